What follows belongs to an exercise in optimizing a design on an open flow for small area and a short achievable clock period; a production flow would make more cautious choices. Function was checked by simulation only, so behaviour that the tests miss may differ from the original. Runs are listed by start time; runs that overlapped did not see each other's results, and the first one shown may already differ from the original design. The series may have gaps, and a smaller design here may also do less where the tests do not look. Power is estimated from default activity; no workload was simulated.

$ cat flow/design.v
`timescale 1ns / 1ps
module riscv_core(clk,restart,imem_addr,imem_rdata,dmem_addr,dmem_wdata,dmem_we,dmem_rdata);
input clk,restart;
output [31:0]imem_addr;
input  [31:0]imem_rdata;
output [31:0]dmem_addr;
output [31:0]dmem_wdata;
output dmem_we;
input  [31:0]dmem_rdata;
wire CLK=clk, RESTART=restart;
wire [31:0]INSTR,DATA_OUT,RD1,RD2,IMM_i,IMM_u,IMM_s,IMM_b,IMM_j,SHMT_i,WR_DATA;
wire [31:0]RESULT,JLR,A,B,PC_plus_4,PC_plus_IMM_u,REG_INPUT;
wire [3:0]ALUop;
wire [2:0]CTRL;
wire [1:0]CTR,SEL,X,ALU_src,MEM_ALU;
wire FLAG,MEM_EN,WR_RD,REG_WR,REG_RD,PC_R,ALU_DT;
wire  BT,PC_SRC,JT;
wire  [31:0]PC_OUT,PC_ADD;
assign      PC_ADD=RESTART?32'b0:PC_OUT;
PC_GEN      M1(PC_OUT,CLK,RESTART,IMM_j,IMM_b,PC_SRC,JLR,JT,BT);
memory      M2(PC_ADD,RD2,RESULT,PC_R,CLK,RESTART,MEM_EN,WR_RD,INSTR,DATA_OUT,
               imem_rdata,dmem_addr,dmem_wdata,dmem_we,dmem_rdata);
assign      imem_addr=PC_ADD;
assign      WR_DATA=ALU_DT?DATA_OUT:REG_INPUT;
reg_file    M4(INSTR,WR_DATA,REG_WR,REG_RD,CLK,RESTART,RD1,RD2);
assign      A=RD1;
assign      B=ALU_src[1]?(ALU_src[0]?SHMT_i:IMM_s):(ALU_src[0]?IMM_i:RD2);
ALU         M7(A,B,CLK,RESTART,CTRL,FLAG,SEL,X,CTR,BT,JLR,RESULT);
addition    M8(PC_OUT,32'd1,PC_plus_4);
addition    M9(PC_OUT,IMM_u,PC_plus_IMM_u);
assign      REG_INPUT=MEM_ALU[1]?(MEM_ALU[0]?RESULT:IMM_u):(MEM_ALU[0]?PC_plus_IMM_u:PC_plus_4);
CONTROLLER  M3(INSTR,CLK,RESTART,ALUop,PC_SRC,JT,REG_RD,REG_WR,WR_RD,MEM_EN,PC_R,ALU_DT,MEM_ALU,ALU_src);
ALU_ctrl    M5(ALUop,CLK,RESTART,CTRL,FLAG,CTR,SEL,X);
imm_gen     M6(INSTR,CLK,RESTART,IMM_i,IMM_u,IMM_s,IMM_b,IMM_j,SHMT_i);
endmodule
module CONTROLLER(instr,clock,rst,ALUop,PC_src,JT,reg_rd,reg_wr,wr_rd,mem_en,pc_r,alu_dt,mem_alu,alu_src);
input [31:0]instr;
input clock,rst;
output reg [3:0]ALUop;
output reg [1:0]mem_alu;
output reg [1:0]alu_src;
output reg mem_en,wr_rd,pc_r,reg_wr,reg_rd,alu_dt,PC_src,JT;
always@(posedge clock)
begin
if(rst) begin ALUop<=4'd0;PC_src<=1'b0;JT<=1'b0;reg_rd<=1'b0;reg_wr<=1'b0;wr_rd<=1'b0;pc_r<=1'b0;mem_alu<=2'd0;alu_src<=2'd0;alu_dt<=1'b0;mem_en<=1'b1; end
else begin
mem_en<=1'b1;
case(instr[6:0])
7'b0110011:begin  
           case({instr[30],instr[14:12]})
           4'b0000: begin ALUop<=4'd1;PC_src<=1'b0;JT<=1'b0;reg_rd<=1'b1;reg_wr<=1'b1;wr_rd<=1'b0;pc_r<=1'b0;mem_alu<=2'd3;alu_src<=2'd0;alu_dt<=1'b0; end   
           4'b1000: begin ALUop<=4'd2;PC_src<=1'b0;JT<=1'b0;reg_rd<=1'b1;reg_wr<=1'b1;wr_rd<=1'b0;pc_r<=1'b0;mem_alu<=2'd3;alu_src<=2'd0;alu_dt<=1'b0; end   
           4'b0001: begin ALUop<=4'd6;PC_src<=1'b0;JT<=1'b0;reg_rd<=1'b1;reg_wr<=1'b1;wr_rd<=1'b0;pc_r<=1'b0;mem_alu<=2'd3;alu_src<=2'd0;alu_dt<=1'b0; end   
           4'b0010: begin ALUop<=4'd9;PC_src<=1'b0;JT<=1'b0;reg_rd<=1'b1;reg_wr<=1'b1;wr_rd<=1'b0;pc_r<=1'b0;mem_alu<=2'd3;alu_src<=2'd0;alu_dt<=1'b0; end   
           4'b0100: begin ALUop<=4'd5;PC_src<=1'b0;JT<=1'b0;reg_rd<=1'b1;reg_wr<=1'b1;wr_rd<=1'b0;pc_r<=1'b0;mem_alu<=2'd3;alu_src<=2'd0;alu_dt<=1'b0; end   
           4'b0101: begin ALUop<=4'd7;PC_src<=1'b0;JT<=1'b0;reg_rd<=1'b1;reg_wr<=1'b1;wr_rd<=1'b0;pc_r<=1'b0;mem_alu<=2'd3;alu_src<=2'd0;alu_dt<=1'b0; end   
           4'b1101: begin ALUop<=4'd8;PC_src<=1'b0;JT<=1'b0;reg_rd<=1'b1;reg_wr<=1'b1;wr_rd<=1'b0;pc_r<=1'b0;mem_alu<=2'd3;alu_src<=2'd0;alu_dt<=1'b0; end   
           4'b0110: begin ALUop<=4'd3;PC_src<=1'b0;JT<=1'b0;reg_rd<=1'b1;reg_wr<=1'b1;wr_rd<=1'b0;pc_r<=1'b0;mem_alu<=2'd3;alu_src<=2'd0;alu_dt<=1'b0; end   
           4'b0111: begin ALUop<=4'd4;PC_src<=1'b0;JT<=1'b0;reg_rd<=1'b1;reg_wr<=1'b1;wr_rd<=1'b0;pc_r<=1'b0;mem_alu<=2'd3;alu_src<=2'd0;alu_dt<=1'b0; end   
           default  : begin ALUop<=4'd0;PC_src<=1'b0;JT<=1'b0;reg_rd<=1'b0;reg_wr<=1'b0;wr_rd<=1'b0;pc_r<=1'b0;mem_alu<=2'd0;alu_src<=2'd0;alu_dt<=1'b0; end
           endcase
           end
7'b0010011:begin  
           case({instr[30],instr[14:12]})
           4'b000: begin ALUop<=4'd1;PC_src<=1'b0;JT<=1'b0;reg_rd<=1'b1;reg_wr<=1'b1;wr_rd<=1'b0;pc_r<=1'b0;mem_alu<=2'd3;alu_src<=2'd1;alu_dt<=1'b0; end   
           4'b010: begin ALUop<=4'd9;PC_src<=1'b0;JT<=1'b0;reg_rd<=1'b1;reg_wr<=1'b1;wr_rd<=1'b0;pc_r<=1'b0;mem_alu<=2'd3;alu_src<=2'd1;alu_dt<=1'b0; end   
           4'b100: begin ALUop<=4'd5;PC_src<=1'b0;JT<=1'b0;reg_rd<=1'b1;reg_wr<=1'b1;wr_rd<=1'b0;pc_r<=1'b0;mem_alu<=2'd3;alu_src<=2'd1;alu_dt<=1'b0; end   
           4'b110: begin ALUop<=4'd3;PC_src<=1'b0;JT<=1'b0;reg_rd<=1'b1;reg_wr<=1'b1;wr_rd<=1'b0;pc_r<=1'b0;mem_alu<=2'd3;alu_src<=2'd1;alu_dt<=1'b0; end   
           4'b111: begin ALUop<=4'd4;PC_src<=1'b0;JT<=1'b0;reg_rd<=1'b1;reg_wr<=1'b1;wr_rd<=1'b0;pc_r<=1'b0;mem_alu<=2'd3;alu_src<=2'd1;alu_dt<=1'b0; end   
           4'b0001: begin ALUop<=4'd6;PC_src<=1'b0;JT<=1'b0;reg_rd<=1'b1;reg_wr<=1'b1;wr_rd<=1'b0;pc_r<=1'b0;mem_alu<=2'd3;alu_src<=2'd1;alu_dt<=1'b0; end    
           4'b0101: begin ALUop<=4'd7;PC_src<=1'b0;JT<=1'b0;reg_rd<=1'b1;reg_wr<=1'b1;wr_rd<=1'b0;pc_r<=1'b0;mem_alu<=2'd3;alu_src<=2'd1;alu_dt<=1'b0; end    
           4'b1101: begin ALUop<=4'd8;PC_src<=1'b0;JT<=1'b0;reg_rd<=1'b1;reg_wr<=1'b1;wr_rd<=1'b0;pc_r<=1'b0;mem_alu<=2'd3;alu_src<=2'd1;alu_dt<=1'b0; end    
           default  : begin ALUop<=4'd0;PC_src<=1'b0;JT<=1'b0;reg_rd<=1'b0;reg_wr<=1'b0;wr_rd<=1'b0;pc_r<=1'b0;mem_alu<=2'd0;alu_src<=2'd0;alu_dt<=1'b0; end
           endcase
           end
7'b0000011:begin  
           if(instr[14:12]==3'b010)
           begin ALUop<=4'd1;PC_src<=1'b0;JT<=1'b0;reg_rd<=1'b1;reg_wr<=1'b1;wr_rd<=1'b0;pc_r<=1'b1;mem_alu<=2'd0;alu_src<=2'd1;alu_dt<=1'b1; end  
           end
7'b1100111:begin  
           if(instr[14:12]==3'b000)
           begin ALUop<=4'd14;PC_src<=1'b0;JT<=1'b1;reg_rd<=1'b1;reg_wr<=1'b1;wr_rd<=1'b0;pc_r<=1'b0;mem_alu<=2'd0;alu_src<=2'd1;alu_dt<=1'b0; end  
           end
7'b0100011:begin  
           if(instr[14:12]==3'b010)
           begin ALUop<=4'd1;PC_src<=1'b0;JT<=1'b0;reg_rd<=1'b1;reg_wr<=1'b0;wr_rd<=1'b1;pc_r<=1'b1;mem_alu<=2'd0;alu_src<=2'd2;alu_dt<=1'b0; end  
           end
7'b1100011:begin  
           case(instr[14:12])
           3'b000: begin ALUop<=4'd10;PC_src<=1'b0;JT<=1'b0;reg_rd<=1'b1;reg_wr<=1'b0;wr_rd<=1'b0;pc_r<=1'b0;mem_alu<=2'd0;alu_src<=2'd0;alu_dt<=1'b0; end  
           3'b001: begin ALUop<=4'd11;PC_src<=1'b0;JT<=1'b0;reg_rd<=1'b1;reg_wr<=1'b0;wr_rd<=1'b0;pc_r<=1'b0;mem_alu<=2'd0;alu_src<=2'd0;alu_dt<=1'b0; end  
           3'b100: begin ALUop<=4'd12;PC_src<=1'b0;JT<=1'b0;reg_rd<=1'b1;reg_wr<=1'b0;wr_rd<=1'b0;pc_r<=1'b0;mem_alu<=2'd0;alu_src<=2'd0;alu_dt<=1'b0; end  
           3'b101: begin ALUop<=4'd13;PC_src<=1'b0;JT<=1'b0;reg_rd<=1'b1;reg_wr<=1'b0;wr_rd<=1'b0;pc_r<=1'b0;mem_alu<=2'd0;alu_src<=2'd0;alu_dt<=1'b0; end  
           default : begin ALUop<=4'd0;PC_src<=1'b0;JT<=1'b0;reg_rd<=1'b0;reg_wr<=1'b0;wr_rd<=1'b0;pc_r<=1'b0;mem_alu<=2'd0;alu_src<=2'd0;alu_dt<=1'b0; end
           endcase
           end
7'b1101111:begin  
           ALUop<=4'd0;PC_src<=1'b1;JT<=1'b0;reg_rd<=1'b0;reg_wr<=1'b1;wr_rd<=1'b0;pc_r<=1'b0;mem_alu<=2'd0;alu_src<=2'd0;alu_dt<=1'b0;    
           end
7'b0110111:begin  
           ALUop<=4'd0;PC_src<=1'b0;JT<=1'b0;reg_rd<=1'b0;reg_wr<=1'b1;wr_rd<=1'b0;pc_r<=1'b0;mem_alu<=2'd2;alu_src<=2'd0;alu_dt<=1'b0;    
           end
7'b0010111:begin  
           ALUop<=4'd1;PC_src<=1'b0;JT<=1'b0;reg_rd<=1'b0;reg_wr<=1'b1;wr_rd<=1'b0;pc_r<=1'b0;mem_alu<=2'd1;alu_src<=2'd0;alu_dt<=1'b0;  
           end
default   :begin ALUop<=4'd0;PC_src<=1'b0;JT<=1'b0;reg_rd<=1'b0;reg_wr<=1'b0;wr_rd<=1'b0;pc_r<=1'b0;mem_alu<=2'd0;alu_src<=2'd0;alu_dt<=1'b0; end
endcase
end
end
endmodule
module ALU_ctrl(ALUop,clk,rst,ctrl,flag,ctr,sel,x);
input [3:0]ALUop;
input clk,rst;
output reg[2:0]ctrl;
output reg[1:0]ctr,sel,x;
output reg flag;
always @(posedge clk)
begin
     if(rst)          begin ctrl<=3'b000; flag<=1'b0; sel<=2'd0;x<=2'd0;ctr<=2'd0;end
else if(ALUop==4'd1)  begin ctrl<=3'b000; flag<=1'b0; sel<=2'd0;x<=2'd0;ctr<=2'd0;end       
else if(ALUop==4'd2)  begin ctrl<=3'b000; flag<=1'b1; sel<=2'd0;x<=2'd0;ctr<=2'd0;end       
else if(ALUop==4'd3)  begin ctrl<=3'b001; sel<=2'd1; flag<=1'b0;x<=2'd0;ctr<=2'd0;end       
else if(ALUop==4'd4)  begin ctrl<=3'b001; sel<=2'd0; flag<=1'b0;x<=2'd0;ctr<=2'd0;end       
else if(ALUop==4'd5)  begin ctrl<=3'b001; sel<=2'd2; flag<=1'b0;x<=2'd0;ctr<=2'd0;end       
else if(ALUop==4'd6)  begin ctrl<=3'b010; x<=2'd0; flag<=1'b0;sel<=2'd0;ctr<=2'd0;end       
else if(ALUop==4'd7)  begin ctrl<=3'b010; x<=2'd1; flag<=1'b0;sel<=2'd0;ctr<=2'd0;end       
else if(ALUop==4'd8)  begin ctrl<=3'b010; x<=2'd2; flag<=1'b0;sel<=2'd0;ctr<=2'd0;end       
else if(ALUop==4'd9)  begin ctrl<=3'b011; flag<=1'b0;sel<=2'd0;x<=2'd0;ctr<=2'd0; end       
else if(ALUop==4'd10) begin ctrl<=3'b100; ctr<=2'd0; flag<=1'b0;sel<=2'd0;x<=2'd0;end       
else if(ALUop==4'd11) begin ctrl<=3'b100; ctr<=2'd1; flag<=1'b0;sel<=2'd0;x<=2'd0;end       
else if(ALUop==4'd12) begin ctrl<=3'b100; ctr<=2'd2; flag<=1'b0;sel<=2'd0;x<=2'd0;end       
else if(ALUop==4'd13) begin ctrl<=3'b100; ctr<=2'd3; flag<=1'b0;sel<=2'd0;x<=2'd0;end       
else if(ALUop==4'd14) begin ctrl<=3'b101; flag<=1'b0; sel<=2'd0;x<=2'd0;ctr<=2'd0;end       
else                  begin ctrl<=3'd0;flag<=1'b0;sel<=2'd0;x<=2'd0;ctr<=2'd0;    end
end
endmodule
module memory(add,data_in,ALU_res,i_r,clk,rst,rd_i,wr_rd,instr,data_out,
              imem_rdata,dmem_addr,dmem_wdata,dmem_we,dmem_rdata);
input [31:0]add,data_in,ALU_res;
input clk,rst,rd_i,wr_rd,i_r;
output reg[31:0]instr;
output [31:0]data_out;
input  [31:0]imem_rdata;
output [31:0]dmem_addr;
output [31:0]dmem_wdata;
output dmem_we;
input  [31:0]dmem_rdata;
wire [31:0]add1;
assign add1=i_r?ALU_res:add;
always@(posedge clk)
begin
if(rst)
instr<=32'd0;
else if(rd_i)
instr<=imem_rdata;
end
assign dmem_addr=add1;
assign dmem_wdata=data_in;
assign dmem_we=wr_rd;
assign data_out=wr_rd?32'b0:dmem_rdata;
endmodule
module reg_file(instr,wr_data,reg_wr,reg_rd,clk,rst,rd1,rd2);
input [31:0]instr,wr_data;
input reg_wr,reg_rd,clk,rst;
output reg[31:0]rd1,rd2;
reg [31:0]R[0:31];
wire [4:0]rs1,rs2,rd;
integer k;
assign rd =instr[11:7];
assign rs1=instr[19:15];
assign rs2=instr[24:20];
always@(negedge clk)
begin
if(rst)
begin
for(k=0;k<32;k=k+1) R[k]<=32'd0;
R[1]<=32'h00000007;
R[2]<=32'h0000000a;
end
else if(reg_wr)
R[rd]<=wr_data;
end
always@(posedge clk)
begin
if(rst)
begin
rd1<=32'd0; rd2<=32'd0;
end
else if(reg_rd)
begin
rd1<=R[rs1];
rd2<=R[rs2];
end
end
endmodule
module PC_GEN(pc_out,clock,i_pc,imm_j,imm_b,pc_src,jlr,jt,bt);
input [31:0]jlr,imm_j,imm_b;
input jt,bt,clock,pc_src,i_pc;
output reg[31:0]pc_out;
wire [31:0]i1,i2,i3,pc,out;
assign i1=bt?imm_b:32'd1;
assign i2=pc_src?imm_j:i1;
assign pc=i_pc?32'b0:pc_out;
addition m1(pc,i2,i3);
assign out=jt?jlr:i3;
always @(posedge clock)
begin
if(i_pc)
pc_out<=32'd0;
else
pc_out<=out;
end
endmodule
module addition(a,b,res);
input [31:0]a,b;
output [31:0]res;
wire c1,c2,c3;
wire [31:16]out1,out2;
wire [32:0]out;
adder A1(1'b0,a[15:0],b[15:0],out[15:0],c1);
adder A2(1'b0,a[31:16],b[31:16],out1[31:16],c2);
adder A3(1'b1,a[31:16],b[31:16],out2[31:16],c3);
assign out[32:16]=c1?{c3,out2[31:16]}:{c2,out1[31:16]};
assign res = out[31:0];
endmodule
module imm_gen(instr,clock,rst,imm_i,imm_u,imm_s,imm_b,imm_j,shmt_i);
input [31:0]instr;
input clock,rst;
output reg[31:0]imm_i,imm_u,imm_s,imm_b,imm_j,shmt_i;
always @(posedge clock)
begin
if(rst) begin imm_i<=32'b0;imm_u<=32'b0;imm_s<=32'b0;imm_b<=32'b0;imm_j<=32'b0;shmt_i<=32'b0;end
else if(instr[6:0]==7'b0000011) imm_i<= {{20{instr[31]}},instr[31:20]};        
else if(instr[6:0]==7'b0010011) begin
            if((instr[14:12]==3'd1)||(instr[14:12]==3'd5))
            shmt_i<= {27'b0,instr[24:20]};        
            else
            imm_i<= {{20{instr[31]}},instr[31:20]};        
            end
else if(instr[6:0]==7'b1100111) imm_i<= {{20{instr[31]}},instr[31:20]};        
else if(instr[6:0]==7'b0100011) imm_s<= {{20{instr[31]}},instr[31:25],instr[11:7]};        
else if(instr[6:0]==7'b1100011) imm_b<= {{18{instr[31]}},instr[31],instr[7],instr[30:25],instr[11:8],1'b0};        
else if(instr[6:0]==7'b1101111) imm_j<= {{11{instr[31]}},instr[31],instr[19:12],instr[21],instr[30:22],1'b0};        
else if(instr[6:0]==7'b0110111) imm_u<= {instr[31:12],12'b0} ;        
else if(instr[6:0]==7'b0010111) imm_u<= {instr[31:12],12'b0} ;        
else begin imm_i<=32'b0;imm_u<=32'b0;imm_s<=32'b0;imm_b<=32'b0;imm_j<=32'b0;shmt_i<=32'b0;end
end
endmodule
module ALU(A,B,clock,rst,ctrl,flag,sel,x,ctr,BT,JLR,result);
input [31:0]A,B;
input [2:0]ctrl;
input [1:0]sel,x,ctr;
input clock,rst,flag;
output reg[31:0]result,JLR;
output reg BT;
wire [32:0]i0;
wire [31:0]i1,i2;
wire i8,i3;
sub_add m1(A,B,flag,i0);           
logical m3(A,B,clock,rst,sel,i1);     
shift   m6(A,B,clock,rst,x,i2);      
comp    m9(A,B,2'd2,clock,rst,i8);     
comp    m10(A,B,ctr,clock,rst,i3);    
always@(posedge clock)
begin
if(rst) begin result <= 32'd0; BT<=1'b0; JLR<=32'b0; end
else
case (ctrl)
3'd0: begin result <= i0[31:0]; BT<=1'b0; JLR<=32'b0; end                            
3'd1: begin result <= i1; BT<=1'b0; JLR<=32'b0; end                                  
3'd2: begin result <= i2; BT<=1'b0; JLR<=32'b0; end                                  
3'd3: begin result <=(i8)?(32'd1):(32'd0); BT<=1'b0; JLR<=32'b0; end                 
3'd4:begin  BT<=i3; JLR<=32'b0; result <= 32'd0; end                                 
3'd5:begin JLR<=i0[31:0]; result <= 32'd0; BT<=1'b0; end                             
default:begin result <= 32'd0; BT<=1'b0; JLR<=32'b0; end
endcase
end
endmodule
module shift(rs,s_value,clk,rst,x,out);
input [31:0]rs,s_value;
input [1:0]x;
input clk,rst;
output reg[31:0]out;
always@(posedge clk)
begin
if(rst) out<=32'd0;
else
case(x)
2'd0:out<=rs<<s_value;
2'd1:out<=rs>>s_value;
2'd2:out<=rs>>>s_value;
default:out<=32'd0;
endcase
end
endmodule
module logical(x,y,clk,rst,sel,out);
input [31:0]x,y;
input [1:0]sel;
input clk,rst;
output reg[31:0]out;
always@(posedge clk)
begin
if(rst) out<=32'd0;
else
case (sel)
2'd0: out<=(x&y);
2'd1: out<=(x|y);
2'd2: out<=(x^y);
default: out<=32'b0;
endcase
end
endmodule
module comp(x,y,ctrl,clk,rst,bt);
input [31:0]x,y;
input clk,rst;
input [1:0]ctrl;
output reg bt;
wire [32:0]tempo;
sub_add m1(x,y,1'b1,tempo);
always@ (posedge clk)
begin
if(rst) bt<=1'b0;
else
case(ctrl)
2'd0: bt<=(x==y)?1'b1:1'b0;
2'd1: bt<=(x!=y)?1'b1:1'b0;
2'd2: bt<=(tempo[32]==1'b1)?1'b1:1'b0;
2'd3: bt<=(tempo[32]==1'b0)?1'b1:1'b0;
endcase
end
endmodule
module sub_add(a,B,flag,res);
input [31:0]a,B;
input flag;
output [32:0]res;
wire [31:0]b;
wire c1,c2,c3,cin;
wire [31:16]out1,out2;
wire [32:0]out;
assign cin = flag?1'b1:1'b0;
assign b = cin?(~B):B;
adder A1(cin,a[15:0],b[15:0],out[15:0],c1);
adder A2(1'b0,a[31:16],b[31:16],out1[31:16],c2);
adder A3(1'b1,a[31:16],b[31:16],out2[31:16],c3);
assign out[32:16]=c1?{c3,out2[31:16]}:{c2,out1[31:16]};
assign res = {out[31],out[31:0]};
endmodule
module adder(carryin,x,y,s,carryout);
output [15:0]s;
output carryout;
input [15:0]x,y;
input carryin;
 wire [15:1]w;
full_adder fa0(s[0],w[1],x[0],y[0],carryin);
full_adder fa1(s[1],w[2],x[1],y[1],w[1]);
full_adder fa2(s[2],w[3],x[2],y[2],w[2]);
full_adder fa3(s[3],w[4],x[3],y[3],w[3]);
full_adder fa4(s[4],w[5],x[4],y[4],w[4]);
full_adder fa5(s[5],w[6],x[5],y[5],w[5]);
full_adder fa6(s[6],w[7],x[6],y[6],w[6]);
full_adder fa7(s[7],w[8],x[7],y[7],w[7]);
full_adder fa8(s[8],w[9],x[8],y[8],w[8]);
full_adder fa9(s[9],w[10],x[9],y[9],w[9]);
full_adder fa10(s[10],w[11],x[10],y[10],w[10]);
full_adder fa11(s[11],w[12],x[11],y[11],w[11]);
full_adder fa12(s[12],w[13],x[12],y[12],w[12]);
full_adder fa13(s[13],w[14],x[13],y[13],w[13]);
full_adder fa14(s[14],w[15],x[14],y[14],w[14]);
full_adder fa15(s[15],carryout,x[15],y[15],w[15]);
endmodule
module full_adder(sum,cout,a,b,cin);
output sum,cout;
input a,b,cin;
assign sum = a^b^cin;
assign cout = (a&b)|(b&cin)|(a&cin);
endmodule
$ cat flow/run.sh
#!/bin/bash
# synth_recipe.tcl (not shown) runs the flow's synth.tcl, then flattens the netlist and writes it again
# the make line also repeats each setting of config.mk as NAME=value (left out here)
make -C /OpenROAD-flow-scripts/flow DESIGN_CONFIG=/design/flow/config.mk WORK_HOME=/design/flow/orfs CLKGATE_MAP_FILE= SYNTH_SCRIPT=/design/flow/synth_recipe.tcl finish
$ cat flow/config.mk
export PLATFORM = sky130hd
export DESIGN_NAME = riscv_core
export DESIGN_NICKNAME = riscv_core
export VERILOG_FILES = /design/flow/design.v
export SDC_FILE = /design/flow/constraint.sdc
export NUM_CORES = 4
export LEC_CHECK = 0
export CAP_MARGIN = 20
export CORE_MARGIN = 2
export CORE_UTILIZATION = 35
export GPL_ROUTABILITY_DRIVEN = 1
export PLACE_DENSITY = 0.45
export SLEW_MARGIN = 20
$ cat flow/constraint.sdc
create_clock -name core_clock -period 13.0 [get_ports {clk}]
set_input_delay 2.6000 -clock core_clock [delete_from_list [all_inputs] [get_ports {clk}]]
set_output_delay 2.6000 -clock core_clock [all_outputs]
set_load 0.01 [all_outputs]
==> results of run 1 <==
==> layer usage <==
metal  wire length (microns)  share of wire  track usage
met1                  130000           0.39        0.364
met2                  161000           0.49        0.486
met3                   25300          0.076       0.0684
met4                   15000          0.045        0.142
met5                      29       0.000087            0
==> power breakdown <==
group	total (W)	internal (W)	switching, W
Combinational	0.000972	0.000394	0.000577
Clock	0.00587	0.00302	0.00285
Sequential	0.00502	0.00491	0.000113
Total	0.0119	0.00833	0.00354
==> layout make-up <==
type	count	area, sq um	area share
Sequential cell	1394	38200	0.422
Antenna cell	6	15.0	0.000166
Multi-Input combinational cell	4101	35400	0.391
Timing Repair Buffer	384	3630	0.0401
Tap cell	2854	3570	0.0395
Clock inverter	1146	4810	0.0531
Clock buffer	185	4360	0.0482
Inverter	125	470	0.00520
==> worst paths after layout <==
path                  end  slack (ns)    startpoint  cells past startpoint
max          M4.R[29][20]        0.87  M1.pc_out[0]                     23
min           M6.imm_i[4]        0.45   M6.imm_i[4]                      2
max reg2reg  M4.R[29][20]        0.87  M1.pc_out[0]                     23
min reg2reg   M6.imm_i[4]        0.45   M6.imm_i[4]                      2
==> worst min-delay path, cell delays in order (launching register included) <==
cell,delay (ns)
sky130_fd_sc_hd__dfxtp_1,0.31
sky130_fd_sc_hd__nand2_1,0.05
sky130_fd_sc_hd__a21oi_1,0.05
==> cells by family (layout without fill, tap and decap cells) <==
family,count (synthesis),after routing,share of synthesized area
AO/OA/AOI/OAI,734,734,0.0651
XOR/XNOR,82,82,0.00943
buffers and inverters,732,1840,0.0390
multiplexers,949,949,0.232
AND/OR/NAND/NOR,2125,2125,0.116
adder cells (fa/ha/maj),211,211,0.0379
flip-flops,1394,1394,0.501
other,0,6,0
==> layout by cell type (no fill, tap or decap), types with 12 or more instances in the layout <==
master                            count
sky130_fd_sc_hd__nor2b_1             55
sky130_fd_sc_hd__or3_1               13
sky130_fd_sc_hd__inv_1             1173
sky130_fd_sc_hd__dfxtp_1            351
sky130_fd_sc_hd__a22oi_1             84
sky130_fd_sc_hd__nand2b_1            30
sky130_fd_sc_hd__nand2_1            249
sky130_fd_sc_hd__nand2_2             60
sky130_fd_sc_hd__buf_4              196
sky130_fd_sc_hd__ha_1               178
sky130_fd_sc_hd__a21oi_1            155
sky130_fd_sc_hd__mux2i_1            263
sky130_fd_sc_hd__o22a_1              38
sky130_fd_sc_hd__buf_12              25
sky130_fd_sc_hd__and3_1              21
sky130_fd_sc_hd__fa_1                33
sky130_fd_sc_hd__nor2_1            1412
sky130_fd_sc_hd__o211ai_1            20
sky130_fd_sc_hd__nor3_1             146
sky130_fd_sc_hd__and2_1              17
sky130_fd_sc_hd__a32oi_1             12
sky130_fd_sc_hd__nor4_1              23
sky130_fd_sc_hd__inv_2               13
sky130_fd_sc_hd__mux4_2             644
sky130_fd_sc_hd__xor2_1              20
sky130_fd_sc_hd__edfxtp_1          1024
sky130_fd_sc_hd__a211oi_1            91
sky130_fd_sc_hd__a31oi_1             13
sky130_fd_sc_hd__xnor2_1             62
sky130_fd_sc_hd__clkbuf_16          170
sky130_fd_sc_hd__o21ai_1             12
sky130_fd_sc_hd__clkinvlp_2          38
sky130_fd_sc_hd__nand3_1             35
sky130_fd_sc_hd__o21ai_0            160
sky130_fd_sc_hd__mux2_2              33
sky130_fd_sc_hd__a221oi_1            17
sky130_fd_sc_hd__clkdlybuf4s50_1    161
==> through the flow <==
stage,setup WS [ns],utilization,hold WS (ns)
floorplan,1.22,-,0.413
global placement,0.854,0.375,0.438
detailed placement,0.916,0.375,0.447
CTS,0.861,0.417,0.455
global route,0.597,0.417,0.473
finish,0.867,0.417,0.453
==> state kept, by name (all words and copies together) (netlist names), 32 cells and up, named ones only <==
signal	cells
M7.m6.out	32
M4.rd1	32
M1.pc_out	32
M7.JLR	32
M7.m3.out	32
M7.result	32
M4.rd2	32
M2.instr	32
M4.R	1024
==> impl_summary.txt, run 1 <==
----------------------------------------------------
[Run status]
  Run status ... complete, no violations

[Worst setup path]
  Sort of element at the end of the critical path ... flop
  Buf/Inv on CP ... 2
  Top cell by count, worst path ... sky130_fd_sc_hd__ha_1
  Crit path launch type ... flop
  Standard cell with the maximum stage delay on the critical path ... sky130_fd_sc_hd__buf_4
  Top fanout value on the critical path ... 32
  Arrival @ worst endpoint ... 6.14 ns
  Worst path required time ... about 7.0 ns
  Critical Path, Cell by Cell ... ha_1 -> ha_1 -> ha_1 -> ha_1 -> ha_1 -> ha_1 -> ha_1 -> ha_1 -> ha_1 -> ha_1 -> ha_1 -> and2_1 -> ha_1 -> ha_1 -> ha_1 -> buf_4 -> a211oi_1 -> a21oi_1 -> o21ai_0 -> o21ai_0 -> nand2_1 -> buf_4 -> nor2_1
  Slowest cell delay on critical path ... just under 0.4 ns
  Cell type group with the largest total delay on the critical path ... adder cells
  Kind of critical path ... reg -> reg

[Clocking]
  Hold_buf cts ... 0
  Clock Tree Root ... sky130_fd_sc_hd__clkbuf_16
  Maximum clock insertion buffer count ... 3
  Number of clock sinks seen by CTS ... between 1k and 1.5k
  Clock transition time at the flip-flop clock pins of the worst setup and hold paths ... 0.06 ns
  Clock buffer count from CTS ... 168
  H-tree depth ... 4
  CTS tree ... done
  Post-cts repair resize count ... 0
  Source-to-sink clock delay at the later pin of the worst-skew pair ... 0.86 ns
  Setup Fix Bufs, Post-CTS ... 0

[Placed design]
  Global placer's final weighted congestion ... 0.905
  Count of placed standard cells including taps ... 8858
  Post-detail-place hpwl ... ~210000 microns
  Area after DPL ... 0.0813 sq mm
  Port buffer count ... 162

[Final layout]
  Final design instance area without fill ... 0.0905 sq mm
  Final-stage net count ... 7475
  Fill cells ... 20.7k
  Relative area change from synthesis to final layout ... 18.8%
  Post-route insts no fill ... 10.2k
  Share of layout cells above drive strength 1 ... 0.181

[Global routing]
  Overall fraction of global-route tracks in use ... 0.295
  Remaining Overflow, GRT ... 0
  Antenna violations before repair ... 14
  Pin count of the biggest net entering global routing ... 126
  First-pass GRT wire length ... 458000 microns
  Vias in the first global route ... 60.4k

[Synth]
  Synth Cell Area ... 0.0762 sq mm
  Most used standard cells in the synthesized netlist ... 1413 x sky130_fd_sc_hd__nor2_1, 1024 x sky130_fd_sc_hd__edfxtp_1, 644 x sky130_fd_sc_hd__mux4_2, 453 x sky130_fd_sc_hd__clkbuf_1, 370 x sky130_fd_sc_hd__dfxtp_1
  Avg Synthesized Cell Area ... 12.2 sq um
  Post-Synthesis Cells ... 6227
  Share of the synthesized area in the top cell type ... 0.404
  Share of synthesized registers carrying an async set or reset ... 0
  Proportion of synthesized chip area in sequential cells ... 0.501
  Post-synthesis register bit count ... 1394
  Warning count from the yosys run ... 10
  Leading post-synthesis cells by cell area ... sky130_fd_sc_hd__edfxtp_1 40%, sky130_fd_sc_hd__mux4_2 19%, sky130_fd_sc_hd__dfxtp_1 9.7%
  Most common flop cell mapped by yosys ... sky130_fd_sc_hd__edfxtp_1
  Number of distinct library cells after synthesis ... around 100
  Largest area contributor in the synthesized netlist ... sky130_fd_sc_hd__edfxtp_1
  Most frequent cell after synthesis ... sky130_fd_sc_hd__nor2_1
  Count of flip-flops with a built-in enable after synthesis ... 1024
  Net Count, Synth ... 6504

[Die]
  Die Area ... 0.221 sq mm
  Std cell rows ... 171
  Ports placed on the boundary ... around 160
  Starting density of the core ... 0.351
  Height of the chip ... 470 microns
  X dimension of the die ... 470 microns
  Std-Cell Core Area ... 0.217 sq mm

[STA]
  RSZ-0062 raised after global routing ... no
  Hold violation total from the final report ... 0
  Normalized max-slew margin ... 0.0944
  Worst clock skew on the final layout ... 0.0668 ns
  Transition at the pin with the smallest max-transition slack ... 1.36 ns
  Count of pins over their slew limit ... 0
  Setup violations, final ... 0
  Total Neg Setup Slack ... 0 ns

[Drt]
  Routed wire length per instance ... 32.5 microns
  Total number of vias ... 59.3k
  Residual DRC count ... 0
  Number of antenna-violating nets in the routed design ... 0
  Number of DRC markers in iteration 0 ... around 6.5k
  Vias/cell ... 5.82
  Router iterations before antenna repair ... 7
  Total length of routed wires ... about 330000 microns

[Pwr]
  Leak pwr ... 35.0 nW
  IR Drop Worst-Case VDD ... between 0.08 and 0.09 mV
  Power per cell area ... 131 mW/mm^2
  Power, Total ... 0.0119 W

[Hold path]
  Class of the most critical hold timing path ... reg -> reg

[Flow run]
  Number of violations of the max-capacitance limit ... 0

----------------------------------------------------
==> run 2: changes to the inputs <==
==> flow/design.v (replaced) <==
`timescale 1ns / 1ps
module riscv_core(clk,restart,imem_addr,imem_rdata,dmem_addr,dmem_wdata,dmem_we,dmem_rdata);
input clk,restart;
output [31:0]imem_addr;
input  [31:0]imem_rdata;
output [31:0]dmem_addr;
output [31:0]dmem_wdata;
output dmem_we;
input  [31:0]dmem_rdata;
localparam [3:0] K_ADD  = 4'b0000,
                 K_SUB  = 4'b0001,
                 K_SLL  = 4'b0010,
                 K_SRL  = 4'b0011,
                 K_AND  = 4'b0100,
                 K_OR   = 4'b0101,
                 K_XOR  = 4'b0110,
                 K_SLT  = 4'b0111,
                 K_BEQ  = 4'b1000,
                 K_BNE  = 4'b1001,
                 K_BLT  = 4'b1010,
                 K_BGE  = 4'b1011,
                 K_JALR = 4'b1100;
reg [31:0] pc;
reg [31:0] ir;           
reg        rst_q;        
reg [3:0]  aluop;
reg        pc_src, jt, reg_rd, reg_wr, wr_rd, pc_r, alu_dt;
reg [1:0]  mem_alu, alu_src;
reg [3:0]  op2;
reg [11:0] imm_i_r;      
reg [11:0] imm_s_r;      
reg [11:0] imm_b_r;      
reg [19:0] imm_uj_r;     
reg [31:0] rd1, rd2;
reg [31:0] alu_y;        
reg        r_en, j_en;   
reg [31:0] alu_p;        
reg        bt;
reg [31:0] rf [0:31];
reg [31:0] rf_v;
wire [6:0] opc = rst_q ? 7'd0 : ir[6:0];
wire [2:0] f3  = ir[14:12];
wire       f30 = ir[30];
wire op_r    = opc == 7'b0110011;
wire op_i    = opc == 7'b0010011;
wire op_lw   = opc == 7'b0000011;
wire op_jalr = opc == 7'b1100111;
wire op_sw   = opc == 7'b0100011;
wire op_br   = opc == 7'b1100011;
wire op_jal  = opc == 7'b1101111;
wire op_lui  = opc == 7'b0110111;
wire op_aui  = opc == 7'b0010111;
wire op_unk  = !(op_r | op_i | op_lw | op_jalr | op_sw | op_br | op_jal | op_lui | op_aui);
reg        c_hold;
reg [3:0]  n_aluop;
reg        n_pc_src, n_jt, n_reg_rd, n_reg_wr, n_wr_rd, n_pc_r, n_alu_dt;
reg [1:0]  n_mem_alu, n_alu_src;
always @* begin
  c_hold = 1'b0;
  n_aluop = K_ADD; n_pc_src = 1'b0; n_jt = 1'b0; n_reg_rd = 1'b0; n_reg_wr = 1'b0;
  n_wr_rd = 1'b0; n_pc_r = 1'b0; n_alu_dt = 1'b0; n_mem_alu = 2'd0; n_alu_src = 2'd0;
  if (op_r) begin
    n_reg_rd = 1'b1; n_reg_wr = 1'b1; n_mem_alu = 2'd3;
    case ({f30,f3})
      4'b0000: n_aluop = K_ADD;
      4'b1000: n_aluop = K_SUB;
      4'b0001: n_aluop = K_SLL;
      4'b0010: n_aluop = K_SLT;
      4'b0100: n_aluop = K_XOR;
      4'b0101: n_aluop = K_SRL;
      4'b1101: n_aluop = K_SRL;
      4'b0110: n_aluop = K_OR;
      4'b0111: n_aluop = K_AND;
      default: begin n_reg_rd = 1'b0; n_reg_wr = 1'b0; n_mem_alu = 2'd0; end
    endcase
  end
  else if (op_i) begin
    n_reg_rd = 1'b1; n_reg_wr = 1'b1; n_mem_alu = 2'd3; n_alu_src = 2'd1;
    case ({f30,f3})
      4'b0000: n_aluop = K_ADD;
      4'b0010: n_aluop = K_SLT;
      4'b0100: n_aluop = K_XOR;
      4'b0110: n_aluop = K_OR;
      4'b0111: n_aluop = K_AND;
      4'b0001: n_aluop = K_SLL;
      4'b0101: n_aluop = K_SRL;
      4'b1101: n_aluop = K_SRL;
      default: begin n_reg_rd = 1'b0; n_reg_wr = 1'b0; n_mem_alu = 2'd0; n_alu_src = 2'd0; end
    endcase
  end
  else if (op_lw) begin
    c_hold = f3 != 3'b010;
    n_reg_rd = 1'b1; n_reg_wr = 1'b1; n_pc_r = 1'b1; n_alu_src = 2'd1; n_alu_dt = 1'b1;
  end
  else if (op_jalr) begin
    c_hold = f3 != 3'b000;
    n_aluop = K_JALR; n_jt = 1'b1; n_reg_rd = 1'b1; n_reg_wr = 1'b1; n_alu_src = 2'd1;
  end
  else if (op_sw) begin
    c_hold = f3 != 3'b010;
    n_reg_rd = 1'b1; n_wr_rd = 1'b1; n_pc_r = 1'b1; n_alu_src = 2'd2;
  end
  else if (op_br) begin
    n_reg_rd = 1'b1;
    case (f3)
      3'b000: n_aluop = K_BEQ;
      3'b001: n_aluop = K_BNE;
      3'b100: n_aluop = K_BLT;
      3'b101: n_aluop = K_BGE;
      default: n_reg_rd = 1'b0;
    endcase
  end
  else if (op_jal) begin
    n_pc_src = 1'b1; n_reg_wr = 1'b1;
  end
  else if (op_lui) begin
    n_reg_wr = 1'b1; n_mem_alu = 2'd2;
  end
  else if (op_aui) begin
    n_reg_wr = 1'b1; n_mem_alu = 2'd1;
  end
end
always @(posedge clk) begin
  if (restart) begin
    aluop <= K_ADD; pc_src <= 1'b0; jt <= 1'b0; reg_rd <= 1'b0; reg_wr <= 1'b0;
    wr_rd <= 1'b0; pc_r <= 1'b0; alu_dt <= 1'b0; mem_alu <= 2'd0; alu_src <= 2'd0;
  end
  else if (!c_hold) begin
    aluop <= n_aluop; pc_src <= n_pc_src; jt <= n_jt; reg_rd <= n_reg_rd; reg_wr <= n_reg_wr;
    wr_rd <= n_wr_rd; pc_r <= n_pc_r; alu_dt <= n_alu_dt; mem_alu <= n_mem_alu; alu_src <= n_alu_src;
  end
end
wire imm_clr = op_unk | op_r;
always @(posedge clk) begin
  if (imm_clr) imm_i_r <= 12'd0;
  else if (op_lw || op_jalr || (op_i && f3 != 3'd1 && f3 != 3'd5)) imm_i_r <= ir[31:20];
  if (op_sw) imm_s_r <= {ir[31:25], ir[11:7]};
  if (imm_clr) imm_b_r <= 12'd0;
  else if (op_br) imm_b_r <= {ir[31], ir[7], ir[30:25], ir[11:8]};
  if (op_jal || op_lui || op_aui) imm_uj_r <= ir[31:12];
end
wire [31:0] imm_i = {{20{imm_i_r[11]}}, imm_i_r};
wire [31:0] imm_s = {{20{imm_s_r[11]}}, imm_s_r};
wire [31:0] imm_b = {1'b0, {19{imm_b_r[11]}}, imm_b_r[10:0], 1'b0};
wire [31:0] imm_j = {1'b0, {11{imm_uj_r[19]}}, imm_uj_r[19], imm_uj_r[7:0], imm_uj_r[9], imm_uj_r[18:10], 1'b0};
wire [31:0] imm_u = {imm_uj_r, 12'd0};
wire [31:0] A = rd1;
wire [31:0] B = alu_src[1] ? imm_s : (alu_src[0] ? imm_i : rd2);
wire        flag = op2 == K_SUB;
wire [31:0] addsub = A + (flag ? ~B : B) + {31'd0, flag};
wire [31:0] diff = A - B;
wire [31:0] logic_o = (op2 == K_OR) ? (A | B) : (op2 == K_XOR) ? (A ^ B) : (A & B);
wire        sh_right = op2 == K_SRL;
wire [31:0] sh_in;
wire [31:0] sh_out;
wire [31:0] sh_r = (|B[31:5]) ? 32'd0 : (sh_in >> B[4:0]);
genvar gi;
generate
  for (gi = 0; gi < 32; gi = gi + 1) begin : g_rev
    assign sh_in[gi]  = sh_right ? A[gi] : A[31-gi];
    assign sh_out[gi] = sh_right ? sh_r[gi] : sh_r[31-gi];
  end
endgenerate
wire cmp_o = (op2 == K_BNE) ? (A != B) :
             (op2 == K_BLT) ? diff[31] :
             (op2 == K_BGE) ? !diff[31] : (A == B);
wire nx_shift = aluop[3:1] == 3'b001;
wire nx_slt   = aluop == K_SLT;
wire nx_br    = aluop[3:2] == 2'b10;
wire cu_p     = (op2[3:2] == 2'b01) || (op2[3:1] == 3'b001);    
wire cu_br    = op2[3:2] == 2'b10;
wire cu_jalr  = op2 == K_JALR;
always @(posedge clk) begin
  alu_p <= nx_shift ? sh_out :
           nx_slt   ? {31'd0, diff[31]} :
           nx_br    ? {31'd0, cmp_o} : logic_o;
  alu_y <= cu_p ? alu_p : addsub;
  if (restart) begin
    op2 <= K_ADD; r_en <= 1'b0; j_en <= 1'b0; bt <= 1'b0;
  end
  else begin
    op2 <= aluop; r_en <= !cu_br && !cu_jalr; j_en <= cu_jalr; bt <= cu_br && alu_p[0];
  end
end
wire [31:0] result = r_en ? alu_y : 32'd0;
wire [31:0] jlr    = j_en ? alu_y : 32'd0;
wire [31:0] pc_inc = pc_src ? imm_j : (bt ? imm_b : 32'd1);
wire [31:0] pc_sum = pc + pc_inc;
always @(posedge clk) begin
  if (restart) pc <= 32'd0;
  else         pc <= jt ? jlr : pc_sum;
  ir    <= imem_rdata;
  rst_q <= restart;
end
assign imem_addr = restart ? 32'd0 : pc;
assign dmem_addr  = pc_r ? result : imem_addr;
assign dmem_wdata = rd2;
assign dmem_we    = wr_rd;
wire [31:0] pc_usum = pc + (mem_alu[0] ? imm_u : 32'd1);
wire [31:0] reg_in  = mem_alu[1] ? (mem_alu[0] ? result : imm_u) : pc_usum;
wire [31:0] wd      = alu_dt ? dmem_rdata : reg_in;
wire [4:0]  a_rd  = ir[11:7];
wire [4:0]  a_rs1 = ir[19:15];
wire [4:0]  a_rs2 = ir[24:20];
wire [31:0] dec_rd  = 32'd1 << a_rd;
wire [31:0] dec_rs1 = 32'd1 << a_rs1;
wire [31:0] dec_rs2 = 32'd1 << a_rs2;
generate
  for (gi = 0; gi < 32; gi = gi + 1) begin : g_rf
    always @(posedge clk)
      if (reg_wr && dec_rd[gi]) rf[gi] <= wd;
  end
endgenerate
always @(posedge clk)
  if (restart)     rf_v <= 32'd0;
  else if (reg_wr) rf_v <= rf_v | dec_rd;
wire [31:0] s1 = dec_rs1 & rf_v;
wire [31:0] s2 = dec_rs2 & rf_v;
wire        i1_7  = dec_rs1[1] & !rf_v[1], i1_10 = dec_rs1[2] & !rf_v[2];
wire        i2_7  = dec_rs2[1] & !rf_v[1], i2_10 = dec_rs2[2] & !rf_v[2];
reg [31:0] q1, q2;
integer k;
always @* begin
  q1 = {28'd0, i1_10, i1_7, i1_7 | i1_10, i1_7};
  q2 = {28'd0, i2_10, i2_7, i2_7 | i2_10, i2_7};
  for (k = 0; k < 32; k = k + 1) begin
    q1 = q1 | ({32{s1[k]}} & rf[k]);
    q2 = q2 | ({32{s2[k]}} & rf[k]);
  end
end
wire byp1 = reg_wr && (a_rd == a_rs1);
wire byp2 = reg_wr && (a_rd == a_rs2);
always @(posedge clk) begin
  if (restart) begin
    rd1 <= 32'd0; rd2 <= 32'd0;
  end
  else if (reg_rd) begin
    rd1 <= byp1 ? wd : q1;
    rd2 <= byp2 ? wd : q2;
  end
end
endmodule
==> run 2 against run 1 <==
Compared with the run above:
- routed wire length grew 7.0%
- final cell count shrank 19%
- cell area shrank 18%
- hold slack lost 0.037 ns
- die area shrank 15%
- critical path type is now in -> out
- largest cell class unchanged
==> impl_summary.txt, run 2 <==
----------------------------------------------------
[Global routing]
  Global-route layer with the greatest usage ... met2 (unchanged)
  Pin count of the biggest net entering global routing ... 73 (was 126)
  Met1 demand-to-capacity share in global routing ... 0.455 (was 0.364)
  Remaining Overflow, GRT ... 0 (unchanged)
  Met2 track utilization from global routing ... 0.558 (was 0.486)
  Antenna violations before repair ... 15 (was 14)
  First-pass GRT wire length ... 469000 microns (was 458000 microns)
  Overall fraction of global-route tracks in use ... 0.368 (was 0.295)
  Vias in the first global route ... 52.7k (was 60.4k)
  Met3 demand-to-capacity share in global routing ... 0.118 (was 0.0684)

[Synth]
  Number of distinct library cells after synthesis ... 86 (was 103)
  Most frequent cell after synthesis ... sky130_fd_sc_hd__edfxtp_1 (was sky130_fd_sc_hd__nor2_1)
  Largest area contributor in the synthesized netlist ... sky130_fd_sc_hd__edfxtp_1 (unchanged)
  Most used standard cells in the synthesized netlist ... 1056 x sky130_fd_sc_hd__edfxtp_1, 560 x sky130_fd_sc_hd__a22oi_1, 378 x sky130_fd_sc_hd__nor2_1, 370 x sky130_fd_sc_hd__clkbuf_1, 351 x sky130_fd_sc_hd__nand2_1 (was 1413 x sky130_fd_sc_hd__nor2_1, 1024 x sky130_fd_sc_hd__edfxtp_1, 644 x sky130_fd_sc_hd__mux4_2, 453 x sky130_fd_sc_hd__clkbuf_1, 370 x sky130_fd_sc_hd__dfxtp_1)
  Proportion of synthesized chip area in sequential cells ... 0.578 (was 0.501)
  Share of synthesized registers carrying an async set or reset ... 0 (unchanged)
  Avg Synthesized Cell Area ... 11.6 sq um (was 12.2 sq um)
  Warning count from the yosys run ... 2 (was 10)
  Net Count, Synth ... 5823 (was 6504)
  Leading post-synthesis cells by cell area ... sky130_fd_sc_hd__edfxtp_1 49%, sky130_fd_sc_hd__dfxtp_1 8.6%, sky130_fd_sc_hd__a22oi_1 6.5% (was sky130_fd_sc_hd__edfxtp_1 40%, sky130_fd_sc_hd__mux4_2 19%, sky130_fd_sc_hd__dfxtp_1 9.7%)
  Synth Cell Area ... 0.0644 sq mm (was 0.0762 sq mm)
  Count of flip-flops with a built-in enable after synthesis ... 1056 (was 1024)
  Most common flop cell mapped by yosys ... sky130_fd_sc_hd__edfxtp_1 (unchanged)
  Post-synthesis register bit count ... 1332 (was 1394)
  Post-Synthesis Cells ... 5544 (was 6227)
  Share of the synthesized area in the top cell type ... 0.492 (was 0.404)

[STA]
  Transition at the pin with the smallest max-transition slack ... 1.29 ns (was 1.36 ns)
  Final critical path time including I/O delays and setup ... roughly 7.2 ns
  Part of the cycle the worst path needs ... 0.555
  Hold violation total from the final report ... 0 (unchanged)
  Worst clock skew on the final layout ... 0.0318 ns (was 0.0668 ns)
  Count of pins over their slew limit ... 0 (unchanged)
  Setup violations, final ... 0 (unchanged)
  Total Neg Setup Slack ... 0 ns (unchanged)
  Final hold slack ... 0.416 ns (was 0.453 ns)
  Max Fclk ... roughly 140 MHz
  RSZ-0062 raised after global routing ... no (unchanged)
  Normalized max-slew margin ... 0.134 (was 0.0944)

[Run status]
  Run status ... complete, no violations (unchanged)

[Final layout]
  Final-stage net count ... 5899 (was 7475)
  Number of flip-flops in the largest register ... 1024 (unchanged)
  Commonest non-fill, non-tap cell in the layout ... sky130_fd_sc_hd__edfxtp_1 (was sky130_fd_sc_hd__nor2_1)
  Biggest register ... rf (was M4.R)
  Relative area change from synthesis to final layout ... 15.6% (was 18.8%)
  Final design instance area without fill ... 0.0744 sq mm (was 0.0905 sq mm)
  Most frequent cells in the layout ... 1056 x sky130_fd_sc_hd__edfxtp_1, 560 x sky130_fd_sc_hd__a22oi_1, 351 x sky130_fd_sc_hd__nand2_1, 341 x sky130_fd_sc_hd__nor2_1, 274 x sky130_fd_sc_hd__a21oi_1 (was 1412 x sky130_fd_sc_hd__nor2_1, 1173 x sky130_fd_sc_hd__inv_1, 1024 x sky130_fd_sc_hd__edfxtp_1, 644 x sky130_fd_sc_hd__mux4_2, 351 x sky130_fd_sc_hd__dfxtp_1)
  Fill cells ... 17.3k (was 20.7k)
  Sequential standard cell area ... 0.0372 sq mm (was 0.0382 sq mm)
  Share of layout cells above drive strength 1 ... 0.0991 (was 0.181)
  Area used by multi-input combinational logic ... 0.0256 sq mm (was 0.0354 sq mm)

[Worst setup path]
  Endpoint of the worst-slack reg-to-reg timing path ... rf[23][28] (was M4.R[29][20])
  Arrival @ worst endpoint ... 4.61 ns (was 6.14 ns)
  Kind of critical path ... in -> out (was reg -> reg)
  Crit path launch type ... input pin (was flop)
  Cell type group with the largest total delay on the critical path ... buffers and inverters (was adder cells)
  Slowest cell delay on critical path ... 0.58 ns (was 0.39 ns)
  Worst path required time ... 10.40 ns (was 7.01 ns)
  Standard cell with the maximum stage delay on the critical path ... sky130_fd_sc_hd__buf_4 (unchanged)
  Critical Path, Cell by Cell ... buf_6 -> buf_4 -> nor2b_1 -> a22o_1 -> clkdlybuf4s50_1 (was ha_1 -> ha_1 -> ha_1 -> ha_1 -> ha_1 -> ha_1 -> ha_1 -> ha_1 -> ha_1 -> ha_1 -> ha_1 -> and2_1 -> ha_1 -> ha_1 -> ha_1 -> buf_4 -> a211oi_1 -> a21oi_1 -> o21ai_0 -> o21ai_0 -> nand2_1 -> buf_4 -> nor2_1)
  R2R Path Start ... mem_alu[0] (was M1.pc_out[0])
  Reg2reg path depth ... 14 (was 23)
  Register-to-register path setup slack ... 7.69 ns (was 0.87 ns)
  Sort of element at the end of the critical path ... primary output (was flop)
  Top fanout value on the critical path ... 72 (was 32)
  Buf/Inv on CP ... 3 (was 2)

[Placed design]
  Area after DPL ... 0.0695 sq mm (was 0.0813 sq mm)
  Post-detail-place hpwl ... 211000 microns (was 209000 microns)
  Global placer's final weighted congestion ... 0.929 (was 0.905)
  Port buffer count ... 162 (unchanged)

[Clocking]
  Clock buffer count from CTS ... 151 (was 168)
  Setup Fix Bufs, Post-CTS ... 0 (unchanged)
  Clock transition time at the flip-flop clock pins of the worst setup and hold paths ... 0.06 ns (about the same)
  Number of clock sinks seen by CTS ... 1332 (was 1394)
  Post-cts repair resize count ... 0 (unchanged)
  CTS tree ... done (unchanged)
  Hold_buf cts ... 0 (unchanged)
  H-tree depth ... 4 (unchanged)
  Source-to-sink clock delay at the later pin of the worst-skew pair ... 0.84 ns (was 0.86 ns)
  Maximum clock insertion buffer count ... 3 (unchanged)
  Clock Tree Root ... sky130_fd_sc_hd__clkbuf_16 (unchanged)

[Drt]
  Number of antenna-violating nets in the routed design ... 0 (unchanged)
  Routed wire length per instance ... 43.2 microns (was 32.5 microns)
  Number of DRC markers in iteration 0 ... 10.8k (was 6518)
  Total length of routed wires ... 355000 microns (was 332000 microns)
  Total number of vias ... 56.4k (was 59.3k)
  Vias/cell ... 6.87 (was 5.82)
  Residual DRC count ... 0 (unchanged)
  Router iterations before antenna repair ... 9 (was 7)

[Die]
  Die Area ... 0.187 sq mm (was 0.221 sq mm)
  Std-Cell Core Area ... 0.183 sq mm (was 0.217 sq mm)
  Height of the chip ... 433 microns (was 470 microns)
  Ports placed on the boundary ... 163 (unchanged)
  Std cell rows ... 157 (was 171)
  Starting density of the core ... 0.352 (was 0.351)
  X dimension of the die ... 433 microns (was 470 microns)

[Flow run]
  Number of violations of the max-capacitance limit ... 0 (unchanged)

[Hold path]
  Worst hold endpoint ... alu_y[14] (was M6.imm_i[4])
  Class of the most critical hold timing path ... reg -> reg (unchanged)
  Startpoint of the worst hold path ... alu_p[14] (was M6.imm_i[4])
  Worst hold path depth ... 2 (unchanged)

----------------------------------------------------
-- run 2: cell type report --
class / instances / area share
Sequential cell: 1332 / 0.500
Multi-Input combinational cell: 3650 / 0.344
Clock buffer: 195 / 0.0547
Timing Repair Buffer: 353 / 0.0416
Tap cell: 2464 / 0.0414
Clock inverter: 82 / 0.0110
Inverter: 132 / 0.00666
Antenna cell: 9 / 0.000303
-- run 2: worst register-to-register path: stages (launching register included) --
cell,delay [ns]
sky130_fd_sc_hd__dfxtp_1,0.30
sky130_fd_sc_hd__inv_1,0.41
sky130_fd_sc_hd__ha_1,0.32
sky130_fd_sc_hd__ha_1,0.22
sky130_fd_sc_hd__nand4_1,0.20
sky130_fd_sc_hd__o41ai_2,0.58
sky130_fd_sc_hd__o31ai_1,0.22
sky130_fd_sc_hd__o2111ai_1,0.29
sky130_fd_sc_hd__and2_1,0.23
sky130_fd_sc_hd__a21o_1,0.13
sky130_fd_sc_hd__a21oi_1,0.07
sky130_fd_sc_hd__xnor2_1,0.13
sky130_fd_sc_hd__a211oi_1,0.35
sky130_fd_sc_hd__o21bai_1,0.58
sky130_fd_sc_hd__inv_1,0.80
-- run 2: kinds of logic (layout without fill, tap and decap cells) --
kind of cell / after synthesis / after routing / synth area share
buf+inv: 562 / 762 / 0.0333
mux: 159 / 159 / 0.0251
compound gates: 1747 / 1747 / 0.199
flops: 1332 / 1332 / 0.578
simple gates: 1414 / 1414 / 0.107
other cells: 0 / 9 / 0
xor+xnor: 117 / 117 / 0.0159
fa+ha+maj: 213 / 213 / 0.0416
-- run 2: per-stage QoR --
stage,cells,utilization,setup WS (ns)
final,8217,0.407,5.79
after global routing,8209,0.407,5.64
after CTS,8208,0.407,5.77
after detailed placement,7931,0.380,5.78
after global placement,7928,0.380,5.80
after floorplan,5544,-,6.90
-- run 2: worst max-delay path by stage --
stage	slack, ns	cells past startpoint	from	end
finish	5.79	5	restart	dmem_addr[11]
global route	5.64	6	restart	dmem_addr[14]
floorplan	6.90	4	restart	dmem_addr[10]
CTS	5.77	5	restart	dmem_addr[11]
global placement	5.80	5	restart	dmem_addr[11]
detailed placement	5.78	5	restart	dmem_addr[11]
-- run 2: per-layer routing --
metal  wire, microns  vias to the layer above
li1                -                    22035
met1          130000                    28253
met2          154000                     4836
met3           44100                     1278
met4           26400                       14
met5             100                        -
Power of run 2 is not shown: the default activity estimate is doubtful for this run.
==> run 3: changes to the inputs <==
--- a/flow/design.v
+++ b/flow/design.v
@@ -33,4 +33,7 @@
 reg [19:0] imm_uj_r;     
 reg [31:0] rd1, rd2;
+reg        rd_z;
+wire [31:0] rd1_e = rd_z ? 32'd0 : rd1;
+wire [31:0] rd2_e = rd_z ? 32'd0 : rd2;
 reg [31:0] alu_y;        
 reg        r_en, j_en;   
@@ -145,6 +148,6 @@
 wire [31:0] imm_j = {1'b0, {11{imm_uj_r[19]}}, imm_uj_r[19], imm_uj_r[7:0], imm_uj_r[9], imm_uj_r[18:10], 1'b0};
 wire [31:0] imm_u = {imm_uj_r, 12'd0};
-wire [31:0] A = rd1;
-wire [31:0] B = alu_src[1] ? imm_s : (alu_src[0] ? imm_i : rd2);
+wire [31:0] A = rd1_e;
+wire [31:0] B = alu_src[1] ? imm_s : (alu_src[0] ? imm_i : rd2_e);
 wire        flag = op2 == K_SUB;
 wire [31:0] addsub = A + (flag ? ~B : B) + {31'd0, flag};
@@ -185,17 +188,17 @@
 wire [31:0] result = r_en ? alu_y : 32'd0;
 wire [31:0] jlr    = j_en ? alu_y : 32'd0;
+wire [31:0] pc_e   = rst_q ? 32'd0 : pc;
 wire [31:0] pc_inc = pc_src ? imm_j : (bt ? imm_b : 32'd1);
-wire [31:0] pc_sum = pc + pc_inc;
-always @(posedge clk) begin
-  if (restart) pc <= 32'd0;
-  else         pc <= jt ? jlr : pc_sum;
+wire [31:0] pc_sum = pc_e + pc_inc;
+always @(posedge clk) begin
+  pc    <= jt ? jlr : pc_sum;
   ir    <= imem_rdata;
   rst_q <= restart;
 end
-assign imem_addr = restart ? 32'd0 : pc;
+assign imem_addr = restart ? 32'd0 : pc_e;
 assign dmem_addr  = pc_r ? result : imem_addr;
-assign dmem_wdata = rd2;
+assign dmem_wdata = rd2_e;
 assign dmem_we    = wr_rd;
-wire [31:0] pc_usum = pc + (mem_alu[0] ? imm_u : 32'd1);
+wire [31:0] pc_usum = pc_e + (mem_alu[0] ? imm_u : 32'd1);
 wire [31:0] reg_in  = mem_alu[1] ? (mem_alu[0] ? result : imm_u) : pc_usum;
 wire [31:0] wd      = alu_dt ? dmem_rdata : reg_in;
@@ -212,11 +215,11 @@
   end
 endgenerate
+wire [31:0] rf_ve = rst_q ? 32'd0 : rf_v;
 always @(posedge clk)
-  if (restart)     rf_v <= 32'd0;
-  else if (reg_wr) rf_v <= rf_v | dec_rd;
-wire [31:0] s1 = dec_rs1 & rf_v;
-wire [31:0] s2 = dec_rs2 & rf_v;
-wire        i1_7  = dec_rs1[1] & !rf_v[1], i1_10 = dec_rs1[2] & !rf_v[2];
-wire        i2_7  = dec_rs2[1] & !rf_v[1], i2_10 = dec_rs2[2] & !rf_v[2];
+  rf_v <= reg_wr ? (rf_ve | dec_rd) : rf_ve;
+wire [31:0] s1 = dec_rs1 & rf_ve;
+wire [31:0] s2 = dec_rs2 & rf_ve;
+wire        i1_7  = dec_rs1[1] & !rf_ve[1], i1_10 = dec_rs1[2] & !rf_ve[2];
+wire        i2_7  = dec_rs2[1] & !rf_ve[1], i2_10 = dec_rs2[2] & !rf_ve[2];
 reg [31:0] q1, q2;
 integer k;
@@ -232,11 +235,10 @@
 wire byp2 = reg_wr && (a_rd == a_rs2);
 always @(posedge clk) begin
-  if (restart) begin
-    rd1 <= 32'd0; rd2 <= 32'd0;
-  end
-  else if (reg_rd) begin
+  if (reg_rd) begin
     rd1 <= byp1 ? wd : q1;
     rd2 <= byp2 ? wd : q2;
   end
+  if (restart)     rd_z <= 1'b1;
+  else if (reg_rd) rd_z <= 1'b0;
 end
 endmodule
==> flow/flow/run.sh (new file) <==
#!/bin/bash
set -uo pipefail
bash standard.sh SETUP_SLACK_MARGIN=7.5 finish > run_standard.log 2>&1
==> flow/standard.sh (new file) <==
#!/bin/bash
# synth_recipe.tcl (not shown) runs the flow's synth.tcl, then flattens the netlist and writes it again
# the make line also repeats each setting of config.mk as NAME=value (left out here)
make -C /OpenROAD-flow-scripts/flow DESIGN_CONFIG=/design/flow/config.mk WORK_HOME=/design/flow/orfs CLKGATE_MAP_FILE= SYNTH_SCRIPT=/design/flow/synth_recipe.tcl "${@:-finish}"
removed: flow/run.sh
==> run 3 against run 2 <==
Compared with the run above:
- via count down 0.27%
- sequential cell count increased by 1
- synthesized cell count is 1.3% lower
- clock skew increased by 0.077 ns
- core utilization is 0.70 points higher
- non-clock buffer count increased by 71
- count of clock-buffer cells in the layout is 7 lower
- first-iteration DRC count fell by 3.5%
- fmax up 20%
- critical endpoint is now dmem_addr[22]
- largest cell class unchanged
==> impl_summary.txt, run 3 <==
----------------------------------------------------
[Synth]
  Share of synthesized registers carrying an async set or reset ... 0 (unchanged)
  Leading post-synthesis cells by cell area ... sky130_fd_sc_hd__edfxtp_1 52%, sky130_fd_sc_hd__dfxtp_1 6.5%, sky130_fd_sc_hd__a22oi_1 5.8% (was sky130_fd_sc_hd__edfxtp_1 49%, sky130_fd_sc_hd__dfxtp_1 8.6%, sky130_fd_sc_hd__a22oi_1 6.5%)
  Number of distinct library cells after synthesis ... 92 (was 86)
  Post-synthesis register bit count ... 1333 (was 1332)
  Most common flop cell mapped by yosys ... sky130_fd_sc_hd__edfxtp_1 (unchanged)
  Synth Cell Area ... 0.0651 sq mm (was 0.0644 sq mm)
  Count of flip-flops with a built-in enable after synthesis ... 1120 (was 1056)
  Most frequent cell after synthesis ... sky130_fd_sc_hd__edfxtp_1 (unchanged)
  Post-Synthesis Cells ... 5472 (was 5544)
  Avg Synthesized Cell Area ... 11.9 sq um (was 11.6 sq um)
  Share of the synthesized area in the top cell type ... 0.516 (was 0.492)
  Net Count, Synth ... 5751 (was 5823)
  Warning count from the yosys run ... 2 (unchanged)
  Largest area contributor in the synthesized netlist ... sky130_fd_sc_hd__edfxtp_1 (unchanged)
  Proportion of synthesized chip area in sequential cells ... 0.582 (was 0.578)
  Most used standard cells in the synthesized netlist ... 1120 x sky130_fd_sc_hd__edfxtp_1, 507 x sky130_fd_sc_hd__a22oi_1, 306 x sky130_fd_sc_hd__nand2_1, 295 x sky130_fd_sc_hd__clkbuf_1, 289 x sky130_fd_sc_hd__nor2_1 (was 1056 x sky130_fd_sc_hd__edfxtp_1, 560 x sky130_fd_sc_hd__a22oi_1, 378 x sky130_fd_sc_hd__nor2_1, 370 x sky130_fd_sc_hd__clkbuf_1, 351 x sky130_fd_sc_hd__nand2_1)

[STA]
  Hold violation total from the final report ... 0 (unchanged)
  RSZ-0062 raised after global routing ... yes (was no)
  Max Fclk ... 167 MHz (was 139 MHz)
  Final critical path time including I/O delays and setup ... 5.99 ns (was 7.21 ns)
  Count of pins over their slew limit ... 0 (unchanged)
  Normalized max-slew margin ... 0.0981 (was 0.134)
  Part of the cycle the worst path needs ... 0.461 (was 0.555)
  Setup violations, final ... 0 (unchanged)
  Transition at the pin with the smallest max-transition slack ... 1.34 ns (was 1.29 ns)
  Worst clock skew on the final layout ... 0.108 ns (was 0.0318 ns)
  Total Neg Setup Slack ... 0 ns (unchanged)
  Final hold slack ... 0.397 ns (was 0.416 ns)

[Die]
  Die Area ... 0.190 sq mm (was 0.187 sq mm)
  Ports placed on the boundary ... 163 (unchanged)
  Std cell rows ... 158 (was 157)
  Height of the chip ... 435 microns (was 433 microns)
  Starting density of the core ... 0.352 (about the same)
  X dimension of the die ... 435 microns (was 433 microns)
  Std-Cell Core Area ... 0.185 sq mm (was 0.183 sq mm)

[Drt]
  Router iterations before antenna repair ... 7 (was 9)
  Number of DRC markers in iteration 0 ... 10.4k (was 10.8k)
  Number of antenna-violating nets in the routed design ... 0 (unchanged)
  Vias/cell ... 6.78 (was 6.87)
  Residual DRC count ... 0 (unchanged)
  Total length of routed wires ... 352000 microns (was 355000 microns)
  Total number of vias ... 56.3k (was 56.4k)
  Routed wire length per instance ... 42.5 microns (was 43.2 microns)

[Worst setup path]
  Worst path required time ... 10.40 ns (about the same)
  Crit path launch type ... input pin (unchanged)
  Arrival @ worst endpoint ... 3.39 ns (was 4.61 ns)
  Top fanout value on the critical path ... 8 (was 72)
  Kind of critical path ... in -> out (unchanged)
  Sort of element at the end of the critical path ... primary output (unchanged)

[Pwr]
  Power per cell area ... 121 mW/mm^2
  Leak pwr ... 27.2 nW
  IR Drop Worst-Case VDD ... 0.0987 mV

[Final layout]
  Relative area change from synthesis to final layout ... 17.7% (was 15.6%)
  Most frequent cells in the layout ... 1120 x sky130_fd_sc_hd__edfxtp_1, 507 x sky130_fd_sc_hd__a22oi_1, 304 x sky130_fd_sc_hd__nand2_1, 249 x sky130_fd_sc_hd__nor2_1, 241 x sky130_fd_sc_hd__a221oi_1 (was 1056 x sky130_fd_sc_hd__edfxtp_1, 560 x sky130_fd_sc_hd__a22oi_1, 351 x sky130_fd_sc_hd__nand2_1, 341 x sky130_fd_sc_hd__nor2_1, 274 x sky130_fd_sc_hd__a21oi_1)
  Final-stage net count ... 5959 (was 5899)
  Biggest register ... rf (unchanged)
  Share of layout cells above drive strength 1 ... 0.136 (was 0.0991)
  Sequential standard cell area ... 0.0379 sq mm (was 0.0372 sq mm)
  Commonest non-fill, non-tap cell in the layout ... sky130_fd_sc_hd__edfxtp_1 (unchanged)
  Area used by multi-input combinational logic ... 0.0262 sq mm (was 0.0256 sq mm)
  Fill cells ... 17.5k (was 17.3k)
  Number of flip-flops in the largest register ... 1024 (unchanged)

[Clocking]
  Hold_buf cts ... 0 (unchanged)
  Clock buffer count from CTS ... 154 (was 151)
  Maximum clock insertion buffer count ... 3 (unchanged)
  CTS tree ... done (unchanged)
  Number of clock sinks seen by CTS ... 1333 (was 1332)
  H-tree depth ... 4 (unchanged)
  Clock transition time at the flip-flop clock pins of the worst setup and hold paths ... 0.05 ns (was 0.06 ns)
  Clock Tree Root ... sky130_fd_sc_hd__clkbuf_16 (unchanged)
  Source-to-sink clock delay at the later pin of the worst-skew pair ... 0.86 ns (was 0.84 ns)

[Hold path]
  Class of the most critical hold timing path ... reg -> reg (unchanged)

[Global routing]
  Vias in the first global route ... 52.9k (was 52.7k)
  Pin count of the biggest net entering global routing ... 69 (was 73)
  First-pass GRT wire length ... 468000 microns (was 469000 microns)
  Remaining Overflow, GRT ... 0 (unchanged)
  Overall fraction of global-route tracks in use ... 0.358 (was 0.368)
  Antenna violations before repair ... 16 (was 15)

[Placed design]
  Post-detail-place hpwl ... 213000 microns (was 211000 microns)
  Port buffer count ... 162 (unchanged)
  Global placer's final weighted congestion ... 0.945 (was 0.929)

[Flow run]
  Number of violations of the max-capacitance limit ... 0 (unchanged)

[Run status]
  Run status ... complete, no violations (unchanged)

----------------------------------------------------
run 3: cell type report:
class                   count  share of cell area
diodes                     12            0.000391
clock buffers             188              0.0532
clock inverters            94              0.0143
inverters                 143             0.00710
multi-input cells        3622               0.342
flip-flops and latches   1333               0.494
well taps                2480              0.0405
repair buffers            424              0.0484
repair inverters            2            0.000196
run 3: cell families after synthesis:
family                   Yosys count  synth area share
adder cells (fa/ha/maj)          213            0.0411
buffers and inverters            517            0.0312
AND/OR/NAND/NOR                 1395             0.109
AO/OA/AOI/OAI                   1756             0.198
flip-flops                      1333             0.582
XOR/XNOR                         112            0.0151
multiplexers                     146            0.0235
run 3: what timing repair did:
action	in CTS	in global routing
cloned	4	1
pin swaps	3	4
setup buffers	13	16
setup endpoints to repair	161	132
gates resized for setup	294	32
run 3: final timing paths:
path,from,endpoint,slack (ns),depth (start not counted)
worst max-delay path,restart,dmem_addr[22],7.01,6
worst min-delay path,alu_p[20],alu_y[20],0.40,2
worst max register to register,rst_q,rf[23][30],7.84,12
worst min register to register,alu_p[20],alu_y[20],0.40,2
run 3: stage by stage:
stage	instance area (sq um)	setup WS, ns	instances	power, W	util
4_1_cts	76400	7.02	8269	0.00933	0.413
6_report	76700	7.01	8298	0.00931	0.414
5_1_grt	76700	6.97	8286	0.00951	0.414
2_1_floorplan	65400	7.31	5472	0.00478	-
3_3_place_gp	71100	5.86	7970	0.00488	0.384
3_5_place_dp	71100	5.83	7970	0.00488	0.384
run 3: power breakdown:
group	switching (W)	internal, W	total, W	leakage, nW
logic	0.000114	0.0000611	0.000176	12.6
registers	0.0000238	0.00460	0.00463	12.1
clock network	0.00195	0.00256	0.00451	2.51
total	0.00208	0.00723	0.00931	27.2
run 3: metal layers:
metal / wire (microns) / part of all wire / track usage
met5: 92 / 0.00026 / 0
met4: 24800 / 0.070 / 0.206
met3: 42000 / 0.12 / 0.102
met2: 155000 / 0.44 / 0.552
met1: 130000 / 0.37 / 0.450
run 3: critical path: stages:
cell,delay [ns]
sky130_fd_sc_hd__buf_16,0.12
sky130_fd_sc_hd__buf_16,0.14
sky130_fd_sc_hd__buf_12,0.15
sky130_fd_sc_hd__nor2b_4,0.12
sky130_fd_sc_hd__a21o_1,0.13
sky130_fd_sc_hd__buf_2,0.13
==> run 4: changes to the inputs <==
--- a/flow/design.v
+++ b/flow/design.v
@@ -33,7 +33,4 @@
 reg [19:0] imm_uj_r;     
 reg [31:0] rd1, rd2;
-reg        rd_z;
-wire [31:0] rd1_e = rd_z ? 32'd0 : rd1;
-wire [31:0] rd2_e = rd_z ? 32'd0 : rd2;
 reg [31:0] alu_y;        
 reg        r_en, j_en;   
@@ -148,9 +145,10 @@
 wire [31:0] imm_j = {1'b0, {11{imm_uj_r[19]}}, imm_uj_r[19], imm_uj_r[7:0], imm_uj_r[9], imm_uj_r[18:10], 1'b0};
 wire [31:0] imm_u = {imm_uj_r, 12'd0};
-wire [31:0] A = rd1_e;
-wire [31:0] B = alu_src[1] ? imm_s : (alu_src[0] ? imm_i : rd2_e);
+wire [31:0] A = rd1;
+wire [31:0] B = alu_src[1] ? imm_s : (alu_src[0] ? imm_i : rd2);
 wire        flag = op2 == K_SUB;
-wire [31:0] addsub = A + (flag ? ~B : B) + {31'd0, flag};
-wire [31:0] diff = A - B;
+wire [31:0] addsub, diff;
+bk_add32 u_addsub(.a(A), .b(flag ? ~B : B), .cin(flag), .s(addsub));
+bk_add32 u_diff  (.a(A), .b(~B),            .cin(1'b1), .s(diff));
 wire [31:0] logic_o = (op2 == K_OR) ? (A | B) : (op2 == K_XOR) ? (A ^ B) : (A & B);
 wire        sh_right = op2 == K_SRL;
@@ -188,17 +186,19 @@
 wire [31:0] result = r_en ? alu_y : 32'd0;
 wire [31:0] jlr    = j_en ? alu_y : 32'd0;
-wire [31:0] pc_e   = rst_q ? 32'd0 : pc;
 wire [31:0] pc_inc = pc_src ? imm_j : (bt ? imm_b : 32'd1);
-wire [31:0] pc_sum = pc_e + pc_inc;
-always @(posedge clk) begin
-  pc    <= jt ? jlr : pc_sum;
+wire [31:0] pc_sum;
+bk_add32 u_pc_sum(.a(pc), .b(pc_inc), .cin(1'b0), .s(pc_sum));
+always @(posedge clk) begin
+  if (restart) pc <= 32'd0;
+  else         pc <= jt ? jlr : pc_sum;
   ir    <= imem_rdata;
   rst_q <= restart;
 end
-assign imem_addr = restart ? 32'd0 : pc_e;
+assign imem_addr = restart ? 32'd0 : pc;
 assign dmem_addr  = pc_r ? result : imem_addr;
-assign dmem_wdata = rd2_e;
+assign dmem_wdata = rd2;
 assign dmem_we    = wr_rd;
-wire [31:0] pc_usum = pc_e + (mem_alu[0] ? imm_u : 32'd1);
+wire [31:0] pc_usum;
+bk_add32 u_pc_usum(.a(pc), .b(mem_alu[0] ? imm_u : 32'd0), .cin(!mem_alu[0]), .s(pc_usum));
 wire [31:0] reg_in  = mem_alu[1] ? (mem_alu[0] ? result : imm_u) : pc_usum;
 wire [31:0] wd      = alu_dt ? dmem_rdata : reg_in;
@@ -215,11 +215,11 @@
   end
 endgenerate
-wire [31:0] rf_ve = rst_q ? 32'd0 : rf_v;
 always @(posedge clk)
-  rf_v <= reg_wr ? (rf_ve | dec_rd) : rf_ve;
-wire [31:0] s1 = dec_rs1 & rf_ve;
-wire [31:0] s2 = dec_rs2 & rf_ve;
-wire        i1_7  = dec_rs1[1] & !rf_ve[1], i1_10 = dec_rs1[2] & !rf_ve[2];
-wire        i2_7  = dec_rs2[1] & !rf_ve[1], i2_10 = dec_rs2[2] & !rf_ve[2];
+  if (restart)     rf_v <= 32'd0;
+  else if (reg_wr) rf_v <= rf_v | dec_rd;
+wire [31:0] s1 = dec_rs1 & rf_v;
+wire [31:0] s2 = dec_rs2 & rf_v;
+wire        i1_7  = dec_rs1[1] & !rf_v[1], i1_10 = dec_rs1[2] & !rf_v[2];
+wire        i2_7  = dec_rs2[1] & !rf_v[1], i2_10 = dec_rs2[2] & !rf_v[2];
 reg [31:0] q1, q2;
 integer k;
@@ -235,10 +235,39 @@
 wire byp2 = reg_wr && (a_rd == a_rs2);
 always @(posedge clk) begin
-  if (reg_rd) begin
+  if (restart) begin
+    rd1 <= 32'd0; rd2 <= 32'd0;
+  end
+  else if (reg_rd) begin
     rd1 <= byp1 ? wd : q1;
     rd2 <= byp2 ? wd : q2;
   end
-  if (restart)     rd_z <= 1'b1;
-  else if (reg_rd) rd_z <= 1'b0;
 end
 endmodule
+module bk_add32(a, b, cin, s);
+input  [31:0] a, b;
+input         cin;
+output [31:0] s;
+reg [31:0] g, p, x;
+reg [31:0] c;
+integer l, i;
+always @* begin
+  x = a ^ b;
+  g = a & b;
+  p = x;
+  g[0] = g[0] | (p[0] & cin);
+  for (l = 0; l < 5; l = l + 1)
+    for (i = 0; i < 32; i = i + 1)
+      if (((i + 1) % (2 << l)) == 0) begin
+        g[i] = g[i] | (p[i] & g[i - (1 << l)]);
+        p[i] = p[i] & p[i - (1 << l)];
+      end
+  for (l = 3; l >= 0; l = l - 1)
+    for (i = 0; i < 32; i = i + 1)
+      if (((i + 1) % (2 << l)) == (1 << l) && (i + 1) > (2 << l)) begin
+        g[i] = g[i] | (p[i] & g[i - (1 << l)]);
+        p[i] = p[i] & p[i - (1 << l)];
+      end
+  c = {g[30:0], cin};
+end
+assign s = x ^ c;
+endmodule
==> flow/flow/run.sh (replaced) <==
#!/bin/bash
set -uo pipefail
bash standard.sh SETUP_SLACK_MARGIN=7.5 IO_CONSTRAINTS="$PWD/flow/io.tcl" finish > run_standard.log 2>&1
==> flow/flow/io.tcl (new file) <==
# Keep restart next to the address outputs it gates combinationally.
set_io_pin_constraint -group -order -region right:* -pin_names {imem_addr[31] dmem_addr[31] imem_addr[30] dmem_addr[30] imem_addr[29] dmem_addr[29] imem_addr[28] dmem_addr[28] imem_addr[27] dmem_addr[27] imem_addr[26] dmem_addr[26] imem_addr[25] dmem_addr[25] imem_addr[24] dmem_addr[24] imem_addr[23] dmem_addr[23] imem_addr[22] dmem_addr[22] imem_addr[21] dmem_addr[21] imem_addr[20] dmem_addr[20] imem_addr[19] dmem_addr[19] imem_addr[18] dmem_addr[18] imem_addr[17] dmem_addr[17] imem_addr[16] dmem_addr[16] restart imem_addr[15] dmem_addr[15] imem_addr[14] dmem_addr[14] imem_addr[13] dmem_addr[13] imem_addr[12] dmem_addr[12] imem_addr[11] dmem_addr[11] imem_addr[10] dmem_addr[10] imem_addr[9] dmem_addr[9] imem_addr[8] dmem_addr[8] imem_addr[7] dmem_addr[7] imem_addr[6] dmem_addr[6] imem_addr[5] dmem_addr[5] imem_addr[4] dmem_addr[4] imem_addr[3] dmem_addr[3] imem_addr[2] dmem_addr[2] imem_addr[1] dmem_addr[1] imem_addr[0] dmem_addr[0]}
--- a/flow/config.mk
+++ b/flow/config.mk
@@ -8,6 +8,8 @@
 export CAP_MARGIN = 20
 export CORE_MARGIN = 2
-export CORE_UTILIZATION = 35
+export CORE_UTILIZATION = 45
+export CTS_CLUSTER_DIAMETER = 60
+export CTS_CLUSTER_SIZE = 16
 export GPL_ROUTABILITY_DRIVEN = 1
-export PLACE_DENSITY = 0.45
+export PLACE_DENSITY = 0.55
 export SLEW_MARGIN = 20
==> run 4 against run 3 <==
Compared with the run above:
- still clean on timing, DRC and antenna
- fmax up 2.7%
- via count shrank 2.6%
- routed wire length decreased by 9.9%
- sequential cell count is 1 lower
- setup slack gained 0.16 ns
- total power down 11%
- sequential power decreased by 0.9%
- non-clock buffer count fell by 80
- die area is 23% lower
- critical path type unchanged
- largest power group unchanged
- highest routed layer unchanged
==> impl_summary.txt, run 4 <==
----------------------------------------------------
[Placed design]
  Port buffer count ... 162 (unchanged)
  Global placer's final weighted congestion ... 0.959 (was 0.945)
  Count of placed standard cells including taps ... 7173 (was 7970)
  Post-detail-place hpwl ... 175000 microns (was 213000 microns)

[Drt]
  Number of DRC markers in iteration 0 ... 11.2k (was 10.4k)
  Total length of routed wires ... 317000 microns (was 352000 microns)
  Number of antenna-violating nets in the routed design ... 0 (unchanged)
  Router iterations before antenna repair ... 10 (was 7)
  Residual DRC count ... 0 (unchanged)
  Routed wire length per instance ... 42.8 microns (was 42.5 microns)
  Vias/cell ... 7.40 (was 6.78)
  Total number of vias ... 54.8k (was 56.3k)

[Synth]
  Synthesized-area fraction occupied by xor and xnor cells ... 0.0121 (was 0.0151)
  Portion of netlist area occupied by mux cells ... 0.0278 (was 0.0235)
  Post-synthesis register bit count ... 1332 (was 1333)
  Fraction of the mapped netlist area in adder cells ... 0.0541 (was 0.0411)
  Number of distinct library cells after synthesis ... 88 (was 92)
  Net Count, Synth ... 5727 (was 5751)
  Synth Cell Area ... 0.0644 sq mm (was 0.0651 sq mm)
  Share of the synthesized area in the top cell type ... 0.492 (was 0.516)
  Proportion of synthesized chip area in sequential cells ... 0.578 (was 0.582)
  Most common flop cell mapped by yosys ... sky130_fd_sc_hd__edfxtp_1 (unchanged)
  Leading post-synthesis cells by cell area ... sky130_fd_sc_hd__edfxtp_1 49%, sky130_fd_sc_hd__dfxtp_1 8.6%, sky130_fd_sc_hd__a22oi_1 7.6% (was sky130_fd_sc_hd__edfxtp_1 52%, sky130_fd_sc_hd__dfxtp_1 6.5%, sky130_fd_sc_hd__a22oi_1 5.8%)
  Largest area contributor in the synthesized netlist ... sky130_fd_sc_hd__edfxtp_1 (unchanged)
  Simple-gate portion of the synthesized area ... 0.108 (was 0.109)
  Most frequent cell after synthesis ... sky130_fd_sc_hd__edfxtp_1 (unchanged)
  Share of synthesized registers carrying an async set or reset ... 0 (unchanged)
  Compound-gate portion of the synthesized area ... 0.185 (was 0.198)
  Most used standard cells in the synthesized netlist ... 1056 x sky130_fd_sc_hd__edfxtp_1, 654 x sky130_fd_sc_hd__a22oi_1, 386 x sky130_fd_sc_hd__clkbuf_1, 372 x sky130_fd_sc_hd__nor2_1, 276 x sky130_fd_sc_hd__dfxtp_1 (was 1120 x sky130_fd_sc_hd__edfxtp_1, 507 x sky130_fd_sc_hd__a22oi_1, 306 x sky130_fd_sc_hd__nand2_1, 295 x sky130_fd_sc_hd__clkbuf_1, 289 x sky130_fd_sc_hd__nor2_1)
  Main combinational cell family by area after synthesis ... compound AO/OA/AOI/OAI gates (unchanged)
  Warning count from the yosys run ... 3 (was 2)
  Count of flip-flops with a built-in enable after synthesis ... 1056 (was 1120)
  Post-Synthesis Cells ... 5408 (was 5472)
  Avg Synthesized Cell Area ... 11.9 sq um (about the same)

[Final layout]
  Commonest non-fill, non-tap cell in the layout ... sky130_fd_sc_hd__edfxtp_1 (unchanged)
  Final-stage net count ... 5751 (was 5959)
  Most frequent cells in the layout ... 1056 x sky130_fd_sc_hd__edfxtp_1, 654 x sky130_fd_sc_hd__a22oi_1, 331 x sky130_fd_sc_hd__nor2_1, 269 x sky130_fd_sc_hd__dfxtp_1, 251 x sky130_fd_sc_hd__nand2_1 (was 1120 x sky130_fd_sc_hd__edfxtp_1, 507 x sky130_fd_sc_hd__a22oi_1, 304 x sky130_fd_sc_hd__nand2_1, 249 x sky130_fd_sc_hd__nor2_1, 241 x sky130_fd_sc_hd__a221oi_1)
  Relative area change from synthesis to final layout ... 13.3% (was 17.7%)
  Number of flip-flops in the largest register ... 1024 (unchanged)
  Post-route insts no fill ... 7409 (was 8298)
  Biggest register ... rf (unchanged)
  Share of layout cells above drive strength 1 ... 0.119 (was 0.136)

[Die]
  Std-Cell Core Area ... 0.142 sq mm (was 0.185 sq mm)
  Ports placed on the boundary ... 163 (unchanged)
  X dimension of the die ... 382 microns (was 435 microns)
  Starting density of the core ... 0.454 (was 0.352)
  Std cell rows ... 138 (was 158)
  Height of the chip ... 382 microns (was 435 microns)
  Die Area ... 0.146 sq mm (was 0.190 sq mm)

[Clocking]
  Number of clock sinks seen by CTS ... 1332 (was 1333)
  Maximum clock insertion buffer count ... 3 (unchanged)
  Clock Tree Root ... sky130_fd_sc_hd__clkbuf_16 (unchanged)
  Source-to-sink clock delay at the later pin of the worst-skew pair ... 0.79 ns (was 0.86 ns)
  Clock transition time at the flip-flop clock pins of the worst setup and hold paths ... 0.07 ns (was 0.05 ns)
  H-tree depth ... 3 (was 4)
  Clock buffer count from CTS ... 116 (was 154)
  CTS tree ... done (unchanged)

[Global routing]
  Vias in the first global route ... 50.9k (was 52.9k)
  First-pass GRT wire length ... 424000 microns (was 468000 microns)
  Pin count of the biggest net entering global routing ... 73 (was 69)
  Remaining Overflow, GRT ... 0 (unchanged)
  Antenna violations before repair ... 16 (unchanged)
  Overall fraction of global-route tracks in use ... 0.421 (was 0.358)

[Pwr]
  Power, Total ... 0.00831 W (was 0.00931 W)
  Power per cell area ... 114 mW/mm^2 (was 121 mW/mm^2)
  IR Drop Worst-Case VDD ... 0.117 mV (was 0.0987 mV)
  Leak pwr ... 25.2 nW (was 27.2 nW)

[Worst setup path]
  Top fanout value on the critical path ... 8 (unchanged)
  Worst path required time ... 10.40 ns (about the same)
  Crit path launch type ... input pin (unchanged)
  Kind of critical path ... in -> out (unchanged)
  Arrival @ worst endpoint ... 3.23 ns (was 3.39 ns)
  Sort of element at the end of the critical path ... primary output (unchanged)

[STA]
  Final critical path time including I/O delays and setup ... 5.83 ns (was 5.99 ns)
  Part of the cycle the worst path needs ... 0.449 (was 0.461)
  Total Neg Setup Slack ... 0 ns (unchanged)
  RSZ-0062 raised after global routing ... yes (unchanged)
  Normalized max-slew margin ... 0.148 (was 0.0981)
  Count of pins over their slew limit ... 0 (unchanged)
  Transition at the pin with the smallest max-transition slack ... 1.26 ns (was 1.34 ns)
  Hold violation total from the final report ... 0 (unchanged)
  Worst clock skew on the final layout ... 0.0487 ns (was 0.108 ns)
  Max Fclk ... 171 MHz (was 167 MHz)
  Setup violations, final ... 0 (unchanged)

[Run status]
  Run status ... complete, no violations (unchanged)

[Flow run]
  Number of violations of the max-capacitance limit ... 0 (unchanged)

[Hold path]
  Class of the most critical hold timing path ... reg -> reg (unchanged)

----------------------------------------------------
-- run 4: cell types whose count changed after synthesis, moves of 69 or more --
| cell | delta |
|---|---|
| sky130_fd_sc_hd__a22oi_1 | +147 |
| sky130_fd_sc_hd__nor3_1 | -69 |
| sky130_fd_sc_hd__nor2b_1 | -75 |
| sky130_fd_sc_hd__clkbuf_1 | +91 |
| sky130_fd_sc_hd__nor2_1 | +83 |
| sky130_fd_sc_hd__a221oi_1 | -107 |
| sky130_fd_sc_hd__nand4_1 | +82 |
| sky130_fd_sc_hd__o21ai_0 | -71 |
| sky130_fd_sc_hd__a22o_1 | -82 |
-- run 4: cell type report --
type | instances | area, sq um
antenna | 4 | 10.0
clock inverter | 64 | 717
sequential | 1332 | 37200
multi-input combinational | 3491 | 25900
inverter | 147 | 556
clock buffer | 137 | 3070
fill | 12316 | 68800
timing repair buffer | 344 | 3120
tap | 1890 | 2360
-- run 4: cell families (layout without fill, tap and decap cells) --
kind of cell	Yosys count	after routing
xor gates and xnor gates	89	89
and+or+nand+nor	1362	1362
adders and majority gates	253	253
buffers and inverters	585	692
other	0	4
DFF	1332	1332
muxes	174	174
AOI/OAI and AO/OA	1613	1613
-- run 4: path summary, 6_finish.rpt --
path | slack (ns) | from | endpoint | cells past startpoint
setup reg to reg | 7.92 | mem_alu[0] | rd2[20] | 17
hold / removal | 0.47 | alu_p[29] | alu_y[29] | 2
setup / recovery | 7.17 | restart | dmem_addr[16] | 4
hold reg to reg | 0.47 | alu_p[29] | alu_y[29] | 2
-- run 4: where the power goes --
part           switching (W)  leakage, nW  internal (W)
clock                0.00174         1.85       0.00184
sequential         0.0000231         11.9       0.00457
combinational      0.0000903         11.4     0.0000515
-- run 4: stage by stage --
| stage | hold slack [ns] | area, sq um | worst slack, ns | util |
|---|---|---|---|---|
| 6_report | 0.469 | 73000 | 7.17 | 0.515 |
| 4_1_cts | 0.455 | 72700 | 7.17 | 0.513 |
| 5_1_grt | 0.489 | 73000 | 7.16 | 0.515 |
| 2_1_floorplan | 0.406 | 64800 | 7.09 | - |
| 3_3_place_gp | 0.454 | 68700 | 5.58 | 0.485 |
| 3_5_place_dp | 0.462 | 68700 | 5.56 | 0.485 |
-- run 4: layer usage --
layer	up-vias	global-route usage	share of wire
met5	-	0	0.00050
met3	1595	0.140	0.15
met4	18	0.305	0.092
met2	5246	0.623	0.42
met1	26593	0.515	0.34
li1	21353	-	-
-- run 4: critical path, cell delays in order --
cell and delay (ns):
sky130_fd_sc_hd__buf_16 0.14, sky130_fd_sc_hd__buf_16 0.14, sky130_fd_sc_hd__o31ai_4 0.16, sky130_fd_sc_hd__buf_2 0.17
-- run 4: repair_timing --
action,in CTS,in global routing
setup buffers,5,18
endpoints found under the setup margin,66,68
resized for setup,289,38
gates cloned,7,0
endpoints found under the hold margin,0,0
pin swaps,4,3
hold buffers,0,0
==> run 5: changes to the inputs <==
--- a/flow/config.mk
+++ b/flow/config.mk
@@ -9,6 +9,6 @@
 export CORE_MARGIN = 2
 export CORE_UTILIZATION = 45
-export CTS_CLUSTER_DIAMETER = 60
-export CTS_CLUSTER_SIZE = 16
+export CTS_CLUSTER_DIAMETER = 70
+export CTS_CLUSTER_SIZE = 20
 export GPL_ROUTABILITY_DRIVEN = 1
 export PLACE_DENSITY = 0.55
==> run 5 against run 4 <==
Compared with the run above:
- still clean
- final cell count decreased by 0.35%
- synthesized cell count unchanged
- via count increased by 0.65%
- non-clock buffer count decreased by 1
- hold slack got worse by 0.018 ns
- clock power decreased by 11%
- sequential cell count unchanged
- global-route usage increased by 0.050 points
- cell area decreased by 0.84%
- largest cell class unchanged
==> impl_summary.txt, run 5 <==
----------------------------------------------------
[Placed design]
  Area after DPL ... 0.0687 sq mm (unchanged)
  Port buffer count ... 162 (unchanged)
  Global placer's final weighted congestion ... 0.959 (unchanged)
  Post-detail-place hpwl ... 175000 microns (unchanged)

[STA]
  Final critical path time including I/O delays and setup ... 5.84 ns (was 5.83 ns)
  Total Neg Setup Slack ... 0 ns (unchanged)
  RSZ-0062 raised after global routing ... yes (unchanged)
  Setup violations, final ... 0 (unchanged)
  Final hold slack ... 0.452 ns (was 0.469 ns)
  Count of pins over their slew limit ... 0 (unchanged)
  Max Fclk ... 171 MHz (about the same)
  Normalized max-slew margin ... 0.151 (was 0.148)
  Transition at the pin with the smallest max-transition slack ... 1.27 ns (was 1.26 ns)
  Part of the cycle the worst path needs ... 0.449 (about the same)
  Worst clock skew on the final layout ... 0.0662 ns (was 0.0487 ns)
  Hold violation total from the final report ... 0 (unchanged)

[Hold path]
  Class of the most critical hold timing path ... reg -> reg (unchanged)

[Clocking]
  CTS tree ... done (unchanged)
  Maximum clock insertion buffer count ... 3 (unchanged)
  Clock buffer count from CTS ... 96 (was 116)
  Clock Tree Root ... sky130_fd_sc_hd__clkbuf_16 (unchanged)
  H-tree depth ... 3 (unchanged)
  Hold_buf cts ... 0 (unchanged)
  Source-to-sink clock delay at the later pin of the worst-skew pair ... 0.78 ns (was 0.79 ns)
  Clock transition time at the flip-flop clock pins of the worst setup and hold paths ... 0.07 ns (about the same)
  Number of clock sinks seen by CTS ... 1332 (unchanged)

[Synth]
  Number of distinct library cells after synthesis ... 88 (unchanged)
  Synth Cell Area ... 0.0644 sq mm (unchanged)
  Most frequent cell after synthesis ... sky130_fd_sc_hd__edfxtp_1 (unchanged)
  Share of synthesized registers carrying an async set or reset ... 0 (unchanged)
  Most used standard cells in the synthesized netlist ... 1056 x sky130_fd_sc_hd__edfxtp_1, 654 x sky130_fd_sc_hd__a22oi_1, 386 x sky130_fd_sc_hd__clkbuf_1, 372 x sky130_fd_sc_hd__nor2_1, 276 x sky130_fd_sc_hd__dfxtp_1 (unchanged)
  Post-Synthesis Cells ... 5408 (unchanged)
  Warning count from the yosys run ... 3 (unchanged)
  Post-synthesis register bit count ... 1332 (unchanged)
  Proportion of synthesized chip area in sequential cells ... 0.578 (unchanged)
  Net Count, Synth ... 5727 (unchanged)
  Count of flip-flops with a built-in enable after synthesis ... 1056 (unchanged)
  Share of the synthesized area in the top cell type ... 0.492 (unchanged)
  Largest area contributor in the synthesized netlist ... sky130_fd_sc_hd__edfxtp_1 (unchanged)
  Avg Synthesized Cell Area ... 11.9 sq um (unchanged)
  Most common flop cell mapped by yosys ... sky130_fd_sc_hd__edfxtp_1 (unchanged)
  Leading post-synthesis cells by cell area ... sky130_fd_sc_hd__edfxtp_1 49%, sky130_fd_sc_hd__dfxtp_1 8.6%, sky130_fd_sc_hd__a22oi_1 7.6% (unchanged)

[Pwr]
  Leak pwr ... 24.9 nW (was 25.2 nW)
  Power, Total ... 0.00793 W (was 0.00831 W)
  Power per cell area ... 110 mW/mm^2 (was 114 mW/mm^2)
  IR Drop Worst-Case VDD ... 0.118 mV (was 0.117 mV)

[Worst setup path]
  Crit path launch type ... input pin (unchanged)
  Kind of critical path ... in -> out (unchanged)
  Buf/Inv on CP ... 3 (unchanged)
  Top cell by count, worst path ... sky130_fd_sc_hd__buf_16 (unchanged)
  Critical Path, Cell by Cell ... buf_16 -> buf_16 -> o31ai_4 -> buf_2 (unchanged)
  Slowest cell delay on critical path ... 0.18 ns (was 0.17 ns)
  Worst path required time ... 10.40 ns (about the same)
  Cell type group with the largest total delay on the critical path ... buffers and inverters (unchanged)
  Arrival @ worst endpoint ... 3.24 ns (was 3.23 ns)
  Sort of element at the end of the critical path ... primary output (unchanged)
  Top fanout value on the critical path ... 8 (unchanged)
  Standard cell with the maximum stage delay on the critical path ... sky130_fd_sc_hd__buf_2 (unchanged)

[Final layout]
  Final-stage net count ... 5730 (was 5751)
  Share of layout cells above drive strength 1 ... 0.115 (was 0.119)
  Fill cells ... 12.4k (was 12.3k)
  Relative area change from synthesis to final layout ... 12.4% (was 13.3%)
  Commonest non-fill, non-tap cell in the layout ... sky130_fd_sc_hd__edfxtp_1 (unchanged)
  Final design instance area without fill ... 0.0724 sq mm (was 0.0730 sq mm)
  Most frequent cells in the layout ... 1056 x sky130_fd_sc_hd__edfxtp_1, 654 x sky130_fd_sc_hd__a22oi_1, 331 x sky130_fd_sc_hd__nor2_1, 269 x sky130_fd_sc_hd__dfxtp_1, 251 x sky130_fd_sc_hd__nand2_1 (unchanged)
  Biggest register ... rf (unchanged)
  Number of flip-flops in the largest register ... 1024 (unchanged)

[Global routing]
  Overall fraction of global-route tracks in use ... 0.422 (was 0.421)
  Antenna violations before repair ... 17 (was 16)
  Pin count of the biggest net entering global routing ... 73 (unchanged)
  Remaining Overflow, GRT ... 0 (unchanged)
  First-pass GRT wire length ... 424000 microns (about the same)
  Vias in the first global route ... 50.7k (was 50.9k)

[Die]
  Die Area ... 0.146 sq mm (unchanged)
  Ports placed on the boundary ... 163 (unchanged)
  Height of the chip ... 382 microns (unchanged)
  X dimension of the die ... 382 microns (unchanged)
  Starting density of the core ... 0.454 (unchanged)
  Std-Cell Core Area ... 0.142 sq mm (unchanged)
  Std cell rows ... 138 (unchanged)

[Drt]
  Routed wire length per instance ... 43.1 microns (was 42.8 microns)
  Total length of routed wires ... 318000 microns (was 317000 microns)
  Residual DRC count ... 0 (unchanged)
  Router iterations before antenna repair ... 10 (unchanged)
  Number of DRC markers in iteration 0 ... 11.1k (was 11.2k)
  Total number of vias ... 55.2k (was 54.8k)
  Number of antenna-violating nets in the routed design ... 0 (unchanged)
  Vias/cell ... 7.47 (was 7.40)

[Flow run]
  Number of violations of the max-capacitance limit ... 0 (unchanged)

[Run status]
  Run status ... complete, no violations (unchanged)

----------------------------------------------------
==> run 5: changes by cell type in the layout (fill, tap and decap cells not counted), sizes merged <==
| cell | before | now |
|---|---|---|
| diode | 4 | 11 |
| inv | 166 | 170 |
| clkinvlp | 2 | 1 |
| bufinv | 6 | 3 |
| dlygate4sd2 | 2 | 3 |
| clkinv | 37 | 27 |
| clkdlybuf4s15 | 3 | 2 |
| clkbuf | 143 | 121 |
| buf | 233 | 232 |
==> run 5: per-stage QoR <==
stage               std cells   util  setup slack (ns)
floorplan                5408      -              7.09
global placement         7173  0.485              5.58
detailed placement       7173  0.485              5.56
CTS                      7354  0.509              7.17
global route             7372  0.510              7.16
finish                   7383  0.510              7.16
==> run 5: worst register-to-register path: stages (launching register included) <==
cell and delay, ns:
sky130_fd_sc_hd__dfxtp_2 0.32, sky130_fd_sc_hd__clkbuf_8 0.32, sky130_fd_sc_hd__mux2_2 0.41, sky130_fd_sc_hd__mux2i_1 0.62, sky130_fd_sc_hd__xnor2_1 0.21, sky130_fd_sc_hd__ha_1 0.26
sky130_fd_sc_hd__or4_1 0.51, sky130_fd_sc_hd__nor2_1 0.10, sky130_fd_sc_hd__o41a_1 0.39, sky130_fd_sc_hd__a2bb2oi_1 0.28, sky130_fd_sc_hd__o2bb2ai_1 0.19, sky130_fd_sc_hd__o21ai_1 0.18
sky130_fd_sc_hd__o41ai_1 0.38, sky130_fd_sc_hd__fa_1 0.26, sky130_fd_sc_hd__xor2_1 0.17, sky130_fd_sc_hd__xnor2_1 0.15, sky130_fd_sc_hd__xnor2_1 0.14, sky130_fd_sc_hd__a21oi_1 0.08
==> run 5: worst paths after layout <==
path,cells after the start,startpoint,end,slack (ns)
setup / recovery,4,restart,dmem_addr[16],7.16
hold / removal,2,alu_p[29],alu_y[29],0.45
setup reg to reg,17,alu_src[0],alu_y[31],7.86
hold reg to reg,2,alu_p[29],alu_y[29],0.45
==> run 5: cell type report <==
cell class / instances / area (sq um) / share of cell area
Sequential cell: 1332 / 37200 / 0.515
Multi-Input combinational cell: 3491 / 25900 / 0.358
Timing Repair Buffer: 343 / 3100 / 0.0428
Clock buffer: 115 / 2590 / 0.0358
Tap cell: 1890 / 2360 / 0.0327
Clock inverter: 54 / 584 / 0.00807
Inverter: 147 / 556 / 0.00768
Antenna cell: 11 / 27.5 / 0.000380
==> run 5: metal layers <==
layer / global-route usage / wire length (microns)
met2: 0.625 / 134000
met3: 0.139 / 46500
met5: 0.00595 / 103
met4: 0.296 / 29000
met1: 0.519 / 108000
==> run 5: power breakdown <==
| part | leakage, nW | internal [W] | switching (W) |
|---|---|---|---|
| sequential | 11.9 | 0.00456 | 0.0000232 |
| clock | 1.56 | 0.00153 | 0.00167 |
| combinational | 11.4 | 0.0000515 | 0.0000907 |
==> run 5: logic make-up (layout without fill, tap and decap cells) <==
logic type / after synthesis / in the layout / share of synthesized area
DFF: 1332 / 1332 / 0.578
xor gates and xnor gates: 89 / 89 / 0.0121
AOI/OAI and AO/OA: 1613 / 1613 / 0.185
and+or+nand+nor: 1362 / 1362 / 0.108
muxes: 174 / 174 / 0.0278
other: 0 / 11 / 0
adders and majority gates: 253 / 253 / 0.0541
buffers and inverters: 585 / 659 / 0.0355
==> run 5: timing repair <==
action | in CTS | in global routing
buffers inserted | 5 | 18
endpoints found under the setup margin | 66 | 67
pin swaps | 4 | 3
cloned | 7 | 0
endpoints found under the hold margin | 0 | 0
resized for setup | 288 | 37
==> run 6: changes to the inputs <==
==> flow/flow/run.sh (replaced) <==
#!/bin/bash
set -uo pipefail
bash standard.sh SETUP_SLACK_MARGIN=7.5 IO_CONSTRAINTS="$PWD/flow/io.tcl" \
  BUFFER_PORTS_ARGS="-buffer_cell sky130_fd_sc_hd__buf_1" finish > run_standard.log 2>&1
==> run 6 against run 5 <==
Compared with the run above:
- hold slack lost 0.028 ns
- final cell count up 0.19%
- via count increased by 0.55%
- area after synthesis is the same
- die area unchanged
- first-iteration DRC count up 0.44%
- setup slack worse by 0.081 ns
- clock power rose by 8.1%
- core utilization shrank 0.36 points
- clock skew rose by 0.0056 ns
- critical path type unchanged
- critical endpoint is now dmem_addr[11]
==> impl_summary.txt, run 6 <==
----------------------------------------------------
[STA]
  Setup violations, final ... 0 (unchanged)
  RSZ-0062 raised after global routing ... yes (unchanged)
  Normalized max-slew margin ... 0.117 (was 0.151)
  Transition at the pin with the smallest max-transition slack ... 1.32 ns (was 1.27 ns)
  Worst clock skew on the final layout ... 0.0718 ns (was 0.0662 ns)
  Total Neg Setup Slack ... 0 ns (unchanged)
  Max Fclk ... 169 MHz (was 171 MHz)
  Count of pins over their slew limit ... 0 (unchanged)
  Hold violation total from the final report ... 0 (unchanged)
  Final critical path time including I/O delays and setup ... 5.92 ns (was 5.84 ns)
  Part of the cycle the worst path needs ... 0.455 (was 0.449)

[Global routing]
  Antenna violations before repair ... 12 (was 17)
  Vias in the first global route ... 51.0k (was 50.7k)
  First-pass GRT wire length ... 424000 microns (about the same)
  Overall fraction of global-route tracks in use ... 0.420 (was 0.422)
  Remaining Overflow, GRT ... 0 (unchanged)
  Pin count of the biggest net entering global routing ... 71 (was 73)

[Synth]
  Number of distinct library cells after synthesis ... 88 (unchanged)
  Post-Synthesis Cells ... 5408 (unchanged)
  Net Count, Synth ... 5727 (unchanged)
  Share of synthesized registers carrying an async set or reset ... 0 (unchanged)
  Leading post-synthesis cells by cell area ... sky130_fd_sc_hd__edfxtp_1 49%, sky130_fd_sc_hd__dfxtp_1 8.6%, sky130_fd_sc_hd__a22oi_1 7.6% (unchanged)
  Count of flip-flops with a built-in enable after synthesis ... 1056 (unchanged)
  Most common flop cell mapped by yosys ... sky130_fd_sc_hd__edfxtp_1 (unchanged)
  Post-synthesis register bit count ... 1332 (unchanged)
  Most used standard cells in the synthesized netlist ... 1056 x sky130_fd_sc_hd__edfxtp_1, 654 x sky130_fd_sc_hd__a22oi_1, 386 x sky130_fd_sc_hd__clkbuf_1, 372 x sky130_fd_sc_hd__nor2_1, 276 x sky130_fd_sc_hd__dfxtp_1 (unchanged)
  Avg Synthesized Cell Area ... 11.9 sq um (unchanged)
  Share of the synthesized area in the top cell type ... 0.492 (unchanged)
  Largest area contributor in the synthesized netlist ... sky130_fd_sc_hd__edfxtp_1 (unchanged)
  Proportion of synthesized chip area in sequential cells ... 0.578 (unchanged)
  Synth Cell Area ... 0.0644 sq mm (unchanged)
  Warning count from the yosys run ... 3 (unchanged)
  Most frequent cell after synthesis ... sky130_fd_sc_hd__edfxtp_1 (unchanged)

[Pwr]
  Power, Total ... 0.00817 W (was 0.00793 W)
  Power per cell area ... 114 mW/mm^2 (was 110 mW/mm^2)
  IR Drop Worst-Case VDD ... 0.102 mV (was 0.118 mV)
  Sequential share of power ... 0.562 (was 0.578)
  Net switching power figure ... 0.00188 W (was 0.00178 W)
  Switching share of total power ... 0.231 (was 0.225)
  Combinational power share ... 0.015 (was 0.018)
  Internal cell power ... 0.00628 W (was 0.00615 W)
  Proportion of power drawn by the clock network ... 0.423 (was 0.404)
  Leak pwr ... 24.7 nW (was 24.9 nW)

[Drt]
  Router iterations before antenna repair ... 11 (was 10)
  Vias/cell ... 7.50 (was 7.47)
  Routed wire length per instance ... 43.0 microns (was 43.1 microns)
  Number of DRC markers in iteration 0 ... 11.2k (was 11.1k)
  Total length of routed wires ... 318000 microns (about the same)
  Number of antenna-violating nets in the routed design ... 0 (unchanged)
  Total number of vias ... 55.5k (was 55.2k)
  Residual DRC count ... 0 (unchanged)

[Die]
  Ports placed on the boundary ... 163 (unchanged)
  Height of the chip ... 382 microns (unchanged)
  Std-Cell Core Area ... 0.142 sq mm (unchanged)
  X dimension of the die ... 382 microns (unchanged)
  Die Area ... 0.146 sq mm (unchanged)
  Std cell rows ... 138 (unchanged)
  Starting density of the core ... 0.454 (unchanged)

[Worst setup path]
  Critical Path, Cell by Cell ... clkbuf_16 -> buf_16 -> nor2b_4 -> a22o_1 -> buf_2 (was buf_16 -> buf_16 -> o31ai_4 -> buf_2)
  Sort of element at the end of the critical path ... primary output (unchanged)
  Slowest cell delay on critical path ... 0.22 ns (was 0.18 ns)
  Standard cell with the maximum stage delay on the critical path ... sky130_fd_sc_hd__a22o_1 (was sky130_fd_sc_hd__buf_2)
  Kind of critical path ... in -> out (unchanged)
  Arrival @ worst endpoint ... 3.32 ns (was 3.24 ns)
  Worst path required time ... 10.40 ns (about the same)
  Register-to-register path setup slack ... 7.74 ns (was 7.86 ns)
  Top fanout value on the critical path ... 9 (was 8)
  Crit path launch type ... input pin (unchanged)

[Clocking]
  CTS tree ... done (unchanged)
  Clock transition time at the flip-flop clock pins of the worst setup and hold paths ... 0.08 ns (was 0.07 ns)
  Hold_buf cts ... 0 (unchanged)
  Clock Tree Root ... sky130_fd_sc_hd__clkbuf_16 (unchanged)
  H-tree depth ... 3 (unchanged)
  Source-to-sink clock delay at the later pin of the worst-skew pair ... 0.78 ns (about the same)
  Clock buffer count from CTS ... 100 (was 96)
  Maximum clock insertion buffer count ... 3 (unchanged)
  Number of clock sinks seen by CTS ... 1332 (unchanged)

[Final layout]
  Number of flip-flops in the largest register ... 1024 (unchanged)
  Most frequent cells in the layout ... 1056 x sky130_fd_sc_hd__edfxtp_1, 654 x sky130_fd_sc_hd__a22oi_1, 331 x sky130_fd_sc_hd__nor2_1, 269 x sky130_fd_sc_hd__dfxtp_1, 250 x sky130_fd_sc_hd__nand2_1 (was 1056 x sky130_fd_sc_hd__edfxtp_1, 654 x sky130_fd_sc_hd__a22oi_1, 331 x sky130_fd_sc_hd__nor2_1, 269 x sky130_fd_sc_hd__dfxtp_1, 251 x sky130_fd_sc_hd__nand2_1)
  Final-stage net count ... 5730 (unchanged)
  Fill cells ... 12.5k (was 12.4k)
  Relative area change from synthesis to final layout ... 11.6% (was 12.4%)
  Share of layout cells above drive strength 1 ... 0.117 (was 0.115)
  Commonest non-fill, non-tap cell in the layout ... sky130_fd_sc_hd__edfxtp_1 (unchanged)
  Biggest register ... rf (unchanged)

[Flow run]
  Number of violations of the max-capacitance limit ... 0 (unchanged)

[Placed design]
  Port buffer count ... 162 (unchanged)
  Post-detail-place hpwl ... 180000 microns (was 175000 microns)
  Global placer's final weighted congestion ... 0.972 (was 0.959)

[Run status]
  Run status ... complete, no violations (unchanged)

[Hold path]
  Class of the most critical hold timing path ... reg -> reg (unchanged)

----------------------------------------------------
## run 6: cell counts after synthesis
No cell type changed its count.
## run 6: power by group through the flow
stage	sequential (W)	clock (W)	combinational, W
finish	0.00459	0.00346	0.000121
detailed placement	0.00469	0	0.000106
global route	0.00459	0.00359	0.000128
global placement	0.00469	0	0.000105
floorplan	0.00467	0	0.0000661
CTS	0.00459	0.00343	0.000117
## run 6: worst max-delay path, delay by kind of cell
kind                   cells  cell delay [ns]
buffers and inverters      3             0.44
AOI/OAI and AO/OA          1             0.22
and+or+nand+nor            1             0.05
## run 6: layout make-up
| class | instances | area (sq um) | area share |
|---|---|---|---|
| diodes | 10 | 25.0 | 0.000348 |
| clock buffers | 121 | 2660 | 0.0371 |
| clock inverters | 67 | 863 | 0.0120 |
| inverters | 147 | 558 | 0.00777 |
| multi-input cells | 3491 | 25800 | 0.360 |
| flip-flops and latches | 1332 | 37300 | 0.518 |
| well taps | 1890 | 2360 | 0.0329 |
| repair buffers | 339 | 2290 | 0.0318 |
## run 6: worst paths after layout
check,depth (start not counted),start,to
worst min-delay path,2,alu_p[26],alu_y[26]
worst min register to register,2,alu_p[26],alu_y[26]
worst max register to register,13,mem_alu[0],rd2[13]
worst max-delay path,5,restart,dmem_addr[11]
## run 6: what timing repair did
action,4_1_cts,5_1_grt
gates cloned,5,0
endpoints found under the hold margin,0,0
pin swaps,3,2
setup buffers,5,4
resized for setup,88,31
setup endpoints to repair,66,69
## run 6: kinds of logic after synthesis
logic type,share of synthesized area
mux,0.0278
xor+xnor,0.0121
compound gates,0.185
flops,0.578
buf+inv,0.0355
fa+ha+maj,0.0541
simple gates,0.108
## run 6: per-stage QoR
stage / cell area [sq um] / setup WS, ns / hold slack, ns / cells / util
CTS: 71600 / 7.11 / 0.426 / 7382 / 0.505
detailed placement: 67700 / 5.54 / 0.456 / 7184 / 0.478
finish: 71900 / 7.08 / 0.424 / 7397 / 0.507
global route: 71800 / 7.06 / 0.467 / 7388 / 0.507
floorplan: 64800 / 7.09 / 0.406 / 5408 / -
global placement: 67700 / 5.58 / 0.453 / 7184 / 0.478
## run 6: routing by layer
metal | track usage | wire (microns) | up-vias
li1 | - | - | 21321
met1 | 0.515 | 110000 | 27172
met2 | 0.613 | 133000 | 5442
met3 | 0.158 | 47900 | 1512
met4 | 0.286 | 27400 | 18
met5 | 0.00992 | 301 | -
==> run 7: changes to the inputs <==
==> flow/flow/run.sh (replaced) <==
#!/bin/bash
set -uo pipefail
bash standard.sh SETUP_SLACK_MARGIN=7.2 IO_CONSTRAINTS="$PWD/flow/io.tcl" \
  BUFFER_PORTS_ARGS="-buffer_cell sky130_fd_sc_hd__buf_1" finish > run_standard.log 2>&1
==> run 7 against run 6 <==
Compared with the run above:
- critical endpoint is now imem_addr[14]
- area after synthesis is the same
- core utilization shrank 0.27 points
- non-clock buffer count grew 5
- first-iteration DRC count grew 2.6%
- critical path type unchanged
- largest power group unchanged
- count of clock-buffer cells in the layout shrank 2
- die area is the same
- routed wire length grew 0.38%
- largest cell class unchanged
- cell area shrank 0.53%
- sequential share of layout area grew 0.28 points
==> impl_summary.txt, run 7 <==
----------------------------------------------------
[Flow run]
  Number of violations of the max-capacitance limit ... 0 (unchanged)

[STA]
  Worst clock skew on the final layout ... 0.0422 ns (was 0.0718 ns)
  Setup violations, final ... 0 (unchanged)
  Count of pins over their slew limit ... 0 (unchanged)
  Max Fclk ... 169 MHz (about the same)
  Hold violation total from the final report ... 0 (unchanged)
  PnR worst setup slack ... 7.09 ns (was 7.08 ns)
  Final critical path time including I/O delays and setup ... 5.91 ns (was 5.92 ns)
  Part of the cycle the worst path needs ... 0.455 (about the same)
  Total Neg Setup Slack ... 0 ns (unchanged)
  Transition at the pin with the smallest max-transition slack ... 1.26 ns (was 1.32 ns)
  Normalized max-slew margin ... 0.160 (was 0.117)
  RSZ-0062 raised after global routing ... yes (unchanged)

[Synth]
  Warning count from the yosys run ... 3 (unchanged)
  Count of flip-flops with a built-in enable after synthesis ... 1056 (unchanged)
  Synth Cell Area ... 0.0644 sq mm (unchanged)
  Most frequent cell after synthesis ... sky130_fd_sc_hd__edfxtp_1 (unchanged)
  Share of synthesized registers carrying an async set or reset ... 0 (unchanged)
  Number of distinct library cells after synthesis ... 88 (unchanged)
  Post-Synthesis Cells ... 5408 (unchanged)
  Most common flop cell mapped by yosys ... sky130_fd_sc_hd__edfxtp_1 (unchanged)
  Post-synthesis register bit count ... 1332 (unchanged)
  Most used standard cells in the synthesized netlist ... 1056 x sky130_fd_sc_hd__edfxtp_1, 654 x sky130_fd_sc_hd__a22oi_1, 386 x sky130_fd_sc_hd__clkbuf_1, 372 x sky130_fd_sc_hd__nor2_1, 276 x sky130_fd_sc_hd__dfxtp_1 (unchanged)
  Leading post-synthesis cells by cell area ... sky130_fd_sc_hd__edfxtp_1 49%, sky130_fd_sc_hd__dfxtp_1 8.6%, sky130_fd_sc_hd__a22oi_1 7.6% (unchanged)
  Proportion of synthesized chip area in sequential cells ... 0.578 (unchanged)
  Avg Synthesized Cell Area ... 11.9 sq um (unchanged)
  Share of the synthesized area in the top cell type ... 0.492 (unchanged)
  Largest area contributor in the synthesized netlist ... sky130_fd_sc_hd__edfxtp_1 (unchanged)
  Net Count, Synth ... 5727 (unchanged)

[Worst setup path]
  Kind of critical path ... in -> out (unchanged)
  Top fanout value on the critical path ... 5 (was 9)
  Worst Setup SP ... restart (unchanged)
  Critical Path, Cell by Cell ... clkbuf_16 -> buf_16 -> buf_12 -> buf_4 -> nor2_4 -> buf_6 (was clkbuf_16 -> buf_16 -> nor2b_4 -> a22o_1 -> buf_2)
  Arrival @ worst endpoint ... 3.31 ns (was 3.32 ns)
  Buf/Inv on CP ... 5 (was 3)
  R2R Path Start ... alu_src[0] (was mem_alu[0])
  Standard cell with the maximum stage delay on the critical path ... sky130_fd_sc_hd__clkbuf_16 (was sky130_fd_sc_hd__a22o_1)
  Slowest cell delay on critical path ... 0.14 ns (was 0.22 ns)
  Cell type group with the largest total delay on the critical path ... buffers and inverters (unchanged)
  Sort of element at the end of the critical path ... primary output (unchanged)
  Crit path launch type ... input pin (unchanged)
  Worst path required time ... 10.40 ns (about the same)

[Clocking]
  Maximum clock insertion buffer count ... 3 (unchanged)
  Clock buffer count from CTS ... 99 (was 100)
  CTS tree ... done (unchanged)
  Hold_buf cts ... 0 (unchanged)
  Clock Tree Root ... sky130_fd_sc_hd__clkbuf_16 (unchanged)
  H-tree depth ... 3 (unchanged)
  Number of clock sinks seen by CTS ... 1332 (unchanged)
  Clock transition time at the flip-flop clock pins of the worst setup and hold paths ... 0.07 ns (was 0.08 ns)
  Source-to-sink clock delay at the later pin of the worst-skew pair ... 0.79 ns (was 0.78 ns)

[Hold path]
  Class of the most critical hold timing path ... reg -> reg (unchanged)
  Startpoint of the worst hold path ... alu_p[11] (was alu_p[26])

[Drt]
  Number of antenna-violating nets in the routed design ... 0 (unchanged)
  Vias/cell ... 7.47 (was 7.50)
  Total length of routed wires ... 319000 microns (was 318000 microns)
  Total number of vias ... 55.3k (was 55.5k)
  Number of DRC markers in iteration 0 ... 11.5k (was 11.2k)
  Routed wire length per instance ... 43.2 microns (was 43.0 microns)
  Residual DRC count ... 0 (unchanged)
  Router iterations before antenna repair ... 13 (was 11)

[Final layout]
  Number of flip-flops in the largest register ... 1024 (unchanged)
  Biggest register ... rf (unchanged)
  Area used by multi-input combinational logic ... 0.0257 sq mm (was 0.0258 sq mm)
  Relative area change from synthesis to final layout ... 11.0% (was 11.6%)
  Most frequent cells in the layout ... 1056 x sky130_fd_sc_hd__edfxtp_1, 654 x sky130_fd_sc_hd__a22oi_1, 331 x sky130_fd_sc_hd__nor2_1, 271 x sky130_fd_sc_hd__dfxtp_1, 251 x sky130_fd_sc_hd__nand2_1 (was 1056 x sky130_fd_sc_hd__edfxtp_1, 654 x sky130_fd_sc_hd__a22oi_1, 331 x sky130_fd_sc_hd__nor2_1, 269 x sky130_fd_sc_hd__dfxtp_1, 250 x sky130_fd_sc_hd__nand2_1)
  Final design instance area without fill ... 0.0715 sq mm (was 0.0719 sq mm)
  Share of layout cells above drive strength 1 ... 0.107 (was 0.117)
  Commonest non-fill, non-tap cell in the layout ... sky130_fd_sc_hd__edfxtp_1 (unchanged)
  Sequential standard cell area ... 0.0372 sq mm (was 0.0373 sq mm)
  Utilization of the core after routing ... 0.504 (was 0.507)
  Final-stage net count ... 5734 (was 5730)
  Fill cells ... 12.4k (was 12.5k)

[Pwr]
  IR Drop Worst-Case VDD ... 0.130 mV (was 0.102 mV)
  Power, Total ... 0.00809 W (was 0.00817 W)
  Power per cell area ... 113 mW/mm^2 (was 114 mW/mm^2)
  Leak pwr ... 24.5 nW (was 24.7 nW)

[Placed design]
  Area after DPL ... 0.0677 sq mm (about the same)
  Global placer's final weighted congestion ... 0.968 (was 0.972)
  Port buffer count ... 162 (unchanged)
  Post-placement setup slack ... 5.73 ns (was 5.54 ns)
  Post-detail-place hpwl ... 184000 microns (was 180000 microns)

[Die]
  Die Area ... 0.146 sq mm (unchanged)
  Height of the chip ... 382 microns (unchanged)
  Ports placed on the boundary ... 163 (unchanged)
  X dimension of the die ... 382 microns (unchanged)
  Starting density of the core ... 0.454 (unchanged)
  Std-Cell Core Area ... 0.142 sq mm (unchanged)
  Std cell rows ... 138 (unchanged)

[Global routing]
  First-pass GRT wire length ... 427000 microns (was 424000 microns)
  Overall fraction of global-route tracks in use ... 0.423 (was 0.420)
  Pin count of the biggest net entering global routing ... 72 (was 71)
  Antenna violations before repair ... 16 (was 12)
  Vias in the first global route ... 50.9k (was 51.0k)
  Remaining Overflow, GRT ... 0 (unchanged)

[Run status]
  Run status ... complete, no violations (unchanged)

----------------------------------------------------
[run 7: cell count changes in the layout (fill, tap and decap cells not counted), moves of 8 or more]
cell,change
sky130_fd_sc_hd__nor2b_1,+8
sky130_fd_sc_hd__buf_4,+8
sky130_fd_sc_hd__nor2b_4,-16
sky130_fd_sc_hd__buf_2,-34
sky130_fd_sc_hd__nor2b_2,+8
sky130_fd_sc_hd__buf_1,+42
sky130_fd_sc_hd__buf_6,-19
[run 7: layout make-up]
class,count,area share
clock inverters,64,0.0102
repair buffers,344,0.0304
well taps,1890,0.0331
multi-input cells,3491,0.360
diodes,9,0.000315
clock buffers,119,0.0376
flip-flops and latches,1332,0.521
inverters,147,0.00772
[run 7: stage by stage]
stage,cells,hold WS [ns]
CTS,7383,0.475
global placement,7191,0.456
detailed placement,7191,0.462
floorplan,5408,0.406
global route,7387,0.490
finish,7396,0.472
[run 7: final timing paths]
check        slack [ns]            end  cells past startpoint
max                7.09  imem_addr[14]                      6
min                0.47      alu_y[11]                      2
max reg2reg        7.54      alu_y[31]                     20
min reg2reg        0.47      alu_y[11]                      2
[run 7: what timing repair did]
| action | in CTS | in global routing |
|---|---|---|
| gates cloned | 6 | 0 |
| endpoints found under the hold margin | 0 | 0 |
| gates resized for setup | 14 | 22 |
| setup buffers | 3 | 2 |
| setup endpoints to repair | 64 | 30 |
[run 7: power by group]
group	total [W]	internal, W	switching (W)
Combinational	0.000119	0.0000329	0.0000859
Clock	0.00338	0.00164	0.00173
Sequential	0.00459	0.00456	0.0000250
[run 7: layer usage]
layer	track usage	wire, microns	vias to the layer above
met4	0.284	27300	24
met3	0.148	48100	1457
met2	0.620	134000	5447
met5	0.00430	301	-
met1	0.527	110000	27008
li1	-	-	21319
[run 7: cells by family (layout without fill, tap and decap cells)]
group | after synthesis | in the layout | synth area share
compound gates | 1613 | 1613 | 0.185
xor+xnor | 89 | 89 | 0.0121
fa+ha+maj | 253 | 253 | 0.0541
buf+inv | 585 | 674 | 0.0355
flops | 1332 | 1332 | 0.578
mux | 174 | 174 | 0.0278
other cells | 0 | 9 | 0
simple gates | 1362 | 1362 | 0.108
[run 7: worst register-to-register path: stages (launching register included)]
cell and delay [ns]:
sky130_fd_sc_hd__dfxtp_2 0.32, sky130_fd_sc_hd__buf_4 0.39, sky130_fd_sc_hd__mux2i_1 0.26, sky130_fd_sc_hd__o21a_2 0.14
sky130_fd_sc_hd__buf_4 0.44, sky130_fd_sc_hd__inv_2 0.40, sky130_fd_sc_hd__xnor2_1 0.24, sky130_fd_sc_hd__fa_1 0.46
sky130_fd_sc_hd__nand2b_1 0.19, sky130_fd_sc_hd__a21oi_1 0.18, sky130_fd_sc_hd__nor2_1 0.07, sky130_fd_sc_hd__o41a_1 0.46
sky130_fd_sc_hd__a2bb2oi_1 0.23, sky130_fd_sc_hd__o2bb2ai_1 0.18, sky130_fd_sc_hd__o21ai_0 0.27, sky130_fd_sc_hd__o41ai_1 0.14
sky130_fd_sc_hd__fa_1 0.41, sky130_fd_sc_hd__xor2_1 0.16, sky130_fd_sc_hd__xnor2_1 0.17, sky130_fd_sc_hd__xnor2_1 0.13
sky130_fd_sc_hd__a21oi_1 0.08
==> run 8: changes to the inputs <==
==> flow/flow/run.sh (replaced) <==
#!/bin/bash
set -uo pipefail
bash standard.sh SETUP_SLACK_MARGIN=7.5 IO_CONSTRAINTS="$PWD/flow/io.tcl" \
  BUFFER_PORTS_ARGS="-buffer_cell sky130_fd_sc_hd__buf_1" finish > run_standard.log 2>&1
--- a/flow/config.mk
+++ b/flow/config.mk
@@ -8,8 +8,8 @@
 export CAP_MARGIN = 20
 export CORE_MARGIN = 2
-export CORE_UTILIZATION = 45
+export CORE_UTILIZATION = 52
 export CTS_CLUSTER_DIAMETER = 70
 export CTS_CLUSTER_SIZE = 20
 export GPL_ROUTABILITY_DRIVEN = 1
-export PLACE_DENSITY = 0.55
+export PLACE_DENSITY = 0.62
 export SLEW_MARGIN = 20
==> run 8 against run 7 <==
Compared with the run above:
- still clean on timing, DRC and antenna
- total power decreased by 4.2%
- count of clock-buffer cells in the layout decreased by 1
- final cell count is 3.7% lower
- largest power group unchanged
- global-route usage is 4.7 points higher
- cell area fell by 0.56%
- non-clock buffer count down 3
- first-iteration DRC count grew 14%
- register-to-register slack better by 0.26 ns
- hold slack got worse by 0.015 ns
- routed wire length shrank 3.6%
- fmax about the same
==> impl_summary.txt, run 8 <==
----------------------------------------------------
[Synth]
  Number of distinct library cells after synthesis ... 88 (unchanged)
  Simple-gate portion of the synthesized area ... 0.108 (unchanged)
  Share of the synthesized area in the top cell type ... 0.492 (unchanged)
  Largest area contributor in the synthesized netlist ... sky130_fd_sc_hd__edfxtp_1 (unchanged)
  Compound-gate portion of the synthesized area ... 0.185 (unchanged)
  Count of flip-flops with a built-in enable after synthesis ... 1056 (unchanged)
  Proportion of synthesized chip area in sequential cells ... 0.578 (unchanged)
  Post-synthesis register bit count ... 1332 (unchanged)
  Warning count from the yosys run ... 3 (unchanged)
  Portion of netlist area occupied by mux cells ... 0.0278 (unchanged)
  Synthesized-area fraction occupied by xor and xnor cells ... 0.0121 (unchanged)
  Most frequent cell after synthesis ... sky130_fd_sc_hd__edfxtp_1 (unchanged)
  Main combinational cell family by area after synthesis ... compound AO/OA/AOI/OAI gates (unchanged)
  Post-Synthesis Cells ... 5408 (unchanged)
  Share of synthesized registers carrying an async set or reset ... 0 (unchanged)
  Synth Cell Area ... 0.0644 sq mm (unchanged)
  Most used standard cells in the synthesized netlist ... 1056 x sky130_fd_sc_hd__edfxtp_1, 654 x sky130_fd_sc_hd__a22oi_1, 386 x sky130_fd_sc_hd__clkbuf_1, 372 x sky130_fd_sc_hd__nor2_1, 276 x sky130_fd_sc_hd__dfxtp_1 (unchanged)
  Avg Synthesized Cell Area ... 11.9 sq um (unchanged)
  Net Count, Synth ... 5727 (unchanged)
  Fraction of the mapped netlist area in adder cells ... 0.0541 (unchanged)
  Most common flop cell mapped by yosys ... sky130_fd_sc_hd__edfxtp_1 (unchanged)
  Leading post-synthesis cells by cell area ... sky130_fd_sc_hd__edfxtp_1 49%, sky130_fd_sc_hd__dfxtp_1 8.6%, sky130_fd_sc_hd__a22oi_1 7.6% (unchanged)

[Drt]
  Number of antenna-violating nets in the routed design ... 0 (unchanged)
  Residual DRC count ... 0 (unchanged)
  Number of DRC markers in iteration 0 ... 13.1k (was 11.5k)
  Total length of routed wires ... 308000 microns (was 319000 microns)
  Vias/cell ... 7.86 (was 7.47)
  Routed wire length per instance ... 43.2 microns (about the same)
  Router iterations before antenna repair ... 13 (unchanged)
  Total number of vias ... 56.0k (was 55.3k)

[STA]
  Worst clock skew on the final layout ... 0.0393 ns (was 0.0422 ns)
  Count of pins over their slew limit ... 0 (unchanged)
  Total Neg Setup Slack ... 0 ns (unchanged)
  PnR worst setup slack ... 7.08 ns (was 7.09 ns)
  Normalized max-slew margin ... 0.159 (was 0.160)
  Max Fclk ... 169 MHz (about the same)
  Final critical path time including I/O delays and setup ... 5.92 ns (was 5.91 ns)
  Transition at the pin with the smallest max-transition slack ... 1.26 ns (about the same)
  RSZ-0062 raised after global routing ... yes (unchanged)
  Hold violation total from the final report ... 0 (unchanged)
  Part of the cycle the worst path needs ... 0.455 (about the same)
  Setup violations, final ... 0 (unchanged)

[Clocking]
  H-tree depth ... 3 (unchanged)
  Source-to-sink clock delay at the later pin of the worst-skew pair ... 0.74 ns (was 0.79 ns)
  Clock Tree Root ... sky130_fd_sc_hd__clkbuf_16 (unchanged)
  Clock buffer count from CTS ... 89 (was 99)
  Clock transition time at the flip-flop clock pins of the worst setup and hold paths ... 0.08 ns (was 0.07 ns)
  CTS tree ... done (unchanged)
  Number of clock sinks seen by CTS ... 1332 (unchanged)
  Maximum clock insertion buffer count ... 3 (unchanged)

[Global routing]
  Vias in the first global route ... 51.2k (was 50.9k)
  Pin count of the biggest net entering global routing ... 73 (was 72)
  Remaining Overflow, GRT ... 0 (unchanged)
  Antenna violations before repair ... 20 (was 16)
  First-pass GRT wire length ... 412000 microns (was 427000 microns)
  Overall fraction of global-route tracks in use ... 0.470 (was 0.423)

[Die]
  Starting density of the core ... 0.522 (was 0.454)
  Std-Cell Core Area ... 0.123 sq mm (was 0.142 sq mm)
  X dimension of the die ... 356 microns (was 382 microns)
  Std cell rows ... 129 (was 138)
  Ports placed on the boundary ... 163 (unchanged)
  Height of the chip ... 356 microns (was 382 microns)
  Die Area ... 0.127 sq mm (was 0.146 sq mm)

[Placed design]
  Post-placement setup slack ... 5.86 ns (was 5.73 ns)
  Area after DPL ... 0.0674 sq mm (was 0.0677 sq mm)
  Post-detail-place hpwl ... 170000 microns (was 184000 microns)
  Global placer's final weighted congestion ... 0.996 (was 0.968)
  Port buffer count ... 162 (unchanged)

[Pwr]
  Power per cell area ... 109 mW/mm^2 (was 113 mW/mm^2)
  IR Drop Worst-Case VDD ... 0.123 mV (was 0.130 mV)
  Leak pwr ... 24.5 nW (about the same)
  Power, Total ... 0.00774 W (was 0.00809 W)

[Final layout]
  Final design instance area without fill ... 0.0711 sq mm (was 0.0715 sq mm)
  Share of layout cells above drive strength 1 ... 0.111 (was 0.107)
  Fill cells ... 10.3k (was 12.4k)
  Area used by multi-input combinational logic ... 0.0259 sq mm (was 0.0257 sq mm)
  Number of flip-flops in the largest register ... 1024 (unchanged)
  Commonest non-fill, non-tap cell in the layout ... sky130_fd_sc_hd__edfxtp_1 (unchanged)
  Final-stage net count ... 5721 (was 5734)
  Sequential standard cell area ... 0.0373 sq mm (was 0.0372 sq mm)
  Most frequent cells in the layout ... 1056 x sky130_fd_sc_hd__edfxtp_1, 654 x sky130_fd_sc_hd__a22oi_1, 331 x sky130_fd_sc_hd__nor2_1, 270 x sky130_fd_sc_hd__dfxtp_1, 251 x sky130_fd_sc_hd__nand2_1 (was 1056 x sky130_fd_sc_hd__edfxtp_1, 654 x sky130_fd_sc_hd__a22oi_1, 331 x sky130_fd_sc_hd__nor2_1, 271 x sky130_fd_sc_hd__dfxtp_1, 251 x sky130_fd_sc_hd__nand2_1)
  Relative area change from synthesis to final layout ... 10.4% (was 11.0%)
  Biggest register ... rf (unchanged)

[Hold path]
  Class of the most critical hold timing path ... reg -> reg (unchanged)
  Worst hold path depth ... 2 (unchanged)

[Worst setup path]
  Kind of critical path ... in -> out (unchanged)
  Worst path required time ... 10.40 ns (about the same)
  Sort of element at the end of the critical path ... primary output (unchanged)
  Arrival @ worst endpoint ... 3.32 ns (was 3.31 ns)
  Reg2reg path depth ... 17 (was 20)
  Top fanout value on the critical path ... 8 (was 5)
  Crit path launch type ... input pin (unchanged)

[Flow run]
  Number of violations of the max-capacitance limit ... 0 (unchanged)

[Run status]
  Run status ... complete, no violations (unchanged)

----------------------------------------------------
## run 8: cell counts after synthesis
Identical to the previous run, type by type.
## run 8: power by group
group	switching [W]	leakage, nW	internal, W
Sequential	0.0000233	11.9	0.00456
Combinational	0.0000913	11.1	0.0000380
Clock	0.00159	1.42	0.00144
Total	0.00170	24.5	0.00604
## run 8: final cells by class
type	count	area share
flip-flops and latches	1332	0.524
multi-input cells	3491	0.364
clock buffers	118	0.0343
repair buffers	341	0.0335
well taps	1637	0.0288
inverters	147	0.00785
clock inverters	45	0.00692
diodes	11	0.000387
## run 8: path summary, 6_finish.rpt
check / start / end / slack [ns]
setup / recovery: restart / dmem_addr[19] / 7.08
hold / removal: alu_p[23] / alu_y[23] / 0.46
setup reg to reg: alu_src[0] / alu_y[31] / 7.80
hold reg to reg: alu_p[23] / alu_y[23] / 0.46
## run 8: repair_timing
action,4_1_cts,5_1_grt
hold buffers,0,0
endpoints found under the setup margin,64,68
gates resized for setup,97,27
cloned,8,1
pin swaps,4,1
setup buffers,6,6
## run 8: through the flow
stage               utilization  instances  hold slack [ns]
floorplan                     -       5408            0.406
global placement          0.547       6927            0.458
detailed placement        0.547       6927            0.459
CTS                       0.575       7104            0.461
global route              0.576       7112            0.500
finish                    0.576       7122            0.457
## run 8: per-layer routing
metal  vias up  GRT usage  share of wire
li1      21264          -              -
met3      1819      0.221           0.18
met2      6006      0.661           0.40
met1     26854      0.570           0.33
met4        26      0.322          0.094
met5         -    0.00981        0.00097
## run 8: critical path: stages
cell                        delay, ns
sky130_fd_sc_hd__clkbuf_16       0.16
sky130_fd_sc_hd__buf_16          0.16
sky130_fd_sc_hd__nor2b_4         0.12
sky130_fd_sc_hd__a21o_1          0.13
sky130_fd_sc_hd__buf_2           0.13
## run 8: cells by family (layout without fill, tap and decap cells)
kind of cell,after synthesis,in the layout
flip-flops,1332,1332
other,0,11
buffers and inverters,585,651
multiplexers,174,174
adder cells (fa/ha/maj),253,253
XOR/XNOR,89,89
AO/OA/AOI/OAI,1613,1613
AND/OR/NAND/NOR,1362,1362
==> run 9: changes to the inputs <==
--- a/flow/config.mk
+++ b/flow/config.mk
@@ -8,8 +8,9 @@
 export CAP_MARGIN = 20
 export CORE_MARGIN = 2
-export CORE_UTILIZATION = 52
+export CORE_UTILIZATION = 45
 export CTS_CLUSTER_DIAMETER = 70
 export CTS_CLUSTER_SIZE = 20
 export GPL_ROUTABILITY_DRIVEN = 1
-export PLACE_DENSITY = 0.62
+export PLACE_DENSITY = 0.55
 export SLEW_MARGIN = 20
+export TNS_END_PERCENT = 5
==> run 9 against run 8 <==
Compared with the run above:
- core utilization down 7.1 points
- clock power increased by 18%
- sequential share of layout area down 0.42 points
- routed wire length up 3.4%
- critical endpoint is now dmem_addr[13]
- highest routed layer unchanged
- total power grew 6.9%
- synthesized cell count unchanged
- largest power group unchanged
==> impl_summary.txt, run 9 <==
----------------------------------------------------
[Final layout]
  Biggest register ... rf (unchanged)
  Sequential standard cell area ... 0.0372 sq mm (was 0.0373 sq mm)
  Area used by multi-input combinational logic ... 0.0256 sq mm (was 0.0259 sq mm)
  Final-stage net count ... 5738 (was 5721)
  Commonest non-fill, non-tap cell in the layout ... sky130_fd_sc_hd__edfxtp_1 (unchanged)
  Share of layout cells above drive strength 1 ... 0.104 (was 0.111)
  Final design instance area without fill ... 0.0716 sq mm (was 0.0711 sq mm)
  Fill cells ... 12.5k (was 10.3k)
  Relative area change from synthesis to final layout ... 11.3% (was 10.4%)
  Most frequent cells in the layout ... 1056 x sky130_fd_sc_hd__edfxtp_1, 654 x sky130_fd_sc_hd__a22oi_1, 341 x sky130_fd_sc_hd__nor2_1, 270 x sky130_fd_sc_hd__dfxtp_1, 251 x sky130_fd_sc_hd__nand2_1 (was 1056 x sky130_fd_sc_hd__edfxtp_1, 654 x sky130_fd_sc_hd__a22oi_1, 331 x sky130_fd_sc_hd__nor2_1, 270 x sky130_fd_sc_hd__dfxtp_1, 251 x sky130_fd_sc_hd__nand2_1)
  Post-route insts no fill ... 7408 (was 7122)
  Number of flip-flops in the largest register ... 1024 (unchanged)

[Synth]
  Number of distinct library cells after synthesis ... 88 (unchanged)
  Net Count, Synth ... 5727 (unchanged)
  Synth Cell Area ... 0.0644 sq mm (unchanged)
  Proportion of synthesized chip area in sequential cells ... 0.578 (unchanged)
  Most frequent cell after synthesis ... sky130_fd_sc_hd__edfxtp_1 (unchanged)
  Avg Synthesized Cell Area ... 11.9 sq um (unchanged)
  Most used standard cells in the synthesized netlist ... 1056 x sky130_fd_sc_hd__edfxtp_1, 654 x sky130_fd_sc_hd__a22oi_1, 386 x sky130_fd_sc_hd__clkbuf_1, 372 x sky130_fd_sc_hd__nor2_1, 276 x sky130_fd_sc_hd__dfxtp_1 (unchanged)
  Leading post-synthesis cells by cell area ... sky130_fd_sc_hd__edfxtp_1 49%, sky130_fd_sc_hd__dfxtp_1 8.6%, sky130_fd_sc_hd__a22oi_1 7.6% (unchanged)
  Most common flop cell mapped by yosys ... sky130_fd_sc_hd__edfxtp_1 (unchanged)
  Share of synthesized registers carrying an async set or reset ... 0 (unchanged)
  Count of flip-flops with a built-in enable after synthesis ... 1056 (unchanged)
  Warning count from the yosys run ... 3 (unchanged)
  Post-synthesis register bit count ... 1332 (unchanged)
  Largest area contributor in the synthesized netlist ... sky130_fd_sc_hd__edfxtp_1 (unchanged)
  Share of the synthesized area in the top cell type ... 0.492 (unchanged)
  Post-Synthesis Cells ... 5408 (unchanged)

[Drt]
  Top layer in use ... met5 (unchanged)
  DR WL met2 ... 134000 microns (was 123000 microns)
  Total length of routed wires ... 318000 microns (was 308000 microns)
  Met3 wire length ... 46600 microns (was 54100 microns)
  Routed wire length per instance ... 43.0 microns (was 43.2 microns)
  Router iterations before antenna repair ... 10 (was 13)
  Total number of vias ... 55.0k (was 56.0k)
  Number of DRC markers in iteration 0 ... 10.8k (was 13.1k)
  Vias/cell ... 7.43 (was 7.86)
  Number of antenna-violating nets in the routed design ... 0 (unchanged)
  Routed metal-1 wirelength ... 109000 microns (was 101000 microns)
  Residual DRC count ... 0 (unchanged)

[Clocking]
  Source-to-sink clock delay at the later pin of the worst-skew pair ... 0.79 ns (was 0.74 ns)
  H-tree depth ... 3 (unchanged)
  CTS tree ... done (unchanged)
  Clock Tree Root ... sky130_fd_sc_hd__clkbuf_16 (unchanged)
  Number of clock sinks seen by CTS ... 1332 (unchanged)
  Clock buffer count from CTS ... 105 (was 89)
  Maximum clock insertion buffer count ... 3 (unchanged)
  Hold_buf cts ... 0 (unchanged)
  Clock transition time at the flip-flop clock pins of the worst setup and hold paths ... 0.07 ns (was 0.08 ns)

[STA]
  Max Fclk ... 169 MHz (about the same)
  PnR worst setup slack ... 7.07 ns (was 7.08 ns)
  Setup violations, final ... 0 (unchanged)
  Normalized max-slew margin ... 0.163 (was 0.159)
  Hold violation total from the final report ... 0 (unchanged)
  RSZ-0062 raised after global routing ... yes (unchanged)
  Total Neg Setup Slack ... 0 ns (unchanged)
  Transition at the pin with the smallest max-transition slack ... 1.26 ns (about the same)
  Worst clock skew on the final layout ... 0.0677 ns (was 0.0393 ns)
  Part of the cycle the worst path needs ... 0.456 (was 0.455)
  Final critical path time including I/O delays and setup ... 5.93 ns (was 5.92 ns)
  Count of pins over their slew limit ... 0 (unchanged)

[Worst setup path]
  Standard cell with the maximum stage delay on the critical path ... sky130_fd_sc_hd__clkbuf_16 (unchanged)
  Worst path required time ... 10.40 ns (about the same)
  Sort of element at the end of the critical path ... primary output (unchanged)
  Buf/Inv on CP ... 3 (unchanged)
  R2R Path Start ... mem_alu[0] (was alu_src[0])
  Endpoint of the worst-slack reg-to-reg timing path ... rd1[13] (was alu_y[31])
  Reg2reg path depth ... 13 (was 17)
  Arrival @ worst endpoint ... 3.33 ns (was 3.32 ns)
  Critical Path, Cell by Cell ... clkbuf_16 -> buf_16 -> nor2b_4 -> nand2_1 -> o21ai_1 -> buf_2 (was clkbuf_16 -> buf_16 -> nor2b_4 -> a21o_1 -> buf_2)
  Slowest cell delay on critical path ... 0.15 ns (was 0.16 ns)
  Critical path endpoint ... dmem_addr[13] (was dmem_addr[19])
  Number of gates on the worst path with buffers counted ... 6 (was 5)
  Crit path launch type ... input pin (unchanged)
  Kind of critical path ... in -> out (unchanged)
  Worst Setup SP ... restart (unchanged)
  Cell type group with the largest total delay on the critical path ... buffers and inverters (unchanged)
  Top fanout value on the critical path ... 8 (unchanged)
  Register-to-register path setup slack ... 7.51 ns (was 7.80 ns)

[Die]
  Ports placed on the boundary ... 163 (unchanged)
  X dimension of the die ... 382 microns (was 356 microns)
  Std-Cell Core Area ... 0.142 sq mm (was 0.123 sq mm)
  Die Area ... 0.146 sq mm (was 0.127 sq mm)
  Height of the chip ... 382 microns (was 356 microns)
  Std cell rows ... 138 (was 129)
  Starting density of the core ... 0.454 (was 0.522)

[Pwr]
  Net switching power figure ... 0.00194 W (was 0.00170 W)
  Combinational power share ... 0.015 (was 0.017)
  Sequential share of power ... 0.554 (was 0.592)
  Proportion of power drawn by the clock network ... 0.431 (was 0.391)
  IR Drop Worst-Case VDD ... 0.100 mV (was 0.123 mV)
  Switching share of total power ... 0.234 (was 0.220)
  Power per cell area ... 116 mW/mm^2 (was 109 mW/mm^2)
  Internal cell power ... 0.00634 W (was 0.00604 W)
  Power, Total ... 0.00827 W (was 0.00774 W)
  Leak pwr ... 24.6 nW (was 24.5 nW)

[Hold path]
  Class of the most critical hold timing path ... reg -> reg (unchanged)

[Placed design]
  Area after DPL ... 0.0676 sq mm (was 0.0674 sq mm)
  Post-detail-place hpwl ... 180000 microns (was 170000 microns)
  Global placer's final weighted congestion ... 0.960 (was 0.996)
  Count of placed standard cells including taps ... 7189 (was 6927)
  Port buffer count ... 162 (unchanged)
  Post-placement setup slack ... 5.82 ns (was 5.86 ns)

[Global routing]
  Vias in the first global route ... 51.3k (was 51.2k)
  Pin count of the biggest net entering global routing ... 67 (was 73)
  Remaining Overflow, GRT ... 0 (unchanged)
  First-pass GRT wire length ... 425000 microns (was 412000 microns)
  Antenna violations before repair ... 19 (was 20)
  Overall fraction of global-route tracks in use ... 0.420 (was 0.470)

[Flow run]
  Number of violations of the max-capacitance limit ... 0 (unchanged)

[Run status]
  Run status ... complete, no violations (unchanged)

----------------------------------------------------
run 9: cell count changes in the layout (fill, tap and decap cells not counted), moves of 6 or more:
cell	change
sky130_fd_sc_hd__clkbuf_1	-6
sky130_fd_sc_hd__nor2_4	-9
sky130_fd_sc_hd__clkbuf_16	+14
sky130_fd_sc_hd__nor2b_2	+7
sky130_fd_sc_hd__inv_12	+7
sky130_fd_sc_hd__nor2b_1	+9
sky130_fd_sc_hd__nor2_1	+10
sky130_fd_sc_hd__inv_8	+10
sky130_fd_sc_hd__buf_1	+48
sky130_fd_sc_hd__buf_4	+10
sky130_fd_sc_hd__nor2b_4	-16
sky130_fd_sc_hd__buf_2	-24
sky130_fd_sc_hd__buf_6	-27
run 9: logic make-up (layout without fill, tap and decap cells):
family,count (synthesis),count (layout),synth area share
other cells,0,10,0
flops,1332,1332,0.578
mux,174,174,0.0278
fa+ha+maj,253,253,0.0541
simple gates,1362,1362,0.108
compound gates,1613,1613,0.185
xor+xnor,89,89,0.0121
buf+inv,585,685,0.0355
run 9: area by class of cell:
class	count	area share
Sequential cell	1332	0.520
Multi-Input combinational cell	3491	0.358
Clock buffer	130	0.0394
Tap cell	1890	0.0330
Timing Repair Buffer	342	0.0296
Clock inverter	66	0.0122
Inverter	147	0.00770
Antenna cell	10	0.000349
run 9: worst min-delay path by stage:
stage                         start            to  slack [ns]  cells after the start
after detailed placement  alu_p[13]     alu_y[13]        0.46                      2
after global placement    alu_p[24]     alu_y[24]        0.46                      2
after floorplan              ir[22]  imm_uj_r[10]        0.41                      0
after global routing      alu_p[29]     alu_y[29]        0.47                      2
after CTS                 alu_p[29]     alu_y[29]        0.45                      2
final                     alu_p[29]     alu_y[29]        0.45                      2
run 9: worst min-delay path: stages, from the launching register on:
cell and delay (ns):
sky130_fd_sc_hd__dfxtp_1 0.31, sky130_fd_sc_hd__nor2_1 0.04, sky130_fd_sc_hd__a21oi_1 0.09
run 9: stage by stage:
| step | utilization | hold slack [ns] |
|---|---|---|
| after floorplan | - | 0.406 |
| after global placement | 0.477 | 0.458 |
| after detailed placement | 0.477 | 0.459 |
| after CTS | 0.505 | 0.452 |
| after global routing | 0.505 | 0.472 |
| final | 0.505 | 0.448 |
run 9: timing repair:
item / 4_1_cts / 5_1_grt
endpoints found under the setup margin: 65 / 72
endpoints found under the hold margin: 0 / 0
buffers inserted: 1 / 4
gates resized for setup: 34 / 2
gates cloned: 5 / 2
pin swaps: 0 / 1
run 9: layer usage:
layer / track usage / vias to the layer above
met5: 0.00430 / -
met4: 0.291 / 24
met3: 0.156 / 1562
met2: 0.623 / 5170
met1: 0.508 / 26901
li1: - / 21350
run 9: power by group through the flow:
stage,Sequential (W),Clock (W),Combinational [W]
4_1_cts,0.00459,0.00356,0.000115
3_5_place_dp,0.00469,0,0.000106
2_1_floorplan,0.00467,0,0.0000624
3_3_place_gp,0.00469,0,0.000106
6_report,0.00459,0.00357,0.000120
5_1_grt,0.00459,0.00371,0.000126
==> run 10: changes to the inputs <==
==> flow/flow/run.sh (replaced) <==
#!/bin/bash
set -uo pipefail
bash standard.sh SETUP_SLACK_MARGIN=7.2 IO_CONSTRAINTS="$PWD/flow/io.tcl" \
  BUFFER_PORTS_ARGS="-buffer_cell sky130_fd_sc_hd__buf_1" finish > run_standard.log 2>&1
--- a/flow/config.mk
+++ b/flow/config.mk
@@ -8,9 +8,9 @@
 export CAP_MARGIN = 20
 export CORE_MARGIN = 2
-export CORE_UTILIZATION = 45
+export CORE_UTILIZATION = 52
 export CTS_CLUSTER_DIAMETER = 70
 export CTS_CLUSTER_SIZE = 20
 export GPL_ROUTABILITY_DRIVEN = 1
-export PLACE_DENSITY = 0.55
+export PLACE_DENSITY = 0.62
 export SLEW_MARGIN = 20
 export TNS_END_PERCENT = 5
==> run 10 against run 9 <==
Compared with the run above:
- still clean
- non-clock buffer count decreased by 11
- core utilization increased by 6.5 points
- via count grew 1.1%
- first-iteration DRC count is 13% higher
- final cell count is 4.0% lower
- register-to-register slack worse by 0.06 ns
- cell area shrank 1.9%
- die area fell by 13%
- combinational power fell by 4%
==> impl_summary.txt, run 10 <==
----------------------------------------------------
[STA]
  Setup violations, final ... 0 (unchanged)
  Count of pins over their slew limit ... 0 (unchanged)
  RSZ-0062 raised after global routing ... yes (unchanged)
  Part of the cycle the worst path needs ... 0.449 (was 0.456)
  Hold violation total from the final report ... 0 (unchanged)
  Total Neg Setup Slack ... 0 ns (unchanged)
  Max Fclk ... 171 MHz (was 169 MHz)
  Worst clock skew on the final layout ... 0.0376 ns (was 0.0677 ns)
  Normalized max-slew margin ... 0.144 (was 0.163)
  Final critical path time including I/O delays and setup ... 5.83 ns (was 5.93 ns)
  Transition at the pin with the smallest max-transition slack ... 1.28 ns (was 1.26 ns)

[Worst setup path]
  Slowest cell delay on critical path ... 0.17 ns (was 0.15 ns)
  Crit path launch type ... input pin (unchanged)
  Critical Path, Cell by Cell ... clkbuf_16 -> buf_16 -> o31ai_2 -> buf_2 (was clkbuf_16 -> buf_16 -> nor2b_4 -> nand2_1 -> o21ai_1 -> buf_2)
  Cell type group with the largest total delay on the critical path ... buffers and inverters (unchanged)
  Sort of element at the end of the critical path ... primary output (unchanged)
  Top fanout value on the critical path ... 11 (was 8)
  Standard cell with the maximum stage delay on the critical path ... sky130_fd_sc_hd__o31ai_2 (was sky130_fd_sc_hd__clkbuf_16)
  Arrival @ worst endpoint ... 3.23 ns (was 3.33 ns)
  Worst path required time ... 10.40 ns (about the same)
  Kind of critical path ... in -> out (unchanged)
  Buf/Inv on CP ... 3 (unchanged)

[Final layout]
  Post-route insts no fill ... 7108 (was 7408)
  Sequential standard cell area ... 0.0372 sq mm (about the same)
  Relative area change from synthesis to final layout ... 9.16% (was 11.3%)
  Area used by multi-input combinational logic ... 0.0256 sq mm (about the same)
  Biggest register ... rf (unchanged)
  Most frequent cells in the layout ... 1056 x sky130_fd_sc_hd__edfxtp_1, 654 x sky130_fd_sc_hd__a22oi_1, 341 x sky130_fd_sc_hd__nor2_1, 272 x sky130_fd_sc_hd__dfxtp_1, 251 x sky130_fd_sc_hd__nand2_1 (was 1056 x sky130_fd_sc_hd__edfxtp_1, 654 x sky130_fd_sc_hd__a22oi_1, 341 x sky130_fd_sc_hd__nor2_1, 270 x sky130_fd_sc_hd__dfxtp_1, 251 x sky130_fd_sc_hd__nand2_1)
  Utilization of the core after routing ... 0.570 (was 0.505)
  Share of layout cells above drive strength 1 ... 0.0925 (was 0.104)
  Final design instance area without fill ... 0.0703 sq mm (was 0.0716 sq mm)
  Commonest non-fill, non-tap cell in the layout ... sky130_fd_sc_hd__edfxtp_1 (unchanged)
  Fill cells ... 10.3k (was 12.5k)
  Number of flip-flops in the largest register ... 1024 (unchanged)
  Final-stage net count ... 5710 (was 5738)

[Synth]
  Net Count, Synth ... 5727 (unchanged)
  Most common flop cell mapped by yosys ... sky130_fd_sc_hd__edfxtp_1 (unchanged)
  Share of synthesized registers carrying an async set or reset ... 0 (unchanged)
  Synth Cell Area ... 0.0644 sq mm (unchanged)
  Warning count from the yosys run ... 3 (unchanged)
  Number of distinct library cells after synthesis ... 88 (unchanged)
  Post-Synthesis Cells ... 5408 (unchanged)
  Count of flip-flops with a built-in enable after synthesis ... 1056 (unchanged)
  Most frequent cell after synthesis ... sky130_fd_sc_hd__edfxtp_1 (unchanged)
  Share of the synthesized area in the top cell type ... 0.492 (unchanged)
  Largest area contributor in the synthesized netlist ... sky130_fd_sc_hd__edfxtp_1 (unchanged)
  Leading post-synthesis cells by cell area ... sky130_fd_sc_hd__edfxtp_1 49%, sky130_fd_sc_hd__dfxtp_1 8.6%, sky130_fd_sc_hd__a22oi_1 7.6% (unchanged)
  Avg Synthesized Cell Area ... 11.9 sq um (unchanged)
  Post-synthesis register bit count ... 1332 (unchanged)
  Most used standard cells in the synthesized netlist ... 1056 x sky130_fd_sc_hd__edfxtp_1, 654 x sky130_fd_sc_hd__a22oi_1, 386 x sky130_fd_sc_hd__clkbuf_1, 372 x sky130_fd_sc_hd__nor2_1, 276 x sky130_fd_sc_hd__dfxtp_1 (unchanged)
  Proportion of synthesized chip area in sequential cells ... 0.578 (unchanged)

[Hold path]
  Class of the most critical hold timing path ... reg -> reg (unchanged)

[Pwr]
  IR Drop Worst-Case VDD ... 0.107 mV (was 0.100 mV)
  Combinational power share ... 0.015 (about the same)
  Switching share of total power ... 0.219 (was 0.234)
  Leak pwr ... 24.1 nW (was 24.6 nW)
  Power, Total ... 0.00768 W (was 0.00827 W)
  Proportion of power drawn by the clock network ... 0.388 (was 0.431)
  Sequential share of power ... 0.597 (was 0.554)
  Power per cell area ... 109 mW/mm^2 (was 116 mW/mm^2)
  Net switching power figure ... 0.00168 W (was 0.00194 W)
  Internal cell power ... 0.00600 W (was 0.00634 W)

[Drt]
  Number of antenna-violating nets in the routed design ... 0 (unchanged)
  Router iterations before antenna repair ... 10 (unchanged)
  Routed wire length per instance ... 42.9 microns (was 43.0 microns)
  Number of DRC markers in iteration 0 ... 12.2k (was 10.8k)
  Total length of routed wires ... 305000 microns (was 318000 microns)
  Total number of vias ... 55.6k (was 55.0k)
  Residual DRC count ... 0 (unchanged)
  Vias/cell ... 7.82 (was 7.43)

[Global routing]
  Antenna violations before repair ... 20 (was 19)
  Vias in the first global route ... 51.0k (was 51.3k)
  Remaining Overflow, GRT ... 0 (unchanged)
  Pin count of the biggest net entering global routing ... 67 (unchanged)
  Overall fraction of global-route tracks in use ... 0.467 (was 0.420)
  First-pass GRT wire length ... 409000 microns (was 425000 microns)

[Die]
  Std cell rows ... 129 (was 138)
  Starting density of the core ... 0.522 (was 0.454)
  Ports placed on the boundary ... 163 (unchanged)
  Height of the chip ... 356 microns (was 382 microns)
  Die Area ... 0.127 sq mm (was 0.146 sq mm)
  X dimension of the die ... 356 microns (was 382 microns)
  Std-Cell Core Area ... 0.123 sq mm (was 0.142 sq mm)

[Flow run]
  Number of violations of the max-capacitance limit ... 0 (unchanged)

[Placed design]
  Count of placed standard cells including taps ... 6928 (was 7189)
  Post-detail-place hpwl ... 171000 microns (was 180000 microns)
  Area after DPL ... 0.0672 sq mm (was 0.0676 sq mm)
  Global placer's final weighted congestion ... 1.01 (was 0.960)
  Port buffer count ... 162 (unchanged)

[Clocking]
  Clock transition time at the flip-flop clock pins of the worst setup and hold paths ... 0.08 ns (was 0.07 ns)
  Maximum clock insertion buffer count ... 3 (unchanged)
  Clock Tree Root ... sky130_fd_sc_hd__clkbuf_16 (unchanged)
  Clock buffer count from CTS ... 88 (was 105)
  Hold_buf cts ... 0 (unchanged)
  H-tree depth ... 3 (unchanged)
  Source-to-sink clock delay at the later pin of the worst-skew pair ... 0.73 ns (was 0.79 ns)
  Number of clock sinks seen by CTS ... 1332 (unchanged)
  CTS tree ... done (unchanged)

[Run status]
  Run status ... complete, no violations (unchanged)

----------------------------------------------------
-- run 10: cell types whose count changed in the layout (fill, tap and decap cells not counted), sizes merged --
cell	change
clkinvlp	+2
clkinv	+1
clkbuf	-10
inv	-26
bufinv	-2
buf	-12
-- run 10: through the flow --
| step | setup slack (ns) | hold slack [ns] |
|---|---|---|
| 2_1_floorplan | 7.09 | 0.406 |
| 3_5_place_dp | 5.95 | 0.460 |
| 5_1_grt | 7.13 | 0.479 |
| 6_report | 7.17 | 0.480 |
| 4_1_cts | 7.18 | 0.477 |
| 3_3_place_gp | 5.99 | 0.454 |
-- run 10: metal layers --
| layer | track usage | routed length (microns) | vias to the layer above |
|---|---|---|---|
| li1 | - | - | 21238 |
| met1 | 0.565 | 99900 | 26510 |
| met2 | 0.669 | 124000 | 5948 |
| met3 | 0.201 | 51200 | 1880 |
| met4 | 0.330 | 29200 | 29 |
| met5 | 0.00340 | 240 | - |
-- run 10: path summary, 6_finish.rpt --
path	from	to	slack [ns]	cells past startpoint
max	restart	dmem_addr[16]	7.17	4
min	alu_p[28]	alu_y[28]	0.48	2
max reg2reg	mem_alu[0]	rd1[13]	7.45	14
min reg2reg	alu_p[28]	alu_y[28]	0.48	2
-- run 10: cell families after synthesis --
kind of cell,count (synthesis),synth area share
AO/OA/AOI/OAI,1613,0.185
flip-flops,1332,0.578
adder cells (fa/ha/maj),253,0.0541
buffers and inverters,585,0.0355
AND/OR/NAND/NOR,1362,0.108
multiplexers,174,0.0278
XOR/XNOR,89,0.0121
-- run 10: tightest hold or removal path, cell delays in order (launching register included) --
cell and delay, ns:
sky130_fd_sc_hd__dfxtp_1 0.30, sky130_fd_sc_hd__nor2_1 0.09, sky130_fd_sc_hd__a21oi_1 0.04
-- run 10: what timing repair did --
item                       in CTS  in global routing
buffers inserted                1                  4
resized for setup              14                  6
setup endpoints to repair      64                 40
cloned                          5                  0
pin swaps                       0                  1
-- run 10: power by group through the flow --
stage | logic (W) | registers (W) | clock network, W
final | 0.000115 | 0.00459 | 0.00298
after global routing | 0.000121 | 0.00459 | 0.00311
after CTS | 0.000111 | 0.00459 | 0.00295
after detailed placement | 0.000104 | 0.00468 | 0
after global placement | 0.000102 | 0.00468 | 0
after floorplan | 0.0000625 | 0.00467 | 0
-- run 10: final cells by class --
type,count,share of cell area
Antenna cell,10,0.000356
Tap cell,1637,0.0291
Clock buffer,119,0.0344
Multi-Input combinational cell,3491,0.364
Clock inverter,41,0.00605
Inverter,147,0.00790
Sequential cell,1332,0.530
Timing Repair Buffer,331,0.0285
==> run 11: changes to the inputs <==
==> flow/flow/run.sh (replaced) <==
#!/bin/bash
set -uo pipefail
bash standard.sh SETUP_SLACK_MARGIN=7.5 IO_CONSTRAINTS="$PWD/flow/io.tcl" \
  BUFFER_PORTS_ARGS="-buffer_cell sky130_fd_sc_hd__buf_1" finish > run_standard.log 2>&1
--- a/flow/config.mk
+++ b/flow/config.mk
@@ -9,8 +9,7 @@
 export CORE_MARGIN = 2
 export CORE_UTILIZATION = 52
-export CTS_CLUSTER_DIAMETER = 70
-export CTS_CLUSTER_SIZE = 20
+export CTS_CLUSTER_DIAMETER = 80
+export CTS_CLUSTER_SIZE = 24
 export GPL_ROUTABILITY_DRIVEN = 1
 export PLACE_DENSITY = 0.62
 export SLEW_MARGIN = 20
-export TNS_END_PERCENT = 5
==> run 11 against run 10 <==
Compared with the run above:
- clock skew up 0.032 ns
- combinational power up 12%
- area after synthesis unchanged
- routed wire length up 0.77%
- via count up 0.76%
- still clean on timing, DRC and antenna
- fmax down 1.3%
==> impl_summary.txt, run 11 <==
----------------------------------------------------
[Final layout]
  Biggest register ... rf (unchanged)
  Share of layout cells above drive strength 1 ... 0.106 (was 0.0925)
  Post-route insts no fill ... 7079 (was 7108)
  Number of flip-flops in the largest register ... 1024 (unchanged)
  Relative area change from synthesis to final layout ... 9.30% (was 9.16%)
  Most frequent cells in the layout ... 1056 x sky130_fd_sc_hd__edfxtp_1, 654 x sky130_fd_sc_hd__a22oi_1, 331 x sky130_fd_sc_hd__nor2_1, 270 x sky130_fd_sc_hd__dfxtp_1, 251 x sky130_fd_sc_hd__nand2_1 (was 1056 x sky130_fd_sc_hd__edfxtp_1, 654 x sky130_fd_sc_hd__a22oi_1, 341 x sky130_fd_sc_hd__nor2_1, 272 x sky130_fd_sc_hd__dfxtp_1, 251 x sky130_fd_sc_hd__nand2_1)
  Commonest non-fill, non-tap cell in the layout ... sky130_fd_sc_hd__edfxtp_1 (unchanged)
  Fill cells ... 10.3k (about the same)
  Final design instance area without fill ... 0.0704 sq mm (was 0.0703 sq mm)
  Final-stage net count ... 5703 (was 5710)

[Placed design]
  Count of placed standard cells including taps ... 6927 (was 6928)
  Port buffer count ... 162 (unchanged)
  Global placer's final weighted congestion ... 0.996 (was 1.01)
  Area after DPL ... 0.0674 sq mm (was 0.0672 sq mm)
  Post-placement setup slack ... 5.86 ns (was 5.95 ns)
  Post-detail-place hpwl ... 170000 microns (was 171000 microns)

[Synth]
  Share of synthesized registers carrying an async set or reset ... 0 (unchanged)
  Proportion of synthesized chip area in sequential cells ... 0.578 (unchanged)
  Share of the synthesized area in the top cell type ... 0.492 (unchanged)
  Leading post-synthesis cells by cell area ... sky130_fd_sc_hd__edfxtp_1 49%, sky130_fd_sc_hd__dfxtp_1 8.6%, sky130_fd_sc_hd__a22oi_1 7.6% (unchanged)
  Post-synthesis register bit count ... 1332 (unchanged)
  Warning count from the yosys run ... 3 (unchanged)
  Count of flip-flops with a built-in enable after synthesis ... 1056 (unchanged)
  Most frequent cell after synthesis ... sky130_fd_sc_hd__edfxtp_1 (unchanged)
  Most used standard cells in the synthesized netlist ... 1056 x sky130_fd_sc_hd__edfxtp_1, 654 x sky130_fd_sc_hd__a22oi_1, 386 x sky130_fd_sc_hd__clkbuf_1, 372 x sky130_fd_sc_hd__nor2_1, 276 x sky130_fd_sc_hd__dfxtp_1 (unchanged)
  Largest area contributor in the synthesized netlist ... sky130_fd_sc_hd__edfxtp_1 (unchanged)
  Number of distinct library cells after synthesis ... 88 (unchanged)
  Post-Synthesis Cells ... 5408 (unchanged)
  Avg Synthesized Cell Area ... 11.9 sq um (unchanged)
  Most common flop cell mapped by yosys ... sky130_fd_sc_hd__edfxtp_1 (unchanged)
  Net Count, Synth ... 5727 (unchanged)
  Synth Cell Area ... 0.0644 sq mm (unchanged)

[Worst setup path]
  Crit path launch type ... input pin (unchanged)
  Worst path required time ... 10.40 ns (about the same)
  Arrival @ worst endpoint ... 3.31 ns (was 3.23 ns)
  Endpoint of the worst-slack reg-to-reg timing path ... alu_y[31] (was rd1[13])
  Reg2reg path depth ... 20 (was 14)
  Register-to-register path setup slack ... 7.76 ns (was 7.45 ns)
  R2R Path Start ... alu_src[0] (was mem_alu[0])
  Sort of element at the end of the critical path ... primary output (unchanged)
  Top fanout value on the critical path ... 8 (was 11)
  Kind of critical path ... in -> out (unchanged)

[Drt]
  Met3 wire length ... 54000 microns (was 51200 microns)
  DR WL met2 ... 124000 microns (about the same)
  Number of antenna-violating nets in the routed design ... 0 (unchanged)
  Router iterations before antenna repair ... 13 (was 10)
  Number of DRC markers in iteration 0 ... 13.2k (was 12.2k)
  Residual DRC count ... 0 (unchanged)
  Vias/cell ... 7.91 (was 7.82)
  Routed metal-1 wirelength ... 100000 microns (was 99900 microns)
  Total length of routed wires ... 307000 microns (was 305000 microns)
  Top layer in use ... met5 (unchanged)
  Total number of vias ... 56.0k (was 55.6k)
  Routed wire length per instance ... 43.4 microns (was 42.9 microns)

[STA]
  Hold violation total from the final report ... 0 (unchanged)
  Part of the cycle the worst path needs ... 0.455 (was 0.449)
  Normalized max-slew margin ... 0.145 (was 0.144)
  Transition at the pin with the smallest max-transition slack ... 1.28 ns (about the same)
  Total Neg Setup Slack ... 0 ns (unchanged)
  Final hold slack ... 0.473 ns (was 0.480 ns)
  PnR worst setup slack ... 7.09 ns (was 7.17 ns)
  Final critical path time including I/O delays and setup ... 5.91 ns (was 5.83 ns)
  RSZ-0062 raised after global routing ... yes (unchanged)
  Count of pins over their slew limit ... 0 (unchanged)
  Max Fclk ... 169 MHz (was 171 MHz)
  Worst clock skew on the final layout ... 0.0698 ns (was 0.0376 ns)
  Setup violations, final ... 0 (unchanged)

[Clocking]
  Clock transition time at the flip-flop clock pins of the worst setup and hold paths ... 0.08 ns (about the same)
  Source-to-sink clock delay at the later pin of the worst-skew pair ... 0.74 ns (was 0.73 ns)
  CTS tree ... done (unchanged)
  Clock Tree Root ... sky130_fd_sc_hd__clkbuf_16 (unchanged)
  H-tree depth ... 3 (unchanged)
  Maximum clock insertion buffer count ... 3 (unchanged)
  Hold_buf cts ... 0 (unchanged)
  Clock buffer count from CTS ... 71 (was 88)
  Number of clock sinks seen by CTS ... 1332 (unchanged)

[Global routing]
  Remaining Overflow, GRT ... 0 (unchanged)
  Antenna violations before repair ... 23 (was 20)
  First-pass GRT wire length ... 410000 microns (was 409000 microns)
  Vias in the first global route ... 50.7k (was 51.0k)
  Pin count of the biggest net entering global routing ... 73 (was 67)
  Overall fraction of global-route tracks in use ... 0.468 (was 0.467)

[Pwr]
  Net switching power figure ... 0.00159 W (was 0.00168 W)
  Proportion of power drawn by the clock network ... 0.354 (was 0.388)
  Power per cell area ... 104 mW/mm^2 (was 109 mW/mm^2)
  Switching share of total power ... 0.218 (was 0.219)
  Combinational power share ... 0.018 (was 0.015)
  Internal cell power ... 0.00571 W (was 0.00600 W)
  Sequential share of power ... 0.628 (was 0.597)
  Leak pwr ... 24.1 nW (about the same)
  IR Drop Worst-Case VDD ... 0.113 mV (was 0.107 mV)

[Die]
  Height of the chip ... 356 microns (unchanged)
  Die Area ... 0.127 sq mm (unchanged)
  Std cell rows ... 129 (unchanged)
  X dimension of the die ... 356 microns (unchanged)
  Starting density of the core ... 0.522 (unchanged)
  Std-Cell Core Area ... 0.123 sq mm (unchanged)
  Ports placed on the boundary ... 163 (unchanged)

[Hold path]
  Worst hold endpoint ... alu_y[11] (was alu_y[28])
  Class of the most critical hold timing path ... reg -> reg (unchanged)
  Startpoint of the worst hold path ... alu_p[11] (was alu_p[28])
  Worst hold path depth ... 2 (unchanged)

[Flow run]
  Number of violations of the max-capacitance limit ... 0 (unchanged)

[Run status]
  Run status ... complete, no violations (unchanged)

----------------------------------------------------
## run 11: cell families (layout without fill, tap and decap cells)
family	count (synthesis)	in the layout	synth area share
AND/OR/NAND/NOR	1362	1362	0.108
buffers and inverters	585	607	0.0355
flip-flops	1332	1332	0.578
other	0	12	0
multiplexers	174	174	0.0278
adder cells (fa/ha/maj)	253	253	0.0541
AO/OA/AOI/OAI	1613	1613	0.185
XOR/XNOR	89	89	0.0121
## run 11: layout make-up
class                   count  area (sq um)  share of cell area
diodes                     12          30.0            0.000427
clock buffers              93          1930              0.0275
clock inverters            26           299             0.00425
inverters                 147           558             0.00793
multi-input cells        3491         25900               0.368
flip-flops and latches   1332         37300               0.529
well taps                1637          2050              0.0291
repair buffers            341          2380              0.0338
## run 11: metrics by stage
stage / total power (W) / util
2_1_floorplan: 0.00474 / -
3_3_place_gp: 0.00479 / 0.547
3_5_place_dp: 0.00479 / 0.547
4_1_cts: 0.00727 / 0.569
5_1_grt: 0.00742 / 0.571
6_report: 0.00730 / 0.571
## run 11: worst max path at each step
stage	start	end	slack, ns	cells past startpoint
2_1_floorplan	restart	dmem_addr[22]	7.09	4
3_3_place_gp	restart	dmem_addr[31]	5.94	5
3_5_place_dp	restart	dmem_addr[31]	5.86	5
4_1_cts	restart	dmem_addr[26]	7.11	4
5_1_grt	restart	dmem_addr[19]	7.07	5
6_report	restart	dmem_addr[19]	7.09	5
## run 11: worst max-delay path, cell delays in order
cell	delay (ns)
sky130_fd_sc_hd__clkbuf_16	0.16
sky130_fd_sc_hd__buf_16	0.16
sky130_fd_sc_hd__nor2b_4	0.12
sky130_fd_sc_hd__a21o_1	0.13
sky130_fd_sc_hd__buf_2	0.13
## run 11: routing by layer
metal,global-route usage,up-vias
met5,0.00943,-
met4,0.312,28
met3,0.218,1784
met2,0.663,6126
met1,0.569,26898
li1,-,21194
## run 11: what timing repair did
item                       4_1_cts  5_1_grt
setup buffers                    6        6
setup endpoints to repair       65       68
resized for setup               97       29
pin swaps                        4        1
gates cloned                     8        1
## run 11: power groups by stage
stage	combinational (W)	clock (W)	sequential, W
6_report	0.000129	0.00258	0.00459
5_1_grt	0.000133	0.00270	0.00459
4_1_cts	0.000122	0.00256	0.00459
3_5_place_dp	0.000107	0	0.00468
3_3_place_gp	0.000106	0	0.00468
2_1_floorplan	0.0000661	0	0.00467
==> run 12: changes to the inputs <==
==> flow/flow/run.sh (replaced) <==
#!/bin/bash
set -uo pipefail
bash standard.sh SETUP_SLACK_MARGIN=7.2 IO_CONSTRAINTS="$PWD/flow/io.tcl" \
  BUFFER_PORTS_ARGS="-buffer_cell sky130_fd_sc_hd__buf_1" finish > run_standard.log 2>&1
--- a/flow/config.mk
+++ b/flow/config.mk
@@ -14,2 +14,3 @@
 export PLACE_DENSITY = 0.62
 export SLEW_MARGIN = 20
+export TNS_END_PERCENT = 5
==> run 12 against run 11 <==
Compared with the run above:
- still clean
- critical path depth decreased by 1
- routed wire length decreased by 0.73%
- hold slack improved by 0.0081 ns
- critical endpoint is now dmem_addr[11]
- highest routed layer unchanged
==> impl_summary.txt, run 12 <==
----------------------------------------------------
[Run status]
  Run status ... complete, no violations (unchanged)

[Final layout]
  Final design instance area without fill ... 0.0697 sq mm (was 0.0704 sq mm)
  Sequential standard cell area ... 0.0372 sq mm (was 0.0373 sq mm)
  Area used by multi-input combinational logic ... 0.0256 sq mm (was 0.0259 sq mm)
  Fill cells ... 10.3k (about the same)
  Biggest register ... rf (unchanged)
  Final-stage net count ... 5691 (was 5703)
  Relative area change from synthesis to final layout ... 8.31% (was 9.30%)
  Share of layout cells above drive strength 1 ... 0.0858 (was 0.106)
  Number of flip-flops in the largest register ... 1024 (unchanged)
  Commonest non-fill, non-tap cell in the layout ... sky130_fd_sc_hd__edfxtp_1 (unchanged)
  Most frequent cells in the layout ... 1056 x sky130_fd_sc_hd__edfxtp_1, 654 x sky130_fd_sc_hd__a22oi_1, 341 x sky130_fd_sc_hd__nor2_1, 272 x sky130_fd_sc_hd__dfxtp_1, 251 x sky130_fd_sc_hd__nand2_1 (was 1056 x sky130_fd_sc_hd__edfxtp_1, 654 x sky130_fd_sc_hd__a22oi_1, 331 x sky130_fd_sc_hd__nor2_1, 270 x sky130_fd_sc_hd__dfxtp_1, 251 x sky130_fd_sc_hd__nand2_1)

[Synth]
  Post-synthesis register bit count ... 1332 (unchanged)
  Largest area contributor in the synthesized netlist ... sky130_fd_sc_hd__edfxtp_1 (unchanged)
  Synth Cell Area ... 0.0644 sq mm (unchanged)
  Net Count, Synth ... 5727 (unchanged)
  Most frequent cell after synthesis ... sky130_fd_sc_hd__edfxtp_1 (unchanged)
  Number of distinct library cells after synthesis ... 88 (unchanged)
  Post-Synthesis Cells ... 5408 (unchanged)
  Fraction of the mapped netlist area in adder cells ... 0.0541 (unchanged)
  Simple-gate portion of the synthesized area ... 0.108 (unchanged)
  Most common flop cell mapped by yosys ... sky130_fd_sc_hd__edfxtp_1 (unchanged)
  Share of the synthesized area in the top cell type ... 0.492 (unchanged)
  Share of synthesized registers carrying an async set or reset ... 0 (unchanged)
  Leading post-synthesis cells by cell area ... sky130_fd_sc_hd__edfxtp_1 49%, sky130_fd_sc_hd__dfxtp_1 8.6%, sky130_fd_sc_hd__a22oi_1 7.6% (unchanged)
  Count of flip-flops with a built-in enable after synthesis ... 1056 (unchanged)
  Warning count from the yosys run ... 3 (unchanged)
  Avg Synthesized Cell Area ... 11.9 sq um (unchanged)
  Compound-gate portion of the synthesized area ... 0.185 (unchanged)
  Portion of netlist area occupied by mux cells ... 0.0278 (unchanged)
  Most used standard cells in the synthesized netlist ... 1056 x sky130_fd_sc_hd__edfxtp_1, 654 x sky130_fd_sc_hd__a22oi_1, 386 x sky130_fd_sc_hd__clkbuf_1, 372 x sky130_fd_sc_hd__nor2_1, 276 x sky130_fd_sc_hd__dfxtp_1 (unchanged)
  Proportion of synthesized chip area in sequential cells ... 0.578 (unchanged)
  Main combinational cell family by area after synthesis ... compound AO/OA/AOI/OAI gates (unchanged)
  Synthesized-area fraction occupied by xor and xnor cells ... 0.0121 (unchanged)

[Hold path]
  Class of the most critical hold timing path ... reg -> reg (unchanged)

[Placed design]
  Global placer's final weighted congestion ... 1.01 (was 0.996)
  Post-placement setup slack ... 5.95 ns (was 5.86 ns)
  Area after DPL ... 0.0672 sq mm (was 0.0674 sq mm)
  Post-detail-place hpwl ... 171000 microns (was 170000 microns)
  Port buffer count ... 162 (unchanged)

[Clocking]
  Maximum clock insertion buffer count ... 3 (unchanged)
  H-tree depth ... 3 (unchanged)
  Number of clock sinks seen by CTS ... 1332 (unchanged)
  Clock buffer count from CTS ... 72 (was 71)
  Clock transition time at the flip-flop clock pins of the worst setup and hold paths ... 0.08 ns (about the same)
  Source-to-sink clock delay at the later pin of the worst-skew pair ... 0.71 ns (was 0.74 ns)
  Hold_buf cts ... 0 (unchanged)
  Clock Tree Root ... sky130_fd_sc_hd__clkbuf_16 (unchanged)
  CTS tree ... done (unchanged)

[Global routing]
  Overall fraction of global-route tracks in use ... 0.467 (was 0.468)
  Pin count of the biggest net entering global routing ... 67 (was 73)
  First-pass GRT wire length ... 409000 microns (was 410000 microns)
  Vias in the first global route ... 50.7k (about the same)
  Remaining Overflow, GRT ... 0 (unchanged)
  Antenna violations before repair ... 20 (was 23)

[STA]
  RSZ-0062 raised after global routing ... yes (unchanged)
  PnR worst setup slack ... 7.16 ns (was 7.09 ns)
  Final critical path time including I/O delays and setup ... 5.84 ns (was 5.91 ns)
  Setup violations, final ... 0 (unchanged)
  Count of pins over their slew limit ... 0 (unchanged)
  Part of the cycle the worst path needs ... 0.449 (was 0.455)
  Hold violation total from the final report ... 0 (unchanged)
  Worst clock skew on the final layout ... 0.0410 ns (was 0.0698 ns)
  Normalized max-slew margin ... 0.165 (was 0.145)
  Max Fclk ... 171 MHz (was 169 MHz)
  Total Neg Setup Slack ... 0 ns (unchanged)
  Transition at the pin with the smallest max-transition slack ... 1.25 ns (was 1.28 ns)

[Die]
  Die Area ... 0.127 sq mm (unchanged)
  Std-Cell Core Area ... 0.123 sq mm (unchanged)
  Starting density of the core ... 0.522 (unchanged)
  Height of the chip ... 356 microns (unchanged)
  Std cell rows ... 129 (unchanged)
  Ports placed on the boundary ... 163 (unchanged)
  X dimension of the die ... 356 microns (unchanged)

[Pwr]
  Power, Total ... 0.00735 W (was 0.00730 W)
  Leak pwr ... 23.7 nW (was 24.1 nW)
  IR Drop Worst-Case VDD ... 0.110 mV (was 0.113 mV)
  Power per cell area ... 105 mW/mm^2 (was 104 mW/mm^2)

[Worst setup path]
  Kind of critical path ... in -> out (unchanged)
  Worst path required time ... 10.40 ns (about the same)
  Top fanout value on the critical path ... 11 (was 8)
  Sort of element at the end of the critical path ... primary output (unchanged)
  Crit path launch type ... input pin (unchanged)
  Arrival @ worst endpoint ... 3.24 ns (was 3.31 ns)

[Drt]
  Router iterations before antenna repair ... 14 (was 13)
  Number of antenna-violating nets in the routed design ... 0 (unchanged)
  Residual DRC count ... 0 (unchanged)
  Vias/cell ... 7.88 (was 7.91)
  Total number of vias ... 55.7k (was 56.0k)
  Number of DRC markers in iteration 0 ... 12.6k (was 13.2k)
  Total length of routed wires ... 305000 microns (was 307000 microns)
  Routed wire length per instance ... 43.1 microns (was 43.4 microns)

[Flow run]
  Number of violations of the max-capacitance limit ... 0 (unchanged)

----------------------------------------------------
[run 12: cell counts after synthesis]
No cell type changed its count.
[run 12: final timing paths]
kind | slack [ns] | from | depth (start not counted) | endpoint
setup / recovery | 7.16 | restart | 4 | dmem_addr[11]
hold / removal | 0.48 | alu_p[18] | 2 | alu_y[18]
setup reg to reg | 7.30 | mem_alu[0] | 14 | rd2[13]
hold reg to reg | 0.48 | alu_p[18] | 2 | alu_y[18]
[run 12: repair_timing]
action	in CTS	in global routing
resized for setup	14	4
setup buffers	1	0
setup endpoints to repair	66	41
gates cloned	5	1
[run 12: cell type report]
cell class | count | area share
diodes | 15 | 0.000538
clock buffers | 98 | 0.0288
clock inverters | 24 | 0.00427
inverters | 147 | 0.00797
multi-input cells | 3491 | 0.367
flip-flops and latches | 1332 | 0.534
well taps | 1637 | 0.0294
repair buffers | 327 | 0.0283
repair inverters | 1 | 0.0000718
[run 12: logic make-up after synthesis]
group	after synthesis
compound gates	1613
simple gates	1362
flops	1332
buf+inv	585
fa+ha+maj	253
mux	174
xor+xnor	89
[run 12: critical path, stage by stage]
cell and delay, ns:
sky130_fd_sc_hd__clkbuf_16 0.16, sky130_fd_sc_hd__nor2b_1 0.16, sky130_fd_sc_hd__a22o_1 0.17, sky130_fd_sc_hd__buf_1 0.15
[run 12: power breakdown]
group	leakage, nW	switching, W	internal (W)	total (W)
combinational	10.7	0.0000826	0.0000323	0.000115
clock	1.10	0.00149	0.00116	0.00265
sequential	11.9	0.0000243	0.00456	0.00459
total	23.7	0.00159	0.00576	0.00735
[run 12: per-layer routing]
metal	track usage	vias up	wire [microns]
met5	0.00604	-	215
met4	0.314	23	28100
met3	0.202	1818	51800
met2	0.670	6120	124000
met1	0.569	26598	101000
li1	-	21173	-
[run 12: metrics by stage]
step,utilization,cells,hold slack (ns)
after floorplan,-,5408,0.406
after global placement,0.545,6928,0.454
after detailed placement,0.545,6928,0.460
after CTS,0.565,7056,0.479
after global routing,0.565,7057,0.498
final,0.566,7072,0.482

static timing again, ports no longer ideal:
The results above use ideal ports. As a check the final layouts listed here were re-extracted and re-timed, cells and wires unchanged.
Step 1 assumes that a clkbuf_16 drives the clock port and a buf_2 every other input.
Step 2, shift: input delay + t, output delay - t, t = (earliest + latest rising clock arrival at the registers) / 2. This alone moves slack from input paths to output paths.
a / b / c = ideal ports / drivers / drivers and shift; a / b = the first two.
run | t (ns) | slack for setup (ns) | slew at the worst register clock pin (ns)
run 2 | 0.902 | 5.787 / 5.734 / 5.734 | 0.07 / 0.07
run 3 | 0.886 | 7.006 / 6.836 / 6.836 | 0.07 / 0.07
run 4 | 0.840 | 7.166 / 6.764 / 6.764 | 0.08 / 0.08
run 5 | 0.825 | 7.161 / 6.758 / 6.758 | 0.09 / 0.09
run 6 | 0.826 | 7.081 / 6.900 / 6.900 | 0.09 / 0.09
run 7 | 0.848 | 7.089 / 6.910 / 6.910 | 0.09 / 0.09
run 8 | 0.798 | 7.085 / 6.911 / 6.911 | 0.09 / 0.09
run 9 | 0.834 | 7.073 / 6.919 / 6.919 | 0.09 / 0.09
run 10 | 0.786 | 7.168 / 7.038 / 7.038 | 0.09 / 0.09
run 11 | 0.779 | 7.091 / 6.913 / 6.913 | 0.10 / 0.10
run 12 | 0.758 | 7.163 / 7.011 / 7.011 | 0.10 / 0.10
After both steps setup and hold are still met in every run listed. For run 5, which loses most, drivers alone change the setup slack by -0.403 ns; drivers and shift together by -0.403 ns.
